Source: an optimization exercise on an open RTL-to-GDS flow (aim: small area and a short achievable clock period). Production flows keep margins and buffers that such runs may drop. Where RTL was checked, it was by simulation tests only, not by an equivalence proof against the original. Order is by start time. A run may have started before the one above it ended, and the first run may already hold edits. Some runs may be left out. An edit can pass the tests and still lose a function that they never use. Only the layout flow was run in runs 1, 2, 5 to 8 and 11; the RTL was not checked for function there. No activity file was given, so power comes from the tool's default toggle rates.

## design/flow/run.sh

```bash
#!/bin/bash
# synth_recipe.tcl (not shown) runs the flow's synth.tcl, then flattens the netlist and writes it again
# the make line also repeats each setting of config.mk as NAME=value (left out here)
make -C /OpenROAD-flow-scripts/flow DESIGN_CONFIG=/design/flow/config.mk WORK_HOME=/design/flow/orfs CLKGATE_MAP_FILE= SYNTH_SCRIPT=/design/flow/synth_recipe.tcl finish
```

## design/flow/config.mk

```make
export PLATFORM = sky130hd
export DESIGN_NAME = multiplier_pipelined
export DESIGN_NICKNAME = multiplier_pipelined
export VERILOG_FILES = /design/flow/design.v
export SDC_FILE = /design/flow/constraint.sdc
export NUM_CORES = 4
export LEC_CHECK = 0
export CAP_MARGIN = 20
export CORE_MARGIN = 2
export CORE_UTILIZATION = 40
export SLEW_MARGIN = 20
```

## design/flow/constraint.sdc

```tcl
create_clock -name core_clock -period 7.5 [get_ports {clk}]
set_input_delay 1.5000 -clock core_clock [delete_from_list [all_inputs] [get_ports {clk}]]
set_output_delay 1.5000 -clock core_clock [all_outputs]
set_load 0.01 [all_outputs]
```

## design/flow/design.v

```verilog
module multiplier_pipelined(
    input clk,
    input logic[31:0] a,
    input logic[31:0] b,
    output logic[63:0] r
);
    logic [31:0] pp_lo_lo;
    logic [31:0] pp_hi_lo;
    logic [31:0] pp_lo_hi;
    logic [31:0] pp_hi_hi;
    logic[15:0] a_hi, a_lo, b_hi, b_lo;
    assign a_hi = a[31:16];
    assign a_lo = a[15:0];
    assign b_hi = b[31:16];
    assign b_lo = b[15:0];
    always_ff @(posedge clk) begin
        pp_lo_lo <= a_lo * b_lo;
        pp_hi_lo <= a_hi * b_lo;
        pp_lo_hi <= a_lo * b_hi;
        pp_hi_hi <= a_hi * b_hi;
        r <= { pp_hi_hi , 32'h00000000}
             +
             { 32'h00000000, pp_lo_lo}
             +
             { 16'h0000, pp_hi_lo, 16'h0000}
             +
             { 16'h0000, pp_lo_hi, 16'h0000};
    end
endmodule
```

==> results of run 1 <==
## stage by stage
step | hold WS, ps | area, sq um | worst slack (ps)
2_1_floorplan | 310 | 40200 | 265
3_3_place_gp | 312 | 46600 | -439
3_5_place_dp | 312 | 46600 | -518
4_1_cts | 324 | 47200 | 17.5
5_1_grt | 327 | 47500 | -45.2
6_report | 324 | 47500 | 206
## synthesized netlist by cell type (all sizes together) (3+ instances only)
master	number
inv	962
fa	809
nand2	624
and2	474
ha	448
clkbuf	200
dfxtp	192
a21oi	132
xnor2	103
nor2	81
o21ai	59
a21o	58
xor2	49
nand3	24
o21bai	23
and3	22
o21a	17
a211oi	16
nor2b	16
nand2b	13
nand4	10
o31ai	9
a31oi	8
nor3	8
o31a	7
a2111oi	6
a221oi	5
a311o	5
o211ai	5
or3	5
nor4b	4
o2111ai	4
o22ai	3
o311ai	3
## cell type report
| type | count | area share |
|---|---|---|
| tap | 1298 | 0.0342 |
| clock buffer | 19 | 0.00933 |
| antenna | 3 | 0.000158 |
| clock inverter | 13 | 0.00303 |
| inverter | 962 | 0.0760 |
| sequential | 192 | 0.0809 |
| multi-input combinational | 3083 | 0.677 |
| timing repair buffer | 596 | 0.119 |
## path summary, 6_finish.rpt
kind / from / end / slack (ps)
worst max-delay path: b[3] / pp_hi_lo[28] / 210
worst min register to register: pp_lo_lo[15] / r[15] / 320
worst min-delay path: pp_lo_lo[15] / r[15] / 320
worst max register to register: pp_lo_lo[17] / r[63] / 3170
## cells by family (layout without fill, tap and decap cells)
kind of cell / count (synthesis) / in the layout / share of synthesized area
AND/OR/NAND/NOR: 1293 / 1293 / 0.157
adder cells (fa/ha/maj): 1257 / 1257 / 0.543
buffers and inverters: 1163 / 1590 / 0.109
AO/OA/AOI/OAI: 381 / 381 / 0.0620
flip-flops: 192 / 192 / 0.0957
XOR/XNOR: 152 / 152 / 0.0332
other: 0 / 3 / 0
## layer usage
metal	global-route usage	wire length [microns]	vias up
met2	0.364	49800	856
met4	0.0750	3910	0
met3	0.0399	7040	149
met5	0	0	-
met1	0.299	48100	15200
li1	-	-	14100
## placed cells by master, fill, tap and decap left out, drive strengths merged, types with 6 or more instances in the layout
| cell | synthesis | final |
|---|---|---|
| nand3 | 24 | 24 |
| xnor2 | 103 | 103 |
| ha | 448 | 448 |
| buf | 1 | 466 |
| fa | 809 | 809 |
| clkbuf | 200 | 21 |
| o31ai | 9 | 9 |
| nand2b | 13 | 13 |
| a31oi | 8 | 8 |
| clkdlybuf4s50 | 0 | 124 |
| nor2b | 16 | 16 |
| a211oi | 16 | 16 |
| dfxtp | 192 | 192 |
| o31a | 7 | 7 |
| o21bai | 23 | 23 |
| nand2 | 624 | 624 |
| o21ai | 59 | 59 |
| a21o | 58 | 58 |
| a2111oi | 6 | 6 |
| and3 | 22 | 22 |
| nor2 | 81 | 81 |
| nand4 | 10 | 10 |
| o21a | 17 | 17 |
| inv | 962 | 969 |
| xor2 | 49 | 49 |
| a21oi | 132 | 132 |
| nor3 | 8 | 8 |
| and2 | 474 | 474 |
## what timing repair did
item,4_1_cts,5_1_grt
buffers inserted,0,4
endpoints found under the setup margin,0,31
gates resized for setup,0,59
## registers in the layout, summed over array words and instances, names as in the netlist
register	flops
r	64
pp_hi_hi	32
pp_hi_lo	32
pp_lo_hi	32
pp_lo_lo	32
## critical path, cell delays in order
cell                              delay [ps]
sky130_fd_sc_hd__clkdlybuf4s50_1         510
sky130_fd_sc_hd__buf_12                  160
sky130_fd_sc_hd__buf_4                   140
sky130_fd_sc_hd__nand2_1                  80
sky130_fd_sc_hd__fa_1                    520
sky130_fd_sc_hd__fa_1                    510
sky130_fd_sc_hd__fa_1                    510
sky130_fd_sc_hd__inv_1                    50
sky130_fd_sc_hd__fa_1                    470
sky130_fd_sc_hd__fa_1                    500
sky130_fd_sc_hd__inv_1                    50
sky130_fd_sc_hd__fa_1                    470
sky130_fd_sc_hd__inv_1                    40
sky130_fd_sc_hd__ha_1                    280
sky130_fd_sc_hd__buf_4                   140
sky130_fd_sc_hd__nand4_1                 170
sky130_fd_sc_hd__buf_4                   160
sky130_fd_sc_hd__o31ai_4                  60
sky130_fd_sc_hd__a311o_1                 300
sky130_fd_sc_hd__a31o_2                  260
sky130_fd_sc_hd__a22o_1                  260
sky130_fd_sc_hd__o41a_1                  380
sky130_fd_sc_hd__xor2_1                  140
==> results.yml, run 1 <==
outcome:
  status: "finished clean"
layout:
  fillerInstances: 9579
  final_core_util: 0.476
  final_layout_size_suffix_gt1_frac: 0.113
  synthToLayoutAreaGrowth_pct: 18.3
  area_used_by_multi_input_combinational_logic_sq_um: 32100
  layout.cells.non_filler: 6166
  seqCellArea_sq_um: 3840
  number_of_nets_in_the_layout: 6174
placed_design:
  dpl.hpwl_mm: 91.1
  placed_cells: 6125
  portBuffers: 128
  place_congestion: 0.902
route:
  drt-vias-per-instance: 4.91
  detail-route-antenna-nets: 0
  remaining_drc_errors: 0
  initialDrtViolationCount: 1735
  post_drt_wl_per_cell_microns: 17.7
  drt_pre_antenna_iters: 5
  drt_wirelength_mm: 109
  vias: 30300
logic_synthesis:
  synth.yosys.seq_area_share: 0.0957
  ys.warnings.count: 1
  synth_top_cells_by_area: "sky130_fd_sc_hd__fa_1, sky130_fd_sc_hd__ha_1, sky130_fd_sc_hd__dfxtp_1, sky130_fd_sc_hd__inv_1, sky130_fd_sc_hd__and2_1"
  avgSynthCellArea_sq_um: 9.05
  postSynthRegisterBits: 192
  dominantRegCellSynth: "sky130_fd_sc_hd__dfxtp_1"
  synth_top_area_cell: "sky130_fd_sc_hd__fa_1"
  synth_cell_type_count: 67
  syn_inst: 4438
  synthesized_cell_area_sq_um: 40200
  synth.top_cell.area_share: 0.403
  synth-edff-count: 0
  asyncSetResetFlopFracSynth: 0
clock_network:
  cts-buffers-inserted: 17
  cts_tree: "built"
  clkTransAtPathRegs_ps: 80
  root_buffer: "sky130_fd_sc_hd__clkbuf_16"
  cts_htree_levels: 4
  clock_sink_count: 192
  insertion_delay_ps: 520
  holdBufCountCts: 0
  clock_path_buffers: 2
timing:
  fin_worst_skew_ps: 33.3
  setup-tns-final_ps: 0
  report.final.hold_viol_count: 0
  worst-slew-pin-transition_ps: 793
  max_clock_freq_mhz: 137
  drv_slew: 0
  grt_setup_unrepaired: "yes"
  final-setup-viol-count: 0
  final_min_period_over_clock_period: 0.973
  max_slew_margin: 0.470
  finalCriticalPeriod_ps: 7290
floorplanning:
  floorplan.core_area_sq_um: 99900
  boundaryPins: 129
  floorplan.rows: 116
  floorplan.initialDensity: 0.402
  die_area_sq_um: 103000
  chipHeight_microns: 321
  die_w_microns: 321
global_route:
  globalRoute.totalOverflow: 0
  grt_pass1_wl_mm: 177
  largest_net_degree_at_the_start_of_global_routing: 33
  total_track_usage: 0.223
  first_global_vias: 32500
  number_of_antenna_violations_at_the_first_check_in_global_routing: 4
critical_path:
  worstPathArrival_ps: 7680
  crit_required_ps: 7880
  endpoint_kind: "flip-flop"
  worst-path-max-fanout: 8
  rr_worst_depth: 13
  cp-start-kind: "input pin"
  setup.worst_path.class: "input pin to flip-flop"
worst_hold_path:
  holdCritPathClass: "flip-flop to flip-flop"
  holdPathStages: 0
job:
  cap_violations: 0
Power of run 1 is not shown: default switching activity piles up to over one toggle a cycle in this logic, so the estimate is an artifact.
## Run 2: large edit since run 1, in outline
design/flow/design.v: 29 -> 2835 lines; modules unchanged: 0
  multiplier_pipelined: edited, 29 -> 2835 lines, shown in part
==> module multiplier_pipelined, changes in run 2, first 96 of 2853 lines <==
@@ -4,26 +4,2832 @@
     input logic[31:0] b,
     output logic[63:0] r
 );
-    logic [31:0] pp_lo_lo;
-    logic [31:0] pp_hi_lo;
-    logic [31:0] pp_lo_hi;
-    logic [31:0] pp_hi_hi;
-    logic[15:0] a_hi, a_lo, b_hi, b_lo;
-    assign a_hi = a[31:16];
-    assign a_lo = a[15:0];
-    assign b_hi = b[31:16];
-    assign b_lo = b[15:0];
+    logic [31:0] a_q;
+    logic [16:0] one_q;
+    logic [15:0] two_q, neg_q;
+    logic [63:0] hx_q, hy_q;
+    logic pp1;
+    logic pp2;
+    logic pp3;
+    logic pp4;
+    logic pp5;
+    logic pp6;
+    logic pp7;
+    logic pp8;
+    logic pp9;
+    logic pp10;
+    logic pp11;
+    logic pp12;
+    logic pp13;
+    logic pp14;
+    logic pp15;
+    logic pp16;
+    logic pp17;
+    logic pp18;
+    logic pp19;
+    logic pp20;
+    logic pp21;
+    logic pp22;
+    logic pp23;
+    logic pp24;
+    logic pp25;
+    logic pp26;
+    logic pp27;
+    logic pp28;
+    logic pp29;
+    logic pp30;
+    logic pp31;
+    logic pp32;
+    logic pp33;
+    logic ns34;
+    logic pp35;
+    logic pp36;
+    logic pp37;
+    logic pp38;
+    logic pp39;
+    logic pp40;
+    logic pp41;
+    logic pp42;
+    logic pp43;
+    logic pp44;
+    logic pp45;
+    logic pp46;
+    logic pp47;
+    logic pp48;
+    logic pp49;
+    logic pp50;
+    logic pp51;
+    logic pp52;
+    logic pp53;
+    logic pp54;
+    logic pp55;
+    logic pp56;
+    logic pp57;
+    logic pp58;
+    logic pp59;
+    logic pp60;
+    logic pp61;
+    logic pp62;
+    logic pp63;
+    logic pp64;
+    logic pp65;
+    logic pp66;
+    logic pp67;
+    logic ns68;
+    logic pp69;
+    logic pp70;
+    logic pp71;
+    logic pp72;
+    logic pp73;
+    logic pp74;
+    logic pp75;
+    logic pp76;
+    logic pp77;
+    logic pp78;
+    logic pp79;
==> run 2 against run 1 <==
Compared with the run above:
- maximum frequency is 19% higher
- count of clock-buffer cells in the layout is 2 lower
- design area fell by 35%
- die area is 29% lower
- critical endpoint is now r[56]
- hold slack improved by 390 ps
- setup slack better by 1200 ps
- area after synthesis down 30%
- highest routed layer is now met5
- routed wire length fell by 6.0%
- core utilization fell by 3.3 points
- via count fell by 23%
==> results.yml, run 2 <==
floorplanning:
  die_area_sq_um: 72900
  floorplan.core_area_sq_um: 70000
  die_w_microns: 270
  floorplan.initialDensity: 0.404
  boundaryPins: 129
  chipHeight_microns: 270
  floorplan.rows: 97
clock_network:
  cts_htree_levels: 4
  clock_path_buffers: 2
  clkTransAtPathRegs_ps: 80
  insertion_delay_ps: 520
  clock_sink_count: 196
  cts_tree: "built"
  root_buffer: "sky130_fd_sc_hd__clkbuf_16"
  holdBufCountCts: 0
  cts_resized: 0
  cts_setup_buffers: 0
  cts-buffers-inserted: 17
layout:
  final_design_area_no_fill_sq_um: 31000
  synthToLayoutAreaGrowth_pct: 9.46
  layout_commonest_cell: "sky130_fd_sc_hd__xnor2_1"
  final_cell_mix: "sky130_fd_sc_hd__xnor2_1, sky130_fd_sc_hd__a22oi_1, sky130_fd_sc_hd__fa_1"
  fillerInstances: 6625
  number_of_nets_in_the_layout: 3421
  n_antenna_cell: 0
  final_layout_size_suffix_gt1_frac: 0.0697
  registers.top_by_ff_count: "hx_q"
  largest_reg_flops: 64
  layout.cells.non_filler: 3722
  regs_by_ff_count: "hx_q (64), hy_q (51), a_q (32)"
route:
  detail-route-antenna-nets: 0
  initialDrtViolationCount: 3418
  remaining_drc_errors: 0
  drt_pre_antenna_iters: 14
  drt-vias-per-instance: 6.25
  drt_wirelength_mm: 102
  vias: 23300
  post_drt_wl_per_cell_microns: 27.5
critical_path:
  timing.critical_path.to: "r[56]"
  regToRegStartpoint: "neg_q[1]"
  worst_r2r_endpoint: "hx_q[30]"
  setup.worst_path.class: "flip-flop to output port"
  rr_worst_depth: 11
  worst-path-max-fanout: 8
  worstPathArrival_ps: 4610
  crit_required_ps: 6000
  r2r_setup_slack_ps: 2010
  crit_path_start: "hx_q[11]"
  endpoint_kind: "output port"
  cp-start-kind: "flip-flop"
placed_design:
  portBuffers: 128
  placed_cells: 3690
  dpl-instance-area_sq_um: 30300
  dpl.hpwl_mm: 74.3
  place_congestion: 0.938
worst_hold_path:
  holdCritPathClass: "flip-flop to flip-flop"
  min-delay-start: "neg_q[1]"
global_route:
  globalRoute.totalOverflow: 0
  first_global_vias: 24700
  number_of_antenna_violations_at_the_first_check_in_global_routing: 1
  total_track_usage: 0.281
  largest_net_degree_at_the_start_of_global_routing: 34
  grt_pass1_wl_mm: 154
logic_synthesis:
  synth.top_cell.area_share: 0.334
  synth_top_cells_by_area: "sky130_fd_sc_hd__fa_1, sky130_fd_sc_hd__xnor2_1, sky130_fd_sc_hd__dfxtp_1, sky130_fd_sc_hd__a22oi_1, sky130_fd_sc_hd__ha_1"
  postSynthRegisterBits: 196
  synthesized_cell_area_sq_um: 28300
  dominantRegCellSynth: "sky130_fd_sc_hd__dfxtp_1"
  synth_top_area_cell: "sky130_fd_sc_hd__fa_1"
  synthMostInstantiatedCell: "sky130_fd_sc_hd__xnor2_1"
  synth_cell_type_count: 62
  synth-edff-count: 0
  synth_top_cells_by_count: "sky130_fd_sc_hd__xnor2_1, sky130_fd_sc_hd__a22oi_1, sky130_fd_sc_hd__fa_1, sky130_fd_sc_hd__clkbuf_1"
  avgSynthCellArea_sq_um: 9.99
  ys.warnings.count: 1
  synth.yosys.seq_area_share: 0.139
  syn_inst: 2833
  asyncSetResetFlopFracSynth: 0
timing:
  final-setup-viol-count: 0
  drv_slew: 0
  grt_setup_unrepaired: "no"
  worst-slew-pin-transition_ps: 1260
  max_slew_margin: 0.162
  finalCriticalPeriod_ps: 6110
  final_min_period_over_clock_period: 0.815
  max_clock_freq_mhz: 164
  setup-tns-final_ps: 0
  fin_worst_skew_ps: 22.4
  report.final.hold_viol_count: 0
job:
  cap_violations: 0
outcome:
  status: "finished clean"
==> run 2: layout make-up <==
class | instances | area [sq um] | area share
clock buffers | 17 | 425 | 0.0137
flip-flops and latches | 196 | 3990 | 0.129
repair buffers | 210 | 1900 | 0.0612
well taps | 940 | 1180 | 0.0380
inverters | 210 | 788 | 0.0254
clock inverters | 15 | 226 | 0.00731
multi-input cells | 2134 | 22500 | 0.726
==> run 2: kinds of logic after synthesis <==
kind of cell | synth area share
AOI/OAI and AO/OA | 0.178
muxes | 0.00111
xor gates and xnor gates | 0.183
and+or+nand+nor | 0.0473
DFF | 0.139
adders and majority gates | 0.385
buffers and inverters | 0.0670
==> run 2: worst min path at each step <==
stage | endpoint | slack [ps] | cells past startpoint
2_1_floorplan | hx_q[0] | 350 | 0
3_3_place_gp | hy_q[3] | 670 | 1
3_5_place_dp | hy_q[3] | 690 | 1
4_1_cts | hy_q[3] | 710 | 1
5_1_grt | hy_q[3] | 730 | 1
6_report | hy_q[3] | 710 | 1
==> run 2: worst max-delay path: stages (launching register included) <==
cell and delay (ps):
sky130_fd_sc_hd__dfxtp_1 310, sky130_fd_sc_hd__ha_1 400, sky130_fd_sc_hd__a21o_1 250, sky130_fd_sc_hd__a41o_1 250
sky130_fd_sc_hd__a221oi_2 560, sky130_fd_sc_hd__nand2_1 200, sky130_fd_sc_hd__a31oi_2 320, sky130_fd_sc_hd__o21bai_2 100
sky130_fd_sc_hd__buf_4 200, sky130_fd_sc_hd__a2111oi_2 650, sky130_fd_sc_hd__o21ai_1 140, sky130_fd_sc_hd__xor2_1 160
sky130_fd_sc_hd__clkdlybuf4s50_1 550
==> run 2: routing by layer <==
metal	vias to the layer above	track usage	wire length, microns
met5	-	0	49
met4	6	0.159	6240
met3	454	0.0939	13000
met2	1810	0.424	44700
met1	11600	0.352	38400
li1	9390	-	-
==> run 2: through the flow <==
stage / setup slack (ps) / hold slack [ps] / utilization
after floorplan: 2680 / 354 / -
final: 1390 / 713 / 0.442
after CTS: 1260 / 707 / 0.442
after detailed placement: 1840 / 691 / 0.433
after global placement: 1830 / 674 / 0.433
after global routing: 958 / 735 / 0.442
Power of run 2 is not shown: the default activity estimate is doubtful for this run.
==> run 3, diff against run 2 <==
--- a/design/flow/design.v
+++ b/design/flow/design.v
@@ -7,7 +7,10 @@
     logic [31:0] a_q;
     logic [16:0] one_q;
     logic [15:0] two_q, neg_q;
-    logic [63:0] hx_q, hy_q;
+    logic [11:0] lo_q;
+    logic ci_q;
+    logic [63:0] p_q, g_q;
+    logic [7:0] h0_q, h1_q;
     logic pp1;
     logic pp2;
     logic pp3;
@@ -1636,6 +1639,236 @@
     logic c1626;
     logic s1627;
     logic c1628;
+    logic pg1629;
+    logic pg1630;
+    logic pp1631;
+    logic pg1632;
+    logic pp1633;
+    logic pg1634;
+    logic pp1635;
+    logic pg1636;
+    logic pp1637;
+    logic pg1638;
+    logic pp1639;
+    logic pg1640;
+    logic pp1641;
+    logic pg1642;
+    logic pp1643;
+    logic pg1644;
+    logic pp1645;
+    logic pg1646;
+    logic pp1647;
+    logic pg1648;
+    logic pp1649;
+    logic pg1650;
+    logic pp1651;
+    logic pg1652;
+    logic pp1653;
+    logic pg1654;
+    logic pp1655;
+    logic pg1656;
+    logic pp1657;
+    logic pg1658;
+    logic pp1659;
+    logic pg1660;
+    logic pp1661;
+    logic pg1662;
+    logic pp1663;
+    logic pg1664;
+    logic pp1665;
+    logic pg1666;
+    logic pp1667;
+    logic pg1668;
+    logic pp1669;
+    logic pg1670;
+    logic pp1671;
+    logic pg1672;
+    logic pg1673;
+    logic pg1674;
+    logic pp1675;
+    logic pg1676;
+    logic pp1677;
+    logic pg1678;
+    logic pp1679;
+    logic pg1680;
+    logic pp1681;
+    logic pg1682;
+    logic pp1683;
+    logic pg1684;
+    logic pp1685;
+    logic pg1686;
+    logic pp1687;
+    logic pg1688;
+    logic pp1689;
+    logic pg1690;
+    logic pp1691;
+    logic pg1692;
+    logic pp1693;
+    logic pg1694;
+    logic pp1695;
+    logic pg1696;
+    logic pp1697;
+    logic pg1698;
+    logic pp1699;
+    logic pg1700;
+    logic pp1701;
+    logic pg1702;
+    logic pp1703;
+    logic pg1704;
+    logic pp1705;
+    logic pg1706;
+    logic pp1707;
+    logic pg1708;
+    logic pp1709;
+    logic pg1710;
+    logic pp1711;
+    logic pg1712;
+    logic pp1713;
+    logic pg1714;
+    logic pg1715;
+    logic pg1716;
+    logic pg1717;
+    logic pg1718;
+    logic pp1719;
+    logic pg1720;
+    logic pp1721;
+    logic pg1722;
+    logic pp1723;
+    logic pg1724;
+    logic pp1725;
+    logic pg1726;
+    logic pp1727;
+    logic pg1728;
+    logic pp1729;
+    logic pg1730;
+    logic pp1731;
+    logic pg1732;
+    logic pp1733;
+    logic pg1734;
+    logic pp1735;
+    logic pg1736;
+    logic pp1737;
+    logic pg1738;
+    logic pp1739;
+    logic pg1740;
+    logic pp1741;
+    logic pg1742;
+    logic pp1743;
+    logic pg1744;
+    logic pp1745;
+    logic pg1746;
+    logic pp1747;
+    logic pg1748;
+    logic pp1749;
+    logic pg1750;
+    logic pp1751;
+    logic pg1752;
+    logic pg1753;
+    logic pg1754;
+    logic pg1755;
+    logic pg1756;
+    logic pg1757;
+    logic pg1758;
+    logic pg1759;
+    logic pg1760;
+    logic pp1761;
+    logic pg1762;
+    logic pp1763;
+    logic pg1764;
+    logic pp1765;
+    logic pg1766;
+    logic pp1767;
+    logic pg1768;
+    logic pp1769;
+    logic pg1770;
+    logic pp1771;
+    logic pg1772;
+    logic pp1773;
+    logic pg1774;
+    logic pp1775;
+    logic pg1776;
+    logic pp1777;
+    logic pg1778;
+    logic pp1779;
+    logic pg1780;
+    logic pp1781;
+    logic pg1782;
+    logic pp1783;
+    logic pg1784;
+    logic pp1785;
+    logic pg1786;
+    logic pg1787;
+    logic pg1788;
+    logic pg1789;
+    logic pg1790;
+    logic pg1791;
+    logic pg1792;
+    logic pg1793;
+    logic pg1794;
+    logic pg1795;
+    logic pg1796;
+    logic pg1797;
+    logic pg1798;
+    logic pg1799;
+    logic pg1800;
+    logic pg1801;
+    logic pg1802;
+    logic pg1803;
+    logic pg1804;
+    logic pg1805;
+    logic pg1806;
+    logic pg1807;
+    logic pg1808;
+    logic pg1809;
+    logic pg1810;
+    logic pg1811;
+    logic pg1812;
+    logic pg1813;
+    logic pg1814;
+    logic sm1815;
+    logic sm1816;
+    logic sm1817;
+    logic sm1818;
+    logic sm1819;
+    logic sm1820;
+    logic sm1821;
+    logic sm1822;
+    logic sm1823;
+    logic sm1824;
+    logic sm1825;
+    logic sm1826;
+    logic sm1827;
+    logic sm1828;
+    logic sm1829;
+    logic sm1830;
+    logic sm1831;
+    logic sm1832;
+    logic sm1833;
+    logic sm1834;
+    logic sm1835;
+    logic sm1836;
+    logic sm1837;
+    logic sm1838;
+    logic sm1839;
+    logic sm1840;
+    logic sm1841;
+    logic sm1842;
+    logic sm1843;
+    logic sm1844;
+    logic sm1845;
+    logic sm1846;
+    logic sm1847;
+    logic sm1848;
+    logic sm1849;
+    logic sm1850;
+    logic sm1851;
+    logic sm1852;
+    logic sm1853;
+    logic sm1854;
+    logic sm1855;
+    logic sm1856;
+    logic sm1857;
+    logic sm1858;
     always_ff @(posedge clk) begin
         a_q <= a;
         one_q[0] <= b[0] ^ 1'b0;
@@ -2824,12 +3057,327 @@
     assign s1625 = c1620 ^ s1623;
     assign c1626 = c1620 & s1623;
     assign {c1628, s1627} = {1'b0, ns544} + {1'b0, pp576} + {1'b0, c1624};
-    logic [63:0] hx, hy;
-    assign hx = {c1626, s1625, c1618, s1617, c1606, s1605, c1590, s1589, c1570, s1569, c1546, c1532, c1518, s1517, c1486, c1468, c1450, c1430, c1410, s1409, c1366, s1365, c1318, c1292, c1266, c1238, c1210, s1209, s1179, s1149, s1117, c1056, s1055, s1025, s995, s967, c914, c888, s887, s863, c818, c796, s795, s775, s755, s737, c704, s703, s687, s673, s659, c636, c626, c616, s615, c600, c594, s593, s587, s583, s579, s577, pp2, neg_q[0]};
-    assign hy = {s1627, c1622, s1621, c1612, s1611, c1598, s1597, c1580, s1579, c1558, s1557, s1545, s1531, c1502, s1501, s1485, s1467, s1449, s1429, c1388, s1387, c1342, s1341, s1317, s1291, s1265, s1237, c1180, c1150, 1'b0, c1086, s1085, c1026, 1'b0, c968, 1'b0, s939, s913, c864, 1'b0, s839, s817, c776, 1'b0, c738, 1'b0, s719, c688, 1'b0, c660, 1'b0, s647, s635, s625, 1'b0, s607, s599, 1'b0, c584, 1'b0, c578, 1'b0, 1'b0, pp1};
+    logic [12:0] lo_sum;
+    assign lo_sum = {1'b0, {c626, c616, s615, c600, c594, s593, s587, s583, s579, s577, pp2, neg_q[0]}} + {1'b0, {s635, s625, 1'b0, s607, s599, 1'b0, c584, 1'b0, c578, 1'b0, 1'b0, pp1}};
+    logic [7:0] hi0, hi1;
+    assign hi0 = {c1626, s1625, c1618, s1617, c1606, s1605, c1590, s1589} + {s1627, c1622, s1621, c1612, s1611, c1598, s1597, c1580};
+    assign hi1 = {c1626, s1625, c1618, s1617, c1606, s1605, c1590, s1589} + {s1627, c1622, s1621, c1612, s1611, c1598, s1597, c1580} + 8'd1;
     always_ff @(posedge clk) begin
-        hx_q <= hx;
-        hy_q <= hy;
+        lo_q <= lo_sum[11:0];
+        ci_q <= lo_sum[12];
+        p_q[12] <= c636 ^ s647;
+        g_q[12] <= c636 & s647;
+        p_q[13] <= s659;
+        p_q[14] <= s673 ^ c660;
+        g_q[14] <= s673 & c660;
+        p_q[15] <= s687;
+        p_q[16] <= s703 ^ c688;
+        g_q[16] <= s703 & c688;
+        p_q[17] <= c704 ^ s719;
+        g_q[17] <= c704 & s719;
+        p_q[18] <= s737;
+        p_q[19] <= s755 ^ c738;
+        g_q[19] <= s755 & c738;
+        p_q[20] <= s775;
+        p_q[21] <= s795 ^ c776;
+        g_q[21] <= s795 & c776;
+        p_q[22] <= c796 ^ s817;
+        g_q[22] <= c796 & s817;
+        p_q[23] <= c818 ^ s839;
+        g_q[23] <= c818 & s839;
+        p_q[24] <= s863;
+        p_q[25] <= s887 ^ c864;
+        g_q[25] <= s887 & c864;
+        p_q[26] <= c888 ^ s913;
+        g_q[26] <= c888 & s913;
+        p_q[27] <= c914 ^ s939;
+        g_q[27] <= c914 & s939;
+        p_q[28] <= s967;
+        p_q[29] <= s995 ^ c968;
+        g_q[29] <= s995 & c968;
+        p_q[30] <= s1025;
+        p_q[31] <= s1055 ^ c1026;
+        g_q[31] <= s1055 & c1026;
+        p_q[32] <= c1056 ^ s1085;
+        g_q[32] <= c1056 & s1085;
+        p_q[33] <= s1117 ^ c1086;
+        g_q[33] <= s1117 & c1086;
+        p_q[34] <= s1149;
+        p_q[35] <= s1179 ^ c1150;
+        g_q[35] <= s1179 & c1150;
+        p_q[36] <= s1209 ^ c1180;
+        g_q[36] <= s1209 & c1180;
+        p_q[37] <= c1210 ^ s1237;
+        g_q[37] <= c1210 & s1237;
+        p_q[38] <= c1238 ^ s1265;
+        g_q[38] <= c1238 & s1265;
+        p_q[39] <= c1266 ^ s1291;
+        g_q[39] <= c1266 & s1291;
+        p_q[40] <= c1292 ^ s1317;
+        g_q[40] <= c1292 & s1317;
+        p_q[41] <= c1318 ^ s1341;
+        g_q[41] <= c1318 & s1341;
+        p_q[42] <= s1365 ^ c1342;
+        g_q[42] <= s1365 & c1342;
+        p_q[43] <= c1366 ^ s1387;
+        g_q[43] <= c1366 & s1387;
+        p_q[44] <= s1409 ^ c1388;
+        g_q[44] <= s1409 & c1388;
+        p_q[45] <= c1410 ^ s1429;
+        g_q[45] <= c1410 & s1429;
+        p_q[46] <= c1430 ^ s1449;
+        g_q[46] <= c1430 & s1449;
+        p_q[47] <= c1450 ^ s1467;
+        g_q[47] <= c1450 & s1467;
+        p_q[48] <= c1468 ^ s1485;
+        g_q[48] <= c1468 & s1485;
+        p_q[49] <= c1486 ^ s1501;
+        g_q[49] <= c1486 & s1501;
+        p_q[50] <= s1517 ^ c1502;
+        g_q[50] <= s1517 & c1502;
+        p_q[51] <= c1518 ^ s1531;
+        g_q[51] <= c1518 & s1531;
+        p_q[52] <= c1532 ^ s1545;
+        g_q[52] <= c1532 & s1545;
+        p_q[53] <= c1546 ^ s1557;
+        g_q[53] <= c1546 & s1557;
+        p_q[54] <= s1569 ^ c1558;
+        g_q[54] <= s1569 & c1558;
+        p_q[55] <= c1570 ^ s1579;
+        g_q[55] <= c1570 & s1579;
+        h0_q <= hi0;
+        h1_q <= hi1;
     end
-    assign r = hx_q + hy_q;
+    assign pg1629 = g_q[12] | (p_q[12] & ci_q);
+    assign pg1630 = g_q[14];
+    assign pp1631 = p_q[14] & p_q[13];
+    assign pg1632 = g_q[16];
+    assign pp1633 = p_q[16] & p_q[15];
+    assign pg1634 = 1'b0 | (p_q[18] & g_q[17]);
+    assign pp1635 = p_q[18] & p_q[17];
+    assign pg1636 = 1'b0 | (p_q[20] & g_q[19]);
+    assign pp1637 = p_q[20] & p_q[19];
+    assign pg1638 = g_q[22] | (p_q[22] & g_q[21]);
+    assign pp1639 = p_q[22] & p_q[21];
+    assign pg1640 = 1'b0 | (p_q[24] & g_q[23]);
+    assign pp1641 = p_q[24] & p_q[23];
+    assign pg1642 = g_q[26] | (p_q[26] & g_q[25]);
+    assign pp1643 = p_q[26] & p_q[25];
+    assign pg1644 = 1'b0 | (p_q[28] & g_q[27]);
+    assign pp1645 = p_q[28] & p_q[27];
+    assign pg1646 = 1'b0 | (p_q[30] & g_q[29]);
+    assign pp1647 = p_q[30] & p_q[29];
+    assign pg1648 = g_q[32] | (p_q[32] & g_q[31]);
+    assign pp1649 = p_q[32] & p_q[31];
+    assign pg1650 = 1'b0 | (p_q[34] & g_q[33]);
+    assign pp1651 = p_q[34] & p_q[33];
+    assign pg1652 = g_q[36] | (p_q[36] & g_q[35]);
+    assign pp1653 = p_q[36] & p_q[35];
+    assign pg1654 = g_q[38] | (p_q[38] & g_q[37]);
+    assign pp1655 = p_q[38] & p_q[37];
+    assign pg1656 = g_q[40] | (p_q[40] & g_q[39]);
+    assign pp1657 = p_q[40] & p_q[39];
+    assign pg1658 = g_q[42] | (p_q[42] & g_q[41]);
+    assign pp1659 = p_q[42] & p_q[41];
+    assign pg1660 = g_q[44] | (p_q[44] & g_q[43]);
+    assign pp1661 = p_q[44] & p_q[43];
+    assign pg1662 = g_q[46] | (p_q[46] & g_q[45]);
+    assign pp1663 = p_q[46] & p_q[45];
+    assign pg1664 = g_q[48] | (p_q[48] & g_q[47]);
+    assign pp1665 = p_q[48] & p_q[47];
+    assign pg1666 = g_q[50] | (p_q[50] & g_q[49]);
+    assign pp1667 = p_q[50] & p_q[49];
+    assign pg1668 = g_q[52] | (p_q[52] & g_q[51]);
+    assign pp1669 = p_q[52] & p_q[51];
+    assign pg1670 = g_q[54] | (p_q[54] & g_q[53]);
+    assign pp1671 = p_q[54] & p_q[53];
+    assign pg1672 = 1'b0 | (p_q[13] & pg1629);
+    assign pg1673 = pg1630 | (pp1631 & pg1629);
+    assign pg1674 = g_q[17] | (p_q[17] & pg1632);
+    assign pp1675 = p_q[17] & pp1633;
+    assign pg1676 = pg1634 | (pp1635 & pg1632);
+    assign pp1677 = pp1635 & pp1633;
+    assign pg1678 = g_q[21] | (p_q[21] & pg1636);
+    assign pp1679 = p_q[21] & pp1637;
+    assign pg1680 = pg1638 | (pp1639 & pg1636);
+    assign pp1681 = pp1639 & pp1637;
+    assign pg1682 = g_q[25] | (p_q[25] & pg1640);
+    assign pp1683 = p_q[25] & pp1641;
+    assign pg1684 = pg1642 | (pp1643 & pg1640);
+    assign pp1685 = pp1643 & pp1641;
+    assign pg1686 = g_q[29] | (p_q[29] & pg1644);
+    assign pp1687 = p_q[29] & pp1645;
+    assign pg1688 = pg1646 | (pp1647 & pg1644);
+    assign pp1689 = pp1647 & pp1645;
+    assign pg1690 = g_q[33] | (p_q[33] & pg1648);
+    assign pp1691 = p_q[33] & pp1649;
+    assign pg1692 = pg1650 | (pp1651 & pg1648);
+    assign pp1693 = pp1651 & pp1649;
+    assign pg1694 = g_q[37] | (p_q[37] & pg1652);
+    assign pp1695 = p_q[37] & pp1653;
+    assign pg1696 = pg1654 | (pp1655 & pg1652);
+    assign pp1697 = pp1655 & pp1653;
+    assign pg1698 = g_q[41] | (p_q[41] & pg1656);
+    assign pp1699 = p_q[41] & pp1657;
+    assign pg1700 = pg1658 | (pp1659 & pg1656);
+    assign pp1701 = pp1659 & pp1657;
+    assign pg1702 = g_q[45] | (p_q[45] & pg1660);
+    assign pp1703 = p_q[45] & pp1661;
+    assign pg1704 = pg1662 | (pp1663 & pg1660);
+    assign pp1705 = pp1663 & pp1661;
+    assign pg1706 = g_q[49] | (p_q[49] & pg1664);
+    assign pp1707 = p_q[49] & pp1665;
+    assign pg1708 = pg1666 | (pp1667 & pg1664);
+    assign pp1709 = pp1667 & pp1665;
+    assign pg1710 = g_q[53] | (p_q[53] & pg1668);
+    assign pp1711 = p_q[53] & pp1669;
+    assign pg1712 = pg1670 | (pp1671 & pg1668);
+    assign pp1713 = pp1671 & pp1669;
+    assign pg1714 = 1'b0 | (p_q[15] & pg1673);
+    assign pg1715 = pg1632 | (pp1633 & pg1673);
+    assign pg1716 = pg1674 | (pp1675 & pg1673);
+    assign pg1717 = pg1676 | (pp1677 & pg1673);
+    assign pg1718 = g_q[23] | (p_q[23] & pg1680);
+    assign pp1719 = p_q[23] & pp1681;
+    assign pg1720 = pg1640 | (pp1641 & pg1680);
+    assign pp1721 = pp1641 & pp1681;
+    assign pg1722 = pg1682 | (pp1683 & pg1680);
+    assign pp1723 = pp1683 & pp1681;
+    assign pg1724 = pg1684 | (pp1685 & pg1680);
+    assign pp1725 = pp1685 & pp1681;
+    assign pg1726 = g_q[31] | (p_q[31] & pg1688);
+    assign pp1727 = p_q[31] & pp1689;
+    assign pg1728 = pg1648 | (pp1649 & pg1688);
+    assign pp1729 = pp1649 & pp1689;
+    assign pg1730 = pg1690 | (pp1691 & pg1688);
+    assign pp1731 = pp1691 & pp1689;
+    assign pg1732 = pg1692 | (pp1693 & pg1688);
+    assign pp1733 = pp1693 & pp1689;
+    assign pg1734 = g_q[39] | (p_q[39] & pg1696);
+    assign pp1735 = p_q[39] & pp1697;
+    assign pg1736 = pg1656 | (pp1657 & pg1696);
+    assign pp1737 = pp1657 & pp1697;
+    assign pg1738 = pg1698 | (pp1699 & pg1696);
+    assign pp1739 = pp1699 & pp1697;
+    assign pg1740 = pg1700 | (pp1701 & pg1696);
+    assign pp1741 = pp1701 & pp1697;
+    assign pg1742 = g_q[47] | (p_q[47] & pg1704);
+    assign pp1743 = p_q[47] & pp1705;
+    assign pg1744 = pg1664 | (pp1665 & pg1704);
+    assign pp1745 = pp1665 & pp1705;
+    assign pg1746 = pg1706 | (pp1707 & pg1704);
+    assign pp1747 = pp1707 & pp1705;
+    assign pg1748 = pg1708 | (pp1709 & pg1704);
+    assign pp1749 = pp1709 & pp1705;
+    assign pg1750 = g_q[55] | (p_q[55] & pg1712);
+    assign pp1751 = p_q[55] & pp1713;
+    assign pg1752 = g_q[19] | (p_q[19] & pg1717);
+    assign pg1753 = pg1636 | (pp1637 & pg1717);
+    assign pg1754 = pg1678 | (pp1679 & pg1717);
+    assign pg1755 = pg1680 | (pp1681 & pg1717);
+    assign pg1756 = pg1718 | (pp1719 & pg1717);
+    assign pg1757 = pg1720 | (pp1721 & pg1717);
+    assign pg1758 = pg1722 | (pp1723 & pg1717);
+    assign pg1759 = pg1724 | (pp1725 & pg1717);
+    assign pg1760 = g_q[35] | (p_q[35] & pg1732);
+    assign pp1761 = p_q[35] & pp1733;
+    assign pg1762 = pg1652 | (pp1653 & pg1732);
+    assign pp1763 = pp1653 & pp1733;
+    assign pg1764 = pg1694 | (pp1695 & pg1732);
+    assign pp1765 = pp1695 & pp1733;
+    assign pg1766 = pg1696 | (pp1697 & pg1732);
+    assign pp1767 = pp1697 & pp1733;
+    assign pg1768 = pg1734 | (pp1735 & pg1732);
+    assign pp1769 = pp1735 & pp1733;
+    assign pg1770 = pg1736 | (pp1737 & pg1732);
+    assign pp1771 = pp1737 & pp1733;
+    assign pg1772 = pg1738 | (pp1739 & pg1732);
+    assign pp1773 = pp1739 & pp1733;
+    assign pg1774 = pg1740 | (pp1741 & pg1732);
+    assign pp1775 = pp1741 & pp1733;
+    assign pg1776 = g_q[51] | (p_q[51] & pg1748);
+    assign pp1777 = p_q[51] & pp1749;
+    assign pg1778 = pg1668 | (pp1669 & pg1748);
+    assign pp1779 = pp1669 & pp1749;
+    assign pg1780 = pg1710 | (pp1711 & pg1748);
+    assign pp1781 = pp1711 & pp1749;
+    assign pg1782 = pg1712 | (pp1713 & pg1748);
+    assign pp1783 = pp1713 & pp1749;
+    assign pg1784 = pg1750 | (pp1751 & pg1748);
+    assign pp1785 = pp1751 & pp1749;
+    assign pg1786 = g_q[27] | (p_q[27] & pg1759);
+    assign pg1787 = pg1644 | (pp1645 & pg1759);
+    assign pg1788 = pg1686 | (pp1687 & pg1759);
+    assign pg1789 = pg1688 | (pp1689 & pg1759);
+    assign pg1790 = pg1726 | (pp1727 & pg1759);
+    assign pg1791 = pg1728 | (pp1729 & pg1759);
+    assign pg1792 = pg1730 | (pp1731 & pg1759);
+    assign pg1793 = pg1732 | (pp1733 & pg1759);
+    assign pg1794 = pg1760 | (pp1761 & pg1759);
+    assign pg1795 = pg1762 | (pp1763 & pg1759);
+    assign pg1796 = pg1764 | (pp1765 & pg1759);
+    assign pg1797 = pg1766 | (pp1767 & pg1759);
+    assign pg1798 = pg1768 | (pp1769 & pg1759);
+    assign pg1799 = pg1770 | (pp1771 & pg1759);
+    assign pg1800 = pg1772 | (pp1773 & pg1759);
+    assign pg1801 = pg1774 | (pp1775 & pg1759);
+    assign pg1802 = g_q[43] | (p_q[43] & pg1801);
+    assign pg1803 = pg1660 | (pp1661 & pg1801);
+    assign pg1804 = pg1702 | (pp1703 & pg1801);
+    assign pg1805 = pg1704 | (pp1705 & pg1801);
+    assign pg1806 = pg1742 | (pp1743 & pg1801);
+    assign pg1807 = pg1744 | (pp1745 & pg1801);
+    assign pg1808 = pg1746 | (pp1747 & pg1801);
+    assign pg1809 = pg1748 | (pp1749 & pg1801);
+    assign pg1810 = pg1776 | (pp1777 & pg1801);
+    assign pg1811 = pg1778 | (pp1779 & pg1801);
+    assign pg1812 = pg1780 | (pp1781 & pg1801);
+    assign pg1813 = pg1782 | (pp1783 & pg1801);
+    assign pg1814 = pg1784 | (pp1785 & pg1801);
+    assign sm1815 = p_q[12] ^ ci_q;
+    assign sm1816 = p_q[13] ^ pg1629;
+    assign sm1817 = p_q[14] ^ pg1672;
+    assign sm1818 = p_q[15] ^ pg1673;
+    assign sm1819 = p_q[16] ^ pg1714;
+    assign sm1820 = p_q[17] ^ pg1715;
+    assign sm1821 = p_q[18] ^ pg1716;
+    assign sm1822 = p_q[19] ^ pg1717;
+    assign sm1823 = p_q[20] ^ pg1752;
+    assign sm1824 = p_q[21] ^ pg1753;
+    assign sm1825 = p_q[22] ^ pg1754;
+    assign sm1826 = p_q[23] ^ pg1755;
+    assign sm1827 = p_q[24] ^ pg1756;
+    assign sm1828 = p_q[25] ^ pg1757;
+    assign sm1829 = p_q[26] ^ pg1758;
+    assign sm1830 = p_q[27] ^ pg1759;
+    assign sm1831 = p_q[28] ^ pg1786;
+    assign sm1832 = p_q[29] ^ pg1787;
+    assign sm1833 = p_q[30] ^ pg1788;
+    assign sm1834 = p_q[31] ^ pg1789;
+    assign sm1835 = p_q[32] ^ pg1790;
+    assign sm1836 = p_q[33] ^ pg1791;
+    assign sm1837 = p_q[34] ^ pg1792;
+    assign sm1838 = p_q[35] ^ pg1793;
+    assign sm1839 = p_q[36] ^ pg1794;
+    assign sm1840 = p_q[37] ^ pg1795;
+    assign sm1841 = p_q[38] ^ pg1796;
+    assign sm1842 = p_q[39] ^ pg1797;
+    assign sm1843 = p_q[40] ^ pg1798;
+    assign sm1844 = p_q[41] ^ pg1799;
+    assign sm1845 = p_q[42] ^ pg1800;
+    assign sm1846 = p_q[43] ^ pg1801;
+    assign sm1847 = p_q[44] ^ pg1802;
+    assign sm1848 = p_q[45] ^ pg1803;
+    assign sm1849 = p_q[46] ^ pg1804;
+    assign sm1850 = p_q[47] ^ pg1805;
+    assign sm1851 = p_q[48] ^ pg1806;
+    assign sm1852 = p_q[49] ^ pg1807;
+    assign sm1853 = p_q[50] ^ pg1808;
+    assign sm1854 = p_q[51] ^ pg1809;
+    assign sm1855 = p_q[52] ^ pg1810;
+    assign sm1856 = p_q[53] ^ pg1811;
+    assign sm1857 = p_q[54] ^ pg1812;
+    assign sm1858 = p_q[55] ^ pg1813;
+    assign r[63:56] = pg1814 ? h1_q : h0_q;
+    assign r[55:0] = {sm1858, sm1857, sm1856, sm1855, sm1854, sm1853, sm1852, sm1851, sm1850, sm1849, sm1848, sm1847, sm1846, sm1845, sm1844, sm1843, sm1842, sm1841, sm1840, sm1839, sm1838, sm1837, sm1836, sm1835, sm1834, sm1833, sm1832, sm1831, sm1830, sm1829, sm1828, sm1827, sm1826, sm1825, sm1824, sm1823, sm1822, sm1821, sm1820, sm1819, sm1818, sm1817, sm1816, sm1815, lo_q[11], lo_q[10], lo_q[9], lo_q[8], lo_q[7], lo_q[6], lo_q[5], lo_q[4], lo_q[3], lo_q[2], lo_q[1], lo_q[0]};
 endmodule
--- a/design/flow/config.mk
+++ b/design/flow/config.mk
@@ -8,4 +8,5 @@
 export CAP_MARGIN = 20
 export CORE_MARGIN = 2
 export CORE_UTILIZATION = 40
+export SETUP_SLACK_MARGIN = 2.0
 export SLEW_MARGIN = 20
==> run 3 against run 2 <==
Compared with the run above:
- critical endpoint is now p_q[31]
- maximum frequency increased by 13%
- routed wire length decreased by 9.2%
- design area decreased by 2.6%
- area after synthesis decreased by 2.1%
- clock skew increased by 5.0 ps
- register-to-register slack improved by 80 ps
==> results.yml, run 3 <==
outcome:
  status: "finished clean"
layout:
  number_of_nets_in_the_layout: 3283
  largest_reg_flops: 44
  final_layout_size_suffix_gt1_frac: 0.0774
  final_core_util: 0.440
  registers.top_by_ff_count: "p_q"
  layout_commonest_cell: "sky130_fd_sc_hd__a22oi_1"
  synthToLayoutAreaGrowth_pct: 8.93
  final_cell_mix: "sky130_fd_sc_hd__a22oi_1, sky130_fd_sc_hd__fa_1, sky130_fd_sc_hd__xnor2_1"
  regs_by_ff_count: "p_q (44), g_q (35), a_q (32)"
  n_antenna_cell: 0
  fillerInstances: 6479
logic_synthesis:
  ys.warnings.count: 1
  syn_inst: 2727
  synth_top_cells_by_count: "sky130_fd_sc_hd__a22oi_1, sky130_fd_sc_hd__fa_1, sky130_fd_sc_hd__xnor2_1, sky130_fd_sc_hd__clkbuf_1, sky130_fd_sc_hd__inv_1"
  synthesized_cell_area_sq_um: 27700
  postSynthRegisterBits: 190
  synth_cell_type_count: 56
  synth.yosys.seq_area_share: 0.137
  asyncSetResetFlopFracSynth: 0
  synth-edff-count: 0
  synth.top_cell.area_share: 0.342
  dominantRegCellSynth: "sky130_fd_sc_hd__dfxtp_1"
  synth_top_area_cell: "sky130_fd_sc_hd__fa_1"
  avgSynthCellArea_sq_um: 10.2
  synth_top_cells_by_area: "sky130_fd_sc_hd__fa_1, sky130_fd_sc_hd__xnor2_1, sky130_fd_sc_hd__dfxtp_1, sky130_fd_sc_hd__a22oi_1, sky130_fd_sc_hd__ha_1"
  synthMostInstantiatedCell: "sky130_fd_sc_hd__a22oi_1"
global_route:
  grt_pass1_wl_mm: 141
  largest_net_degree_at_the_start_of_global_routing: 34
  globalRoute.totalOverflow: 0
  number_of_antenna_violations_at_the_first_check_in_global_routing: 1
  first_global_vias: 22300
  total_track_usage: 0.265
placed_design:
  place_congestion: 0.937
  portBuffers: 128
  dpl.hpwl_mm: 67.3
clock_network:
  cts_htree_levels: 4
  cts-buffers-inserted: 17
  clock_path_buffers: 2
  cts_tree: "built"
  insertion_delay_ps: 530
  root_buffer: "sky130_fd_sc_hd__clkbuf_16"
  clock_sink_count: 190
  clkTransAtPathRegs_ps: 100
floorplanning:
  floorplan.rows: 96
  die_area_sq_um: 71400
  boundaryPins: 129
  die_w_microns: 267
  floorplan.initialDensity: 0.404
  floorplan.core_area_sq_um: 68600
  chipHeight_microns: 267
route:
  detail-route-antenna-nets: 0
  post_drt_wl_per_cell_microns: 26.1
  drt-vias-per-instance: 5.94
  initialDrtViolationCount: 2806
  drt_wirelength_mm: 93.0
  remaining_drc_errors: 0
  vias: 21200
  drt_pre_antenna_iters: 7
critical_path:
  worst-path-max-fanout: 32
  endpoint_kind: "flip-flop"
  crit_required_ps: 7920
  worstPathArrival_ps: 5830
  cp-start-kind: "flip-flop"
  setup.worst_path.class: "flip-flop to flip-flop"
timing:
  final_min_period_over_clock_period: 0.722
  max_clock_freq_mhz: 185
  fin_worst_skew_ps: 27.4
  final-setup-viol-count: 0
  report.final.hold_viol_count: 0
  max_slew_margin: 0.331
  timing.hold.ws_ps: 761
  drv_slew: 0
  setup-tns-final_ps: 0
  worst-slew-pin-transition_ps: 1000
  grt_setup_unrepaired: "yes"
  finalCriticalPeriod_ps: 5410
job:
  cap_violations: 0
worst_hold_path:
  holdCritPathClass: "flip-flop to flip-flop"
run 3: kinds of logic after synthesis:
| family | count (synthesis) | share of synthesized area |
|---|---|---|
| flip-flops | 190 | 0.137 |
| XOR/XNOR | 585 | 0.186 |
| AO/OA/AOI/OAI | 606 | 0.160 |
| adder cells (fa/ha/maj) | 595 | 0.397 |
| AND/OR/NAND/NOR | 196 | 0.0358 |
| buffers and inverters | 545 | 0.0799 |
| multiplexers | 10 | 0.00402 |
run 3: final cells by class:
class	instances	area, sq um	share of cell area
well taps	931	1160	0.0386
flip-flops and latches	190	3920	0.130
clock inverters	15	220	0.00730
repair buffers	203	1890	0.0626
multi-input cells	1992	21700	0.720
inverters	219	836	0.0277
clock buffers	17	425	0.0141
run 3: repair_timing:
item                                    4_1_cts  5_1_grt
setup buffers                                 1        0
endpoints found under the setup margin       19       29
hold buffers                                  0        0
pin swaps                                     1        0
gates resized for setup                      22       51
run 3: layer usage:
layer	vias to the layer above	GRT usage	wire, microns
met5	-	0.00277	0
met4	0	0.121	4090
met3	296	0.0769	11500
met2	1493	0.396	40900
met1	10600	0.354	36500
li1	8788	-	-
run 3: final timing paths:
path	from	to	slack, ps	cells past startpoint
hold / removal	a_q[0]	lo_q[0]	760	3
setup / recovery	two_q[10]	p_q[31]	2090	12
hold reg to reg	a_q[0]	lo_q[0]	760	3
setup reg to reg	two_q[10]	p_q[31]	2090	12
run 3: worst max-delay path, cell delays in order (launching register included):
cell and delay [ps]:
sky130_fd_sc_hd__dfxtp_2 990, sky130_fd_sc_hd__a22oi_1 180, sky130_fd_sc_hd__xnor2_1 220, sky130_fd_sc_hd__fa_1 560, sky130_fd_sc_hd__fa_1 420, sky130_fd_sc_hd__fa_1 480, sky130_fd_sc_hd__fa_1 490, sky130_fd_sc_hd__fa_1 550
sky130_fd_sc_hd__inv_1 50, sky130_fd_sc_hd__fa_1 450, sky130_fd_sc_hd__ha_1 210, sky130_fd_sc_hd__fa_1 410, sky130_fd_sc_hd__ha_1 290
run 3: stage by stage:
step | area, sq um | setup WS, ps | std cells
5_1_grt | 30200 | 1940 | 3567
4_1_cts | 30100 | 2010 | 3567
2_1_floorplan | 27700 | 2420 | 2727
6_report | 30200 | 2090 | 3567
3_3_place_gp | 29400 | 1770 | 3534
3_5_place_dp | 29400 | 1830 | 3534
Power of run 3 is not shown: the default activity estimate is doubtful for this run.
==> run 4, diff against run 3 <==
--- a/design/flow/config.mk
+++ b/design/flow/config.mk
@@ -8,5 +8,6 @@
 export CAP_MARGIN = 20
 export CORE_MARGIN = 2
 export CORE_UTILIZATION = 40
-export SETUP_SLACK_MARGIN = 2.0
+export SETUP_SLACK_MARGIN = 2.8
 export SLEW_MARGIN = 20
+export TNS_END_PERCENT = 20
==> run 4 against run 3 <==
Compared with the run above:
- setup slack better by 510 ps
- register-to-register slack better by 580 ps
- global-route usage up 2.1 points
- critical path depth unchanged
- clock skew down 4.1 ps
- non-clock buffer count up 120
- area after synthesis unchanged
- design area up 7.5%
- routed wire length up 7.3%
- core utilization up 3.3 points
- via count up 4.1%
- critical path type is now flip-flop to output port
==> results.yml, run 4 <==
outcome:
  status: "finished clean"
layout:
  synthToLayoutAreaGrowth_pct: 17.1
  seqCellArea_sq_um: 4050
  final_layout_size_suffix_gt1_frac: 0.149
  fillerInstances: 6265
  layout_commonest_cell: "sky130_fd_sc_hd__a22oi_1"
  number_of_nets_in_the_layout: 3403
  final_design_area_no_fill_sq_um: 32400
  area_used_by_multi_input_combinational_logic_sq_um: 22000
  registers.top_by_ff_count: "p_q"
  largest_reg_flops: 44
  n_antenna_cell: 0
  final_cell_mix: "sky130_fd_sc_hd__a22oi_1, sky130_fd_sc_hd__fa_1, sky130_fd_sc_hd__xnor2_1"
  regs_by_ff_count: "p_q (44), g_q (35), a_q (32)"
logic_synthesis:
  synth_cell_type_count: 56
  synth.yosys.seq_area_share: 0.137
  syn_inst: 2727
  synth_top_area_cell: "sky130_fd_sc_hd__fa_1"
  synthesized_cell_area_sq_um: 27700
  synth-edff-count: 0
  synth_top_cells_by_count: "sky130_fd_sc_hd__a22oi_1, sky130_fd_sc_hd__fa_1, sky130_fd_sc_hd__xnor2_1, sky130_fd_sc_hd__clkbuf_1, sky130_fd_sc_hd__inv_1"
  ys.warnings.count: 1
  postSynthRegisterBits: 190
  synth-compound-area-share: 0.160
  mux_contribution_to_synthesized_area: 0.00402
  dominantRegCellSynth: "sky130_fd_sc_hd__dfxtp_1"
  avgSynthCellArea_sq_um: 10.2
  asyncSetResetFlopFracSynth: 0
  synth.top_cell.area_share: 0.342
  yosys.area_share.simple: 0.0358
  synth_xor_xnor_area_share: 0.186
  synth_top_family_by_area: "adder cells"
  synthMostInstantiatedCell: "sky130_fd_sc_hd__a22oi_1"
  synth_fa_ha_area_frac: 0.397
  synth_top_cells_by_area: "sky130_fd_sc_hd__fa_1, sky130_fd_sc_hd__xnor2_1, sky130_fd_sc_hd__dfxtp_1, sky130_fd_sc_hd__a22oi_1, sky130_fd_sc_hd__ha_1"
timing:
  setup-tns-final_ps: 0
  drv_slew: 0
  max_clock_freq_mhz: 204
  final-setup-viol-count: 0
  max_slew_margin: 0.587
  finalCriticalPeriod_ps: 4900
  timing.hold.ws_ps: 854
  report.final.hold_viol_count: 0
  final_min_period_over_clock_period: 0.653
  fin_worst_skew_ps: 23.3
  worst-slew-pin-transition_ps: 615
  grt_setup_unrepaired: "yes"
floorplanning:
  boundaryPins: 129
  floorplan.rows: 96
  chipHeight_microns: 267
  die_area_sq_um: 71400
  floorplan.initialDensity: 0.404
  die_w_microns: 267
  floorplan.core_area_sq_um: 68600
clock_network:
  clkTransAtPathRegs_ps: 90
  cts_htree_levels: 4
  holdBufCountCts: 0
  root_buffer: "sky130_fd_sc_hd__clkbuf_16"
  cts-buffers-inserted: 17
  clock_sink_count: 190
  cts_tree: "built"
  clock_path_buffers: 2
  insertion_delay_ps: 530
critical_path:
  timing.critical_path.cells: "ha_4 > o211ai_1 > a311o_1 > a211o_1 > buf_12 > a211oi_4 > o31ai_4 > o21ai_4 > o31ai_4 > buf_12 > mux2_4 > buf_6"
  setup.worst_path.class: "flip-flop to output port"
  crit_slowest_cell: "sky130_fd_sc_hd__a311o_1"
  cp_slowest_stage_delay_ps: 440
  endpoint_kind: "output port"
  cp-start-kind: "flip-flop"
  worst-path-max-fanout: 8
  timing.critical_path.max_delay_family: "compound AO/OA/AOI/OAI gates"
  worstPathArrival_ps: 3400
  critical_path_buf_inv_count: 3
  crit_required_ps: 6000
global_route:
  grt_pass1_wl_mm: 151
  globalRoute.totalOverflow: 0
  first_global_vias: 23600
  largest_net_degree_at_the_start_of_global_routing: 34
  number_of_antenna_violations_at_the_first_check_in_global_routing: 2
  total_track_usage: 0.286
route:
  vias: 22100
  post_drt_wl_per_cell_microns: 27.1
  detail-route-antenna-nets: 0
  drt_wirelength_mm: 99.8
  drt_pre_antenna_iters: 8
  drt-vias-per-instance: 5.99
  initialDrtViolationCount: 2977
  remaining_drc_errors: 0
job:
  cap_violations: 0
placed_design:
  place_congestion: 0.957
  dpl.hpwl_mm: 67.8
  dpl-instance-area_sq_um: 29400
  portBuffers: 128
worst_hold_path:
  holdCritPathClass: "flip-flop to flip-flop"
==> run 4: cell count changes in the layout (fill, tap and decap cells not counted), moves of 28 or more <==
cell / previous run / this run
sky130_fd_sc_hd__dfxtp_2: 41 / 13
sky130_fd_sc_hd__fa_2: 0 / 33
sky130_fd_sc_hd__fa_1: 473 / 440
sky130_fd_sc_hd__buf_12: 2 / 32
sky130_fd_sc_hd__dfxtp_4: 17 / 61
sky130_fd_sc_hd__buf_6: 3 / 40
sky130_fd_sc_hd__buf_4: 69 / 109
==> run 4: repair_timing <==
action / CTS / global route
pin swaps: 39 / 7
gates resized for setup: 376 / 14
cloned: 6 / 0
buffers inserted: 102 / 4
endpoints found under the setup margin: 111 / 65
==> run 4: final timing paths <==
kind	from	to	slack (ps)	cells past startpoint
setup reg to reg	two_q[2]	p_q[39]	2670	12
hold reg to reg	neg_q[1]	lo_q[3]	850	4
hold / removal	neg_q[1]	lo_q[3]	850	4
setup / recovery	p_q[12]	r[61]	2600	12
==> run 4: metal layers <==
metal	global-route usage	wire (microns)	up-vias
met2	0.423	42700	1648
met1	0.363	37300	11000
li1	-	-	9041
met4	0.156	6030	6
met3	0.103	13600	426
met5	0.00762	98	-
==> run 4: kinds of logic after synthesis <==
kind of cell,count (synthesis)
fa+ha+maj,595
flops,190
xor+xnor,585
simple gates,196
buf+inv,545
mux,10
compound gates,606
==> run 4: worst register-to-register path, delay by kind of cell (launching register included) <==
family | cells | cell delay, ps
AO/OA/AOI/OAI | 1 | 180
adder cells (fa/ha/maj) | 8 | 3650
XOR/XNOR | 1 | 200
buffers and inverters | 2 | 140
flip-flops | 1 | 570
==> run 4: cell type report <==
cell class | count | area share
flip-flops and latches | 190 | 0.125
repair buffers | 323 | 0.112
inverters | 219 | 0.0279
clock buffers | 17 | 0.0131
well taps | 931 | 0.0359
multi-input cells | 1992 | 0.679
clock inverters | 15 | 0.00710
==> run 4: stage by stage <==
| step | std cells | setup slack (ps) | utilization |
|---|---|---|---|
| floorplan | 2727 | 2740 | - |
| global placement | 3543 | 1930 | 0.429 |
| detailed placement | 3543 | 1860 | 0.429 |
| CTS | 3683 | 2560 | 0.472 |
| global route | 3687 | 2480 | 0.473 |
| finish | 3687 | 2600 | 0.473 |
Power of run 4 is not shown: the default activity estimate is doubtful for this run.
--- run 5: outline of the changes from run 4 ---
design/flow/design.v: 3383 -> 3298 lines; modules unchanged: 0
  multiplier_pipelined: edited, 3383 -> 3275 lines, shown in part
  mul_fa: new, 4 lines
  mul_aoi: new, 3 lines
  mul_oai: new, 3 lines
  mul_nand: new, 3 lines
  mul_nor: new, 3 lines
  mul_inv: new, 3 lines
  mul_ha: new, 4 lines
==> module multiplier_pipelined, changes in run 5, first 94 of 5087 lines <==
@@ -5,12 +5,15 @@
     output logic[63:0] r
 );
     logic [31:0] a_q;
-    logic [16:0] one_q;
-    logic [15:0] two_q, neg_q;
+    logic [33:0] a3_q;
+    logic [10:0] s1_q, s2_q, s3_q, s4_q;
+    logic [9:0] neg_q;
     logic [11:0] lo_q;
     logic ci_q;
-    logic [63:0] p_q, g_q;
-    logic [7:0] h0_q, h1_q;
+    logic [63:12] p_q;
+    logic [63:12] g_q;
+    logic [63:12] x_q;
+    logic [63:12] y_q;
     logic pp1;
     logic pp2;
     logic pp3;
@@ -44,8 +47,8 @@
     logic pp31;
     logic pp32;
     logic pp33;
-    logic ns34;
-    logic pp35;
+    logic pp34;
+    logic ns35;
     logic pp36;
     logic pp37;
     logic pp38;
@@ -78,9 +81,9 @@
     logic pp65;
     logic pp66;
     logic pp67;
-    logic ns68;
+    logic pp68;
     logic pp69;
-    logic pp70;
+    logic ns70;
     logic pp71;
     logic pp72;
     logic pp73;
@@ -112,10 +115,10 @@
     logic pp99;
     logic pp100;
     logic pp101;
-    logic ns102;
+    logic pp102;
     logic pp103;
     logic pp104;
-    logic pp105;
+    logic ns105;
     logic pp106;
     logic pp107;
     logic pp108;
@@ -146,11 +149,11 @@
     logic pp133;
     logic pp134;
     logic pp135;
-    logic ns136;
+    logic pp136;
     logic pp137;
     logic pp138;
     logic pp139;
-    logic pp140;
+    logic ns140;
     logic pp141;
     logic pp142;
     logic pp143;
@@ -180,12 +183,12 @@
     logic pp167;
     logic pp168;
     logic pp169;
-    logic ns170;
+    logic pp170;
     logic pp171;
     logic pp172;
     logic pp173;
     logic pp174;
-    logic pp175;
+    logic ns175;
     logic pp176;
     logic pp177;
     logic pp178;
@@ -214,13 +217,13 @@
     logic pp201;
     logic pp202;
     logic pp203;
-    logic ns204;
+    logic pp204;
     logic pp205;
     logic pp206;
     logic pp207;
==> module mul_fa as of run 5 <==
module mul_fa(input a, input b, input c, output s, output co);
    assign s = a ^ b ^ c;
    assign co = (a & b) | (a & c) | (b & c);
endmodule
==> module mul_aoi as of run 5 <==
module mul_aoi(input a, input b, input c, output y);
    assign y = ~(a | (b & c));
endmodule
==> module mul_oai as of run 5 <==
module mul_oai(input a, input b, input c, output y);
    assign y = ~(a & (b | c));
endmodule
==> module mul_nand as of run 5 <==
module mul_nand(input a, input b, output y);
    assign y = ~(a & b);
endmodule
==> module mul_nor as of run 5 <==
module mul_nor(input a, input b, output y);
    assign y = ~(a | b);
endmodule
==> module mul_inv as of run 5 <==
module mul_inv(input a, output y);
    assign y = ~a;
endmodule
==> module mul_ha as of run 5 <==
module mul_ha(input a, input b, output s, output co);
    assign s = a ^ b;
    assign co = a & b;
endmodule
--- a/design/flow/config.mk
+++ b/design/flow/config.mk
@@ -8,6 +8,7 @@
 export CAP_MARGIN = 20
 export CORE_MARGIN = 2
 export CORE_UTILIZATION = 40
-export SETUP_SLACK_MARGIN = 2.8
+export SETUP_SLACK_MARGIN = 3.0
 export SLEW_MARGIN = 20
+export SYNTH_HIERARCHICAL = 1
 export TNS_END_PERCENT = 20
==> run 5 against run 4 <==
Compared with the run above:
- synthesized cell count grew 15%
- routed wire length increased by 16%
- setup slack better by 240 ps
- area after synthesis is 3.5% higher
- critical path depth fell by 3
- sequential cell count is 37 higher
- die area grew 3.4%
- largest cell class unchanged
==> results.yml, run 5 <==
outcome:
  status: "finished clean"
placed_design:
  placed_cells: 3929
  detailedPlace.worstSlack_ps: 2770
  portBuffers: 128
  place_congestion: 0.987
  dpl.hpwl_mm: 82.4
logic_synthesis:
  dominantRegCellSynth: "sky130_fd_sc_hd__dfxtp_1"
  synth_top_cells_by_area: "sky130_fd_sc_hd__fa_1, sky130_fd_sc_hd__dfxtp_1, sky130_fd_sc_hd__xnor2_1, sky130_fd_sc_hd__a221oi_1, sky130_fd_sc_hd__a22o_1"
  synth-edff-count: 0
  synthMostInstantiatedCell: "sky130_fd_sc_hd__xnor2_1"
  asyncSetResetFlopFracSynth: 0
  avgSynthCellArea_sq_um: 9.17
  synthesized_cell_area_sq_um: 28700
  synth.top_cell.area_share: 0.196
  postSynthRegisterBits: 227
  synth_top_cells_by_count: "sky130_fd_sc_hd__xnor2_1, sky130_fd_sc_hd__a221oi_1, sky130_fd_sc_hd__a22o_1, sky130_fd_sc_hd__clkbuf_1, sky130_fd_sc_hd__fa_1"
  synth.yosys.seq_area_share: 0.159
  synth_cell_type_count: 60
  synth_top_area_cell: "sky130_fd_sc_hd__fa_1"
  syn_inst: 3124
  ys.warnings.count: 50
critical_path:
  worst_path_most_repeated_cell: "sky130_fd_sc_hd__nand2_1"
  worst_r2r_endpoint: "y_q[28]"
  setup.worst_path.class: "flip-flop to output port"
  crit_required_ps: 6000
  timing.critical_path.cells: "ha_2 > nand2_1 > nor2_2 > nand2_1 > o21ai_4 > inv_1 > o21ai_1 > xor2_1 > clkdlybuf4s50_1"
  crit_slowest_cell: "sky130_fd_sc_hd__clkdlybuf4s50_1"
  regToRegStartpoint: "a_q[25]"
  worst-path-max-fanout: 4
  cp_slowest_stage_delay_ps: 580
  worstPathArrival_ps: 3160
  rr_worst_depth: 9
  cp-start-kind: "flip-flop"
  endpoint_kind: "output port"
  r2r_setup_slack_ps: 2860
global_route:
  globalRoute.totalOverflow: 0
  first_global_vias: 26400
  grt_pass1_wl_mm: 171
  total_track_usage: 0.302
  largest_net_degree_at_the_start_of_global_routing: 35
  number_of_antenna_violations_at_the_first_check_in_global_routing: 1
route:
  post_drt_wl_per_cell_microns: 29.0
  drt_wirelength_mm: 115
  detail-route-antenna-nets: 0
  drt_pre_antenna_iters: 9
  initialDrtViolationCount: 3488
  vias: 26600
  drt-vias-per-instance: 6.69
  remaining_drc_errors: 0
clock_network:
  clock_sink_count: 227
  clock_path_buffers: 3
  cts-buffers-inserted: 25
  insertion_delay_ps: 570
  holdBufCountCts: 0
  cts_tree: "built"
  root_buffer: "sky130_fd_sc_hd__clkbuf_16"
  clkTransAtPathRegs_ps: 70
  cts_htree_levels: 1
floorplanning:
  floorplan.core_area_sq_um: 71200
  floorplan.rows: 98
  boundaryPins: 129
  die_w_microns: 272
  chipHeight_microns: 272
  floorplan.initialDensity: 0.402
  die_area_sq_um: 73800
job:
  cap_violations: 0
layout:
  seqCellArea_sq_um: 4610
  synthToLayoutAreaGrowth_pct: 11.3
  final_layout_size_suffix_gt1_frac: 0.161
  layout.cells.non_filler: 3978
  final_cell_mix: "sky130_fd_sc_hd__xnor2_1, sky130_fd_sc_hd__a22o_1, sky130_fd_sc_hd__a221oi_1"
  layout_commonest_cell: "sky130_fd_sc_hd__xnor2_1"
  fillerInstances: 6788
  regs_by_ff_count: "x_q (43), y_q (43), a3_q (34)"
  n_antenna_cell: 0
  number_of_nets_in_the_layout: 3517
  area_used_by_multi_input_combinational_logic_sq_um: 22900
timing:
  finalCriticalPeriod_ps: 4660
  worst-slew-pin-transition_ps: 1120
  drv_slew: 0
  grt_setup_unrepaired: "yes"
  fin_worst_skew_ps: 24.1
  max_clock_freq_mhz: 214
  layout_setup_ws_ps: 2840
  final-setup-viol-count: 0
  report.final.hold_viol_count: 0
  setup-tns-final_ps: 0
  max_slew_margin: 0.251
  final_min_period_over_clock_period: 0.622
worst_hold_path:
  min-delay-start: "a3_q[33]"
  holdCritPathClass: "flip-flop to flip-flop"
  holdPathStages: 3
  worstHoldEndpoint: "p_q[63]"
[run 5: what timing repair did]
| item | in CTS | in global routing |
|---|---|---|
| pin swaps | 7 | 3 |
| buffers inserted | 5 | 2 |
| endpoints found under the setup margin | 53 | 54 |
| gates resized for setup | 126 | 91 |
[run 5: worst max path at each step]
stage / from / end / cells after the start
floorplan: neg_q[3] / p_q[29] / 10
global placement: a_q[20] / p_q[29] / 11
detailed placement: s4_q[5] / p_q[29] / 10
CTS: a_q[20] / p_q[29] / 11
global route: y_q[5] / r[53] / 9
finish: y_q[8] / r[58] / 9
[run 5: routing by layer]
metal  global-route usage  share of wire
met1                0.391           0.39
met2                0.449           0.42
met3                0.111           0.14
met4                0.133          0.054
met5                    0       0.000069
[run 5: modules after synthesis, one instance, submodules excluded]
| module | cell area (sq um) | cells inside |
|---|---|---|
| multiplier_pipelined | 19700 | 2287 |
| mul_fa | 20.0 | 1 |
| mul_ha | 12.5 | 1 |
| mul_aoi | 8.76 | 1 |
| mul_oai | 5.00 | 1 |
| mul_inv | 3.75 | 1 |
| mul_nand | 3.75 | 1 |
| mul_nor | 3.75 | 1 |
[run 5: through the flow]
step,utilization,instance area (sq um),hold WS (ps)
after floorplan,-,28700,577
after global placement,0.425,30300,862
after detailed placement,0.425,30300,873
after CTS,0.444,31600,869
after global routing,0.448,31900,921
final,0.448,31900,880
[run 5: cells by family (layout without fill, tap and decap cells)]
kind of cell / after synthesis / after routing / synth area share
compound gates: 1103 / 1103 / 0.309
xor+xnor: 433 / 433 / 0.132
fa+ha+maj: 439 / 439 / 0.265
buf+inv: 481 / 361 / 0.0698
flops: 227 / 227 / 0.159
other cells: 1 / 25 / 0.000131
simple gates: 440 / 440 / 0.0648
[run 5: critical path, delay by kind of cell (launching register included)]
kind            cells  cell delay, ps
buf+inv             2             640
simple gates        3             530
compound gates      2             510
fa+ha+maj           1             410
flops               1             320
xor+xnor            1             190
[run 5: final cells by class]
class                           count  share of cell area
Clock buffer                       31              0.0216
Clock inverter                     11             0.00506
Sequential cell                   227               0.144
Timing Repair Buffer              223              0.0627
Multi-Input combinational cell   2440               0.718
Tap cell                          950              0.0373
Inverter                           96              0.0113
Power of run 5 is not shown: the default activity estimate is doubtful for this run.
==> run 6, diff against run 5 <==
--- a/design/flow/config.mk
+++ b/design/flow/config.mk
@@ -8,7 +8,6 @@
 export CAP_MARGIN = 20
 export CORE_MARGIN = 2
 export CORE_UTILIZATION = 40
-export SETUP_SLACK_MARGIN = 3.0
+export SETUP_SLACK_MARGIN = 3.2
 export SLEW_MARGIN = 20
 export SYNTH_HIERARCHICAL = 1
-export TNS_END_PERCENT = 20
==> run 6 against run 5 <==
Compared with the run above:
- first-iteration DRC count decreased by 21%
- die area stayed put
- count of clock-buffer cells in the layout fell by 1
- non-clock buffer count is 20 higher
- area after synthesis stayed put
- setup slack improved by 330 ps
- critical path type unchanged
==> results.yml, run 6 <==
logic_synthesis:
  synth_cell_type_count: 60
  synth.yosys.seq_area_share: 0.159
  ys.warnings.count: 50
  synth_top_area_cell: "sky130_fd_sc_hd__fa_1"
  synth_fa_ha_area_frac: 0.265
  postSynthRegisterBits: 227
  dominantRegCellSynth: "sky130_fd_sc_hd__dfxtp_1"
  synth_xor_xnor_area_share: 0.132
  synth_top_family_by_area: "compound AO/OA/AOI/OAI gates"
  synthMostInstantiatedCell: "sky130_fd_sc_hd__xnor2_1"
  synth-compound-area-share: 0.309
  syn_inst: 3124
  yosys.area_share.simple: 0.0648
  mux_contribution_to_synthesized_area: 0
  asyncSetResetFlopFracSynth: 0
  synth_top_cells_by_area: "sky130_fd_sc_hd__fa_1, sky130_fd_sc_hd__dfxtp_1, sky130_fd_sc_hd__xnor2_1, sky130_fd_sc_hd__a221oi_1, sky130_fd_sc_hd__a22o_1"
  synthesized_cell_area_sq_um: 28700
  avgSynthCellArea_sq_um: 9.17
  synth.top_cell.area_share: 0.196
  synth-edff-count: 0
  synth_top_cells_by_count: "sky130_fd_sc_hd__xnor2_1, sky130_fd_sc_hd__a221oi_1, sky130_fd_sc_hd__a22o_1, sky130_fd_sc_hd__clkbuf_1, sky130_fd_sc_hd__fa_1"
critical_path:
  cp-start-kind: "flip-flop"
  rr_worst_depth: 9
  crit_path_start: "x_q[14]"
  r2r_setup_slack_ps: 3280
  worstPathArrival_ps: 2840
  endpoint_kind: "output port"
  crit_required_ps: 6000
  worst_r2r_endpoint: "p_q[34]"
  worst-path-max-fanout: 4
  setup.worst_path.class: "flip-flop to output port"
  regToRegStartpoint: "a3_q[17]"
worst_hold_path:
  worstHoldEndpoint: "lo_q[0]"
  holdCritPathClass: "flip-flop to flip-flop"
  holdPathStages: 3
  min-delay-start: "a3_q[0]"
timing:
  fin_worst_skew_ps: 13.6
  finalCriticalPeriod_ps: 4340
  final_min_period_over_clock_period: 0.578
  drv_slew: 0
  worst-slew-pin-transition_ps: 900
  max_clock_freq_mhz: 231
  grt_setup_unrepaired: "yes"
  max_slew_margin: 0.400
  setup-tns-final_ps: 0
  report.final.hold_viol_count: 0
  final-setup-viol-count: 0
floorplanning:
  die_w_microns: 272
  floorplan.core_area_sq_um: 71200
  chipHeight_microns: 272
  floorplan.rows: 98
  floorplan.initialDensity: 0.402
  boundaryPins: 129
  die_area_sq_um: 73800
route:
  drt-vias-per-instance: 6.55
  drt_pre_antenna_iters: 10
  initialDrtViolationCount: 2746
  remaining_drc_errors: 0
  post_drt_wl_per_cell_microns: 28.0
  detail-route-antenna-nets: 0
  drt_wirelength_mm: 112
  vias: 26200
job:
  cap_violations: 0
global_route:
  grt_use_met3: 0.0944
  number_of_antenna_violations_at_the_first_check_in_global_routing: 2
  globalRoute.totalOverflow: 0
  total_track_usage: 0.292
  largest_net_degree_at_the_start_of_global_routing: 35
  top_usage_layer: "met2"
  grt_pass1_wl_mm: 166
  first_global_vias: 25900
  global_route.usage.met2: 0.444
  met1_grt_util: 0.384
clock_network:
  cts-buffers-inserted: 23
  root_buffer: "sky130_fd_sc_hd__clkbuf_16"
  clkTransAtPathRegs_ps: 70
  cts_htree_levels: 1
  clock_path_buffers: 3
  holdBufCountCts: 0
  clock_sink_count: 227
  insertion_delay_ps: 540
  cts_tree: "built"
placed_design:
  place_congestion: 0.992
  portBuffers: 128
  placed_cells: 3928
  dpl.hpwl_mm: 79.9
layout:
  final_layout_size_suffix_gt1_frac: 0.207
  number_of_nets_in_the_layout: 3535
  seqCellArea_sq_um: 4650
  area_used_by_multi_input_combinational_logic_sq_um: 23700
  layout_commonest_cell: "sky130_fd_sc_hd__xnor2_1"
  final_core_util: 0.462
  regs_by_ff_count: "x_q (43), y_q (43), a3_q (34)"
  n_antenna_cell: 0
  layout.cells.non_filler: 3996
  synthToLayoutAreaGrowth_pct: 15.0
  fillerInstances: 6587
  final_cell_mix: "sky130_fd_sc_hd__xnor2_1, sky130_fd_sc_hd__a22o_1, sky130_fd_sc_hd__a221oi_1"
outcome:
  status: "finished clean"
run 6: worst max-delay path by stage:
stage               to  cells after the start
4_1_cts          r[55]                      9
6_report         r[41]                      8
3_5_place_dp   p_q[29]                     10
2_1_floorplan  p_q[29]                     11
3_3_place_gp   p_q[29]                     10
5_1_grt          r[62]                      9
run 6: through the flow:
step	hold WS (ps)	setup slack, ps	instance area (sq um)
global route	807	3020	32900
detailed placement	814	2700	30200
global placement	817	2680	30200
floorplan	577	3340	28700
CTS	828	2950	32100
finish	753	3160	32900
run 6: timing repair:
action                     4_1_cts  5_1_grt
setup buffers                   16       12
pin swaps                       28       21
resized for setup              283      201
setup endpoints to repair       75       50
run 6: cell families (layout without fill, tap and decap cells):
| kind of cell | Yosys count | in the layout |
|---|---|---|
| other cells | 1 | 25 |
| fa+ha+maj | 439 | 439 |
| compound gates | 1103 | 1103 |
| buf+inv | 481 | 379 |
| flops | 227 | 227 |
| xor+xnor | 433 | 433 |
| simple gates | 440 | 440 |
run 6: final cells by class:
class                           count  area share
Clock buffer                       30      0.0198
Inverter                           96      0.0109
Tap cell                          950      0.0361
Multi-Input combinational cell   2440       0.720
Clock inverter                     10     0.00334
Timing Repair Buffer              243      0.0683
Sequential cell                   227       0.141
run 6: modules after synthesis, one instance, submodules excluded, a selection:
module	flops+latches	cells inside
multiplier_pipelined	227	2287
mul_ha	0	1
mul_aoi	0	1
mul_inv	0	1
mul_nand	0	1
mul_nor	0	1
run 6: worst max-delay path: stages (launching register included):
cell and delay (ps):
sky130_fd_sc_hd__dfxtp_1 370, sky130_fd_sc_hd__ha_4 250, sky130_fd_sc_hd__a21oi_2 270, sky130_fd_sc_hd__o21ai_2 150
sky130_fd_sc_hd__a21oi_2 260, sky130_fd_sc_hd__o21ai_4 120, sky130_fd_sc_hd__a21oi_2 140, sky130_fd_sc_hd__xnor2_1 160
sky130_fd_sc_hd__clkdlybuf4s50_1 570
run 6: layer usage:
metal	part of all wire	vias up
met4	0.048	2
met2	0.43	1836
met3	0.13	391
met5	0.00011	-
li1	-	11200
met1	0.39	12800
Power of run 6 is not shown: the default activity estimate is doubtful for this run.
==> run 7: too many edits to list; what changed since run 6 <==
design/flow/design.v: 3298 -> 3306 lines; modules unchanged: 7
  multiplier_pipelined: edited, 3275 -> 3283 lines, shown in part
==> module multiplier_pipelined, changes in run 7, first 90 of 1987 lines <==
@@ -8,12 +8,12 @@
     logic [33:0] a3_q;
     logic [10:0] s1_q, s2_q, s3_q, s4_q;
     logic [9:0] neg_q;
-    logic [11:0] lo_q;
+    logic [14:0] lo_q;
     logic ci_q;
-    logic [63:12] p_q;
-    logic [63:12] g_q;
-    logic [63:12] x_q;
-    logic [63:12] y_q;
+    logic [63:15] p_q;
+    logic [63:15] g_q;
+    logic [63:15] x_q;
+    logic [63:15] y_q;
     logic pp1;
     logic pp2;
     logic pp3;
@@ -1084,16 +1084,16 @@
     logic lp1068;
     logic lg1069;
     logic lp1070;
-    logic pg1071;
-    logic pp1072;
-    logic pg1073;
-    logic pp1074;
-    logic pg1075;
-    logic pp1076;
-    logic pg1077;
-    logic pp1078;
-    logic pg1079;
-    logic pp1080;
+    logic lg1071;
+    logic lp1072;
+    logic lg1073;
+    logic lp1074;
+    logic lg1075;
+    logic lp1076;
+    logic lg1077;
+    logic lp1078;
+    logic lg1079;
+    logic lp1080;
     logic pg1081;
     logic pp1082;
     logic pg1083;
@@ -1106,8 +1106,8 @@
     logic pp1090;
     logic pg1091;
     logic pp1092;
-    logic iv1093;
-    logic iv1094;
+    logic pg1093;
+    logic pp1094;
     logic pg1095;
     logic pp1096;
     logic pg1097;
@@ -1122,16 +1122,16 @@
     logic pp1106;
     logic pg1107;
     logic pp1108;
-    logic pg1109;
-    logic pp1110;
+    logic iv1109;
+    logic iv1110;
     logic pg1111;
     logic pp1112;
     logic pg1113;
     logic pp1114;
     logic pg1115;
     logic pp1116;
-    logic iv1117;
-    logic iv1118;
+    logic pg1117;
+    logic pp1118;
     logic pg1119;
     logic pp1120;
     logic pg1121;
@@ -1150,49 +1150,49 @@
     logic pp1134;
     logic pg1135;
     logic pp1136;
-    logic iv1137;
-    logic iv1138;
-    logic pg1139;
-    logic pp1140;
-    logic iv1141;
-    logic iv1142;
+    logic pg1137;
+    logic pp1138;
+    logic iv1139;
==> run 7 against run 6 <==
Compared with the run above:
- hold slack lost 130 ps
- critical endpoint is now r[52]
- first-iteration DRC count grew 32%
- area after synthesis is 0.15% higher
- setup slack lost 74 ps
- routed wire length rose by 6.3%
- global-route usage increased by 1.9 points
==> results.yml, run 7 <==
outcome:
  status: "finished clean"
logic_synthesis:
  postSynthRegisterBits: 231
  ys.warnings.count: 54
  dominantRegCellSynth: "sky130_fd_sc_hd__dfxtp_1"
  synth.top_cell.area_share: 0.189
  synth_top_cells_by_count: "sky130_fd_sc_hd__xnor2_1, sky130_fd_sc_hd__clkbuf_1, sky130_fd_sc_hd__a221oi_1, sky130_fd_sc_hd__a22o_1, sky130_fd_sc_hd__fa_1"
  synth_top_area_cell: "sky130_fd_sc_hd__fa_1"
  synth.yosys.seq_area_share: 0.161
  synth_top_cells_by_area: "sky130_fd_sc_hd__fa_1, sky130_fd_sc_hd__dfxtp_1, sky130_fd_sc_hd__xnor2_1, sky130_fd_sc_hd__a221oi_1, sky130_fd_sc_hd__a22o_1"
  synthMostInstantiatedCell: "sky130_fd_sc_hd__xnor2_1"
  syn_inst: 3132
  synthesized_cell_area_sq_um: 28700
  synth_cell_type_count: 61
  asyncSetResetFlopFracSynth: 0
  synth-edff-count: 0
  avgSynthCellArea_sq_um: 9.16
clock_network:
  clock_sink_count: 231
  cts_htree_levels: 1
  root_buffer: "sky130_fd_sc_hd__clkbuf_16"
  cts_tree: "built"
  insertion_delay_ps: 580
  holdBufCountCts: 0
  clkTransAtPathRegs_ps: 60
  clock_path_buffers: 3
  cts-buffers-inserted: 26
layout:
  final_design_area_no_fill_sq_um: 32900
  final_cell_mix: "sky130_fd_sc_hd__xnor2_1, sky130_fd_sc_hd__a22o_1, sky130_fd_sc_hd__a221oi_1"
  number_of_nets_in_the_layout: 3536
  layout_commonest_cell: "sky130_fd_sc_hd__xnor2_1"
  fillerInstances: 6678
  final_layout_size_suffix_gt1_frac: 0.203
  regs_by_ff_count: "x_q (47), y_q (47), a3_q (34)"
  synthToLayoutAreaGrowth_pct: 14.7
route:
  post_drt_wl_per_cell_microns: 29.8
  remaining_drc_errors: 0
  drt-vias-per-instance: 6.72
  vias: 26800
  drt_wirelength_mm: 119
  initialDrtViolationCount: 3631
  drt_pre_antenna_iters: 9
  detail-route-antenna-nets: 0
worst_hold_path:
  worstHoldEndpoint: "lo_q[0]"
  holdCritPathClass: "flip-flop to flip-flop"
  holdPathStages: 1
  min-delay-start: "neg_q[0]"
timing:
  drv_slew: 0
  grt_setup_unrepaired: "yes"
  max_clock_freq_mhz: 227
  final_min_period_over_clock_period: 0.588
  max_slew_margin: 0.355
  worst-slew-pin-transition_ps: 967
  report.final.hold_viol_count: 0
  fin_worst_skew_ps: 24.6
  final-setup-viol-count: 0
  finalCriticalPeriod_ps: 4410
  setup-tns-final_ps: 0
job:
  cap_violations: 0
critical_path:
  timing.critical_path.cells: "ha_2 > a21oi_2 > o21ai_1 > a21oi_2 > o21ai_2 > a21oi_2 > o21ai_2 > xor2_1 > clkdlybuf4s50_1"
  crit_required_ps: 6000
  cp_slowest_stage_delay_ps: 550
  worstPathArrival_ps: 2910
  worst-path-max-fanout: 4
  cp-start-kind: "flip-flop"
  crit_slowest_cell: "sky130_fd_sc_hd__clkdlybuf4s50_1"
  worst_path_most_repeated_cell: "sky130_fd_sc_hd__a21oi_2"
  regToRegStartpoint: "a3_q[17]"
  r2r_setup_slack_ps: 3240
  rr_worst_depth: 9
  setup.worst_path.class: "flip-flop to output port"
  worst_r2r_endpoint: "y_q[22]"
  endpoint_kind: "output port"
placed_design:
  place_congestion: 0.991
  dpl-instance-area_sq_um: 30200
  dpl.hpwl_mm: 80.9
  portBuffers: 128
floorplanning:
  boundaryPins: 129
  die_area_sq_um: 73900
  chipHeight_microns: 272
  die_w_microns: 272
  floorplan.initialDensity: 0.403
  floorplan.core_area_sq_um: 71200
  floorplan.rows: 98
global_route:
  first_global_vias: 26900
  total_track_usage: 0.311
  largest_net_degree_at_the_start_of_global_routing: 35
  number_of_antenna_violations_at_the_first_check_in_global_routing: 2
  globalRoute.totalOverflow: 0
  grt_pass1_wl_mm: 175
## run 7: worst max-delay path by stage
stage                        start  depth (start not counted)  slack (ps)      end
after floorplan           neg_q[3]                          9        3470  y_q[15]
after global placement        ci_q                          8        2880    r[61]
after detailed placement      ci_q                          8        2880    r[57]
after CTS                  y_q[16]                          9        2950    r[60]
after global routing       y_q[34]                          9        2990    r[60]
final                      x_q[18]                          9        3090    r[52]
## run 7: layer usage
layer / track usage / share of wire / wire (microns)
met5: 0.000642 / 0 / 0
met4: 0.136 / 0.051 / 6110
met3: 0.114 / 0.14 / 16900
met2: 0.460 / 0.41 / 49300
met1: 0.405 / 0.39 / 46500
## run 7: modules after synthesis (local to each module, per instance)
| module | area, sq um | cells inside |
|---|---|---|
| mul_aoi | 8.76 | 1 |
| mul_fa | 20.0 | 1 |
| mul_ha | 12.5 | 1 |
| mul_inv | 3.75 | 1 |
| mul_nand | 3.75 | 1 |
| mul_nor | 3.75 | 1 |
| mul_oai | 5.00 | 1 |
| multiplier_pipelined | 19900 | 2307 |
## run 7: logic make-up after synthesis
group                      after synthesis  synth area share
AOI/OAI and AO/OA                     1118             0.310
buffers and inverters                  486            0.0701
adders and majority gates              448             0.266
xor gates and xnor gates               429             0.131
and+or+nand+nor                        419            0.0613
DFF                                    231             0.161
other                                    1          0.000131
## run 7: timing repair
item,CTS,global route
setup endpoints to repair,58,52
hold endpoints to repair,0,0
pin swaps,23,23
buffers inserted,20,9
resized for setup,241,196
## run 7: critical path, delay by kind of cell, from the launching register on
kind	cells	cell delay (ps)
AOI/OAI and AO/OA	6	1020
DFF	1	330
adders and majority gates	1	320
buffers and inverters	1	550
xor gates and xnor gates	1	150
## run 7: layout make-up
| cell class | instances | area (sq um) | area share |
|---|---|---|---|
| multi-input combinational | 2421 | 23600 | 0.716 |
| clock inverter | 12 | 121 | 0.00369 |
| antenna | 1 | 2.50 | 0.0000760 |
| sequential | 231 | 4730 | 0.144 |
| clock buffer | 36 | 790 | 0.0240 |
| tap | 950 | 1190 | 0.0361 |
| timing repair buffer | 243 | 2160 | 0.0655 |
| inverter | 100 | 375 | 0.0114 |
## run 7: stage by stage
| step | hold WS [ps] | std cells | setup WS, ps | util |
|---|---|---|---|---|
| floorplan | 577 | 3138 | 3470 | - |
| global placement | 612 | 3916 | 2880 | 0.424 |
| detailed placement | 613 | 3916 | 2880 | 0.424 |
| CTS | 625 | 3984 | 2950 | 0.451 |
| global route | 642 | 3994 | 2990 | 0.462 |
| finish | 620 | 3994 | 3090 | 0.462 |
Power of run 7 is not shown: the default activity estimate is doubtful for this run.
==> run 8, diff against run 7 <==
==> design/flow/flow/run.sh (new file) <==
#!/bin/bash
# The standard layout (standard.sh, unchanged synthesis and steps), except that the
# input and output ports are buffered with sky130_fd_sc_hd__buf_2 cells rather than the cell
# buffer_ports picks by default (clkdlybuf4s50_1, a slow delay cell). Every port still gets a buffer.
set -euo pipefail
export BUFFER_PORTS_ARGS="-buffer_cell sky130_fd_sc_hd__buf_2"
bash standard.sh > standard_flow.log 2>&1
==> design/flow/standard.sh (new file) <==
#!/bin/bash
# synth_recipe.tcl (not shown) runs the flow's synth.tcl, then flattens the netlist and writes it again
# the make line also repeats each setting of config.mk as NAME=value (left out here)
make -C /OpenROAD-flow-scripts/flow DESIGN_CONFIG=/design/flow/config.mk WORK_HOME=/design/flow/orfs CLKGATE_MAP_FILE= SYNTH_SCRIPT=/design/flow/synth_recipe.tcl "${@:-finish}"
removed: design/flow/run.sh
==> run 8 against run 7 <==
Compared with the run above:
- via count shrank 1.5%
- count of clock-buffer cells in the layout decreased by 2
- still clean
- sequential share of layout area is 0.75 points higher
- critical path depth stayed put
- largest cell class unchanged
- routed wire length grew 0.20%
- critical path type unchanged
- highest routed layer is now met5
==> results.yml, run 8 <==
power_and_ir_drop:
  comb_power_share: 0.765
  vdd.ir_drop.worst_mv: 0.291
  internal_power_mw: 7.45
  reported_net_switching_power_mw: 8.04
  p_total_mw: 15.5
  power_density_of_the_placed_cells_nw_per_um2: 499
  p_seq_frac: 0.148
  power.leakage_nw: 11.5
  power.share.switching: 0.519
  power.clock.fraction: 0.087
layout:
  final_design_area_no_fill_sq_um: 31100
  number_of_nets_in_the_layout: 3509
  final_cell_mix: "sky130_fd_sc_hd__xnor2_1, sky130_fd_sc_hd__a22o_1, sky130_fd_sc_hd__a221oi_1"
  layout_commonest_cell: "sky130_fd_sc_hd__xnor2_1"
  synthToLayoutAreaGrowth_pct: 8.25
  final_core_util: 0.436
  final_layout_size_suffix_gt1_frac: 0.190
  regs_by_ff_count: "x_q (47), y_q (47), a3_q (34)"
  layout.cells.non_filler: 3967
floorplanning:
  chipHeight_microns: 272
  die_w_microns: 272
  boundaryPins: 129
  floorplan.rows: 98
  floorplan.core_area_sq_um: 71200
  floorplan.initialDensity: 0.403
  die_area_sq_um: 73900
clock_network:
  holdBufCountCts: 0
  clock_sink_count: 231
  clkTransAtPathRegs_ps: 60
  cts-buffers-inserted: 26
  root_buffer: "sky130_fd_sc_hd__clkbuf_16"
  insertion_delay_ps: 580
  cts_tree: "built"
  cts_htree_levels: 1
  clock_path_buffers: 3
logic_synthesis:
  postSynthRegisterBits: 231
  synth_top_cells_by_area: "sky130_fd_sc_hd__fa_1, sky130_fd_sc_hd__dfxtp_1, sky130_fd_sc_hd__xnor2_1, sky130_fd_sc_hd__a221oi_1, sky130_fd_sc_hd__a22o_1"
  dominantRegCellSynth: "sky130_fd_sc_hd__dfxtp_1"
  avgSynthCellArea_sq_um: 9.16
  syn_inst: 3132
  synthesized_cell_area_sq_um: 28700
  synthMostInstantiatedCell: "sky130_fd_sc_hd__xnor2_1"
  synth_top_cells_by_count: "sky130_fd_sc_hd__xnor2_1, sky130_fd_sc_hd__clkbuf_1, sky130_fd_sc_hd__a221oi_1, sky130_fd_sc_hd__a22o_1, sky130_fd_sc_hd__fa_1"
  ys.warnings.count: 54
  synth_top_area_cell: "sky130_fd_sc_hd__fa_1"
  asyncSetResetFlopFracSynth: 0
  synth.top_cell.area_share: 0.189
  synth_cell_type_count: 61
  synth-edff-count: 0
  synth.yosys.seq_area_share: 0.161
timing:
  grt_setup_unrepaired: "yes"
  max_clock_freq_mhz: 230
  final_min_period_over_clock_period: 0.579
  report.final.hold_viol_count: 0
  finalCriticalPeriod_ps: 4350
  final-setup-viol-count: 0
  fin_worst_skew_ps: 20.5
  max_slew_margin: 0.311
  worst-slew-pin-transition_ps: 1030
  timing.hold.ws_ps: 914
  drv_slew: 0
  layout_setup_ws_ps: 3150
  setup-tns-final_ps: 0
global_route:
  first_global_vias: 25900
  grt_pass1_wl_mm: 175
  globalRoute.totalOverflow: 0
  number_of_antenna_violations_at_the_first_check_in_global_routing: 3
  total_track_usage: 0.311
  largest_net_degree_at_the_start_of_global_routing: 37
route:
  detail-route-antenna-nets: 0
  initialDrtViolationCount: 3557
  drt_pre_antenna_iters: 8
  drt_wirelength_mm: 119
  post_drt_wl_per_cell_microns: 30.0
  remaining_drc_errors: 0
  vias: 26500
  drt-vias-per-instance: 6.67
placed_design:
  place_congestion: 0.978
  detailedPlace.worstSlack_ps: 2900
  dpl-instance-area_sq_um: 29600
  portBuffers: 128
  placed_cells: 3917
  dpl.hpwl_mm: 84.6
critical_path:
  timing.critical_path.cells: "ha_1 > a21oi_2 > o21ai_2 > a21oi_2 > o21ai_2 > a21oi_2 > buf_4 > xnor2_1 > buf_2"
  cp-start-kind: "flip-flop"
  crit_required_ps: 6000
  endpoint_kind: "output port"
  crit_slowest_cell: "sky130_fd_sc_hd__ha_1"
  cp_slowest_stage_delay_ps: 370
  setup.worst_path.class: "flip-flop to output port"
  worst-path-max-fanout: 4
  worstPathArrival_ps: 2850
  worst_path_most_repeated_cell: "sky130_fd_sc_hd__a21oi_2"
job:
  cap_violations: 0
worst_hold_path:
  holdCritPathClass: "flip-flop to flip-flop"
outcome:
  status: "finished clean"
run 8: path summary, 6_finish.rpt:
check        cells past startpoint      from  slack, ps  endpoint
min reg2reg                      2  neg_q[0]        910   lo_q[0]
max                              9    x_q[1]       3150     r[31]
max reg2reg                      9  a3_q[26]       3160   y_q[15]
min                              2  neg_q[0]        910   lo_q[0]
run 8: layout make-up:
cell class	count	area (sq um)
antenna	1	2.50
clock inverter	14	174
timing repair buffer	216	1340
multi-input combinational	2421	22600
fill	6951	40200
sequential	231	4690
inverter	100	375
clock buffer	34	722
tap	950	1190
run 8: critical path, delay by kind of cell, from the launching register on:
kind / cells / cell delay [ps]
AOI/OAI and AO/OA: 5 / 1100
adders and majority gates: 1 / 370
buffers and inverters: 2 / 360
DFF: 1 / 300
xor gates and xnor gates: 1 / 140
run 8: power groups by stage:
stage / registers [mW] / logic, mW / clock network (mW)
floorplan: 1.98 / 8.31 / 0
global placement: 2.27 / 11.3 / 0
detailed placement: 2.27 / 11.4 / 0
CTS: 2.25 / 11.7 / 1.38
global route: 2.30 / 13.2 / 1.42
finish: 2.29 / 11.9 / 1.35
run 8: layer usage:
| metal | vias up | wire length (microns) | global-route usage |
|---|---|---|---|
| li1 | 11100 | - | - |
| met1 | 13000 | 48600 | 0.425 |
| met2 | 1918 | 49300 | 0.462 |
| met3 | 393 | 16200 | 0.100 |
| met4 | 2 | 4960 | 0.105 |
| met5 | - | 11 | 0 |
run 8: modules after synthesis (local to each module, per instance):
module                cell area (sq um)  cells inside  copies in the design
mul_inv                            3.75             1                    20
mul_oai                            5.00             1                   125
mul_fa                             20.0             1                   270
mul_ha                             12.5             1                    45
mul_nand                           3.75             1                   125
mul_aoi                            8.76             1                   151
multiplier_pipelined              19900          2307                     1
mul_nor                            3.75             1                    89
run 8: kinds of logic after synthesis:
family	count (synthesis)	synth area share
fa+ha+maj	448	0.266
flops	231	0.161
buf+inv	486	0.0701
compound gates	1118	0.310
xor+xnor	429	0.131
other cells	1	0.000131
simple gates	419	0.0613
run 8: timing repair:
| action | in CTS | in global routing |
|---|---|---|
| endpoints found under the setup margin | 46 | 39 |
| buffers inserted | 1 | 0 |
| resized for setup | 63 | 104 |
| pin swaps | 0 | 5 |
==> run 9: too many edits to list; what changed since run 8 <==
design/flow/design.v: 3306 -> 3292 lines; modules unchanged: 7
  multiplier_pipelined: edited, 3283 -> 3269 lines, shown in part
==> module multiplier_pipelined, changes in run 9, first 95 of 3458 lines <==
@@ -8,12 +8,13 @@
     logic [33:0] a3_q;
     logic [10:0] s1_q, s2_q, s3_q, s4_q;
     logic [9:0] neg_q;
+    logic [9:0] negn_q;
     logic [14:0] lo_q;
     logic ci_q;
     logic [63:15] p_q;
     logic [63:15] g_q;
-    logic [63:15] x_q;
-    logic [63:15] y_q;
+    logic [63:15] gn_q;
+    logic [63:15] tn_q;
     logic pp1;
     logic pp2;
     logic pp3;
@@ -48,7 +49,7 @@
     logic pp32;
     logic pp33;
     logic pp34;
-    logic ns35;
+    logic pp35;
     logic pp36;
     logic pp37;
     logic pp38;
@@ -83,7 +84,7 @@
     logic pp67;
     logic pp68;
     logic pp69;
-    logic ns70;
+    logic pp70;
     logic pp71;
     logic pp72;
     logic pp73;
@@ -118,7 +119,7 @@
     logic pp102;
     logic pp103;
     logic pp104;
-    logic ns105;
+    logic pp105;
     logic pp106;
     logic pp107;
     logic pp108;
@@ -153,7 +154,7 @@
     logic pp137;
     logic pp138;
     logic pp139;
-    logic ns140;
+    logic pp140;
     logic pp141;
     logic pp142;
     logic pp143;
@@ -188,7 +189,7 @@
     logic pp172;
     logic pp173;
     logic pp174;
-    logic ns175;
+    logic pp175;
     logic pp176;
     logic pp177;
     logic pp178;
@@ -223,7 +224,7 @@
     logic pp207;
     logic pp208;
     logic pp209;
-    logic ns210;
+    logic pp210;
     logic pp211;
     logic pp212;
     logic pp213;
@@ -258,7 +259,7 @@
     logic pp242;
     logic pp243;
     logic pp244;
-    logic ns245;
+    logic pp245;
     logic pp246;
     logic pp247;
     logic pp248;
@@ -293,7 +294,7 @@
     logic pp277;
     logic pp278;
     logic pp279;
-    logic ns280;
+    logic pp280;
     logic pp281;
     logic pp282;
     logic pp283;
@@ -328,7 +329,7 @@
     logic pp312;
     logic pp313;
     logic pp314;
-    logic ns315;
+    logic pp315;
     logic pp316;
--- a/design/flow/config.mk
+++ b/design/flow/config.mk
@@ -8,6 +8,6 @@
 export CAP_MARGIN = 20
 export CORE_MARGIN = 2
 export CORE_UTILIZATION = 40
-export SETUP_SLACK_MARGIN = 3.2
+export SETUP_SLACK_MARGIN = 3.3
 export SLEW_MARGIN = 20
 export SYNTH_HIERARCHICAL = 1
==> run 9 against run 8 <==
Compared with the run above:
- area after synthesis is 0.62% higher
- still clean on timing, DRC and antenna
- global-route usage fell by 3.1 points
- largest cell class unchanged
- critical path depth unchanged
- clock skew up 14 ps
- critical endpoint is now gn_q[17]
==> results.yml, run 9 <==
outcome:
  status: "finished clean"
layout:
  final_design_area_no_fill_sq_um: 31200
  layout.cells.non_filler: 4075
  final_cell_mix: "sky130_fd_sc_hd__a22o_1, sky130_fd_sc_hd__xnor2_1, sky130_fd_sc_hd__a221oi_1"
  number_of_nets_in_the_layout: 3573
  final_layout_size_suffix_gt1_frac: 0.164
  layout_commonest_cell: "sky130_fd_sc_hd__a22o_1"
  regs_by_ff_count: "gn_q (47), tn_q (47), a3_q (34)"
  fillerInstances: 7021
  synthToLayoutAreaGrowth_pct: 8.13
logic_synthesis:
  synth-edff-count: 0
  synth_top_cells_by_count: "sky130_fd_sc_hd__a221oi_1, sky130_fd_sc_hd__a22o_1, sky130_fd_sc_hd__clkbuf_1, sky130_fd_sc_hd__xnor2_1, sky130_fd_sc_hd__fa_1"
  synthesized_cell_area_sq_um: 28900
  syn_inst: 3239
  synth_top_cells_by_area: "sky130_fd_sc_hd__fa_1, sky130_fd_sc_hd__dfxtp_1, sky130_fd_sc_hd__a221oi_1, sky130_fd_sc_hd__a22o_1, sky130_fd_sc_hd__xnor2_1"
  ys.warnings.count: 54
  avgSynthCellArea_sq_um: 8.92
  dominantRegCellSynth: "sky130_fd_sc_hd__dfxtp_1"
  synth_top_area_cell: "sky130_fd_sc_hd__fa_1"
  synth.top_cell.area_share: 0.188
  asyncSetResetFlopFracSynth: 0
  synth.yosys.seq_area_share: 0.167
  postSynthRegisterBits: 241
  synth_cell_type_count: 60
critical_path:
  endpoint_kind: "flip-flop"
  timing.critical_path.cells: "a22o_1 > a221oi_1 > xnor2_1 > fa_1 > fa_1 > fa_1 > fa_1 > fa_1 > nand2_1"
  rr_worst_depth: 9
  critical_path_buf_inv_count: 0
  worst-path-max-fanout: 11
  setup.worst_path.class: "flip-flop to flip-flop"
  worst_r2r_endpoint: "gn_q[17]"
  r2r_setup_slack_ps: 3240
  timing.critical_path.max_delay_family: "adder cells"
  cp_slowest_stage_delay_ps: 880
  worstPathArrival_ps: 4700
  crit_slowest_cell: "sky130_fd_sc_hd__dfxtp_1"
  crit_required_ps: 7940
  cp-start-kind: "flip-flop"
  worst_path_most_repeated_cell: "sky130_fd_sc_hd__fa_1"
  regToRegStartpoint: "a3_q[30]"
timing:
  finalCriticalPeriod_ps: 4260
  max_slew_margin: 0.424
  drv_slew: 0
  final_min_period_over_clock_period: 0.568
  fin_worst_skew_ps: 34.2
  grt_setup_unrepaired: "yes"
  final-setup-viol-count: 0
  setup-tns-final_ps: 0
  timing.hold.ws_ps: 574
  report.final.hold_viol_count: 0
  worst-slew-pin-transition_ps: 862
  max_clock_freq_mhz: 235
floorplanning:
  floorplan.core_area_sq_um: 71500
  floorplan.initialDensity: 0.404
  floorplan.rows: 98
  die_w_microns: 273
  boundaryPins: 129
  chipHeight_microns: 273
  die_area_sq_um: 74400
clock_network:
  clock_path_buffers: 3
  insertion_delay_ps: 580
  cts_htree_levels: 1
  holdBufCountCts: 0
  clock_sink_count: 241
  clkTransAtPathRegs_ps: 60
  cts-buffers-inserted: 25
  cts_tree: "built"
  root_buffer: "sky130_fd_sc_hd__clkbuf_16"
route:
  drt_pre_antenna_iters: 13
  post_drt_wl_per_cell_microns: 26.4
  vias: 26100
  drt_wirelength_mm: 108
  remaining_drc_errors: 0
  drt-vias-per-instance: 6.40
  initialDrtViolationCount: 3650
  detail-route-antenna-nets: 0
placed_design:
  dpl.hpwl_mm: 77.6
  placed_cells: 4027
  portBuffers: 128
  dpl-instance-area_sq_um: 29800
  place_congestion: 0.991
worst_hold_path:
  min-delay-start: "neg_q[0]"
  holdPathStages: 1
  holdCritPathClass: "flip-flop to flip-flop"
  worstHoldEndpoint: "lo_q[0]"
job:
  cap_violations: 0
global_route:
  total_track_usage: 0.280
  number_of_antenna_violations_at_the_first_check_in_global_routing: 1
  globalRoute.totalOverflow: 0
  grt_pass1_wl_mm: 161
  first_global_vias: 25000
  largest_net_degree_at_the_start_of_global_routing: 35
## run 9: cell count changes after synthesis, moves of 12 or more
cell | before | now
sky130_fd_sc_hd__nand2b_1 | 2 | 24
sky130_fd_sc_hd__buf_1 | 24 | 36
sky130_fd_sc_hd__nor2_1 | 117 | 191
sky130_fd_sc_hd__ha_1 | 177 | 130
sky130_fd_sc_hd__a21oi_2 | 151 | 128
sky130_fd_sc_hd__nand2_1 | 225 | 257
sky130_fd_sc_hd__xnor2_1 | 383 | 295
sky130_fd_sc_hd__clkbuf_1 | 311 | 297
sky130_fd_sc_hd__inv_1 | 92 | 111
sky130_fd_sc_hd__xor2_1 | 46 | 140
sky130_fd_sc_hd__o21ai_1 | 125 | 147
sky130_fd_sc_hd__nor2b_1 | 5 | 31
## run 9: how the worst max path moves through the flow
stage / startpoint / to / cells after the start
5_1_grt: ci_q / r[62] / 8
6_report: a3_q[30] / gn_q[17] / 9
3_3_place_gp: s2_q[3] / gn_q[15] / 9
4_1_cts: ci_q / r[62] / 8
3_5_place_dp: s3_q[4] / tn_q[22] / 11
2_1_floorplan: negn_q[5] / gn_q[22] / 10
## run 9: what timing repair did
action / in CTS / in global routing
buffers inserted: 1 / 2
endpoints found under the setup margin: 48 / 47
endpoints found under the hold margin: 0 / 0
pin swaps: 1 / 3
gates resized for setup: 45 / 100
## run 9: area by class of cell
cell class | count | area [sq um] | area share
sequential | 241 | 4930 | 0.158
clock buffer | 30 | 684 | 0.0219
timing repair buffer | 231 | 1540 | 0.0493
inverter | 112 | 420 | 0.0135
tap | 950 | 1190 | 0.0381
multi-input combinational | 2496 | 22200 | 0.711
clock inverter | 14 | 265 | 0.00849
antenna | 1 | 2.50 | 0.0000801
## run 9: cells by family after synthesis
group,Yosys count,synth area share
AND/OR/NAND/NOR,561,0.0826
buffers and inverters,502,0.0723
flip-flops,241,0.167
XOR/XNOR,435,0.132
adder cells (fa/ha/maj),401,0.244
AO/OA/AOI/OAI,1099,0.302
## run 9: metrics by stage
stage	setup WS, ps	utilization
after global placement	2820	0.417
final	3240	0.437
after floorplan	3380	-
after detailed placement	2930	0.417
after CTS	3280	0.432
after global routing	3260	0.437
## run 9: Yosys stat by module (local to each module, per instance)
| module | cell area, sq um | copies in the design | cells | flops+latches |
|---|---|---|---|---|
| multiplier_pipelined | 20200 | 1 | 2405 | 241 |
| mul_fa | 20.0 | 270 | 1 | 0 |
| mul_ha | 12.5 | 45 | 1 | 0 |
| mul_aoi | 8.76 | 125 | 1 | 0 |
| mul_oai | 5.00 | 142 | 1 | 0 |
| mul_inv | 3.75 | 34 | 1 | 0 |
| mul_nand | 3.75 | 101 | 1 | 0 |
| mul_nor | 3.75 | 117 | 1 | 0 |
## run 9: layer usage
layer	GRT usage	wire length, microns	vias to the layer above
met5	0.00770	118	-
met4	0.0922	4370	4
met3	0.120	16000	382
met2	0.395	42900	1826
met1	0.381	44300	12500
li1	-	-	11400
Power of run 9 is not shown: the default activity estimate is doubtful for this run.
==> run 10: too many edits to list; what changed since run 9 <==
design/flow/design.v: 3292 -> 3001 lines; modules unchanged: 7
  multiplier_pipelined: edited, 3269 -> 2978 lines, shown in part
==> module multiplier_pipelined, changes in run 10, first 95 of 3965 lines <==
@@ -8,13 +8,12 @@
     logic [33:0] a3_q;
     logic [10:0] s1_q, s2_q, s3_q, s4_q;
     logic [9:0] neg_q;
-    logic [9:0] negn_q;
     logic [14:0] lo_q;
     logic ci_q;
     logic [63:15] p_q;
     logic [63:15] g_q;
-    logic [63:15] gn_q;
-    logic [63:15] tn_q;
+    logic [63:15] x_q;
+    logic [63:15] y_q;
     logic pp1;
     logic pp2;
     logic pp3;
@@ -49,7 +48,7 @@
     logic pp32;
     logic pp33;
     logic pp34;
-    logic pp35;
+    logic ns35;
     logic pp36;
     logic pp37;
     logic pp38;
@@ -84,7 +83,7 @@
     logic pp67;
     logic pp68;
     logic pp69;
-    logic pp70;
+    logic ns70;
     logic pp71;
     logic pp72;
     logic pp73;
@@ -119,7 +118,7 @@
     logic pp102;
     logic pp103;
     logic pp104;
-    logic pp105;
+    logic ns105;
     logic pp106;
     logic pp107;
     logic pp108;
@@ -154,7 +153,7 @@
     logic pp137;
     logic pp138;
     logic pp139;
-    logic pp140;
+    logic ns140;
     logic pp141;
     logic pp142;
     logic pp143;
@@ -189,7 +188,7 @@
     logic pp172;
     logic pp173;
     logic pp174;
-    logic pp175;
+    logic ns175;
     logic pp176;
     logic pp177;
     logic pp178;
@@ -224,7 +223,7 @@
     logic pp207;
     logic pp208;
     logic pp209;
-    logic pp210;
+    logic ns210;
     logic pp211;
     logic pp212;
     logic pp213;
@@ -259,7 +258,7 @@
     logic pp242;
     logic pp243;
     logic pp244;
-    logic pp245;
+    logic ns245;
     logic pp246;
     logic pp247;
     logic pp248;
@@ -294,7 +293,7 @@
     logic pp277;
     logic pp278;
     logic pp279;
-    logic pp280;
+    logic ns280;
     logic pp281;
     logic pp282;
     logic pp283;
@@ -329,7 +328,7 @@
     logic pp312;
     logic pp313;
     logic pp314;
-    logic pp315;
+    logic ns315;
     logic pp316;
--- a/design/flow/config.mk
+++ b/design/flow/config.mk
@@ -8,6 +8,6 @@
 export CAP_MARGIN = 20
 export CORE_MARGIN = 2
 export CORE_UTILIZATION = 40
-export SETUP_SLACK_MARGIN = 3.3
+export SETUP_SLACK_MARGIN = 3.6
 export SLEW_MARGIN = 20
 export SYNTH_HIERARCHICAL = 1
==> run 10 against run 9 <==
Compared with the run above:
- maximum frequency barely moved
- design area rose by 6.7%
- highest routed layer is now met4
- routed wire length rose by 11%
- die area fell by 4.8%
- largest cell class unchanged
- core utilization rose by 5.1 points
==> results.yml, run 10 <==
outcome:
  status: "finished clean"
critical_path:
  crit_required_ps: 6000
  setup.worst_path.class: "flip-flop to output port"
  endpoint_kind: "output port"
  cp-start-kind: "flip-flop"
  worst-path-max-fanout: 4
  worstPathArrival_ps: 2760
worst_hold_path:
  holdCritPathClass: "flip-flop to flip-flop"
power_and_ir_drop:
  comb_power_share: 0.769
  vdd.ir_drop.worst_mv: 0.259
  reported_net_switching_power_mw: 7.92
  power.share.switching: 0.487
  internal_power_mw: 8.35
  power_density_of_the_placed_cells_nw_per_um2: 488
  power.leakage_nw: 12.5
  power.clock.fraction: 0.080
  p_seq_frac: 0.150
  p_total_mw: 16.3
global_route:
  total_track_usage: 0.320
  grt_pass1_wl_mm: 170
  largest_net_degree_at_the_start_of_global_routing: 37
  number_of_antenna_violations_at_the_first_check_in_global_routing: 2
  globalRoute.totalOverflow: 0
  first_global_vias: 25400
floorplanning:
  chipHeight_microns: 266
  floorplan.rows: 96
  floorplan.initialDensity: 0.402
  floorplan.core_area_sq_um: 68300
  boundaryPins: 129
  die_area_sq_um: 70800
  die_w_microns: 266
logic_synthesis:
  synth-edff-count: 0
  postSynthRegisterBits: 231
  asyncSetResetFlopFracSynth: 0
  synthesized_cell_area_sq_um: 27500
  syn_inst: 2897
  synth_top_area_cell: "sky130_fd_sc_hd__fa_1"
  synth_top_cells_by_area: "sky130_fd_sc_hd__fa_1, sky130_fd_sc_hd__dfxtp_1, sky130_fd_sc_hd__xnor2_1, sky130_fd_sc_hd__a221oi_1, sky130_fd_sc_hd__a22o_1"
  synth.yosys.seq_area_share: 0.168
  avgSynthCellArea_sq_um: 9.48
  synth_cell_type_count: 60
  synth.top_cell.area_share: 0.198
  synthMostInstantiatedCell: "sky130_fd_sc_hd__xnor2_1"
  dominantRegCellSynth: "sky130_fd_sc_hd__dfxtp_1"
  synth_top_cells_by_count: "sky130_fd_sc_hd__xnor2_1, sky130_fd_sc_hd__clkbuf_1, sky130_fd_sc_hd__a221oi_1, sky130_fd_sc_hd__a22o_1, sky130_fd_sc_hd__fa_1"
  ys.warnings.count: 54
clock_network:
  cts-buffers-inserted: 27
  root_buffer: "sky130_fd_sc_hd__clkbuf_16"
  clock_path_buffers: 3
  clock_sink_count: 231
  insertion_delay_ps: 590
  clkTransAtPathRegs_ps: 60
  cts_htree_levels: 1
  cts_tree: "built"
  holdBufCountCts: 0
timing:
  max_slew_margin: 0.520
  fin_worst_skew_ps: 37.6
  max_clock_freq_mhz: 235
  grt_setup_unrepaired: "yes"
  timing.hold.ws_ps: 585
  final_min_period_over_clock_period: 0.568
  drv_slew: 0
  setup-tns-final_ps: 0
  worst-slew-pin-transition_ps: 720
  report.final.hold_viol_count: 0
  finalCriticalPeriod_ps: 4260
  final-setup-viol-count: 0
layout:
  final_layout_size_suffix_gt1_frac: 0.311
  final_design_area_no_fill_sq_um: 33300
  regs_by_ff_count: "x_q (47), y_q (47), a3_q (34)"
  number_of_nets_in_the_layout: 3390
  layout_commonest_cell: "sky130_fd_sc_hd__xnor2_1"
  area_used_by_multi_input_combinational_logic_sq_um: 23000
  fillerInstances: 6153
  final_cell_mix: "sky130_fd_sc_hd__xnor2_1, sky130_fd_sc_hd__a22o_1, sky130_fd_sc_hd__a221oi_1"
  synthToLayoutAreaGrowth_pct: 21.3
  n_antenna_cell: 0
  seqCellArea_sq_um: 4870
route:
  remaining_drc_errors: 0
  met1_layer_wirelength_in_the_final_routing_mm: 45.2
  route.met2.wl_mm: 48.5
  drt-vias-per-instance: 6.86
  initialDrtViolationCount: 3714
  drt_wirelength_mm: 120
  top_layer: "met4"
  wl_met3_mm: 18.8
  vias: 25900
  detail-route-antenna-nets: 0
  drt_pre_antenna_iters: 8
  post_drt_wl_per_cell_microns: 31.7
placed_design:
  dpl.hpwl_mm: 73.4
  portBuffers: 128
  dpl-instance-area_sq_um: 28100
  place_congestion: 0.941
job:
  cap_violations: 0
-- run 10: final cells by class --
cell class / instances / share of cell area
Sequential cell: 231 / 0.146
Timing Repair Buffer: 337 / 0.0922
Tap cell: 882 / 0.0331
Clock buffer: 34 / 0.0226
Multi-Input combinational cell: 2179 / 0.690
Inverter: 101 / 0.0121
Clock inverter: 13 / 0.00357
-- run 10: worst paths after layout --
check | from | end | slack (ps) | cells after the start
worst min-delay path | neg_q[0] | lo_q[0] | 590 | 1
worst min register to register | neg_q[0] | lo_q[0] | 590 | 1
worst max-delay path | y_q[0] | r[45] | 3240 | 10
worst max register to register | a3_q[9] | y_q[25] | 3540 | 9
-- run 10: modules after synthesis, one instance, submodules excluded --
module | cells | times used | flops+latches
multiplier_pipelined | 2307 | 1 | 231
mul_fa | 1 | 270 | 0
mul_ha | 1 | 45 | 0
mul_aoi | 1 | 98 | 0
mul_oai | 1 | 56 | 0
mul_inv | 1 | 20 | 0
mul_nand | 1 | 60 | 0
mul_nor | 1 | 41 | 0
-- run 10: layer usage --
layer / GRT usage / up-vias
li1: - / 10600
met1: 0.413 / 12600
met2: 0.468 / 2205
met3: 0.132 / 555
met4: 0.143 / 0
met5: 0 / -
-- run 10: metrics by stage --
stage	util	cells	setup WS (ps)
3_3_place_gp	0.411	3586	2990
2_1_floorplan	-	2897	3590
4_1_cts	0.463	3703	3220
5_1_grt	0.487	3777	3130
3_5_place_dp	0.411	3586	2960
6_report	0.487	3777	3240
-- run 10: power by group through the flow --
stage                     combinational (mW)  clock [mW]  sequential [mW]
after global placement                  10.1           0             2.33
after global routing                    13.7        1.38             2.44
after floorplan                         7.59           0             1.97
after CTS                               11.7        1.33             2.39
after detailed placement                10.2           0             2.33
final                                   12.5        1.31             2.45
-- run 10: repair_timing --
action,in CTS,in global routing
endpoints found under the setup margin,93,73
gates resized for setup,412,192
setup buffers,70,70
cloned,0,4
pin swaps,99,104
-- run 10: cell families (layout without fill, tap and decap cells) --
family | Yosys count | count (layout) | share of synthesized area
flip-flops | 231 | 231 | 0.168
XOR/XNOR | 429 | 429 | 0.137
adder cells (fa/ha/maj) | 448 | 448 | 0.278
AND/OR/NAND/NOR | 306 | 306 | 0.0486
AO/OA/AOI/OAI | 996 | 996 | 0.295
buffers and inverters | 487 | 485 | 0.0733
-- run 10: worst max-delay path, stage by stage, from the launching register on --
cell                         delay (ps)
sky130_fd_sc_hd__dfxtp_2            320
sky130_fd_sc_hd__ha_4               250
sky130_fd_sc_hd__a21oi_4            270
sky130_fd_sc_hd__clkinvlp_4         190
sky130_fd_sc_hd__a21oi_4            270
sky130_fd_sc_hd__o21ai_4            130
sky130_fd_sc_hd__a21oi_2            180
sky130_fd_sc_hd__inv_1               70
sky130_fd_sc_hd__a21oi_2            160
sky130_fd_sc_hd__xnor2_2            160
sky130_fd_sc_hd__buf_2              180
==> run 11: too many edits to list; what changed since run 10 <==
design/flow/design.v: 3001 -> 2806 lines; modules unchanged: 7
  multiplier_pipelined: edited, 2978 -> 2783 lines, shown in part
==> module multiplier_pipelined, changes in run 11, first 95 of 3508 lines <==
@@ -8,12 +8,13 @@
     logic [33:0] a3_q;
     logic [10:0] s1_q, s2_q, s3_q, s4_q;
     logic [9:0] neg_q;
+    logic [9:0] negn_q;
     logic [14:0] lo_q;
     logic ci_q;
     logic [63:15] p_q;
     logic [63:15] g_q;
-    logic [63:15] x_q;
-    logic [63:15] y_q;
+    logic [63:15] gn_q;
+    logic [63:15] tn_q;
     logic pp1;
     logic pp2;
     logic pp3;
@@ -48,7 +49,7 @@
     logic pp32;
     logic pp33;
     logic pp34;
-    logic ns35;
+    logic pp35;
     logic pp36;
     logic pp37;
     logic pp38;
@@ -83,7 +84,7 @@
     logic pp67;
     logic pp68;
     logic pp69;
-    logic ns70;
+    logic pp70;
     logic pp71;
     logic pp72;
     logic pp73;
@@ -118,7 +119,7 @@
     logic pp102;
     logic pp103;
     logic pp104;
-    logic ns105;
+    logic pp105;
     logic pp106;
     logic pp107;
     logic pp108;
@@ -153,7 +154,7 @@
     logic pp137;
     logic pp138;
     logic pp139;
-    logic ns140;
+    logic pp140;
     logic pp141;
     logic pp142;
     logic pp143;
@@ -188,7 +189,7 @@
     logic pp172;
     logic pp173;
     logic pp174;
-    logic ns175;
+    logic pp175;
     logic pp176;
     logic pp177;
     logic pp178;
@@ -223,7 +224,7 @@
     logic pp207;
     logic pp208;
     logic pp209;
-    logic ns210;
+    logic pp210;
     logic pp211;
     logic pp212;
     logic pp213;
@@ -258,7 +259,7 @@
     logic pp242;
     logic pp243;
     logic pp244;
-    logic ns245;
+    logic pp245;
     logic pp246;
     logic pp247;
     logic pp248;
@@ -293,7 +294,7 @@
     logic pp277;
     logic pp278;
     logic pp279;
-    logic ns280;
+    logic pp280;
     logic pp281;
     logic pp282;
     logic pp283;
@@ -328,7 +329,7 @@
     logic pp312;
     logic pp313;
     logic pp314;
-    logic ns315;
+    logic pp315;
     logic pp316;
==> run 11 against run 10 <==
Compared with the run above:
- still clean on timing, DRC and antenna
- non-clock buffer count down 1
- clock skew decreased by 5.0 ps
- total power is 5.0% higher
- synthesized cell count is 3.4% higher
- largest power group unchanged
- highest routed layer is now met5
==> results.yml, run 11 <==
critical_path:
  setup.worst_path.class: "flip-flop to flip-flop"
  crit_required_ps: 7990
  worst-path-max-fanout: 8
  worstPathArrival_ps: 4550
  endpoint_kind: "flip-flop"
  cp-start-kind: "flip-flop"
placed_design:
  dpl.hpwl_mm: 79.1
  dpl-instance-area_sq_um: 28500
  portBuffers: 128
  placed_cells: 3707
  place_congestion: 0.986
  detailedPlace.worstSlack_ps: 2790
logic_synthesis:
  synth_top_cells_by_count: "sky130_fd_sc_hd__a221oi_1, sky130_fd_sc_hd__a22o_1, sky130_fd_sc_hd__xnor2_1, sky130_fd_sc_hd__clkbuf_1, sky130_fd_sc_hd__fa_1"
  dominantRegCellSynth: "sky130_fd_sc_hd__dfxtp_1"
  synth_cell_type_count: 60
  synth-edff-count: 0
  ys.warnings.count: 54
  synth_top_cells_by_area: "sky130_fd_sc_hd__fa_1, sky130_fd_sc_hd__dfxtp_1, sky130_fd_sc_hd__a221oi_1, sky130_fd_sc_hd__a22o_1, sky130_fd_sc_hd__xnor2_1"
  synth_top_area_cell: "sky130_fd_sc_hd__fa_1"
  asyncSetResetFlopFracSynth: 0
  postSynthRegisterBits: 241
  syn_inst: 2995
  avgSynthCellArea_sq_um: 9.21
  synthesized_cell_area_sq_um: 27600
  synth.top_cell.area_share: 0.197
  synth.yosys.seq_area_share: 0.175
timing:
  max_slew_margin: 0.347
  final-setup-viol-count: 0
  fin_worst_skew_ps: 32.6
  layout_setup_ws_ps: 3430
  worst-slew-pin-transition_ps: 978
  finalCriticalPeriod_ps: 4070
  grt_setup_unrepaired: "yes"
  report.final.hold_viol_count: 0
  final_min_period_over_clock_period: 0.543
  timing.hold.ws_ps: 904
  drv_slew: 0
  setup-tns-final_ps: 0
  max_clock_freq_mhz: 246
power_and_ir_drop:
  power_density_of_the_placed_cells_nw_per_um2: 516
  p_total_mw: 17.1
  power.leakage_nw: 12.6
  vdd.ir_drop.worst_mv: 0.479
clock_network:
  clock_sink_count: 241
  cts_tree: "built"
  clkTransAtPathRegs_ps: 70
  holdBufCountCts: 0
  clock_path_buffers: 3
  cts-buffers-inserted: 26
  insertion_delay_ps: 600
  root_buffer: "sky130_fd_sc_hd__clkbuf_16"
  cts_htree_levels: 1
floorplanning:
  die_area_sq_um: 71100
  floorplan.rows: 96
  die_w_microns: 267
  boundaryPins: 129
  chipHeight_microns: 267
  floorplan.initialDensity: 0.403
  floorplan.core_area_sq_um: 68500
route:
  vias: 25900
  initialDrtViolationCount: 3622
  drt-vias-per-instance: 6.68
  remaining_drc_errors: 0
  drt_pre_antenna_iters: 13
  detail-route-antenna-nets: 0
  drt_wirelength_mm: 117
  post_drt_wl_per_cell_microns: 30.2
layout:
  regs_by_ff_count: "gn_q (47), tn_q (47), a3_q (34)"
  final_core_util: 0.483
  synthToLayoutAreaGrowth_pct: 20.0
  final_layout_size_suffix_gt1_frac: 0.292
  final_design_area_no_fill_sq_um: 33100
  layout.cells.non_filler: 3873
  layout_commonest_cell: "sky130_fd_sc_hd__a22o_1"
  number_of_nets_in_the_layout: 3435
  final_cell_mix: "sky130_fd_sc_hd__a22o_1, sky130_fd_sc_hd__xnor2_1, sky130_fd_sc_hd__fa_1"
worst_hold_path:
  holdCritPathClass: "flip-flop to flip-flop"
global_route:
  total_track_usage: 0.319
  first_global_vias: 25300
  globalRoute.totalOverflow: 0
  grt_pass1_wl_mm: 171
  number_of_antenna_violations_at_the_first_check_in_global_routing: 2
  largest_net_degree_at_the_start_of_global_routing: 35
job:
  cap_violations: 0
outcome:
  status: "finished clean"
## run 11: logic make-up after synthesis
| family | after synthesis | share of synthesized area |
|---|---|---|
| buffers and inverters | 488 | 0.0737 |
| adder cells (fa/ha/maj) | 401 | 0.256 |
| AND/OR/NAND/NOR | 444 | 0.0706 |
| AO/OA/AOI/OAI | 986 | 0.287 |
| XOR/XNOR | 435 | 0.138 |
| flip-flops | 241 | 0.175 |
## run 11: report_power, final
group / switching (mW) / total (mW) / internal, mW
clock: 0.588 / 1.33 / 0.747
sequential: 0.544 / 2.41 / 1.87
combinational: 7.12 / 13.3 / 6.21
## run 11: timing repair
action                                  CTS  global route
hold endpoints to repair                  0             0
gates resized for setup                 375           222
cloned                                   11             1
buffers inserted                         77            27
endpoints found under the setup margin  115            92
pin swaps                                63           113
## run 11: per-module statistics from Yosys (local to each module, per instance)
| module | times used | flip-flops and latches |
|---|---|---|
| mul_nand | 47 | 0 |
| mul_oai | 90 | 0 |
| mul_fa | 270 | 0 |
| mul_aoi | 64 | 0 |
| mul_inv | 21 | 0 |
| mul_nor | 54 | 0 |
| mul_ha | 45 | 0 |
| multiplier_pipelined | 1 | 241 |
## run 11: metal layers
layer,GRT usage,routed length (microns)
met5,0.00485,129
met1,0.419,45900
met3,0.128,17000
met4,0.123,5880
met2,0.467,48200
## run 11: worst paths after layout
check,startpoint,end,slack (ps),cells after the start
worst max register to register,a_q[17],gn_q[15],3430,11
worst max-delay path,a_q[17],gn_q[15],3430,11
worst min-delay path,a_q[31],p_q[63],900,3
worst min register to register,a_q[31],p_q[63],900,3
## run 11: critical path: stages (launching register included)
cell and delay, ps:
sky130_fd_sc_hd__dfxtp_2 360, sky130_fd_sc_hd__buf_12 160, sky130_fd_sc_hd__buf_4 170, sky130_fd_sc_hd__a221oi_4 330
sky130_fd_sc_hd__xor2_2 230, sky130_fd_sc_hd__fa_1 490, sky130_fd_sc_hd__fa_2 370, sky130_fd_sc_hd__fa_2 410
sky130_fd_sc_hd__fa_1 480, sky130_fd_sc_hd__fa_2 370, sky130_fd_sc_hd__fa_2 550, sky130_fd_sc_hd__nand2_1 50
## run 11: area by class of cell
type	count	area (sq um)
sequential	241	5020
fill	6402	35400
tap	882	1100
antenna	2	5.00
timing repair buffer	336	3020
clock buffer	31	699
clock inverter	17	184
inverter	98	377
multi-input combinational	2266	22700
==> run 12, diff against run 11 <==
==> design/flow/design.v: back to that of run 10 <==
--- a/design/flow/config.mk
+++ b/design/flow/config.mk
@@ -8,6 +8,6 @@
 export CAP_MARGIN = 20
 export CORE_MARGIN = 2
 export CORE_UTILIZATION = 40
-export SETUP_SLACK_MARGIN = 3.6
+export SETUP_SLACK_MARGIN = 3.3
 export SLEW_MARGIN = 20
 export SYNTH_HIERARCHICAL = 1
==> run 12 against run 11 <==
Compared with the run above:
- design area down 7.6%
- sequential cell count down 10
- global-route usage down 1.3 points
- non-clock buffer count down 113
- setup slack worse by 170 ps
- register-to-register slack worse by 100 ps
- sequential share of layout area up 0.55 points
- first-iteration DRC count unchanged
- count of clock-buffer cells in the layout up 3
- final cell count down 5.5%
- synthesized cell count down 3.3%
- core utilization down 3.6 points
==> results.yml, run 12 <==
critical_path:
  cp_slowest_stage_delay_ps: 320
  cp-start-kind: "flip-flop"
  endpoint_kind: "output port"
  worstPathArrival_ps: 2740
  r2r_setup_slack_ps: 3330
  crit_required_ps: 6000
  worst-path-max-fanout: 4
  setup.worst_path.class: "flip-flop to output port"
  worst_path_most_repeated_cell: "sky130_fd_sc_hd__o21ai_4"
  rr_worst_depth: 10
  crit_slowest_cell: "sky130_fd_sc_hd__dfxtp_1"
  timing.critical_path.cells: "ha_4 > a21oi_4 > o21ai_4 > buf_6 > inv_6 > o21ai_4 > buf_6 > inv_1 > o21ai_4 > a21oi_2 > xnor2_1 > buf_2"
power_and_ir_drop:
  comb_power_share: 0.758
  power_density_of_the_placed_cells_nw_per_um2: 491
  power.clock.fraction: 0.079
  power.share.switching: 0.498
  power.leakage_nw: 11.3
  internal_power_mw: 7.55
  vdd.ir_drop.worst_mv: 0.249
  p_seq_frac: 0.163
  reported_net_switching_power_mw: 7.48
route:
  drt_wirelength_mm: 113
  drt-vias-per-instance: 6.82
  initialDrtViolationCount: 3622
  vias: 24900
  post_drt_wl_per_cell_microns: 30.8
  detail-route-antenna-nets: 0
  remaining_drc_errors: 0
  drt_pre_antenna_iters: 7
layout:
  final_layout_size_suffix_gt1_frac: 0.219
  n_antenna_cell: 0
  final_cell_mix: "sky130_fd_sc_hd__xnor2_1, sky130_fd_sc_hd__a22o_1, sky130_fd_sc_hd__a221oi_1"
  regs_by_ff_count: "x_q (47), y_q (47), a3_q (34)"
  layout_commonest_cell: "sky130_fd_sc_hd__xnor2_1"
  final_core_util: 0.448
  synthToLayoutAreaGrowth_pct: 11.4
  final_design_area_no_fill_sq_um: 30600
  layout.cells.non_filler: 3660
  number_of_nets_in_the_layout: 3273
floorplanning:
  boundaryPins: 129
  die_w_microns: 266
  die_area_sq_um: 70800
  floorplan.rows: 96
  floorplan.initialDensity: 0.402
  chipHeight_microns: 266
  floorplan.core_area_sq_um: 68300
logic_synthesis:
  dominantRegCellSynth: "sky130_fd_sc_hd__dfxtp_1"
  synth_cell_type_count: 60
  synthesized_cell_area_sq_um: 27500
  ys.warnings.count: 54
  synth_top_area_cell: "sky130_fd_sc_hd__fa_1"
  avgSynthCellArea_sq_um: 9.48
  synth-edff-count: 0
  synth.yosys.seq_area_share: 0.168
  synth.top_cell.area_share: 0.198
  postSynthRegisterBits: 231
  syn_inst: 2897
  synth_top_cells_by_area: "sky130_fd_sc_hd__fa_1, sky130_fd_sc_hd__dfxtp_1, sky130_fd_sc_hd__xnor2_1, sky130_fd_sc_hd__a221oi_1, sky130_fd_sc_hd__a22o_1"
  asyncSetResetFlopFracSynth: 0
  synthMostInstantiatedCell: "sky130_fd_sc_hd__xnor2_1"
  synth_top_cells_by_count: "sky130_fd_sc_hd__xnor2_1, sky130_fd_sc_hd__clkbuf_1, sky130_fd_sc_hd__a221oi_1, sky130_fd_sc_hd__a22o_1, sky130_fd_sc_hd__fa_1"
placed_design:
  placed_cells: 3586
  portBuffers: 128
  dpl.hpwl_mm: 72.8
  place_congestion: 0.969
  dpl-instance-area_sq_um: 28100
  detailedPlace.worstSlack_ps: 2990
clock_network:
  holdBufCountCts: 0
  clock_sink_count: 231
  cts_tree: "built"
  cts-buffers-inserted: 24
  clock_path_buffers: 3
  root_buffer: "sky130_fd_sc_hd__clkbuf_16"
  insertion_delay_ps: 570
  cts_htree_levels: 1
  clkTransAtPathRegs_ps: 60
timing:
  fin_worst_skew_ps: 16.6
  final-setup-viol-count: 0
  setup-tns-final_ps: 0
  report.final.hold_viol_count: 0
  max_slew_margin: 0.338
  drv_slew: 0
  final_min_period_over_clock_period: 0.565
  finalCriticalPeriod_ps: 4240
  worst-slew-pin-transition_ps: 991
  grt_setup_unrepaired: "yes"
  max_clock_freq_mhz: 236
  layout_setup_ws_ps: 3260
global_route:
  total_track_usage: 0.306
  number_of_antenna_violations_at_the_first_check_in_global_routing: 1
  first_global_vias: 24700
  grt_pass1_wl_mm: 164
  globalRoute.totalOverflow: 0
  largest_net_degree_at_the_start_of_global_routing: 35
outcome:
  status: "finished clean"
worst_hold_path:
  holdPathStages: 1
  holdCritPathClass: "flip-flop to flip-flop"
job:
  cap_violations: 0
## run 12: path summary, 6_finish.rpt
check                           startpoint       to
worst max-delay path                y_q[0]    r[59]
worst min-delay path              neg_q[0]  lo_q[0]
worst max register to register     a_q[13]  y_q[15]
worst min register to register    neg_q[0]  lo_q[0]
## run 12: logic make-up (layout without fill, tap and decap cells)
kind of cell | Yosys count | after routing | share of synthesized area
compound gates | 996 | 996 | 0.295
xor+xnor | 429 | 429 | 0.137
fa+ha+maj | 448 | 448 | 0.278
buf+inv | 487 | 368 | 0.0733
flops | 231 | 231 | 0.168
simple gates | 306 | 306 | 0.0486
## run 12: layout make-up
class / instances / area, sq um
sequential: 231 / 4810
fill: 6398 / 37800
clock inverter: 10 / 72.6
inverter: 101 / 388
tap: 882 / 1100
multi-input combinational: 2179 / 22000
clock buffer: 34 / 709
timing repair buffer: 223 / 1500
## run 12: critical path, delay by kind of cell (launching register included)
family	cells	cell delay [ps]
DFF	1	320
buffers and inverters	5	560
adders and majority gates	1	280
AOI/OAI and AO/OA	5	840
xor gates and xnor gates	1	150
## run 12: per-stage QoR
step	hold slack, ps	power, mW
6_report	601	15.0
5_1_grt	630	16.4
4_1_cts	603	14.5
3_5_place_dp	594	12.6
3_3_place_gp	592	12.3
2_1_floorplan	577	9.56
## run 12: per-module statistics from Yosys, one instance, submodules excluded
| module | cells inside | copies in the design |
|---|---|---|
| mul_nand | 1 | 60 |
| multiplier_pipelined | 2307 | 1 |
| mul_ha | 1 | 45 |
| mul_oai | 1 | 56 |
| mul_nor | 1 | 41 |
| mul_fa | 1 | 270 |
| mul_aoi | 1 | 98 |
| mul_inv | 1 | 20 |
## run 12: timing repair
action,CTS,global route
hold endpoints to repair,0,0
gates resized for setup,184,132
pin swaps,30,41
setup buffers,16,14
endpoints found under the setup margin,56,46
## run 12: metal layers
layer,wire [microns],share of wire,global-route usage
met1,43400,0.39,0.397
met2,46200,0.41,0.442
met3,17100,0.15,0.129
met4,5730,0.051,0.131
met5,130,0.0012,0.0104
## run 12: power by group through the flow
| stage | registers, mW | clock network [mW] | logic (mW) |
|---|---|---|---|
| floorplan | 1.97 | 0 | 7.59 |
| global placement | 2.33 | 0 | 10.0 |
| detailed placement | 2.34 | 0 | 10.2 |
| CTS | 2.34 | 1.22 | 10.9 |
| global route | 2.45 | 1.26 | 12.7 |
| finish | 2.45 | 1.19 | 11.4 |
==> run 13, diff against run 12 <==
--- a/design/flow/config.mk
+++ b/design/flow/config.mk
@@ -8,6 +8,6 @@
 export CAP_MARGIN = 20
 export CORE_MARGIN = 2
 export CORE_UTILIZATION = 40
-export SETUP_SLACK_MARGIN = 3.3
+export SETUP_SLACK_MARGIN = 3.1
 export SLEW_MARGIN = 20
 export SYNTH_HIERARCHICAL = 1
==> run 13 against run 12 <==
Compared with the run above:
- core utilization shrank 1.9 points
- non-clock buffer count down 20
- largest cell class unchanged
- die area is the same
- largest power group unchanged
==> results.yml, run 13 <==
logic_synthesis:
  synth_cell_type_count: 60
  asyncSetResetFlopFracSynth: 0
  synth_top_cells_by_count: "sky130_fd_sc_hd__xnor2_1, sky130_fd_sc_hd__clkbuf_1, sky130_fd_sc_hd__a221oi_1, sky130_fd_sc_hd__a22o_1, sky130_fd_sc_hd__fa_1"
  synth.yosys.seq_area_share: 0.168
  synth-edff-count: 0
  synthesized_cell_area_sq_um: 27500
  dominantRegCellSynth: "sky130_fd_sc_hd__dfxtp_1"
  syn_inst: 2897
  synthMostInstantiatedCell: "sky130_fd_sc_hd__xnor2_1"
  ys.warnings.count: 54
  synth_top_cells_by_area: "sky130_fd_sc_hd__fa_1, sky130_fd_sc_hd__dfxtp_1, sky130_fd_sc_hd__xnor2_1, sky130_fd_sc_hd__a221oi_1, sky130_fd_sc_hd__a22o_1"
  avgSynthCellArea_sq_um: 9.48
  synth.top_cell.area_share: 0.198
  synth_top_area_cell: "sky130_fd_sc_hd__fa_1"
  postSynthRegisterBits: 231
timing:
  worst-slew-pin-transition_ps: 1070
  report.final.hold_viol_count: 0
  final_min_period_over_clock_period: 0.584
  fin_worst_skew_ps: 12.5
  grt_setup_unrepaired: "yes"
  final-setup-viol-count: 0
  max_slew_margin: 0.284
  max_clock_freq_mhz: 228
  drv_slew: 0
  finalCriticalPeriod_ps: 4380
  setup-tns-final_ps: 0
clock_network:
  cts_htree_levels: 1
  holdBufCountCts: 0
  insertion_delay_ps: 570
  root_buffer: "sky130_fd_sc_hd__clkbuf_16"
  clkTransAtPathRegs_ps: 60
  cts_tree: "built"
  cts-buffers-inserted: 24
  clock_path_buffers: 3
  clock_sink_count: 231
floorplanning:
  die_w_microns: 266
  boundaryPins: 129
  chipHeight_microns: 266
  floorplan.initialDensity: 0.402
  floorplan.core_area_sq_um: 68300
  die_area_sq_um: 70800
  floorplan.rows: 96
route:
  vias: 24900
  detail-route-antenna-nets: 0
  drt-vias-per-instance: 6.83
  drt_wirelength_mm: 111
  post_drt_wl_per_cell_microns: 30.4
  remaining_drc_errors: 0
  drt_pre_antenna_iters: 8
  initialDrtViolationCount: 3670
job:
  cap_violations: 0
worst_hold_path:
  holdPathStages: 1
  holdCritPathClass: "flip-flop to flip-flop"
critical_path:
  worst-path-max-fanout: 19
  timing.critical_path.cells: "buf_4 > xnor2_1 > fa_1 > fa_1 > fa_1 > fa_1 > fa_1 > fa_1"
  rr_worst_depth: 8
  setup.worst_path.class: "flip-flop to flip-flop"
  cp_slowest_stage_delay_ps: 860
  worst_path_most_repeated_cell: "sky130_fd_sc_hd__fa_1"
  worst-path-stages: 8
  crit_slowest_cell: "sky130_fd_sc_hd__dfxtp_2"
  cp-start-kind: "flip-flop"
  crit_required_ps: 7940
  endpoint_kind: "flip-flop"
  timing.critical_path.max_delay_family: "adder cells"
  worstPathArrival_ps: 4820
  critical_path_buf_inv_count: 1
global_route:
  largest_net_degree_at_the_start_of_global_routing: 35
  globalRoute.totalOverflow: 0
  first_global_vias: 24600
  grt_pass1_wl_mm: 163
  total_track_usage: 0.305
  number_of_antenna_violations_at_the_first_check_in_global_routing: 0
placed_design:
  portBuffers: 128
  placed_cells: 3586
  dpl.hpwl_mm: 72.8
  place_congestion: 0.969
power_and_ir_drop:
  vdd.ir_drop.worst_mv: 0.249
  power.leakage_nw: 11.0
  power_density_of_the_placed_cells_nw_per_um2: 481
layout:
  seqCellArea_sq_um: 4760
  layout.cells.non_filler: 3641
  fillerInstances: 6539
  area_used_by_multi_input_combinational_logic_sq_um: 21100
  final_layout_size_suffix_gt1_frac: 0.166
  final_cell_mix: "sky130_fd_sc_hd__xnor2_1, sky130_fd_sc_hd__a22o_1, sky130_fd_sc_hd__a221oi_1"
  final_core_util: 0.429
  number_of_nets_in_the_layout: 3253
  synthToLayoutAreaGrowth_pct: 6.67
  regs_by_ff_count: "x_q (47), y_q (47), a3_q (34)"
  layout_commonest_cell: "sky130_fd_sc_hd__xnor2_1"
outcome:
  status: "finished clean"
## run 13: routing by layer
layer / part of all wire / global-route usage
met3: 0.15 / 0.128
met5: 0.00027 / 0.0104
met2: 0.41 / 0.440
met4: 0.050 / 0.134
met1: 0.39 / 0.395
## run 13: stage by stage
step           area [sq um]  hold slack [ps]  total power, mW  setup WS (ps)
2_1_floorplan         27500              577             9.56           3470
3_3_place_gp          28100              592             12.3           2970
3_5_place_dp          28100              594             12.6           2990
4_1_cts               29100              603             14.0           3030
5_1_grt               29300              630             15.5           3080
6_report              29300              602             14.1           3120
## run 13: cell families after synthesis
| logic type | count (synthesis) | synth area share |
|---|---|---|
| AOI/OAI and AO/OA | 996 | 0.295 |
| buffers and inverters | 487 | 0.0733 |
| adders and majority gates | 448 | 0.278 |
| xor gates and xnor gates | 429 | 0.137 |
| and+or+nand+nor | 306 | 0.0486 |
| DFF | 231 | 0.168 |
## run 13: path summary, 6_finish.rpt
check	endpoint	from	slack, ps
hold / removal	lo_q[0]	neg_q[0]	600
setup / recovery	y_q[25]	neg_q[7]	3120
setup reg to reg	y_q[25]	neg_q[7]	3120
hold reg to reg	lo_q[0]	neg_q[0]	600
## run 13: modules after synthesis (local to each module, per instance)
module / cells / area (sq um) / copies in the design / flops+latches
mul_inv: 1 / 3.75 / 20 / 0
mul_nor: 1 / 3.75 / 41 / 0
multiplier_pipelined: 2307 / 19900 / 1 / 231
mul_nand: 1 / 3.75 / 60 / 0
mul_oai: 1 / 5.00 / 56 / 0
mul_aoi: 1 / 8.76 / 98 / 0
mul_ha: 1 / 12.5 / 45 / 0
mul_fa: 1 / 20.0 / 270 / 0
## run 13: timing repair
item                                    CTS  global route
pin swaps                                 4             6
setup buffers                             6             4
endpoints found under the setup margin   38            31
resized for setup                        28            68
## run 13: cell type report
cell class | instances | share of cell area
repair buffers | 203 | 0.0415
clock buffers | 34 | 0.0242
multi-input cells | 2179 | 0.719
flip-flops and latches | 231 | 0.162
diodes | 1 | 0.0000854
clock inverters | 10 | 0.00248
well taps | 882 | 0.0377
inverters | 101 | 0.0131
## run 13: power by group
part	switching [mW]	total, mW	internal, mW
Combinational	5.97	10.5	4.55
Sequential	0.554	2.38	1.82
Clock	0.527	1.19	0.662
Total	7.06	14.1	7.04
==> run 14, diff against run 13 <==
==> design/flow/flow/run.sh (replaced) <==
#!/bin/bash
# The standard layout (standard.sh: unchanged synthesis and steps), with two changes:
# - the input and output ports are buffered with sky130_fd_sc_hd__buf_2 cells rather than
#   the cell buffer_ports picks by default (clkdlybuf4s50_1, a slow delay cell); every port
#   still gets a buffer;
# - after synthesis, flow/upsize.tcl (ORFS's POST_SYNTH_TCL hook) gives flip-flops that drive
#   8 or more loads the dfxtp_4 drive strength; registers keep their names and cell type.
set -euo pipefail
export BUFFER_PORTS_ARGS="-buffer_cell sky130_fd_sc_hd__buf_2"
export POST_SYNTH_TCL="$PWD/flow/upsize.tcl"
bash standard.sh > standard_flow.log 2>&1
==> design/flow/flow/upsize.tcl (new file) <==
# Give the flip-flops that drive many loads a stronger drive (dfxtp_1 -> dfxtp_4).
# Loads are counted through buffers and inverters. Only the drive strength changes:
# every register keeps its name and its cell type.
proc my_sinks {net depth} {
  set n 0
  foreach it [$net getITerms] {
    if {[$it isOutputSignal]} { continue }
    set m [[$it getInst] getMaster]
    if {$depth < 4 && [regexp {__(clk)?(buf|inv)_} [$m getName]]} {
      set o [[$it getInst] findITerm [expr {[regexp {inv} [$m getName]] ? "Y" : "X"}]]
      if {$o ne "NULL" && [$o getNet] ne "NULL"} { incr n [my_sinks [$o getNet] [expr {$depth + 1}]]; continue }
    }
    incr n
  }
  return $n
}
set n_up 0
foreach inst [[ord::get_db_block] getInsts] {
  if {[[$inst getMaster] getName] ne "sky130_fd_sc_hd__dfxtp_1"} { continue }
  set net [[$inst findITerm Q] getNet]
  if {$net eq "NULL"} { continue }
  if {[my_sinks $net 0] >= 8} {
    replace_cell [$inst getName] sky130_fd_sc_hd__dfxtp_4
    incr n_up
  }
}
puts "upsize.tcl: $n_up flip-flops upsized to dfxtp_4"
--- a/design/flow/config.mk
+++ b/design/flow/config.mk
@@ -8,6 +8,6 @@
 export CAP_MARGIN = 20
 export CORE_MARGIN = 2
 export CORE_UTILIZATION = 40
-export SETUP_SLACK_MARGIN = 3.1
+export SETUP_SLACK_MARGIN = 3.3
 export SLEW_MARGIN = 20
 export SYNTH_HIERARCHICAL = 1
==> run 14 against run 13 <==
Compared with the run above:
- clock skew increased by 2.5 ps
- sequential power increased by 13%
- combinational power increased by about 10%
- count of clock-buffer cells in the layout decreased by 1
- still clean on timing, DRC and antenna
- sequential share of layout area increased by 0.20 points
- area after synthesis increased by 1.6%
- largest power group unchanged
- hold slack improved by 190 ps
- non-clock buffer count decreased by 30
==> results.yml, run 14 <==
route:
  initialDrtViolationCount: 3882
  drt_pre_antenna_iters: 10
  drt_wirelength_mm: 113
  vias: 24900
  met1_layer_wirelength_in_the_final_routing_mm: 42.6
  post_drt_wl_per_cell_microns: 30.9
  route.met2.wl_mm: 46.5
  drt-vias-per-instance: 6.80
  remaining_drc_errors: 0
  detail-route-antenna-nets: 0
  top_layer: "met5"
  wl_met3_mm: 17.6
timing:
  fin_worst_skew_ps: 15.0
  max_slew_margin: 0.462
  report.final.hold_viol_count: 0
  grt_setup_unrepaired: "yes"
  final-setup-viol-count: 0
  drv_slew: 0
  max_clock_freq_mhz: 240
  worst-slew-pin-transition_ps: 806
  finalCriticalPeriod_ps: 4170
  setup-tns-final_ps: 0
  final_min_period_over_clock_period: 0.557
  layout_setup_ws_ps: 3330
power_and_ir_drop:
  vdd.ir_drop.worst_mv: 0.291
  power.leakage_nw: 11.2
  power_density_of_the_placed_cells_nw_per_um2: 510
floorplanning:
  floorplan.core_area_sq_um: 68800
  die_w_microns: 268
  chipHeight_microns: 268
  die_area_sq_um: 71900
  floorplan.initialDensity: 0.406
  floorplan.rows: 96
  boundaryPins: 129
global_route:
  number_of_antenna_violations_at_the_first_check_in_global_routing: 2
  globalRoute.totalOverflow: 0
  grt_pass1_wl_mm: 160
  first_global_vias: 24900
  largest_net_degree_at_the_start_of_global_routing: 37
  total_track_usage: 0.294
clock_network:
  cts_htree_levels: 1
  cts_tree: "built"
  clock_path_buffers: 3
  clock_sink_count: 231
  root_buffer: "sky130_fd_sc_hd__clkbuf_16"
  cts-buffers-inserted: 27
  holdBufCountCts: 0
  clkTransAtPathRegs_ps: 60
  insertion_delay_ps: 590
critical_path:
  worstPathArrival_ps: 4630
  critical_path_buf_inv_count: 0
  worst-path-max-fanout: 32
  endpoint_kind: "flip-flop"
  crit_required_ps: 7960
  cp_slowest_stage_delay_ps: 610
  timing.critical_path.max_delay_family: "adder cells"
  setup.worst_path.class: "flip-flop to flip-flop"
  timing.critical_path.cells: "a22o_1 > a221oi_1 > xnor2_1 > fa_1 > fa_1 > fa_1 > fa_2 > fa_1 > ha_1"
  worst_path_most_repeated_cell: "sky130_fd_sc_hd__fa_1"
  crit_slowest_cell: "sky130_fd_sc_hd__fa_2"
  cp-start-kind: "flip-flop"
job:
  cap_violations: 0
layout:
  synthToLayoutAreaGrowth_pct: 10.6
  final_core_util: 0.449
  final_cell_mix: "sky130_fd_sc_hd__xnor2_1, sky130_fd_sc_hd__a22o_1, sky130_fd_sc_hd__a221oi_1"
  seqCellArea_sq_um: 5070
  fillerInstances: 6464
  final_layout_size_suffix_gt1_frac: 0.223
  layout_commonest_cell: "sky130_fd_sc_hd__xnor2_1"
  regs_by_ff_count: "x_q (47), y_q (47), a3_q (34)"
  number_of_nets_in_the_layout: 3226
  n_antenna_cell: 0
  area_used_by_multi_input_combinational_logic_sq_um: 22000
logic_synthesis:
  avgSynthCellArea_sq_um: 9.64
  ys.warnings.count: 54
  syn_inst: 2897
  synthesized_cell_area_sq_um: 27900
outcome:
  status: "finished clean"
worst_hold_path:
  holdCritPathClass: "flip-flop to flip-flop"
placed_design:
  dpl.hpwl_mm: 70.0
  portBuffers: 128
  detailedPlace.worstSlack_ps: 2920
  place_congestion: 0.943
run 14: through the flow:
stage               power [mW]  area [sq um]  std cells  hold WS, ps
floorplan                 9.57         27900       2897          547
global placement          12.8         28100       3573          768
detailed placement        12.9         28100       3573          779
CTS                       15.0         29800       3637          783
global route              17.0         30900       3665          814
finish                    15.7         30900       3665          790
run 14: final timing paths:
path | from | to | slack [ps] | cells after the start
hold reg to reg | a3_q[33] | p_q[63] | 790 | 2
setup / recovery | s4_q[8] | y_q[20] | 3330 | 9
setup reg to reg | s4_q[8] | y_q[20] | 3330 | 9
hold / removal | a3_q[33] | p_q[63] | 790 | 2
run 14: repair_timing:
item | in CTS | in global routing
hold endpoints to repair | 0 | 0
endpoints found under the setup margin | 38 | 33
pin swaps | 28 | 48
gates resized for setup | 127 | 113
setup buffers | 14 | 28
gates cloned | 0 | 0
run 14: where the power goes:
part | internal, mW | total (mW) | leakage [nW] | switching (mW)
Clock | 0.834 | 1.39 | 0.460 | 0.559
Sequential | 1.84 | 2.70 | 1.99 | 0.863
Combinational | 5.20 | 11.6 | 8.79 | 6.45
run 14: cell type report:
class / count / area share
repair buffers: 173 / 0.0411
multi-input cells: 2179 / 0.714
well taps: 931 / 0.0377
inverters: 101 / 0.0124
flip-flops and latches: 231 / 0.164
clock inverters: 17 / 0.00673
clock buffers: 33 / 0.0237
run 14: worst min-delay path, stage by stage, from the launching register on:
cell and delay [ps]:
sky130_fd_sc_hd__dfxtp_4 430, sky130_fd_sc_hd__a22oi_1 220, sky130_fd_sc_hd__xnor2_1 80
run 14: routing by layer:
layer,up-vias,global-route usage
met1,12100,0.379
met2,2048,0.435
li1,10200,-
met4,2,0.131
met5,-,0
met3,559,0.112
==> run 15, diff against run 14 <==
--- a/design/flow/config.mk
+++ b/design/flow/config.mk
@@ -8,6 +8,7 @@
 export CAP_MARGIN = 20
 export CORE_MARGIN = 2
 export CORE_UTILIZATION = 40
+export PLACE_DENSITY = 0.75
 export SETUP_SLACK_MARGIN = 3.3
 export SLEW_MARGIN = 20
 export SYNTH_HIERARCHICAL = 1
==> run 15 against run 14 <==
Compared with the run above:
- still clean on timing, DRC and antenna
- routed wire length decreased by 9.5%
- non-clock buffer count decreased by 11
- design area decreased by 2.3%
- final cell count decreased by 0.49%
- critical path depth increased by 1
- total power decreased by 4.4%
- sequential cell count unchanged
- hold slack got worse by 14 ps
- clock skew decreased by 2.4 ps
- die area unchanged
- register-to-register slack got worse by 30 ps
- sequential power decreased by 1%
- critical endpoint is now r[25]
- highest routed layer unchanged
==> results.yml, run 15 <==
outcome:
  status: "finished clean"
global_route:
  grt_pass1_wl_mm: 149
  largest_net_degree_at_the_start_of_global_routing: 37
  number_of_antenna_violations_at_the_first_check_in_global_routing: 2
  globalRoute.totalOverflow: 0
  first_global_vias: 24000
  total_track_usage: 0.270
route:
  detail-route-antenna-nets: 0
  drt-vias-per-instance: 6.87
  remaining_drc_errors: 0
  post_drt_wl_per_cell_microns: 28.1
  vias: 25100
  initialDrtViolationCount: 4326
  drt_wirelength_mm: 102
  drt_pre_antenna_iters: 12
layout:
  fillerInstances: 6404
  final_layout_size_suffix_gt1_frac: 0.206
  synthToLayoutAreaGrowth_pct: 8.08
  layout.cells.non_filler: 3647
  layout_commonest_cell: "sky130_fd_sc_hd__xnor2_1"
  number_of_nets_in_the_layout: 3212
  final_core_util: 0.438
  final_cell_mix: "sky130_fd_sc_hd__xnor2_1, sky130_fd_sc_hd__a22o_1, sky130_fd_sc_hd__a221oi_1"
  regs_by_ff_count: "x_q (47), y_q (47), a3_q (34)"
power_and_ir_drop:
  power.leakage_nw: 11.0
  reported_net_switching_power_mw: 7.55
  internal_power_mw: 7.51
  p_seq_frac: 0.177
  power.clock.fraction: 0.084
  power.share.switching: 0.501
  vdd.ir_drop.worst_mv: 0.251
  p_total_mw: 15.1
  power_density_of_the_placed_cells_nw_per_um2: 499
  comb_power_share: 0.740
floorplanning:
  die_area_sq_um: 71900
  floorplan.initialDensity: 0.406
  floorplan.core_area_sq_um: 68800
  chipHeight_microns: 268
  floorplan.rows: 96
  boundaryPins: 129
  die_w_microns: 268
critical_path:
  timing.critical_path.cells: "ha_4 > a21oi_4 > o21ai_4 > a21oi_2 > o21ai_1 > buf_4 > buf_4 > a21oi_2 > xnor2_1 > buf_4"
  endpoint_kind: "output port"
  setup.worst_path.class: "flip-flop to output port"
  worst_path_most_repeated_cell: "sky130_fd_sc_hd__buf_4"
  worstPathArrival_ps: 2760
  regToRegStartpoint: "a_q[16]"
  r2r_setup_slack_ps: 3300
  crit_slowest_cell: "sky130_fd_sc_hd__dfxtp_2"
  cp-start-kind: "flip-flop"
  worst_r2r_endpoint: "y_q[22]"
  crit_required_ps: 6000
  cp_slowest_stage_delay_ps: 330
  worst-path-max-fanout: 3
  rr_worst_depth: 9
clock_network:
  root_buffer: "sky130_fd_sc_hd__clkbuf_16"
  cts_htree_levels: 1
  cts_tree: "built"
  clock_path_buffers: 3
  insertion_delay_ps: 550
  clkTransAtPathRegs_ps: 70
  cts-buffers-inserted: 24
  clock_sink_count: 231
  holdBufCountCts: 0
worst_hold_path:
  min-delay-start: "a3_q[33]"
  holdPathStages: 2
  holdCritPathClass: "flip-flop to flip-flop"
  worstHoldEndpoint: "p_q[63]"
placed_design:
  detailedPlace.worstSlack_ps: 3020
  placed_cells: 3573
  portBuffers: 128
  dpl.hpwl_mm: 64.3
  place_congestion: 0.973
timing:
  final_min_period_over_clock_period: 0.568
  setup-tns-final_ps: 0
  grt_setup_unrepaired: "yes"
  max_slew_margin: 0.492
  worst-slew-pin-transition_ps: 762
  drv_slew: 0
  layout_setup_ws_ps: 3240
  fin_worst_skew_ps: 12.6
  report.final.hold_viol_count: 0
  final-setup-viol-count: 0
  max_clock_freq_mhz: 235
  finalCriticalPeriod_ps: 4260
logic_synthesis:
  synthesized_cell_area_sq_um: 27900
  avgSynthCellArea_sq_um: 9.64
  ys.warnings.count: 54
  syn_inst: 2897
job:
  cap_violations: 0
## run 15: cell count changes in the layout (fill, tap and decap cells not counted), moves of 4 or more
| cell | previous run | this run |
|---|---|---|
| sky130_fd_sc_hd__xnor2_2 | 4 | 9 |
| sky130_fd_sc_hd__o21ai_1 | 18 | 29 |
| sky130_fd_sc_hd__a21oi_2 | 74 | 86 |
| sky130_fd_sc_hd__nand2_1 | 127 | 138 |
| sky130_fd_sc_hd__ha_1 | 142 | 153 |
| sky130_fd_sc_hd__buf_12 | 6 | 1 |
| sky130_fd_sc_hd__a21oi_4 | 24 | 12 |
| sky130_fd_sc_hd__nand2_4 | 10 | 2 |
| sky130_fd_sc_hd__xnor2_1 | 397 | 392 |
| sky130_fd_sc_hd__o21ai_2 | 27 | 17 |
| sky130_fd_sc_hd__buf_16 | 7 | 3 |
| sky130_fd_sc_hd__ha_4 | 31 | 18 |
| sky130_fd_sc_hd__inv_8 | 0 | 4 |
## run 15: worst max-delay path by stage
stage / from / endpoint / slack, ps / cells after the start
3_3_place_gp: x_q[0] / r[63] / 3030 / 11
3_5_place_dp: x_q[0] / r[63] / 3020 / 11
2_1_floorplan: neg_q[3] / y_q[15] / 3490 / 9
5_1_grt: x_q[4] / r[25] / 3130 / 10
6_report: y_q[4] / r[25] / 3240 / 10
4_1_cts: x_q[2] / r[63] / 3250 / 11
## run 15: routing by layer
metal,global-route usage,vias to the layer above,part of all wire
met3,0.130,656,0.17
met5,0.0169,-,0.0019
li1,-,10200,-
met4,0.107,6,0.063
met1,0.338,11900,0.36
met2,0.396,2275,0.40
## run 15: power by group through the flow
stage / registers, mW / clock network (mW) / logic (mW)
after floorplan: 1.98 / 0 / 7.59
after global placement: 2.54 / 0 / 9.84
after detailed placement: 2.55 / 0 / 10.1
after CTS: 2.54 / 1.29 / 10.6
after global routing: 2.63 / 1.33 / 12.3
final: 2.66 / 1.26 / 11.1
## run 15: worst max-delay path, delay by kind of cell (launching register included)
family                     cells  cell delay [ps]
adders and majority gates      1              260
DFF                            1              330
AOI/OAI and AO/OA              5              890
xor gates and xnor gates       1              190
buffers and inverters          3              530
## run 15: layout make-up
| cell class | instances | area, sq um | area share |
|---|---|---|---|
| multi-input cells | 2179 | 21700 | 0.719 |
| diodes | 1 | 2.50 | 0.0000829 |
| clock buffers | 27 | 633 | 0.0210 |
| inverters | 101 | 382 | 0.0126 |
| clock inverters | 15 | 195 | 0.00647 |
| repair buffers | 162 | 1020 | 0.0339 |
| flip-flops and latches | 231 | 5070 | 0.168 |
| well taps | 931 | 1160 | 0.0386 |
## run 15: what timing repair did
| action | 4_1_cts | 5_1_grt |
|---|---|---|
| resized for setup | 87 | 92 |
| endpoints found under the setup margin | 37 | 33 |
| pin swaps | 19 | 36 |
| setup buffers | 12 | 19 |
## run 15: stage by stage
step           instance area [sq um]  hold WS [ps]
2_1_floorplan                  27900           547
3_3_place_gp                   28100           764
3_5_place_dp                   28100           762
4_1_cts                        29500           769
5_1_grt                        30200           820
6_report                       30200           777
==> run 16, diff against run 15 <==
--- a/design/flow/config.mk
+++ b/design/flow/config.mk
@@ -8,7 +8,6 @@
 export CAP_MARGIN = 20
 export CORE_MARGIN = 2
 export CORE_UTILIZATION = 40
-export PLACE_DENSITY = 0.75
-export SETUP_SLACK_MARGIN = 3.3
+export SETUP_SLACK_MARGIN = 3.45
 export SLEW_MARGIN = 20
 export SYNTH_HIERARCHICAL = 1
==> run 16 against run 15 <==
Compared with the run above:
- die area is the same
- clock power grew 11%
- hold slack gained 24 ps
- critical path depth grew 1
- core utilization grew 2.9 points
- setup slack gained 94 ps
- routed wire length grew 17%
- first-iteration DRC count grew 3.0%
- design area grew 6.7%
- maximum frequency grew 2.3%
- sequential cell count is the same
- combinational power grew 9%
==> results.yml, run 16 <==
placed_design:
  portBuffers: 128
  place_congestion: 0.943
  placed_cells: 3573
  dpl-instance-area_sq_um: 28100
  dpl.hpwl_mm: 70.0
layout:
  final_layout_size_suffix_gt1_frac: 0.260
  fillerInstances: 6327
  final_core_util: 0.468
  seqCellArea_sq_um: 5090
  final_cell_mix: "sky130_fd_sc_hd__xnor2_1, sky130_fd_sc_hd__a22o_1, sky130_fd_sc_hd__a221oi_1"
  area_used_by_multi_input_combinational_logic_sq_um: 22400
  synthToLayoutAreaGrowth_pct: 15.3
  regs_by_ff_count: "x_q (47), y_q (47), a3_q (34)"
  layout_commonest_cell: "sky130_fd_sc_hd__xnor2_1"
  final_design_area_no_fill_sq_um: 32200
  layout.cells.non_filler: 3740
  number_of_nets_in_the_layout: 3298
timing:
  setup-tns-final_ps: 0
  grt_setup_unrepaired: "yes"
  worst-slew-pin-transition_ps: 809
  max_clock_freq_mhz: 240
  fin_worst_skew_ps: 9.03
  final_min_period_over_clock_period: 0.555
  final-setup-viol-count: 0
  finalCriticalPeriod_ps: 4160
  report.final.hold_viol_count: 0
  drv_slew: 0
  max_slew_margin: 0.461
clock_network:
  clock_path_buffers: 3
  cts_tree: "built"
  cts_htree_levels: 1
  clkTransAtPathRegs_ps: 60
  clock_sink_count: 231
  insertion_delay_ps: 590
  cts-buffers-inserted: 27
  root_buffer: "sky130_fd_sc_hd__clkbuf_16"
critical_path:
  setup.worst_path.class: "flip-flop to output port"
  timing.critical_path.max_delay_family: "compound AO/OA/AOI/OAI gates"
  worst-path-max-fanout: 3
  cp-start-kind: "flip-flop"
  critical_path_buf_inv_count: 3
  worst_path_most_repeated_cell: "sky130_fd_sc_hd__a21oi_4"
  worstPathArrival_ps: 2660
  crit_slowest_cell: "sky130_fd_sc_hd__dfxtp_2"
  timing.critical_path.cells: "ha_4 > a21oi_4 > o21ai_4 > a21oi_4 > o21ai_2 > buf_6 > a21oi_4 > inv_1 > a21oi_2 > xnor2_2 > buf_2"
  crit_required_ps: 6000
  endpoint_kind: "output port"
  cp_slowest_stage_delay_ps: 330
floorplanning:
  boundaryPins: 129
  die_area_sq_um: 71900
  floorplan.core_area_sq_um: 68800
  chipHeight_microns: 268
  die_w_microns: 268
  floorplan.initialDensity: 0.406
  floorplan.rows: 96
global_route:
  grt_pass1_wl_mm: 164
  first_global_vias: 25200
  globalRoute.totalOverflow: 0
  largest_net_degree_at_the_start_of_global_routing: 37
  total_track_usage: 0.303
  number_of_antenna_violations_at_the_first_check_in_global_routing: 1
power_and_ir_drop:
  vdd.ir_drop.worst_mv: 0.303
  power_density_of_the_placed_cells_nw_per_um2: 504
  power.leakage_nw: 11.8
logic_synthesis:
  ys.warnings.count: 54
  syn_inst: 2897
  synthesized_cell_area_sq_um: 27900
  avgSynthCellArea_sq_um: 9.64
route:
  vias: 25900
  initialDrtViolationCount: 4454
  drt_wirelength_mm: 120
  detail-route-antenna-nets: 0
  post_drt_wl_per_cell_microns: 32.0
  drt-vias-per-instance: 6.92
  drt_pre_antenna_iters: 10
  remaining_drc_errors: 0
job:
  cap_violations: 0
outcome:
  status: "finished clean"
worst_hold_path:
  holdCritPathClass: "flip-flop to flip-flop"
==> run 16: stage by stage <==
step           hold slack (ps)  power, mW  setup slack (ps)
3_5_place_dp               779       12.9              2920
6_report                   800       16.2              3340
5_1_grt                    814       17.4              3270
4_1_cts                    783       15.6              3360
3_3_place_gp               768       12.8              2910
2_1_floorplan              547       9.57              3490
==> run 16: worst paths after layout <==
| path | start | end | slack, ps | cells after the start |
|---|---|---|---|---|
| max | y_q[6] | r[41] | 3340 | 11 |
| min reg2reg | a3_q[33] | p_q[63] | 800 | 2 |
| max reg2reg | s2_q[7] | y_q[20] | 3370 | 8 |
| min | a3_q[33] | p_q[63] | 800 | 2 |
==> run 16: final cells by class <==
type | instances | area share
Antenna cell | 3 | 0.000233
Clock buffer | 33 | 0.0227
Clock inverter | 17 | 0.00645
Inverter | 101 | 0.0121
Multi-Input combinational cell | 2179 | 0.696
Sequential cell | 231 | 0.158
Tap cell | 931 | 0.0362
Timing Repair Buffer | 245 | 0.0684
==> run 16: where the power goes <==
| group | switching [mW] | leakage [nW] | total, mW | internal, mW |
|---|---|---|---|---|
| Sequential | 0.853 | 1.99 | 2.70 | 1.85 |
| Clock | 0.565 | 0.460 | 1.40 | 0.834 |
| Combinational | 6.64 | 9.35 | 12.1 | 5.47 |
==> run 16: what timing repair did <==
action | CTS | global route
pin swaps | 70 | 51
hold buffers | 0 | 0
setup buffers | 39 | 75
resized for setup | 224 | 76
endpoints found under the hold margin | 0 | 0
endpoints found under the setup margin | 50 | 47
==> run 16: layer usage <==
metal | share of wire | vias to the layer above | wire (microns) | track usage
li1 | - | 10400 | - | -
met1 | 0.37 | 12500 | 44100 | 0.387
met2 | 0.41 | 2314 | 48800 | 0.450
met3 | 0.16 | 695 | 18600 | 0.120
met4 | 0.068 | 4 | 8130 | 0.134
met5 | 0.0012 | - | 138 | 0.00338
==> run 16: worst register-to-register path: stages, from the launching register on <==
cell and delay, ps:
sky130_fd_sc_hd__dfxtp_4 720, sky130_fd_sc_hd__a221oi_1 260, sky130_fd_sc_hd__xnor2_1 210, sky130_fd_sc_hd__fa_1 500, sky130_fd_sc_hd__fa_1 460, sky130_fd_sc_hd__fa_1 460
sky130_fd_sc_hd__fa_2 620, sky130_fd_sc_hd__fa_1 430, sky130_fd_sc_hd__ha_1 340
==> run 17, diff against run 16 <==
--- a/design/flow/config.mk
+++ b/design/flow/config.mk
@@ -8,6 +8,7 @@
 export CAP_MARGIN = 20
 export CORE_MARGIN = 2
 export CORE_UTILIZATION = 40
-export SETUP_SLACK_MARGIN = 3.45
+export PLACE_DENSITY = 0.75
+export SETUP_SLACK_MARGIN = 3.1
 export SLEW_MARGIN = 20
 export SYNTH_HIERARCHICAL = 1
==> run 17 against run 16 <==
Compared with the run above:
- sequential share of layout area rose by 1.5 points
- area after synthesis stayed put
- still clean
- critical path type unchanged
- clock skew increased by 2.4 ps
- first-iteration DRC count shrank 0.90%
- critical endpoint is now r[47]
- via count decreased by 4.5%
- combinational power shrank 13%
- highest routed layer unchanged
- final cell count down 3.0%
- die area stayed put
- core utilization shrank 4.2 points
==> results.yml, run 17 <==
logic_synthesis:
  ys.warnings.count: 54
  synthesized_cell_area_sq_um: 27900
  syn_inst: 2897
  avgSynthCellArea_sq_um: 9.64
timing:
  worst-slew-pin-transition_ps: 762
  max_clock_freq_mhz: 229
  setup-tns-final_ps: 0
  final-setup-viol-count: 0
  drv_slew: 0
  finalCriticalPeriod_ps: 4360
  max_slew_margin: 0.492
  grt_setup_unrepaired: "yes"
  fin_worst_skew_ps: 11.4
  report.final.hold_viol_count: 0
  final_min_period_over_clock_period: 0.581
critical_path:
  timing.critical_path.max_delay_family: "compound AO/OA/AOI/OAI gates"
  rr_worst_depth: 9
  setup.worst_path.class: "flip-flop to output port"
  endpoint_kind: "output port"
  crit_required_ps: 6000
  regToRegStartpoint: "a_q[14]"
  crit_slowest_cell: "sky130_fd_sc_hd__ha_1"
  timing.critical_path.cells: "ha_1 > a21oi_2 > buf_4 > o21ai_4 > a21oi_4 > o21ai_1 > buf_4 > a21oi_2 > inv_1 > a21oi_2 > xnor2_1 > buf_2"
  worstPathArrival_ps: 2860
  critical_path_buf_inv_count: 4
  cp-start-kind: "flip-flop"
  cp_slowest_stage_delay_ps: 350
  worst_path_most_repeated_cell: "sky130_fd_sc_hd__a21oi_2"
  r2r_setup_slack_ps: 3310
  worst_r2r_endpoint: "y_q[15]"
  worst-path-max-fanout: 4
clock_network:
  insertion_delay_ps: 550
  clock_path_buffers: 3
  cts_tree: "built"
  clock_sink_count: 231
  cts_htree_levels: 1
  clkTransAtPathRegs_ps: 70
  root_buffer: "sky130_fd_sc_hd__clkbuf_16"
  holdBufCountCts: 0
  cts-buffers-inserted: 24
route:
  detail-route-antenna-nets: 0
  drt-vias-per-instance: 6.81
  remaining_drc_errors: 0
  drt_wirelength_mm: 99.8
  drt_pre_antenna_iters: 10
  vias: 24700
  post_drt_wl_per_cell_microns: 27.5
  initialDrtViolationCount: 4414
power_and_ir_drop:
  p_total_mw: 14.4
  power.leakage_nw: 10.8
  vdd.ir_drop.worst_mv: 0.243
  power_density_of_the_placed_cells_nw_per_um2: 491
placed_design:
  dpl.hpwl_mm: 64.3
  portBuffers: 128
  place_congestion: 0.973
layout:
  number_of_nets_in_the_layout: 3193
  final_layout_size_suffix_gt1_frac: 0.170
  synthToLayoutAreaGrowth_pct: 4.99
  regs_by_ff_count: "x_q (47), y_q (47), a3_q (34)"
  final_cell_mix: "sky130_fd_sc_hd__xnor2_1, sky130_fd_sc_hd__a22o_1, sky130_fd_sc_hd__a221oi_1"
  layout_commonest_cell: "sky130_fd_sc_hd__xnor2_1"
worst_hold_path:
  worstHoldEndpoint: "p_q[63]"
  holdPathStages: 2
  min-delay-start: "a3_q[33]"
  holdCritPathClass: "flip-flop to flip-flop"
job:
  cap_violations: 0
global_route:
  grt_pass1_wl_mm: 148
  total_track_usage: 0.269
  number_of_antenna_violations_at_the_first_check_in_global_routing: 2
  first_global_vias: 23900
  globalRoute.totalOverflow: 0
  largest_net_degree_at_the_start_of_global_routing: 37
outcome:
  status: "finished clean"
floorplanning:
  die_w_microns: 268
  floorplan.rows: 96
  die_area_sq_um: 71900
  boundaryPins: 129
  chipHeight_microns: 268
  floorplan.initialDensity: 0.406
  floorplan.core_area_sq_um: 68800
[run 17: cell count changes in the layout (fill, tap and decap cells not counted), sizes merged]
cell / change
buf: -99
clkbuf: -9
clkinv: -3
diode: -2
inv: +2
bufinv: -1
[run 17: what timing repair did]
action                                  4_1_cts  5_1_grt
buffers inserted                              1       11
pin swaps                                     1        9
gates resized for setup                      18       46
endpoints found under the setup margin       31       21
[run 17: worst max path at each step]
stage / slack [ps] / start / end / depth (start not counted)
after floorplan: 3490 / neg_q[3] / y_q[15] / 9
after global placement: 3030 / x_q[0] / r[63] / 11
after detailed placement: 3020 / x_q[0] / r[63] / 11
after CTS: 3050 / x_q[4] / r[49] / 10
after global routing: 3040 / x_q[6] / r[35] / 11
final: 3140 / x_q[6] / r[47] / 12
[run 17: worst register-to-register path, stage by stage (launching register included)]
cell                       delay, ps
sky130_fd_sc_hd__dfxtp_4         510
sky130_fd_sc_hd__a22o_1          300
sky130_fd_sc_hd__a221oi_1        290
sky130_fd_sc_hd__xnor2_1         150
sky130_fd_sc_hd__fa_1            500
sky130_fd_sc_hd__fa_1            500
sky130_fd_sc_hd__fa_1            410
sky130_fd_sc_hd__fa_1            430
sky130_fd_sc_hd__fa_1            510
sky130_fd_sc_hd__fa_1            450
[run 17: routing by layer]
layer,up-vias,share of wire,GRT usage
met5,-,0.0017,0.0169
met4,8,0.059,0.107
met3,600,0.17,0.130
met2,2181,0.41,0.393
met1,11800,0.37,0.337
li1,10200,-,-
[run 17: report_power, final]
part | switching, mW | internal, mW | total (mW)
registers | 0.789 | 1.83 | 2.62
logic | 5.91 | 4.61 | 10.5
clock network | 0.529 | 0.725 | 1.25
[run 17: layout make-up]
cell class,instances,area (sq um)
Inverter,101,379
Fill cell,6554,39500
Clock buffer,27,633
Tap cell,931,1160
Clock inverter,15,195
Sequential cell,231,5070
Timing Repair Buffer,143,753
Antenna cell,1,2.50
Multi-Input combinational cell,2179,21100
[run 17: stage by stage]
step / setup slack, ps / hold slack, ps / utilization / cells / instance area, sq um
after floorplan: 3490 / 547 / - / 2897 / 27900
after global placement: 3030 / 764 / 0.408 / 3573 / 28100
after detailed placement: 3020 / 762 / 0.408 / 3573 / 28100
after CTS: 3050 / 769 / 0.422 / 3616 / 29000
after global routing: 3040 / 820 / 0.426 / 3628 / 29300
final: 3140 / 773 / 0.426 / 3628 / 29300
==> run 18, diff against run 17 <==
--- a/design/flow/config.mk
+++ b/design/flow/config.mk
@@ -9,6 +9,6 @@
 export CORE_MARGIN = 2
 export CORE_UTILIZATION = 40
 export PLACE_DENSITY = 0.75
-export SETUP_SLACK_MARGIN = 3.1
+export SETUP_SLACK_MARGIN = 2.8
 export SLEW_MARGIN = 20
 export SYNTH_HIERARCHICAL = 1
==> run 18 against run 17 <==
Compared with the run above:
- setup slack got worse by 240 ps
- core utilization fell by 0.49 points
- maximum frequency is 5.3% lower
- register-to-register slack got worse by 20 ps
- clock skew grew 5.3 ps
- critical endpoint unchanged
==> results.yml, run 18 <==
critical_path:
  cp-start-kind: "flip-flop"
  endpoint_kind: "output port"
  worst_r2r_endpoint: "y_q[15]"
  regToRegStartpoint: "a_q[14]"
  crit_required_ps: 6000
  setup.worst_path.class: "flip-flop to output port"
  worst-path-max-fanout: 5
  crit_path_start: "x_q[0]"
  cp_slowest_stage_delay_ps: 340
  timing.critical_path.cells: "ha_1 > a21oi_4 > o21ai_2 > a21oi_2 > o21ai_1 > buf_4 > a21oi_2 > inv_1 > a21oi_2 > xnor2_1 > buf_2"
  r2r_setup_slack_ps: 3290
  timing.critical_path.max_delay_family: "compound AO/OA/AOI/OAI gates"
  worst_path_most_repeated_cell: "sky130_fd_sc_hd__a21oi_2"
  worstPathArrival_ps: 3100
  crit_slowest_cell: "sky130_fd_sc_hd__ha_1"
  worst-path-stages: 11
  rr_worst_depth: 9
  critical_path_buf_inv_count: 3
outcome:
  status: "finished clean"
worst_hold_path:
  min-delay-start: "a3_q[33]"
  holdPathStages: 2
  holdCritPathClass: "flip-flop to flip-flop"
  worstHoldEndpoint: "p_q[63]"
power_and_ir_drop:
  power_density_of_the_placed_cells_nw_per_um2: 487
  comb_power_share: 0.725
  power.clock.fraction: 0.089
  p_total_mw: 14.1
  internal_power_mw: 7.03
  vdd.ir_drop.worst_mv: 0.240
  power.share.switching: 0.501
  power.leakage_nw: 10.7
  reported_net_switching_power_mw: 7.07
  p_seq_frac: 0.186
global_route:
  global_route.usage.met2: 0.393
  met1_grt_util: 0.335
  globalRoute.totalOverflow: 0
  grt_use_met3: 0.129
  first_global_vias: 23900
  top_usage_layer: "met2"
  total_track_usage: 0.268
  largest_net_degree_at_the_start_of_global_routing: 37
  grt_pass1_wl_mm: 148
  number_of_antenna_violations_at_the_first_check_in_global_routing: 2
layout:
  seqCellArea_sq_um: 5070
  layout_commonest_cell: "sky130_fd_sc_hd__xnor2_1"
  final_design_area_no_fill_sq_um: 29000
  final_cell_mix: "sky130_fd_sc_hd__xnor2_1, sky130_fd_sc_hd__a22o_1, sky130_fd_sc_hd__a221oi_1"
  regs_by_ff_count: "x_q (47), y_q (47), a3_q (34)"
  area_used_by_multi_input_combinational_logic_sq_um: 20900
  number_of_nets_in_the_layout: 3181
  fillerInstances: 6589
  final_layout_size_suffix_gt1_frac: 0.152
  synthToLayoutAreaGrowth_pct: 3.77
  final_core_util: 0.421
  layout.cells.non_filler: 3616
floorplanning:
  floorplan.rows: 96
  boundaryPins: 129
  floorplan.initialDensity: 0.406
  die_area_sq_um: 71900
  floorplan.core_area_sq_um: 68800
  die_w_microns: 268
  chipHeight_microns: 268
logic_synthesis:
  avgSynthCellArea_sq_um: 9.64
  syn_inst: 2897
  ys.warnings.count: 54
  synthesized_cell_area_sq_um: 27900
timing:
  drv_slew: 0
  grt_setup_unrepaired: "yes"
  max_slew_margin: 0.498
  worst-slew-pin-transition_ps: 752
  finalCriticalPeriod_ps: 4600
  report.final.hold_viol_count: 0
  fin_worst_skew_ps: 16.7
  setup-tns-final_ps: 0
  max_clock_freq_mhz: 217
  final-setup-viol-count: 0
  timing.hold.ws_ps: 774
  final_min_period_over_clock_period: 0.613
  layout_setup_ws_ps: 2900
clock_network:
  cts-buffers-inserted: 24
  cts_tree: "built"
  cts_setup_buffers: 0
  insertion_delay_ps: 550
  clock_sink_count: 231
  root_buffer: "sky130_fd_sc_hd__clkbuf_16"
  cts_htree_levels: 1
  clkTransAtPathRegs_ps: 70
  clock_path_buffers: 3
placed_design:
  dpl-instance-area_sq_um: 28100
  detailedPlace.worstSlack_ps: 3020
  place_congestion: 0.973
  placed_cells: 3573
  portBuffers: 128
  dpl.hpwl_mm: 64.3
route:
  post_drt_wl_per_cell_microns: 27.6
  drt-vias-per-instance: 6.85
  drt_pre_antenna_iters: 13
  drt_wirelength_mm: 99.7
  vias: 24800
  remaining_drc_errors: 0
  initialDrtViolationCount: 4236
  detail-route-antenna-nets: 0
job:
  cap_violations: 0
run 18: routing by layer:
metal | part of all wire | wire, microns
met2 | 0.40 | 40400
met1 | 0.37 | 36900
met3 | 0.17 | 16600
met5 | 0.0017 | 169
met4 | 0.058 | 5750
run 18: cell type report:
cell class / count / share of cell area
clock inverters: 15 / 0.00674
diodes: 1 / 0.0000864
inverters: 101 / 0.0131
well taps: 931 / 0.0402
flip-flops and latches: 231 / 0.175
multi-input cells: 2179 / 0.720
repair buffers: 131 / 0.0229
clock buffers: 27 / 0.0219
run 18: how the worst max path moves through the flow:
stage | to | slack, ps
after global placement | r[63] | 3030
final | r[47] | 2900
after detailed placement | r[63] | 3020
after floorplan | y_q[15] | 3490
after CTS | r[45] | 2800
after global routing | r[49] | 2770
run 18: timing repair:
action,CTS,global route
setup endpoints to repair,9,4
hold buffers,0,0
gates resized for setup,5,1
endpoints found under the hold margin,0,0
run 18: worst register-to-register path: cells and delay by family (launching register included):
family | cells | cell delay (ps)
XOR/XNOR | 1 | 160
adder cells (fa/ha/maj) | 6 | 2830
AO/OA/AOI/OAI | 2 | 580
flip-flops | 1 | 510
run 18: power groups by stage:
stage | Sequential, mW | Clock (mW) | Combinational [mW]
6_report | 2.62 | 1.25 | 10.2
5_1_grt | 2.60 | 1.32 | 11.4
4_1_cts | 2.53 | 1.29 | 10.2
3_5_place_dp | 2.55 | 0 | 10.1
3_3_place_gp | 2.54 | 0 | 9.84
2_1_floorplan | 1.98 | 0 | 7.59

## what the ideal ports hide
No port has a modelled driver above. Below, the same layouts with a new extraction and two added sets of constraints. Step 1: set_driving_cell puts a clkbuf_16 on clk and a buf_2 on each other input, an assumption about the parent block. Step 2 adds t to the input delays and takes it off the output delays; t is the mean of the earliest and latest rising clock arrival at the registers after step 1. Input paths then give back, and output paths get back, about the clock's delay inside the block. Three values: ideal ports, drivers, drivers and shift; two values: the first two.
run	t (ns)	slack for setup (ns)	clock arrival spread, ns
run 1	0.575	0.206 / 0.249 / -0.326	0.035 / 0.036
run 2	0.579	1.391 / 1.324 / 1.903	0.022 / 0.022
run 3	0.577	2.085 / 2.060 / 2.085	0.028 / 0.027
run 4	0.583	2.600 / 2.535 / 2.672	0.023 / 0.023
run 5	0.621	2.837 / 2.772 / 2.859	0.025 / 0.024
run 6	0.599	3.163 / 3.097 / 2.853	0.015 / 0.015
run 7	0.626	3.089 / 3.029 / 3.034	0.024 / 0.024
run 8	0.632	3.154 / 3.094 / 3.155	0.021 / 0.020
run 9	0.628	3.238 / 3.238 / 3.238	0.034 / 0.034
run 10	0.632	3.237 / 3.178 / 3.400	0.037 / 0.038
run 11	0.641	3.431 / 3.413 / 3.431	0.037 / 0.037
run 12	0.625	3.264 / 3.204 / 3.332	0.017 / 0.017
run 13	0.625	3.123 / 3.109 / 3.123	0.013 / 0.014
run 14	0.643	3.326 / 3.274 / 3.326	0.015 / 0.015
run 15	0.605	3.242 / 3.180 / 3.299	0.013 / 0.013
run 16	0.653	3.336 / 3.266 / 3.375	0.009 / 0.009
run 17	0.605	3.142 / 3.080 / 3.307	0.011 / 0.011
run 18	0.604	2.900 / 2.837 / 3.290	0.017 / 0.016
Met with ideal ports but missed after step 2: setup timing in run 1. For run 1, which loses most, drivers alone change the setup slack by +0.043 ns; drivers and shift together by -0.532 ns.
